From an optimization exercise on the open Yosys and OpenROAD flow, aimed at small area, a short achievable clock period and few clock cycles per item; shortcuts taken in it are not production practice.
In this exercise RTL edits were held to simulation tests only and were not proved equivalent to the original.
Order is by start time. A run may have started before the one above it ended, and the first run may already hold edits.
The series may have gaps, and a smaller design here may also do less where the tests do not look.
Power is estimated from default activity; no workload was simulated.

==> flow/design.v <==
`timescale 1ns / 1ps
module mat_mul #
	(
        parameter integer DIM_LOG = 2,     
        parameter integer DIM = 2**DIM_LOG,
        parameter integer SIZE = DIM*DIM,
        parameter integer SIZE_LOG = 2*DIM_LOG,
        parameter integer DATA_WIDTH = 32
    )
    (
		input wire  s00_axi_aclk,
		input wire  s00_axi_aresetn,
		output wire  s00_axis_tready,
		input wire [DATA_WIDTH-1 : 0] s00_axis_tdata,
		input wire  s00_axis_tlast,
        input wire  s00_axis_tvalid,
		output wire  m00_axis_tvalid,
        output wire [DATA_WIDTH-1 : 0] m00_axis_tdata,
        output wire [(DATA_WIDTH/8)-1 : 0] m00_axis_tstrb,
        output wire  m00_axis_tlast,
        input wire  m00_axis_tready,
        input wire sel, 
        input wire start
    );
	reg busy;               
	reg item_done;          
	reg matrix_done;        
	reg start_transfer;     
	reg transfer;           
	reg last_transfer;      
	reg mac_enable;         
    reg [DATA_WIDTH-1 : 0] mem_A [0 : SIZE-1];  
    reg [DATA_WIDTH-1 : 0] mem_B [0 : SIZE-1];  
    reg [DATA_WIDTH-1 : 0] mem_R [0 : SIZE-1];  
    reg [DATA_WIDTH-1 : 0] mat_A;    
    reg [DATA_WIDTH-1 : 0] mat_B;    
    reg [DATA_WIDTH-1 : 0] mat_R;    
    reg [SIZE_LOG-1 : 0] addr_stream_in;     
    reg [SIZE_LOG-1 : 0] addr_stream_out;    
    wire [SIZE_LOG-1 : 0] addr_A;    
    wire [SIZE_LOG-1 : 0] addr_B;    
    reg [SIZE_LOG-1 : 0] addr_R;     
    reg [DIM_LOG-1 : 0] row_cnt;     
    reg [DIM_LOG-1 : 0] col_cnt;     
    reg [DIM_LOG-1 : 0] tmp_cnt;     
    wire [DATA_WIDTH-1 : 0] mad;     
    reg [DATA_WIDTH-1 : 0] mac;      
    assign s00_axis_tready = !busy  && s00_axis_tvalid ;  
    always @ (posedge s00_axi_aclk) begin
        if (!s00_axi_aresetn || s00_axis_tlast)
            addr_stream_in <= 0;
        else if (s00_axis_tready)  
            addr_stream_in <= addr_stream_in+1 ;  
    end
    always @ (posedge s00_axi_aclk) begin 
        if (s00_axis_tvalid && !sel && s00_axis_tready)  
            mem_A [addr_stream_in] <= s00_axis_tdata;
        if (busy)  
            mat_A <= mem_A [addr_A];
    end
    always @ (posedge s00_axi_aclk) begin
        if (s00_axis_tvalid && sel && s00_axis_tready)  
            mem_B [addr_stream_in] <= s00_axis_tdata;
        if (busy)  
            mat_B <= mem_B [addr_B];
    end
    assign m00_axis_tstrb = 4'hf;    
    assign m00_axis_tdata = mat_R;   
    assign m00_axis_tlast = last_transfer;   
    assign m00_axis_tvalid =  transfer; 
    always @ (posedge s00_axi_aclk) begin
        if (!s00_axi_aresetn || matrix_done)  
            addr_stream_out <= 0;
        else if ((m00_axis_tready && transfer  || start_transfer  ))  
            addr_stream_out <=   addr_stream_out + 1;  
    end
    always @ (posedge s00_axi_aclk) begin
        if (!s00_axi_aresetn)
            start_transfer <= 0;
        else
            start_transfer <= matrix_done; 
    end
    always @ (posedge s00_axi_aclk) begin
        if (!s00_axi_aresetn || (m00_axis_tlast && m00_axis_tvalid && m00_axis_tready))  
            transfer <= 0;
        else if (start_transfer)  
            transfer <= 1; 
    end
    always @ (posedge s00_axi_aclk) begin
        if (!s00_axi_aresetn)
            last_transfer <= 0;
        else if (m00_axis_tready && transfer || start_transfer)
            last_transfer <= (addr_stream_out == SIZE-1); 
    end
    always @ (posedge s00_axi_aclk) begin
        if (item_done)  
            mem_R [addr_R] <= mad ;  
        if (m00_axis_tready && transfer || start_transfer)  
            mat_R <= mem_R [addr_stream_out];
    end
    always @ (posedge s00_axi_aclk) begin
        if (!s00_axi_aresetn || matrix_done ) 
            busy <= 0;
        else if (start )  
            busy <= 1'b1;
    end
    always @ (posedge s00_axi_aclk) begin
        if (!s00_axi_aresetn)
            item_done <= 0;
        else
            item_done <= (tmp_cnt==DIM-1 && busy) ;  
    end
    always @ (posedge s00_axi_aclk) begin
        if (!s00_axi_aresetn)
            matrix_done <= 0;
        else
            matrix_done <= (row_cnt == DIM-1) && (col_cnt == DIM-1) && (tmp_cnt==DIM-1) ;  
    end
    always @ (posedge s00_axi_aclk) begin
        if (!s00_axi_aresetn || start || tmp_cnt == DIM)  
            tmp_cnt <= 0;
        else if (busy && !matrix_done)  
            tmp_cnt <= tmp_cnt + 1;
    end
    always @ (posedge s00_axi_aclk) begin
        if (!s00_axi_aresetn || start || col_cnt==DIM)  
            col_cnt <= 0;
        else if (busy && tmp_cnt==DIM-1)  
            col_cnt <= col_cnt + 1;
    end
    always @ (posedge s00_axi_aclk) begin
        if (!s00_axi_aresetn || start || row_cnt==DIM)  
            row_cnt <= 0;
        else if (busy && col_cnt == DIM-1 && tmp_cnt==DIM-1)  
            row_cnt <= row_cnt + 1;
    end
    assign addr_A = row_cnt * (DIM) + tmp_cnt;  
    assign addr_B = tmp_cnt * (DIM) + col_cnt;
    always @ (posedge s00_axi_aclk) begin
        if (!s00_axi_aresetn || start)
            addr_R <= 0;
        else if (busy && item_done)  
            addr_R <= addr_R + 1 ;  
    end
    assign mad = mat_A * mat_B + mac;
    always @ (posedge s00_axi_aclk) begin
       if (!s00_axi_aresetn || tmp_cnt==0 )  
           mac <= 0;
       else if (mac_enable)
           mac <= mad ;  
    end
    always @ (posedge s00_axi_aclk) begin
       if (!s00_axi_aresetn)
           mac_enable <= 0;
       else if (busy)
           mac_enable <= 1;  
    end
endmodule
==> flow/run.sh <==
#!/bin/bash
# synth_recipe.tcl (not shown) runs the flow's synth.tcl, then flattens the netlist and writes it again
# the make line also repeats each setting of config.mk as NAME=value (left out here)
make -C /OpenROAD-flow-scripts/flow DESIGN_CONFIG=/design/flow/config.mk WORK_HOME=/design/flow/orfs CLKGATE_MAP_FILE= SYNTH_SCRIPT=/design/flow/synth_recipe.tcl finish
==> flow/config.mk <==
export PLATFORM = sky130hd
export DESIGN_NAME = mat_mul
export DESIGN_NICKNAME = mat_mul
export VERILOG_FILES = /design/flow/design.v
export SDC_FILE = /design/flow/constraint.sdc
export NUM_CORES = 4
export LEC_CHECK = 0
export CAP_MARGIN = 20
export CORE_MARGIN = 2
export CORE_UTILIZATION = 40
export PLACE_DENSITY = 0.6
export SLEW_MARGIN = 20
==> flow/constraint.sdc <==
create_clock -name core_clock -period 10.0 [get_ports {s00_axi_aclk}]
set_input_delay 2.0000 -clock core_clock [delete_from_list [all_inputs] [get_ports {s00_axi_aclk}]]
set_output_delay 2.0000 -clock core_clock [all_outputs]
set_load 0.01 [all_outputs]
==> results.txt, run 1 <==
- YS warnings: 1
- Max Cap Viol: 0
- Final Hold Vio Count: 0
- Seq. cell area: 50,200 µm²
- Clk buf depth: 3
- Core area: 197,000 µm²
- DRT Wirelength: 189,000 µm
- Crit path required time: 10,550 ps
- Via-to-Cell Ratio: 5.30
- Run status: finished clean
- DRT antenna net count: 0
- Final slew viol count: 0
- Fin crit period: 8930 ps
- Post-CTS Hold Fix Bufs: 0
- EDFF count, synth: 1,632
- First-pass GRT wire length: 279,000 µm
- Die height: 450 µm
- Number of setup buffers added after CTS: 0
- Drt initial violations: 3,437
- CP arrival: 9480 ps
- Clock Latency Late Sink: 870 ps
- Crit path kind: flip-flop to flip-flop
- Hold depth: 1
- Synth area leaders: edfxtp_1 (62%), mux4_2 (14%), fa_1 (11%)
- Multi-input logic area: 27,000 µm²
- Row count: 163
- Reg-to-Reg Start: mat_B[2]
- Yosys top cell by area: edfxtp_1
- Setup repair after global routing missed its margin: false
- Startpoint types: flip-flop
- Drt drc: 0
- Async SR Flop Fraction: 0%
- Syn-to-layout area delta: 12.8%
- Total negative setup slack: 0 ps
- Slew @ Worst Pin: 1040 ps
- DRT Pass-1 Iters: 5
- #FFs+latches synth: 1,689
- Post-synthesis sequential area ratio: 63.1%
- Max Freq: 0.112 GHz
- Total CTS buffers: 175
- Syn Area/Cell: 18.0 µm²
- Crit Path Max Fanout: 30
- Largest net degree at the start of global routing: 64
- Clk sinks: 1,689
- Antenna violations before repair: 21
- DPL Wire Length: 113,000 µm
- Worst clock skew: 94.8 ps
- Synth cell types: 51
- # fillers: 17,100
- CTS resizes: 0
- Post-Synthesis Cells: 4,406
- Layout Nets: 5,184
- Final setup viols: 0
- Layout cells sized above 1: 20.0%
- Tcrit/Tclk final: 89.3%
- Die Width: 450 µm
- Clock-pin slew on the worst setup and hold paths: 60 ps
- H-tree depth: 4
- Min-Delay Path Class: flip-flop to flip-flop
- RD Place Congestion: 0.824
- Most common cell in the synthesized netlist: edfxtp_1
- Congestion Overflow GR: 0
- Min-delay src: mac_enable
- Most used DFF post-synth: edfxtp_1
- Die area: 202,000 µm²
- Reg2reg path depth: 23
- Port Buffers: 73
- Worst slew margin: 28.6%
- CP endpoint kind: flip-flop
- Root Buffer: clkbuf_16
- DR vias: 39,000
- Ports: 78
- Post-synth top area share: 61.6%
- Cell area after synthesis: 79,500 µm²
- Vias in the first global route: 41,400
- Worst Setup SP: mat_B[2]
- Per-cell routed wire length: 25.7 µm
- Initial core utilization: 40.3%
- Tot GR Track Use: 18.9%
- CTS tree: done
- Top cells by count, synth: edfxtp_1 (1,632), inv_1 (510), mux4_2 (480)
[layout by cell type (no fill, tap or decap), types with 7 or more instances in the layout]
cell type | netlist | layout
dfxtp_1 | 57 | 45
xnor2_1 | 70 | 68
dfxtp_4 | 0 | 7
nor2_1 | 103 | 59
bufinv_16 | 0 | 12
clkinv_2 | 0 | 19
diode_2 | 0 | 8
buf_2 | 2 | 27
nand3_1 | 14 | 14
fa_1 | 438 | 438
nand2b_1 | 11 | 11
ha_1 | 137 | 137
inv_1 | 510 | 509
clkbuf_1 | 162 | 48
edfxtp_1 | 1632 | 1632
clkdlybuf4s50_1 | 0 | 46
clkbuf_16 | 0 | 178
a21o_1 | 13 | 13
clkinv_16 | 0 | 8
xor2_1 | 26 | 24
and2_1 | 292 | 292
a21oi_1 | 31 | 31
mux2i_1 | 31 | 31
buf_4 | 4 | 126
clkinv_1 | 0 | 37
nor2_4 | 0 | 44
mux4_2 | 480 | 480
o21ai_0 | 15 | 15
nand2_1 | 265 | 265
[final timing paths]
check,to,slack (ps)
worst max-delay path,mem_R[2][31],1070
worst min-delay path,mac_enable,480
worst max register to register,mem_R[2][31],1070
worst min register to register,mac_enable,480
[metrics by stage]
| stage | setup WS, ps | util (%) | area, µm² | hold slack [ps] | instances |
|---|---|---|---|---|---|
| 3_3_place_gp | 1030 | 42.6 | 84100 | 459 | 7031 |
| 3_5_place_dp | 988 | 42.6 | 84000 | 466 | 7031 |
| 6_report | 1070 | 45.4 | 89700 | 482 | 7360 |
| 5_1_grt | 680 | 45.4 | 89700 | 518 | 7355 |
| 2_1_floorplan | 2540 | - | 79500 | 444 | 4409 |
| 4_1_cts | 946 | 45.4 | 89700 | 480 | 7350 |
[final cells by class]
cell class                      instances  share of cell area [%]
Sequential cell                      1689                    56.0
Inverter                              511                    2.14
Multi-Input combinational cell       1992                    30.1
Timing Repair Buffer                  201                    1.78
Tap cell                             2640                    3.68
Antenna cell                            8                  0.0223
Clock inverter                         89                    1.09
Clock buffer                          230                    5.23
[logic make-up after synthesis]
family	share of synthesized area (%)
AOI/OAI and AO/OA	0.782
xor gates and xnor gates	1.09
adders and majority gates	13.2
buffers and inverters	3.46
DFF	63.1
muxes	14.0
other	0.00472
and+or+nand+nor	4.42
[sequential cells by signal (all words and copies together), names as in the netlist, 4 cells and up]
signal,flops
addr_stream_in,4
mac,32
addr_R,4
mem_R,512
mat_A,32
mem_A,512
addr_stream_out,4
mat_B,32
mem_B,512
mat_R,32
[routing by layer]
layer | up-vias | share of wire (%) | GRT usage (%)
met3 | 254 | 5.3 | 3.06
li1 | 16500 | - | -
met5 | - | 0.0069 | 0
met1 | 21300 | 42 | 26.2
met2 | 1036 | 50 | 31.1
met4 | 2 | 2.3 | 5.00
[worst max-delay path, cell delays in order, from the launching register on]
cell,delay [ps]
edfxtp_1,1050
nand2_1,200
fa_1,550
fa_1,500
inv_1,50
fa_1,470
inv_1,50
fa_1,530
inv_1,50
fa_1,490
inv_1,50
fa_1,550
fa_1,430
fa_1,490
inv_1,50
ha_1,390
a21oi_1,170
o21ai_0,130
a22oi_1,240
o211ai_1,230
a2111oi_0,980
o21ai_0,290
nand3_1,180
and2_1,480
Testbench counts, summed over its fixed seeds: cycles 18,952, jobs 192.
Power of run 1 is left out: the tool's default activity adds up to more than one toggle a clock period on the data nets, which glitch-free logic cannot reach.
## Run 2: large edit since run 1, in outline
flow/design.v: 158 -> 3973 lines; modules unchanged: 0
  mat_mul: edited, 157 -> 3972 lines, shown in part
==> module mat_mul, changes in run 2, first 51 of 4114 lines <==
@@ -1,157 +1,3972 @@
 module mat_mul #
-	(
-        parameter integer DIM_LOG = 2,     
+    (
+        parameter integer DIM_LOG = 2,
         parameter integer DIM = 2**DIM_LOG,
         parameter integer SIZE = DIM*DIM,
         parameter integer SIZE_LOG = 2*DIM_LOG,
         parameter integer DATA_WIDTH = 32
     )
     (
-		input wire  s00_axi_aclk,
-		input wire  s00_axi_aresetn,
-		output wire  s00_axis_tready,
-		input wire [DATA_WIDTH-1 : 0] s00_axis_tdata,
-		input wire  s00_axis_tlast,
+        input wire  s00_axi_aclk,
+        input wire  s00_axi_aresetn,
+        output wire  s00_axis_tready,
+        input wire [DATA_WIDTH-1 : 0] s00_axis_tdata,
+        input wire  s00_axis_tlast,
         input wire  s00_axis_tvalid,
-		output wire  m00_axis_tvalid,
+        output wire  m00_axis_tvalid,
         output wire [DATA_WIDTH-1 : 0] m00_axis_tdata,
         output wire [(DATA_WIDTH/8)-1 : 0] m00_axis_tstrb,
         output wire  m00_axis_tlast,
         input wire  m00_axis_tready,
-        input wire sel, 
+        input wire sel,
         input wire start
     );
-	reg busy;               
-	reg item_done;          
-	reg matrix_done;        
-	reg start_transfer;     
-	reg transfer;           
-	reg last_transfer;      
-	reg mac_enable;         
-    reg [DATA_WIDTH-1 : 0] mem_A [0 : SIZE-1];  
-    reg [DATA_WIDTH-1 : 0] mem_B [0 : SIZE-1];  
-    reg [DATA_WIDTH-1 : 0] mem_R [0 : SIZE-1];  
-    reg [DATA_WIDTH-1 : 0] mat_A;    
-    reg [DATA_WIDTH-1 : 0] mat_B;    
-    reg [DATA_WIDTH-1 : 0] mat_R;    
-    reg [SIZE_LOG-1 : 0] addr_stream_in;     
-    reg [SIZE_LOG-1 : 0] addr_stream_out;    
-    wire [SIZE_LOG-1 : 0] addr_A;    
-    wire [SIZE_LOG-1 : 0] addr_B;    
-    reg [SIZE_LOG-1 : 0] addr_R;     
==> run 2 against run 1 <==
Critical path depth is 2 lower. Wire length is 120% higher. Worst hold slack worse by 2.1 ps. Synthesized cell count grew to 2.8 times the previous value. Final cell count is 120% higher. Register-to-register slack better by 2500 ps. Global-route usage is 6.8 points higher. First-iteration DRC count grew to 3.7 times the previous value. Critical path type unchanged. Critical endpoint is now s2_1_1[31]. Highest routed layer unchanged.
==> results.txt, run 2 <==
- Crit path required time: 10,590 ps
- Per-cell routed wire length: 26.1 µm
- Most used DFF post-synth: edfxtp_1
- Most frequent cells in the layout: edfxtp_1 (1,632), nand2_1 (1,278), a21oi_1 (1,257)
- Final slew viol count: 0
- First-pass GRT wire length: 607,000 µm
- Port Buffers: 73
- Clk sinks: 1,650
- Top cells by count, synth: edfxtp_1 (1,632), nand2_1 (1,278), a21oi_1 (1,257)
- Clk buf depth: 4
- Min-Delay Path Class: flip-flop to flip-flop
- Slew @ Worst Pin: 1110 ps
- Post-Place Setup Slack: 3700 ps
- Most common cell in the synthesized netlist: edfxtp_1
- Tcrit/Tclk final: 64.0%
- Cell area after synthesis: 124,000 µm²
- CP arrival: 6990 ps
- Post-Synthesis Cells: 12,300
- Layout cells sized above 1: 7.75%
- Max Freq: 0.156 GHz
- Root Buffer: clkbuf_16
- Setup repair after global routing missed its margin: false
- # fillers: 28,700
- Clock-pin slew on the worst setup and hold paths: 60 ps
- Drt drc: 0
- Dpl cells: 15,500
- Die Width: 562 µm
- Initial core utilization: 40.2%
- Die height: 562 µm
- Startpoint types: flip-flop
- Syn-to-layout area delta: 7.69%
- Number of setup buffers added after CTS: 0
- YS warnings: 1
- Largest regs: mem_A (512), mem_B (512)
- Async SR Flop Fraction: 0%
- CTS resizes: 0
- Post-synthesis sequential area ratio: 39.7%
- EDFF count, synth: 1,632
- Ports: 78
- Antenna violations before repair: 23
- DR vias: 95,300
- H-tree depth: 4
- Worst clock skew: 90.6 ps
- Core area: 309,000 µm²
- RD Place Congestion: 0.948
- Synth cell types: 71
- Drt initial violations: 12,800
- Adder-cell area share of the yosys netlist: 18.3%
- XOR/XNOR Fraction of Synth Area: 2.87%
- Synth Area in Compound Gates: 17.5%
- Crit Path Max Fanout: 35
- Die area: 315,000 µm²
- Total negative setup slack: 0 ps
- Most common cell after layout, fill and taps aside: edfxtp_1
- Post-synth top area share: 39.4%
- Max Cap Viol: 0
- Crit path kind: flip-flop to flip-flop
- CP endpoint kind: flip-flop
- DPL Wire Length: 280,000 µm
- Vias in the first global route: 89,800
- Worst slew margin: 25.8%
- DRT antenna net count: 0
- DRT Wirelength: 414,000 µm
- Row count: 204
- Mux share of post-synthesis cell area: 5.23%
- Total CTS buffers: 185
- Congestion Overflow GR: 0
- Synth area leaders: edfxtp_1 (39%), fa_1 (15%), a21oi_1 (5.1%)
- Via-to-Cell Ratio: 6.01
- Yosys top cell by area: edfxtp_1
- Post-CTS Hold Fix Bufs: 0
- CTS tree: done
- Tot GR Track Use: 25.7%
- Syn Area/Cell: 10.1 µm²
- DRT Pass-1 Iters: 12
- Final setup viols: 0
- Simple logic cell fraction of the synthesized area: 8.83%
- Run status: finished clean
- Layout Nets: 12,700
- Main combinational cell family by area after synthesis: adder cells
- Final Non-Filler Cells: 15,900
- Final Hold Vio Count: 0
- Final worst slack: 3600 ps
- Largest net degree at the start of global routing: 154
- Clock Latency Late Sink: 890 ps
- #FFs+latches synth: 1,650
- Fin crit period: 6400 ps
run 2: final timing paths:
kind	end	cells past startpoint	slack (ps)	startpoint
max	s2_1_1[31]	21	3600	ay1[3]
min reg2reg	v3	1	480	v2
min	v3	1	480	v2
max reg2reg	s2_1_1[31]	21	3600	ay1[3]
run 2: area by class of cell:
| type | count | area (µm²) | area share (%) |
|---|---|---|---|
| well taps | 4120 | 5150 | 3.85 |
| clock buffers | 214 | 4760 | 3.55 |
| flip-flops and latches | 1650 | 49400 | 36.9 |
| repair buffers | 371 | 3050 | 2.28 |
| clock inverters | 116 | 1300 | 0.969 |
| inverters | 1201 | 4520 | 3.37 |
| diodes | 4 | 10.0 | 0.00747 |
| multi-input cells | 8175 | 65800 | 49.1 |
run 2: cells by family (layout without fill, tap and decap cells):
family          Yosys count  in the layout
compound gates         3538           3538
simple gates           2612           2612
flops                  1650           1650
fa+ha+maj              1296           1296
other cells               1              8
mux                     325            325
xor+xnor                400            400
buf+inv                2493           1902
run 2: critical path, stage by stage, from the launching register on:
cell and delay (ps):
edfxtp_1 930, buf_4 470, and2_1 200, buf_4 340, a22oi_1 110, o22ai_1 150
a21oi_1 90, fa_1 550, inv_1 50, fa_1 480, inv_1 60, fa_1 550
inv_1 60, fa_1 420, fa_1 410, xnor2_1 190, xnor2_1 160, xnor2_1 170
xnor2_1 170, xnor2_1 150, xnor3_1 250, xnor2_1 130
run 2: per-stage QoR:
stage	instance area [µm²]	utilization [%]	hold slack (ps)
2_1_floorplan	124000	-	424
3_3_place_gp	128000	41.3	456
3_5_place_dp	128000	41.3	458
4_1_cts	134000	43.3	479
5_1_grt	134000	43.3	520
6_report	134000	43.3	480
run 2: routing by layer:
metal  global-route usage, %  wire length [µm]
met1                    33.8            162000
met5                       0                56
met4                    11.5             21000
met3                    5.25             38900
met2                    40.8            192000
Testbench counts for the RTL of run 2, summed over its fixed seeds: cycles 6,488, jobs 192.
Power of run 2 is not shown: the default activity estimate is doubtful for this run.
## Run 3: large edit since run 2, in outline
flow/design.v: 3973 -> 4125 lines; modules unchanged: 0
  mat_mul: edited, 3972 -> 4124 lines, shown in part
==> module mat_mul, changes in run 3, first 51 of 3411 lines <==
@@ -74,8 +74,10 @@
         if (pop && f_sel0)
             mem_B[wr_addr] <= f_data0;
     end
-    reg        v1, v2, v3;
-    reg        l1, l2, l3;
+    reg        v1, v2;
+    reg        l1, l2;
+    reg        o_v, o_l, k_v, k_l;    
+    reg [31:0] k_data;
     reg [31:0] ay0, ay1, ay2, ay3;      
     reg [31:0] bx0, bx1, bx2, bx3;      
   reg [31:0] s2_0_0;
@@ -87,7 +89,7 @@
   reg [31:0] s2_3_0;
   reg [31:0] s2_3_1;
     reg [31:0] r_out;
-    wire adv   = !v3 || m00_axis_tready;
+    wire adv   = !k_v;
     wire issue = active && adv;
     always @(posedge s00_axi_aclk) begin
         if (rst) begin
@@ -118,335 +120,368 @@
     end
     always @(posedge s00_axi_aclk) begin
         if (rst) begin
-            v1 <= 1'b0; v2 <= 1'b0; v3 <= 1'b0;
-            l1 <= 1'b0; l2 <= 1'b0; l3 <= 1'b0;
+            v1 <= 1'b0; v2 <= 1'b0;
         end else if (adv) begin
             v1 <= issue;
-            l1 <= issue && idx == 4'd15;
-            v2 <= v1; l2 <= l1;
-            v3 <= v2; l3 <= l2;
+            v2 <= v1;
+        end
+        if (adv) begin
+            l1 <= idx == 4'd15;
+            l2 <= l1;
         end
     end
-  wire p0_one0 = ay0[0] ^ 1'b0;
-  wire p0_two0 = (ay0[1] & ~ay0[0] & ~1'b0) | (~ay0[1] & ay0[0] & 1'b0);
-  wire p0_neg0 = ay0[1];
-  wire p0_pp0_0 = (p0_one0 & bx0[0]) ^ p0_neg0;
-  wire p0_pp0_1 = ((p0_one0 & bx0[1]) | (p0_two0 & bx0[0])) ^ p0_neg0;
-  wire p0_pp0_2 = ((p0_one0 & bx0[2]) | (p0_two0 & bx0[1])) ^ p0_neg0;
-  wire p0_pp0_3 = ((p0_one0 & bx0[3]) | (p0_two0 & bx0[2])) ^ p0_neg0;
-  wire p0_pp0_4 = ((p0_one0 & bx0[4]) | (p0_two0 & bx0[3])) ^ p0_neg0;
-  wire p0_pp0_5 = ((p0_one0 & bx0[5]) | (p0_two0 & bx0[4])) ^ p0_neg0;
-  wire p0_pp0_6 = ((p0_one0 & bx0[6]) | (p0_two0 & bx0[5])) ^ p0_neg0;
==> run 3 against run 2 <==
Still clean. Non-clock buffer count shrank 17. Sequential cell count grew 34. Clock skew grew 7.9 ps. Critical path type unchanged. Highest routed layer unchanged.
==> results.txt, run 3 <==
- Synth area leaders: edfxtp_1 (44%), fa_1 (17%), xnor2_1 (5.9%)
- DR vias: 72,500
- Port Buffers: 73
- DRT Wirelength: 344,000 µm
- Post-Synthesis Cells: 9,271
- Ports: 78
- Run status: finished clean
- # fillers: 25,400
- Layout cells sized above 1: 10.0%
- Startpoint types: flip-flop
- Row count: 194
- EDFF count, synth: 1,635
- Max Freq: 0.164 GHz
- Post-synth top area share: 43.6%
- Fin crit period: 6110 ps
- XOR/XNOR Fraction of Synth Area: 9.12%
- Reg2reg path depth: 19
- Synth Area in Compound Gates: 9.96%
- Yosys top cell by area: edfxtp_1
- YS warnings: 1
- CP endpoint kind: flip-flop
- Adder-cell area share of the yosys netlist: 18.9%
- CTS tree: done
- Die area: 286,000 µm²
- Core area: 280,000 µm²
- DRT antenna net count: 0
- Final slew viol count: 0
- Root Buffer: clkbuf_16
- Synth cell types: 64
- Setup repair after global routing missed its margin: false
- Clk buf depth: 4
- #FFs+latches synth: 1,684
- Total CTS buffers: 185
- Post-CTS Hold Fix Bufs: 0
- Main combinational cell family by area after synthesis: adder cells
- Per-cell routed wire length: 26.7 µm
- Syn-to-layout area delta: 9.97%
- Crit path kind: flip-flop to flip-flop
- Final Hold Vio Count: 0
- Antenna violations before repair: 28
- CP arrival: 6730 ps
- Drt initial violations: 9,203
- DPL Wire Length: 245,000 µm
- Initial core utilization: 40.2%
- Worst slew margin: 22.2%
- DRT Pass-1 Iters: 7
- Final setup viols: 0
- Post-synthesis sequential area ratio: 44.5%
- Async SR Flop Fraction: 0%
- Simple logic cell fraction of the synthesized area: 4.81%
- First-pass GRT wire length: 502,000 µm
- Largest regs: mem_A (512), mem_B (512)
- Drt drc: 0
- Largest net degree at the start of global routing: 135
- Min-Delay Path Class: flip-flop to flip-flop
- Worst clock skew: 98.5 ps
- Most used DFF post-synth: edfxtp_1
- Vias in the first global route: 71,200
- Max Cap Viol: 0
- Most frequent cells in the layout: edfxtp_1 (1,635), inv_1 (1,141), fa_1 (961)
- Syn Area/Cell: 12.1 µm²
- Clock-pin slew on the worst setup and hold paths: 60 ps
- Top cells by count, synth: edfxtp_1 (1,635), inv_1 (1,141), fa_1 (961)
- Via-to-Cell Ratio: 5.63
- Tcrit/Tclk final: 61.1%
- Die height: 534 µm
- Cell area after synthesis: 113,000 µm²
- Clock Latency Late Sink: 890 ps
- Layout Nets: 10,200
- Congestion Overflow GR: 0
- Most common cell after layout, fill and taps aside: edfxtp_1
- Number of setup buffers added after CTS: 0
- Die Width: 534 µm
- Crit Path Max Fanout: 23
- Reg2Reg Setup Slack: 3890 ps
- RD Place Congestion: 0.936
- Total negative setup slack: 0 ps
- Tot GR Track Use: 23.9%
- Clk sinks: 1,684
- Most common cell in the synthesized netlist: edfxtp_1
- Mux share of post-synthesis cell area: 6.12%
- Hold depth: 0
- CTS resizes: 0
- Slew @ Worst Pin: 1170 ps
- Crit path required time: 10,610 ps
- H-tree depth: 4
[run 3: changes by cell type after synthesis, moves of 150 or more]
| cell | change |
|---|---|
| a211oi_1 | -159 |
| a21oi_1 | -937 |
| clkbuf_1 | -439 |
| maj3_1 | -202 |
| nand2_1 | -703 |
| nor2_1 | -308 |
| o21ai_0 | -320 |
| o221ai_1 | +150 |
| o22ai_1 | -155 |
| xnor2_1 | +477 |
| xor2_1 | +300 |
[run 3: kinds of logic (layout without fill, tap and decap cells)]
| family | after synthesis | after routing |
|---|---|---|
| multiplexers | 363 | 363 |
| AND/OR/NAND/NOR | 1307 | 1307 |
| AO/OA/AOI/OAI | 1676 | 1676 |
| adder cells (fa/ha/maj) | 1122 | 1122 |
| buffers and inverters | 1946 | 1828 |
| flip-flops | 1684 | 1684 |
| other | 1 | 12 |
| XOR/XNOR | 1172 | 1172 |
[run 3: cell type report]
type / instances / area, µm² / share of cell area, %
antenna: 8 / 20.0 / 0.0162
tap: 3724 / 4660 / 3.77
clock buffer: 212 / 4780 / 3.87
inverter: 1142 / 4290 / 3.47
multi-input combinational: 5644 / 55400 / 44.8
timing repair buffer: 354 / 3170 / 2.56
clock inverter: 120 / 1290 / 1.05
sequential: 1684 / 50100 / 40.5
[run 3: worst max-delay path, cell delays in order (launching register included)]
cell      delay [ps]
edfxtp_1         700
buf_4            430
nor2_1           120
nand2_1          570
o221ai_1         300
fa_1             550
inv_1             60
fa_1             510
inv_1             70
fa_1             550
inv_1             60
fa_1             410
fa_1             410
xnor2_1          220
xnor2_1          170
xnor2_1          160
xnor2_1          160
xnor2_1          110
xnor2_1          210
xnor2_1           80
[run 3: final timing paths]
check               endpoint    from
setup reg to reg  s2_2_1[31]  ay2[7]
hold / removal            l2      l1
hold reg to reg           l2      l1
setup / recovery  s2_2_1[31]  ay2[7]
[run 3: stage by stage]
step           cell area (µm²)  worst slack [ps]  util (%)  hold WS, ps  cells
2_1_floorplan           113000              2140         -          400   9274
3_3_place_gp            117000              4000      41.9          410  12500
3_5_place_dp            117000              3920      42.0          434  12500
4_1_cts                 124000              3890      44.2          423  12900
5_1_grt                 124000              3540      44.2          436  12900
6_report                124000              3890      44.2          425  12900
[run 3: per-layer routing]
metal	vias up	wire length, µm	global-route usage, %
li1	31500	-	-
met5	-	67	0
met3	486	26700	2.93
met4	8	12400	7.69
met1	37300	148000	35.1
met2	3231	157000	37.0
Testbench counts for the RTL of run 3, summed over its fixed seeds: cycles 6,488, jobs 192.
Power of run 3 is not shown: default switching activity piles up to over one toggle a cycle in this logic, so the estimate is an artifact.
==> run 4: too many edits to list; what changed since run 3 <==
flow/design.v: 4125 -> 3885 lines; modules unchanged: 0
  mat_mul: edited, 4124 -> 3884 lines, shown in part
==> module mat_mul, changes in run 4, first 52 of 2635 lines <==
@@ -78,7 +78,7 @@
     reg        l1, l2;
     reg        o_v, o_l, k_v, k_l;    
     reg [31:0] k_data;
-    reg [31:0] ay0, ay1, ay2, ay3;      
+    reg [63:0] ae0, ae1, ae2, ae3;      
     reg [31:0] bx0, bx1, bx2, bx3;      
   reg [31:0] s2_0_0;
   reg [31:0] s2_0_1;
@@ -90,6 +90,22 @@
   reg [31:0] s2_3_1;
     reg [31:0] r_out;
     wire adv   = !k_v;
+    function [63:0] booth_enc;
+        input [31:0] y;
+        integer d;
+        reg b2, b1, b0;
+        begin
+            for (d = 0; d < 16; d = d + 1) begin
+                b2 = y[2*d+1];
+                b1 = y[2*d];
+                b0 = (d == 0) ? 1'b0 : y[2*d-1];
+                booth_enc[d]    = !b2 && (b1 ^ b0);
+                booth_enc[16+d] = !b2 && b1 && b0;
+                booth_enc[32+d] = b2 && (b1 ^ b0);
+                booth_enc[48+d] = b2 && !b1 && !b0;
+            end
+        end
+    endfunction
     wire issue = active && adv;
     always @(posedge s00_axi_aclk) begin
         if (rst) begin
@@ -107,10 +123,10 @@
     always @(posedge s00_axi_aclk) begin
         if (issue) begin
             if (idx[1:0] == 2'd0) begin
-                ay0 <= mem_A[{idx[3:2], 2'd0}];
-                ay1 <= mem_A[{idx[3:2], 2'd1}];
-                ay2 <= mem_A[{idx[3:2], 2'd2}];
-                ay3 <= mem_A[{idx[3:2], 2'd3}];
+                ae0 <= booth_enc(mem_A[{idx[3:2], 2'd0}]);
+                ae1 <= booth_enc(mem_A[{idx[3:2], 2'd1}]);
+                ae2 <= booth_enc(mem_A[{idx[3:2], 2'd2}]);
+                ae3 <= booth_enc(mem_A[{idx[3:2], 2'd3}]);
             end
             bx0 <= mem_B[{2'd0, idx[1:0]}];
             bx1 <= mem_B[{2'd1, idx[1:0]}];
@@ -130,358 +146,294 @@
             l2 <= l1;
         end
     end
-  wire p0_p10 = ~ay0[1] & (ay0[0] ^ 1'b0);
--- a/flow/config.mk
+++ b/flow/config.mk
@@ -9,4 +9,5 @@
 export CORE_MARGIN = 2
 export CORE_UTILIZATION = 40
 export PLACE_DENSITY = 0.6
+export SETUP_SLACK_MARGIN = 5
 export SLEW_MARGIN = 20
==> run 4 against run 3 <==
Critical path depth fell by 3. Via count fell by 0.24%. Fmax rose by 25%. Wire length is 2.0% higher. Die area grew 5.8%. Non-clock buffer count rose by 122. Sequential cell count is 126 higher. Critical endpoint is now r_out[28]. Highest routed layer unchanged.
==> results.txt, run 4 <==
- Worst clock skew: 67.7 ps
- Fin crit period: 4900 ps
- Startpoint types: flip-flop
- #FFs+latches synth: 1,810
- Reg2reg path depth: 16
- Die height: 550 µm
- Final setup viols: 0
- Met2 usage: 35.3%
- CTS tree: done
- Reg-to-Reg Start: s2_1_0[0]
- Hold depth: 2
- Worst slew margin: 25.4%
- Largest regs: mem_A (512), mem_B (512)
- Run status: finished clean
- Max Cap Viol: 0
- Die area: 302,000 µm²
- Most common cell in the synthesized netlist: edfxtp_1
- Layout cells sized above 1: 16.6%
- Most used DFF post-synth: edfxtp_1
- Crit path required time: 10,580 ps
- Worst hold endpoint: k_data[26]
- Crit Path Max Fanout: 3
- Max Freq: 0.204 GHz
- First-pass GRT wire length: 510,000 µm
- Total negative setup slack: 0 ps
- Drt drc: 0
- Port Buffers: 73
- Reg2reg end: r_out[28]
- Post-synthesis sequential area ratio: 45.2%
- Congestion Overflow GR: 0
- DRT Pass-1 Iters: 5
- DRT Wirelength: 351,000 µm
- Reg2Reg Setup Slack: 5100 ps
- Clk sinks: 1,810
- Min-Delay Path Class: flip-flop to flip-flop
- # fillers: 26,500
- Top cells by count, synth: edfxtp_1 (1,759), inv_1 (1,246), mux2i_1 (1,044)
- RD Place Congestion: 0.897
- YS warnings: 1
- Tcrit/Tclk final: 49.0%
- Final worst slack: 5100 ps
- Post-Place Setup Slack: 4820 ps
- Clock Latency Late Sink: 900 ps
- Initial core utilization: 40.2%
- Row count: 200
- DPL Wire Length: 241,000 µm
- Setup repair after global routing missed its margin: true
- Final Hold Vio Count: 0
- Most frequent cells in the layout: edfxtp_1 (1,759), inv_1 (1,231), mux2i_1 (1,044)
- Drt initial violations: 7,385
- EDFF count, synth: 1,759
- Antenna violations before repair: 26
- Clock-pin slew on the worst setup and hold paths: 60 ps
- Root Buffer: clkbuf_16
- Via-to-Cell Ratio: 5.48
- Layout Nets: 10,300
- CP endpoint kind: flip-flop
- Async SR Flop Fraction: 0%
- Core area: 297,000 µm²
- CP arrival: 5480 ps
- Clk buf depth: 4
- Met1 usage: 33.6%
- Vias in the first global route: 72,900
- Final slew viol count: 0
- Worst Setup SP: s2_1_0[0]
- Synth area leaders: edfxtp_1 (44%), fa_1 (16%), mux2i_1 (8.8%)
- Die Width: 550 µm
- Slew @ Worst Pin: 1110 ps
- Total CTS buffers: 201
- Yosys top cell by area: edfxtp_1
- Syn Area/Cell: 13.0 µm²
- Syn-to-layout area delta: 11.2%
- Gr busiest metal: met2
- Post-Synthesis Cells: 9,163
- Hold slack: 464 ps
- Seq. cell area: 53,900 µm²
- Multi-input logic area: 58,200 µm²
- H-tree depth: 4
- Met3 Usage GRT: 2.87%
- DR vias: 72,400
- Min-delay src: k_data[26]
- Crit path kind: flip-flop to flip-flop
- Per-cell routed wire length: 26.5 µm
- Cell area after synthesis: 119,000 µm²
- Most common cell after layout, fill and taps aside: edfxtp_1
- DRT antenna net count: 0
- Synth cell types: 65
- Tot GR Track Use: 22.8%
- Largest net degree at the start of global routing: 141
- Ports: 78
- Post-synth top area share: 44.4%
[run 4: final cells by class]
class                           instances  area share (%)
Antenna cell                           12          0.0227
Clock buffer                          238            3.96
Clock inverter                        122           0.914
Inverter                             1249            3.56
Multi-Input combinational cell       5362            44.0
Sequential cell                      1810            40.7
Tap cell                             3939            3.72
Timing Repair Buffer                  476            3.16
Timing Repair inverter                  2         0.00756
[run 4: how the worst max path moves through the flow]
stage / endpoint / slack (ps) / cells past startpoint
floorplan: ae0[0] / 4770 / 3
global placement: r_out[29] / 4840 / 17
detailed placement: s2_1_1[31] / 4820 / 16
CTS: r_out[30] / 4980 / 17
global route: r_out[29] / 4950 / 17
finish: r_out[28] / 5100 / 16
[run 4: cell families after synthesis]
group                      Yosys count  share of synthesized area [%]
AOI/OAI and AO/OA                  763                           4.54
muxes                             1767                           18.0
other                                1                        0.00315
xor gates and xnor gates           214                           1.57
DFF                               1810                           45.2
adders and majority gates         1122                           17.8
buffers and inverters             1994                           6.32
and+or+nand+nor                   1492                           6.46
[run 4: through the flow]
step,util [%],std cells,area [µm²]
final,44.6,13200,132000
after global routing,44.6,13200,132000
after CTS,43.9,13000,130000
after detailed placement,41.7,12600,124000
after global placement,41.7,12600,124000
after floorplan,-,9166,119000
[run 4: worst max-delay path, cell delays in order (launching register included)]
cell and delay [ps]:
edfxtp_1 400, fa_2 640, inv_1 70, fa_1 350, inv_1 70, fa_1 430, inv_1 100, fa_1 460
fa_2 380, nor2b_1 150, o211ai_1 130, a31o_1 250, a2111o_1 450, a31oi_4 260, a311oi_4 160, xor2_1 200
o21ai_1 90
[run 4: what timing repair did]
item / CTS / global route
hold buffers: 0 / 0
resized for setup: 16 / 42
pin swaps: 6 / 39
setup endpoints to repair: 12 / 33
gates cloned: 0 / 2
buffers inserted: 13 / 196
[run 4: metal layers]
metal / vias up / share of wire (%) / wire (µm)
met2: 2626 / 45 / 158000
met1: 37800 / 44 / 156000
met4: 4 / 3.5 / 12200
met5: - / 0.0077 / 27
li1: 31500 / - / -
met3: 453 / 6.9 / 24200
Testbench counts for the RTL of run 4, summed over its fixed seeds: cycles 6,488, jobs 192.
Power of run 4 is left out for the same reason.
==> run 5: too many edits to list; what changed since run 4 <==
flow/design.v: 3885 -> 2174 lines; modules unchanged: 0
  mat_mul: edited, 3884 -> 2173 lines, shown in part
==> module mat_mul, changes in run 5, first 41 of 3722 lines <==
@@ -21,6 +21,7 @@
         input wire sel,
         input wire start
     );
+    localparam [1:0] OP_OUT = 2'd0, OP_XI = 2'd1, OP_ETA = 2'd2;
     wire rst = !s00_axi_aresetn;
     reg [31:0] f_data0, f_data1;
     reg        f_sel0, f_sel1, f_last0, f_last1;
@@ -33,9 +34,27 @@
     reg [3:0]  wr_addr;
     reg        active;       
     reg [3:0]  idx;          
-    wire a_safe = (wr_addr[3:2] < idx[3:2]) || (wr_addr[3:2] == idx[3:2] && idx[1:0] != 2'd0);
-    wire wr_ok  = !active || (!f_sel0 && a_safe);
+    reg [3:0]  xi_dirty;     
+    reg [3:0]  eta_dirty;    
+    reg        o_v, o_l, k_v, k_l;    
+    reg [31:0] r_out;
+    reg [31:0] k_data;
+    reg        v0, v1, v2;             
+    reg [1:0]  t0_op, t1_op, t2_op;
+    wire adv      = !k_v;
+    wire any_dirty = (xi_dirty != 4'd0) || (eta_dirty != 4'd0);
+    wire do_out   = adv && active && (idx != 4'd0 || !any_dirty);
+    wire do_aux   = adv && !do_out && any_dirty && (!active || idx == 4'd0);
+    wire aux_xi   = xi_dirty != 4'd0;
+    wire [1:0] xi_sel  = xi_dirty[0] ? 2'd0 : xi_dirty[1] ? 2'd1 : xi_dirty[2] ? 2'd2 : 2'd3;
+    wire [1:0] eta_sel = eta_dirty[0] ? 2'd0 : eta_dirty[1] ? 2'd1 : eta_dirty[2] ? 2'd2 : 2'd3;
+    wire a_safe = (wr_addr[3:2] < idx[3:2]) ||
+                  (wr_addr[3:2] == idx[3:2] && (idx[1:0] != 2'd0 || do_out));
+    wire b_busy = active || (v0 && t0_op == OP_OUT && !adv);
+    wire wr_ok  = f_sel0 ? !b_busy : (!active || a_safe);
     wire pop    = (f_cnt != 2'd0) && wr_ok;
+    wire wr_A   = pop && !f_sel0;
+    wire wr_B   = pop && f_sel0;
     wire [1:0] f_cnt_next = f_cnt + {1'b0, push} - {1'b0, pop};
     always @(posedge s00_axi_aclk) begin
         if (rst) begin
@@ -69,371 +88,393 @@
             wr_addr <= f_last0 ? 4'd0 : wr_addr + 4'd1;
     end
==> run 5 against run 4 <==
Design area shrank 9.7%. Non-clock buffer count shrank 39. Highest routed layer unchanged. Critical path type unchanged. Clock skew shrank 9.1 ps. Via count shrank 15%. Still clean on timing, DRC and antenna.
==> results.txt, run 5 <==
- Min-Delay Path Class: flip-flop to flip-flop
- Synth cell types: 72
- Slew @ Worst Pin: 1100 ps
- Multi-input logic area: 45,000 µm²
- Fin crit period: 5930 ps
- YS warnings: 1
- Ports: 78
- Setup repair after global routing missed its margin: true
- Run status: finished clean
- # fillers: 22,800
- Tcrit/Tclk final: 59.3%
- RD Place Congestion: 0.888
- Post-CTS Hold Fix Bufs: 0
- Startpoint types: flip-flop
- Total CTS buffers: 200
- Top cells by count, synth: edfxtp_1 (1,846), inv_1 (741), mux2i_1 (534)
- DRT antenna net count: 0
- Most common cell in the synthesized netlist: edfxtp_1
- Die Width: 516 µm
- DPL Wire Length: 179,000 µm
- #FFs+latches synth: 1,906
- Post-synthesis sequential area ratio: 54.0%
- Initial core utilization: 40.3%
- CP arrival: 6510 ps
- DR vias: 61,400
- Via-to-Cell Ratio: 5.44
- Post-Synthesis Cells: 7,434
- Vias in the first global route: 63,000
- Die area: 266,000 µm²
- Syn-to-layout area delta: 14.1%
- Synth area leaders: edfxtp_1 (53%), fa_1 (9.8%), mux4_2 (6.8%)
- Clock Latency Late Sink: 880 ps
- Post-synth top area share: 52.9%
- CTS tree: done
- Worst slew margin: 26.7%
- Async SR Flop Fraction: 0%
- Die height: 516 µm
- Final setup viols: 0
- Per-cell routed wire length: 25.0 µm
- Layout cells sized above 1: 19.1%
- Core area: 260,000 µm²
- H-tree depth: 4
- Largest net degree at the start of global routing: 98
- Port Buffers: 73
- Crit Path Max Fanout: 6
- Most common cell after layout, fill and taps aside: edfxtp_1
- Layout Nets: 8,389
- Cell area after synthesis: 105,000 µm²
- Final slew viol count: 0
- Final Hold Vio Count: 0
- Root Buffer: clkbuf_16
- Drt drc: 0
- Drt initial violations: 5,062
- Max Cap Viol: 0
- Clk buf depth: 3
- Congestion Overflow GR: 0
- Clock-pin slew on the worst setup and hold paths: 60 ps
- Clk sinks: 1,906
- Yosys top cell by area: edfxtp_1
- Most used DFF post-synth: edfxtp_1
- Syn Area/Cell: 14.1 µm²
- EDFF count, synth: 1,846
- Post-layout util: 46.0%
- DRT Wirelength: 282,000 µm
- Crit path required time: 10,580 ps
- Row count: 187
- Total negative setup slack: 0 ps
- First-pass GRT wire length: 417,000 µm
- Tot GR Track Use: 21.0%
- Max Freq: 0.169 GHz
- Largest regs: mem_A (512), mem_B (512)
- DRT Pass-1 Iters: 5
- Crit path kind: flip-flop to flip-flop
- CP endpoint kind: flip-flop
- Antenna violations before repair: 14
- Most frequent cells in the layout: edfxtp_1 (1,846), inv_1 (721), mux2i_1 (534)
- Seq. cell area: 56,600 µm²
- Worst clock skew: 58.6 ps
[run 5: kinds of logic (layout without fill, tap and decap cells)]
family          after synthesis  count (layout)  synth area share, %
compound gates              775             775                 4.98
xor+xnor                    237             237                 1.98
fa+ha+maj                   741             741                 12.5
buf+inv                    1211            1553                 4.43
flops                      1906            1906                 54.0
mux                        1126            1126                 14.9
other cells                   1               7              0.00358
simple gates               1437            1440                 7.17
[run 5: worst paths after layout]
path | startpoint | end | slack [ps] | depth (start not counted)
max | t2_j[0] | r_out[31] | 4070 | 22
min | l1 | l2 | 420 | 0
max reg2reg | t2_j[0] | r_out[31] | 4070 | 22
min reg2reg | l1 | l2 | 420 | 0
[run 5: area by class of cell]
| class | instances | share of cell area, % |
|---|---|---|
| Inverter | 741 | 2.33 |
| Sequential cell | 1906 | 47.4 |
| Timing Repair Buffer | 437 | 3.34 |
| Antenna cell | 3 | 0.00628 |
| Clock inverter | 116 | 1.15 |
| Tap cell | 3496 | 3.66 |
| Clock buffer | 259 | 4.53 |
| Multi-Input combinational cell | 4323 | 37.6 |
[run 5: what timing repair did]
| action | in CTS | in global routing |
|---|---|---|
| pin swaps | 46 | 59 |
| gates resized for setup | 115 | 113 |
| endpoints found under the setup margin | 379 | 357 |
| cloned | 3 | 3 |
| buffers inserted | 83 | 95 |
[run 5: critical path, cell delays in order (launching register included)]
cell	delay [ps]
edfxtp_1	390
buf_12	150
buf_12	150
buf_6	120
mux4_2	490
nand2b_4	160
fa_1	480
inv_1	50
fa_1	470
inv_1	50
fa_2	530
inv_2	40
ha_4	210
buf_4	150
and4_4	180
o311a_4	140
o311a_4	410
a2111oi_4	350
o21ai_2	160
a2111oi_4	400
o41ai_4	130
xnor2_2	180
mux2_4	280
[run 5: layer usage]
layer  track usage [%]  up-vias  part of all wire [%]  wire (µm)
met5                 0        -                0.0046         13
met4              6.49        2                   3.3       9430
met3              2.73      399                   5.4      15300
met2              34.4     1910                    48     134000
met1              29.2    32000                    44     123000
li1                  -    27000                     -          -
[run 5: metrics by stage]
step	area [µm²]	std cells	setup slack [ps]	hold WS, ps
after global routing	120000	11300	3940	434
after global placement	110000	10700	3090	404
after floorplan	105000	7437	4350	400
final	120000	11300	4070	422
after detailed placement	110000	10700	2880	405
after CTS	118000	11200	4000	419
Testbench counts for the RTL of run 5, summed over its fixed seeds: cycles 6,504, jobs 192.
Power of run 5 is left out for the same reason.
==> inputs of run 6 (changes only) <==
==> flow/design.v: back to that of run 4 <==
==> flow/flow/run.sh (new file) <==
#!/bin/bash
# Standard layout (standard.sh, unchanged synthesis) with timing repair
# aimed below the 10 ns clock: repair_timing works until the setup slack
# reaches SETUP_SLACK_MARGIN, so the layout gets faster than the clock asks.
set -euo pipefail
export SETUP_SLACK_MARGIN=6
bash standard.sh > standard_make.log 2>&1
==> flow/standard.sh (new file) <==
#!/bin/bash
# synth_recipe.tcl (not shown) runs the flow's synth.tcl, then flattens the netlist and writes it again
# the make line also repeats each setting of config.mk as NAME=value (left out here)
make -C /OpenROAD-flow-scripts/flow DESIGN_CONFIG=/design/flow/config.mk WORK_HOME=/design/flow/orfs CLKGATE_MAP_FILE= SYNTH_SCRIPT=/design/flow/synth_recipe.tcl "${@:-finish}"
--- a/flow/config.mk
+++ b/flow/config.mk
@@ -9,5 +9,4 @@
 export CORE_MARGIN = 2
 export CORE_UTILIZATION = 40
 export PLACE_DENSITY = 0.6
-export SETUP_SLACK_MARGIN = 5
 export SLEW_MARGIN = 20
removed: flow/run.sh
==> run 6 against run 5 <==
Clock-buffer cell count down 15. Die area up 13%. Sequential share of layout area down 9.4 points. Critical path type unchanged. Clock skew up 51 ps. Critical path depth down 4. Highest routed layer unchanged. Largest cell class is now multi-input gates. Area after synthesis up 14%. Still clean. Final cell count up 22%. Sequential cell count down 96. Synthesized cell count up 23%. Register-to-register slack better by 910 ps. Non-clock buffer count up 572. Worst setup slack better by 910 ps.
==> results.txt, run 6 <==
- Drt drc: 0
- YS warnings: 1
- Drt initial violations: 8,249
- Setup repair after global routing missed its margin: true
- DR vias: 76,100
- Post-synthesis sequential area ratio: 45.2%
- CTS tree: done
- Largest stage delay on the critical path: 630 ps
- Min-Delay Path Class: flip-flop to flip-flop
- # fillers: 25,500
- Synth area leaders: edfxtp_1 (44%), fa_1 (16%), mux2i_1 (8.8%)
- Clk buf depth: 4
- Most used DFF post-synth: edfxtp_1
- Port Buffers: 73
- Worst-path cell chain: fa_2 > inv_2 > fa_2 > inv_1 > ha_1 > ha_1 > ha_1 > inv_1 > fa_2 > nor2b_4 > o211ai_1 > a31o_2 > a2111o_1 > a31oi_4 > a311oi_4 > buf_4 > nor3_2 > nor3b_4
- Final Hold Vio Count: 0
- Yosys top cell by area: edfxtp_1
- Max Cap Viol: 0
- CP arrival: 5680 ps
- DRT Wirelength: 385,000 µm
- H-tree depth: 4
- Async SR Flop Fraction: 0%
- Clk sinks: 1,810
- Die height: 550 µm
- Layout Nets: 10,800
- Slew @ Worst Pin: 1180 ps
- Crit path kind: flip-flop to flip-flop
- EDFF count, synth: 1,759
- Largest net degree at the start of global routing: 134
- Vias in the first global route: 77,300
- DRT Pass-1 Iters: 6
- Cell area after synthesis: 119,000 µm²
- DRT antenna net count: 0
- Per-cell routed wire length: 28.0 µm
- Most common cell in the synthesized netlist: edfxtp_1
- Core area: 297,000 µm²
- Layout cells sized above 1: 27.2%
- Top cells by count, synth: edfxtp_1 (1,759), inv_1 (1,246), mux2i_1 (1,044)
- Syn-to-layout area delta: 19.2%
- Fin crit period: 5020 ps
- Syn Area/Cell: 13.0 µm²
- Root Buffer: clkbuf_16
- Crit path required time: 10,660 ps
- Final setup viols: 0
- Row count: 200
- Crit Path Max Fanout: 3
- Ports: 78
- Post-layout util: 47.9%
- Total CTS buffers: 199
- Tot GR Track Use: 25.2%
- Worst clock skew: 110 ps
- Worst slew margin: 21.1%
- Run status: finished clean
- Startpoint types: flip-flop
- Initial core utilization: 40.2%
- Tcrit/Tclk final: 50.2%
- Clock Latency Late Sink: 930 ps
- Reg2Reg Setup Slack: 4980 ps
- Most common cell after layout, fill and taps aside: edfxtp_1
- Crit-path leading delay family: adder cells
- #FFs+latches synth: 1,810
- Synth cell types: 65
- Largest regs: mem_A (512), mem_B (512)
- Number of buffer and inverter stages on the critical path: 4
- Antenna violations before repair: 31
- Die Width: 550 µm
- Die area: 302,000 µm²
- Most frequent cells in the layout: edfxtp_1 (1,759), inv_1 (1,062), mux2i_1 (1,034)
- Clock-pin slew on the worst setup and hold paths: 60 ps
- Final slew viol count: 0
- First-pass GRT wire length: 551,000 µm
- Max Freq: 0.199 GHz
- CP max stage cell: fa_2
- CP endpoint kind: flip-flop
- DPL Wire Length: 242,000 µm
- Post-synth top area share: 44.4%
- RD Place Congestion: 0.898
- Via-to-Cell Ratio: 5.54
- Congestion Overflow GR: 0
- Total negative setup slack: 0 ps
- Post-Synthesis Cells: 9,163
[run 6: cell count changes in the layout (fill, tap and decap cells not counted), sizes merged, moves of 156 or more]
| cell | before | now |
|---|---|---|
| buf | 362 | 873 |
| inv | 748 | 1258 |
| mux2i | 534 | 1044 |
| fa | 515 | 961 |
| a211oi | 257 | 485 |
| mux2 | 274 | 467 |
| nand2 | 382 | 553 |
| nor2b | 418 | 574 |
[run 6: path summary, 6_finish.rpt]
check                                start    endpoint  cells past startpoint
worst min register to register  k_data[15]  k_data[15]                      2
worst max register to register   s2_0_0[0]   r_out[30]                     18
worst max-delay path             s2_0_0[0]   r_out[30]                     18
worst min-delay path            k_data[15]  k_data[15]                      2
[run 6: metal layers]
layer	up-vias	routed length, µm	GRT usage (%)
li1	32600	-	-
met1	39500	162000	35.2
met2	3311	172000	38.6
met3	744	30800	4.30
met4	12	19500	10.8
met5	-	97	0
[run 6: cells by family (layout without fill, tap and decap cells)]
logic type / Yosys count / count (layout) / synth area share (%)
AND/OR/NAND/NOR: 1492 / 1495 / 6.46
XOR/XNOR: 214 / 214 / 1.57
flip-flops: 1810 / 1810 / 45.2
AO/OA/AOI/OAI: 763 / 763 / 4.54
other: 1 / 18 / 0.00315
multiplexers: 1767 / 1767 / 18.0
buffers and inverters: 1994 / 2613 / 6.32
adder cells (fa/ha/maj): 1122 / 1122 / 17.8
[run 6: tightest hold or removal path, stage by stage, from the launching register on]
cell and delay (ps):
dfxtp_1 300, nand2_1 60, o21ai_2 60
[run 6: stage by stage]
step / hold slack (ps) / cell area, µm² / worst slack [ps] / instances
2_1_floorplan: 400 / 119000 / 4770 / 9166
3_3_place_gp: 435 / 124000 / 4770 / 12600
3_5_place_dp: 448 / 124000 / 4820 / 12600
4_1_cts: 451 / 140000 / 5030 / 13600
5_1_grt: 483 / 142000 / 4850 / 13700
6_report: 449 / 142000 / 4980 / 13700
[run 6: layout make-up]
class / instances / area [µm²] / area share (%)
antenna: 14 / 35.0 / 0.0247
clock buffer: 244 / 5340 / 3.76
clock inverter: 109 / 1210 / 0.856
inverter: 1249 / 4720 / 3.32
multi-input combinational: 5365 / 60300 / 42.5
sequential: 1810 / 53900 / 37.9
tap: 3939 / 4930 / 3.47
timing repair buffer: 1009 / 11600 / 8.14
timing repair inverter: 2 / 12.5 / 0.00881
[run 6: repair_timing]
item | 4_1_cts | 5_1_grt
setup buffers | 564 | 95
resized for setup | 772 | 378
gates cloned | 60 | 9
pin swaps | 342 | 273
hold buffers | 0 | 0
endpoints found under the setup margin | 949 | 897
Testbench counts for the RTL of run 6, summed over its fixed seeds: cycles 6,488, jobs 192.
Power of run 6 is left out for the same reason.
## Run 7: large edit since run 6, in outline
flow/design.v: 3885 -> 2175 lines; modules unchanged: 0
  mat_mul: edited, 3884 -> 2174 lines, shown in part
==> module mat_mul, changes in run 7, first 38 of 3723 lines <==
@@ -21,6 +21,7 @@
         input wire sel,
         input wire start
     );
+    localparam [1:0] OP_OUT = 2'd0, OP_XI = 2'd1, OP_ETA = 2'd2;
     wire rst = !s00_axi_aresetn;
     reg [31:0] f_data0, f_data1;
     reg        f_sel0, f_sel1, f_last0, f_last1;
@@ -33,9 +34,30 @@
     reg [3:0]  wr_addr;
     reg        active;       
     reg [3:0]  idx;          
-    wire a_safe = (wr_addr[3:2] < idx[3:2]) || (wr_addr[3:2] == idx[3:2] && idx[1:0] != 2'd0);
-    wire wr_ok  = !active || (!f_sel0 && a_safe);
+    reg [3:0]  xi_dirty;     
+    reg [3:0]  eta_dirty;    
+    reg        o_v, o_l, k_v, k_l;    
+    reg [31:0] r_out;
+    reg [31:0] k_data;
+    reg        v0, v1, v2;             
+    reg [1:0]  t0_op, t1_op, t2_op;
+    reg [1:0]  t0_i, t1_i, t2_i;
+    reg [1:0]  t0_j, t1_j, t2_j;
+    wire adv      = !k_v;
+    wire any_dirty = (xi_dirty != 4'd0) || (eta_dirty != 4'd0);
+    wire hazard   = v0 && ((t0_op == OP_XI && t0_i == idx[3:2]) || (t0_op == OP_ETA && t0_j == idx[1:0]));
+    wire do_out   = adv && active && (idx != 4'd0 || !any_dirty) && !hazard;
+    wire do_aux   = adv && !do_out && any_dirty && (!active || idx == 4'd0);
+    wire aux_xi   = xi_dirty != 4'd0;
+    wire [1:0] xi_sel  = xi_dirty[0] ? 2'd0 : xi_dirty[1] ? 2'd1 : xi_dirty[2] ? 2'd2 : 2'd3;
+    wire [1:0] eta_sel = eta_dirty[0] ? 2'd0 : eta_dirty[1] ? 2'd1 : eta_dirty[2] ? 2'd2 : 2'd3;
+    wire a_safe = (wr_addr[3:2] < idx[3:2]) ||
+                  (wr_addr[3:2] == idx[3:2] && (idx[1:0] != 2'd0 || do_out));
+    wire b_busy = active || (v0 && t0_op == OP_OUT && !adv);
+    wire wr_ok  = f_sel0 ? !b_busy : (!active || a_safe);
     wire pop    = (f_cnt != 2'd0) && wr_ok;
+    wire wr_A   = pop && !f_sel0;
+    wire wr_B   = pop && f_sel0;
removed: flow/flow/run.sh
removed: flow/standard.sh
==> flow/run.sh (new file) <==
#!/bin/bash
# synth_recipe.tcl (not shown) runs the flow's synth.tcl, then flattens the netlist and writes it again
# the make line also repeats each setting of config.mk as NAME=value (left out here)
make -C /OpenROAD-flow-scripts/flow DESIGN_CONFIG=/design/flow/config.mk WORK_HOME=/design/flow/orfs CLKGATE_MAP_FILE= SYNTH_SCRIPT=/design/flow/synth_recipe.tcl finish
--- a/flow/config.mk
+++ b/flow/config.mk
@@ -9,4 +9,5 @@
 export CORE_MARGIN = 2
 export CORE_UTILIZATION = 40
 export PLACE_DENSITY = 0.6
+export SETUP_SLACK_MARGIN = 5
 export SLEW_MARGIN = 20
==> run 7 against run 6 <==
Still clean. First-iteration DRC count fell by 30%. Global-route usage fell by 4.9 points. Clock-buffer cell count fell by 3. Register-to-register slack improved by 70 ps. Via count fell by 20%. Synthesized cell count fell by 19%. Design area fell by 16%. Fmax rose by 1.4%. Sequential share of layout area rose by 11 points. Highest routed layer is now met4.
==> results.txt, run 7 <==
- Async SR Flop Fraction: 0%
- Min-Delay Path Class: flip-flop to flip-flop
- Clock Latency Late Sink: 890 ps
- Max Freq: 0.202 GHz
- Die Width: 520 µm
- Die height: 520 µm
- Tcrit/Tclk final: 49.5%
- Number of buffer and inverter stages on the critical path: 3
- Main combinational cell family by area after synthesis: multiplexers
- DRT antenna net count: 0
- Met2 WL: 128,000 µm
- Post-synthesis sequential area ratio: 55.0%
- # fillers: 23,300
- Reg2reg path depth: 18
- Layout cells sized above 1: 16.5%
- Final Hold Vio Count: 0
- DR vias: 60,800
- Max Cap Viol: 0
- Ports: 78
- First-pass GRT wire length: 410,000 µm
- Crit-path leading delay family: adder cells
- Layout Nets: 8,327
- Total negative setup slack: 0 ps
- Congestion Overflow GR: 0
- Synth area leaders: edfxtp_1 (54%), fa_1 (9.7%), mux4_2 (6.7%)
- Crit path required time: 10,580 ps
- Per-cell routed wire length: 24.6 µm
- Syn-to-layout area delta: 12.4%
- EDFF count, synth: 1,910
- Most common cell after layout, fill and taps aside: edfxtp_1
- Clk sinks: 1,970
- Post-synth top area share: 53.9%
- XOR/XNOR Fraction of Synth Area: 2.07%
- CP max stage cell: fa_1
- Crit path kind: flip-flop to flip-flop
- Worst-path cell chain: nor2_4 > fa_1 > fa_1 > inv_2 > fa_1 > inv_2 > ha_4 > a21oi_2 > and4b_1 > o31a_1 > o211ai_1 > buf_4 > a21oi_2 > o41a_1 > a21o_1 > a21oi_4 > xnor2_4 > mux2_4
- Seq. cell area: 58,600 µm²
- RD Place Congestion: 0.851
- Post-CTS Hold Fix Bufs: 0
- Port Buffers: 73
- Total CTS buffers: 201
- Clk buf depth: 3
- Drt initial violations: 5,797
- H-tree depth: 4
- Crit Path Max Fanout: 6
- Synth cell types: 81
- Top cells by count, synth: edfxtp_1 (1,910), inv_1 (698), mux2i_1 (532)
- CP most frequent cell: fa_1
- Adder-cell area share of the yosys netlist: 12.4%
- Hold depth: 0
- CP endpoint kind: flip-flop
- Most common cell in the synthesized netlist: edfxtp_1
- DRT Wirelength: 277,000 µm
- Syn Area/Cell: 14.3 µm²
- CTS tree: done
- Clock-pin slew on the worst setup and hold paths: 60 ps
- Row count: 189
- Core area: 265,000 µm²
- DPL Wire Length: 177,000 µm
- Yosys top cell by area: edfxtp_1
- Worst clock skew: 96.4 ps
- Initial core utilization: 40.2%
- Startpoint types: flip-flop
- Die area: 270,000 µm²
- Synth Area in Compound Gates: 4.92%
- Most used DFF post-synth: edfxtp_1
- Tot GR Track Use: 20.2%
- Vias in the first global route: 61,400
- Cell area after synthesis: 106,000 µm²
- Largest stage delay on the critical path: 530 ps
- Final slew viol count: 0
- Largest net degree at the start of global routing: 108
- Worst slew margin: 27.1%
- Slew @ Worst Pin: 1090 ps
- Drt drc: 0
- Simple logic cell fraction of the synthesized area: 6.87%
- Most frequent cells in the layout: edfxtp_1 (1,910), inv_1 (694), mux2i_1 (532)
- DRT Pass-1 Iters: 6
- DR WL met3: 14,900 µm
- Met1 Routed Length: 125,000 µm
- Fin crit period: 4950 ps
- YS warnings: 1
- Largest regs: mem_A (512), mem_B (512)
- CP arrival: 5520 ps
- Root Buffer: clkbuf_16
- Multi-input logic area: 44,000 µm²
- CP Depth: 18
- Final setup viols: 0
- Run status: finished clean
- Via-to-Cell Ratio: 5.40
- Mux share of post-synthesis cell area: 14.6%
- Top Layer Used: met4
- #FFs+latches synth: 1,970
- Post-Synthesis Cells: 7,451
- Setup repair after global routing missed its margin: true
- Antenna violations before repair: 4
run 7: changes by cell type after synthesis, sizes merged, moves of 85 or more:
cell	change
inv	-549
nor2	+95
nand2	-168
a21oi	+85
a211oi	-226
nor2b	-160
clkbuf	-227
mux2	-195
fa	-445
edfxtp	+151
and2	+140
mux2i	-512
run 7: cell type report:
type                    count  area share [%]
clock inverters           131            1.22
inverters                 698            2.20
repair buffers            363            2.82
clock buffers             241            4.35
flip-flops and latches   1970            49.0
multi-input cells        4312            36.8
well taps                3533            3.69
diodes                      3         0.00627
run 7: timing repair:
item	in CTS	in global routing
gates cloned	1	0
resized for setup	28	57
buffers inserted	30	101
endpoints found under the setup margin	284	123
pin swaps	2	24
run 7: cells by family (layout without fill, tap and decap cells):
family | Yosys count | after routing
AO/OA/AOI/OAI | 762 | 762
XOR/XNOR | 250 | 250
adder cells (fa/ha/maj) | 742 | 742
buffers and inverters | 1172 | 1433
flip-flops | 1970 | 1970
multiplexers | 1122 | 1122
other | 1 | 7
AND/OR/NAND/NOR | 1432 | 1432
run 7: metal layers:
metal / up-vias / track usage (%)
met5: - / 0
met4: 0 / 6.62
met3: 387 / 2.49
met2: 1804 / 31.8
met1: 31500 / 29.2
li1: 27100 / -
run 7: final timing paths:
| path | end | start | slack [ps] |
|---|---|---|---|
| setup / recovery | r_out[19] | t2_op[0] | 5050 |
| hold / removal | l2 | l1 | 420 |
| setup reg to reg | r_out[19] | t2_op[0] | 5050 |
| hold reg to reg | l2 | l1 | 420 |
run 7: stage by stage:
| stage | worst slack [ps] | instances | hold slack [ps] | instance area (µm²) | utilization (%) |
|---|---|---|---|---|---|
| detailed placement | 4170 | 10700 | 405 | 111000 | 42.0 |
| global route | 4880 | 11200 | 433 | 120000 | 45.2 |
| CTS | 5000 | 11100 | 419 | 118000 | 44.7 |
| floorplan | 5040 | 7454 | 400 | 106000 | - |
| global placement | 4120 | 10700 | 409 | 111000 | 42.0 |
| finish | 5050 | 11300 | 418 | 120000 | 45.2 |
Testbench counts for the RTL of run 7, summed over its fixed seeds: cycles 6,504, jobs 192.
Power of run 7 is left out for the same reason.
==> inputs of run 8 (changes only) <==
--- a/flow/config.mk
+++ b/flow/config.mk
@@ -7,7 +7,7 @@
 export LEC_CHECK = 0
 export CAP_MARGIN = 20
 export CORE_MARGIN = 2
-export CORE_UTILIZATION = 40
-export PLACE_DENSITY = 0.6
+export CORE_UTILIZATION = 60
+export PLACE_DENSITY = 0.75
 export SETUP_SLACK_MARGIN = 5
 export SLEW_MARGIN = 20
==> run 8 against run 7 <==
Sequential share of layout area up 0.73 points. Core utilization up 22 points. Die area down 33%. Critical path type unchanged.
==> results.txt, run 8 <==
- Most common cell in the synthesized netlist: edfxtp_1
- Crit path kind: flip-flop to flip-flop
- Setup repair after global routing missed its margin: true
- Post-synth top area share: 53.9%
- Congestion Overflow GR: 0
- Clk buf depth: 3
- Synth area leaders: edfxtp_1 (54%), fa_1 (9.7%), mux4_2 (6.7%)
- Clock-pin slew on the worst setup and hold paths: 60 ps
- Cell area after synthesis: 106,000 µm²
- Post-synthesis sequential area ratio: 55.0%
- Slew @ Worst Pin: 1160 ps
- Final Hold Vio Count: 0
- Post-layout util: 66.9%
- Min-Delay Path Class: flip-flop to flip-flop
- Yosys top cell by area: edfxtp_1
- Crit path required time: 10,510 ps
- DPL Wire Length: 170,000 µm
- Most used DFF post-synth: edfxtp_1
- Layout Nets: 8,320
- Vias in the first global route: 63,200
- Row count: 154
- Core area: 176,000 µm²
- Drt drc: 0
- Clk sinks: 1,970
- Per-cell routed wire length: 27.0 µm
- DRT Pass-1 Iters: 8
- Top cells by count, synth: edfxtp_1 (1,910), inv_1 (698), mux2i_1 (532)
- Tcrit/Tclk final: 49.9%
- Worst slew margin: 22.2%
- Largest regs: mem_A (512), mem_B (512)
- H-tree depth: 4
- Synth cell types: 81
- Via-to-Cell Ratio: 6.26
- DRT antenna net count: 0
- Layout cells sized above 1: 16.6%
- Startpoint types: flip-flop
- Max Freq: 0.201 GHz
- Clock Latency Late Sink: 840 ps
- #FFs+latches synth: 1,970
- CP max stage cell: fa_1
- Tot GR Track Use: 30.1%
- Initial core utilization: 60.4%
- Worst-path cell chain: nor2_4 > fa_1 > fa_1 > inv_1 > fa_1 > inv_1 > ha_4 > a21oi_2 > and4b_1 > o31a_1 > o211ai_1 > buf_4 > a211oi_2 > o21ai_1 > a31oi_1 > a21oi_2 > o21ba_2 > xnor2_4
- Run status: finished clean
- Crit Path Max Fanout: 8
- Largest net degree at the start of global routing: 164
- DRT Wirelength: 272,000 µm
- Post-CTS Hold Fix Bufs: 0
- EDFF count, synth: 1,910
- YS warnings: 1
- Die area: 181,000 µm²
- CTS tree: done
- Root Buffer: clkbuf_16
- Syn-to-layout area delta: 10.7%
- Total CTS buffers: 192
- Drt initial violations: 7,293
- Dpl cells: 9,567
- CP endpoint kind: flip-flop
- First-pass GRT wire length: 405,000 µm
- Fin crit period: 4990 ps
- Die Width: 425 µm
- DR vias: 62,900
- Post-Synthesis Cells: 7,451
- Total negative setup slack: 0 ps
- Syn Area/Cell: 14.3 µm²
- Final slew viol count: 0
- Ports: 78
- CP arrival: 5500 ps
- Most common cell after layout, fill and taps aside: edfxtp_1
- Largest stage delay on the critical path: 510 ps
- Die height: 425 µm
- Antenna violations before repair: 2
- Async SR Flop Fraction: 0%
- Port Buffers: 73
- RD Place Congestion: 0.932
- Final Non-Filler Cells: 10,000
- Most frequent cells in the layout: edfxtp_1 (1,910), inv_1 (696), mux2i_1 (532)
- Final setup viols: 0
- Worst clock skew: 46.3 ps
- Max Cap Viol: 0
- CP most frequent cell: fa_1
[run 8: cell counts after synthesis]
No cell type changed its count.
[run 8: cell type report]
class,instances,area [µm²]
multi-input cells,4314,44000
fillers,11900,58400
clock inverters,102,1250
repair buffers,363,3190
clock buffers,255,5310
flip-flops and latches,1970,58600
well taps,2340,2930
diodes,4,10.0
inverters,698,2640
[run 8: cells by family (layout without fill, tap and decap cells)]
kind of cell / after synthesis / count (layout) / share of synthesized area (%)
mux: 1122 / 1122 / 14.6
compound gates: 762 / 762 / 4.92
simple gates: 1432 / 1434 / 6.87
fa+ha+maj: 742 / 742 / 12.4
other cells: 1 / 8 / 0.00352
buf+inv: 1172 / 1418 / 4.18
xor+xnor: 250 / 250 / 2.07
flops: 1970 / 1970 / 55.0
[run 8: worst paths after layout]
path | from | to | slack, ps | cells after the start
setup / recovery | t2_op[0] | eta0[31] | 5010 | 18
hold / removal | k_data[9] | k_data[9] | 440 | 2
setup reg to reg | t2_op[0] | eta0[31] | 5010 | 18
hold reg to reg | k_data[9] | k_data[9] | 440 | 2
[run 8: per-layer routing]
layer  share of wire (%)  up-vias  routed length (µm)  global-route usage [%]
met2                  47     3136              129000                    47.3
met4                 4.5        2               12300                    12.3
met1                  40    32200              109000                    42.9
li1                    -    27000                   -                       -
met5              0.0033        -                   9                       0
met3                 8.0      573               21800                    4.12
[run 8: what timing repair did]
item,in CTS,in global routing
pin swaps,3,22
endpoints found under the setup margin,312,305
gates cloned,0,3
buffers inserted,28,87
resized for setup,27,54
[run 8: stage by stage]
stage	hold slack [ps]	worst slack [ps]	cell area [µm²]
floorplan	400	5040	106000
global placement	422	4330	110000
detailed placement	432	4100	110000
CTS	445	4900	117000
global route	467	4900	118000
finish	444	5010	118000
[run 8: worst max-delay path, delay by kind of cell, from the launching register on]
| kind | cells | cell delay (ps) |
|---|---|---|
| DFF | 1 | 430 |
| buffers and inverters | 3 | 300 |
| and+or+nand+nor | 2 | 460 |
| adders and majority gates | 4 | 1710 |
| xor gates and xnor gates | 1 | 170 |
| AOI/OAI and AO/OA | 8 | 1630 |
Power of run 8 is left out for the same reason.
==> inputs of run 9 (changes only) <==
--- a/flow/config.mk
+++ b/flow/config.mk
@@ -7,7 +7,8 @@
 export LEC_CHECK = 0
 export CAP_MARGIN = 20
 export CORE_MARGIN = 2
-export CORE_UTILIZATION = 60
-export PLACE_DENSITY = 0.75
+export CORE_UTILIZATION = 40
+export CTS_BUF_LIST = sky130_fd_sc_hd__clkbuf_8
+export PLACE_DENSITY = 0.6
 export SETUP_SLACK_MARGIN = 5
 export SLEW_MARGIN = 20
==> run 9 against run 8 <==
Clock skew is 61 ps higher. Die area rose by 49%. Critical path depth increased by 2. Non-clock buffer count down 1. Register-to-register slack improved by 50 ps. Sequential share of layout area is 0.62 points lower. First-iteration DRC count shrank 25%. Wire length is 2.9% higher. Fmax rose by 0.98%. Worst hold slack got worse by 22 ps. Design area is 1.3% higher. Via count decreased by 2.1%. Highest routed layer unchanged.
==> results.txt, run 9 <==
- Run status: finished clean
- Layout cells sized above 1: 17.8%
- Congestion Overflow GR: 0
- Drt initial violations: 5,498
- CP most frequent cell: fa_1
- Met3 Usage GRT: 2.71%
- Initial core utilization: 40.2%
- Total negative setup slack: 0 ps
- DRT antenna net count: 0
- Row count: 189
- Largest regs: mem_A (512), mem_B (512)
- Root Buffer: clkbuf_8
- Tot GR Track Use: 20.3%
- Simple logic cell fraction of the synthesized area: 6.87%
- Most used DFF post-synth: edfxtp_1
- Synth cell types: 81
- Gr busiest metal: met2
- Post-synth top area share: 53.9%
- Post-Synthesis Cells: 7,451
- Crit path required time: 10,640 ps
- Final slew viol count: 0
- Post-CTS Hold Fix Bufs: 0
- Largest net degree at the start of global routing: 108
- Max Freq: 0.202 GHz
- Async SR Flop Fraction: 0%
- Startpoint types: flip-flop
- DRT Pass-1 Iters: 5
- RD Place Congestion: 0.851
- Adder-cell area share of the yosys netlist: 12.4%
- Max Cap Viol: 0
- Worst slew margin: 20.7%
- Top cells by count, synth: edfxtp_1 (1,910), inv_1 (698), mux2i_1 (532)
- Main combinational cell family by area after synthesis: multiplexers
- Slew @ Worst Pin: 1180 ps
- Tcrit/Tclk final: 49.4%
- Crit Path Max Fanout: 8
- Syn-to-layout area delta: 12.1%
- Clk sinks: 1,970
- Worst-path cell chain: nor2_4 > fa_1 > fa_1 > inv_2 > fa_1 > inv_2 > ha_4 > a21oi_2 > and4b_1 > o31a_1 > o211ai_1 > buf_4 > buf_6 > a211oi_4 > o21ai_2 > buf_6 > a31oi_4 > a21oi_4 > o21ba_4 > xnor2_4
- Layout Nets: 8,449
- Worst clock skew: 108 ps
- CP max stage cell: fa_1
- First-pass GRT wire length: 412,000 µm
- Crit-path leading delay family: adder cells
- Mux share of post-synthesis cell area: 14.6%
- Min-Delay Path Class: flip-flop to flip-flop
- Number of buffer and inverter stages on the critical path: 5
- H-tree depth: 5
- Final worst slack: 5060 ps
- Syn Area/Cell: 14.3 µm²
- Port Buffers: 73
- Final setup viols: 0
- Setup repair after global routing missed its margin: true
- Core area: 265,000 µm²
- Total CTS buffers: 324
- Die area: 270,000 µm²
- Cell area after synthesis: 106,000 µm²
- Synth area leaders: edfxtp_1 (54%), fa_1 (9.7%), mux4_2 (6.7%)
- YS warnings: 1
- Fin crit period: 4940 ps
- Met2 usage: 31.8%
- DRT Wirelength: 280,000 µm
- Crit path kind: flip-flop to flip-flop
- Post-Place Setup Slack: 4170 ps
- # fillers: 23,500
- Via-to-Cell Ratio: 5.38
- Die height: 520 µm
- Largest stage delay on the critical path: 530 ps
- CP endpoint kind: flip-flop
- Post-layout util: 45.1%
- Clock-pin slew on the worst setup and hold paths: 60 ps
- Antenna violations before repair: 7
- Clock Latency Late Sink: 1080 ps
- CTS tree: done
- Die Width: 520 µm
- DR vias: 61,600
- Yosys top cell by area: edfxtp_1
- Reg-to-Reg Start: t2_op[0]
- Clk buf depth: 4
- Met1 usage: 29.2%
- XOR/XNOR Fraction of Synth Area: 2.07%
- CP arrival: 5580 ps
- Hold depth: 0
- Min-delay src: l1
- Post-synthesis sequential area ratio: 55.0%
- Per-cell routed wire length: 24.4 µm
- Worst hold endpoint: l2
- Reg2Reg Setup Slack: 5060 ps
- Ports: 78
- Reg2reg end: eta0[31]
- Most common cell in the synthesized netlist: edfxtp_1
- Drt drc: 0
- Final Hold Vio Count: 0
- Reg2reg path depth: 20
- Vias in the first global route: 62,500
- Most common cell after layout, fill and taps aside: edfxtp_1
- EDFF count, synth: 1,910
- #FFs+latches synth: 1,970
- Most frequent cells in the layout: edfxtp_1 (1,910), inv_1 (790), mux2i_1 (532)
- DPL Wire Length: 177,000 µm
- Synth Area in Compound Gates: 4.92%
## run 9: cell counts after synthesis
Identical to the previous run, type by type.
## run 9: what timing repair did
| action | in CTS | in global routing |
|---|---|---|
| buffers inserted | 36 | 91 |
| gates cloned | 1 | 2 |
| endpoints found under the setup margin | 297 | 197 |
| pin swaps | 4 | 32 |
| resized for setup | 31 | 74 |
## run 9: layout make-up
cell class | instances | area [µm²] | share of cell area [%]
diodes | 4 | 10.0 | 0.00839
clock buffers | 338 | 4650 | 3.90
clock inverters | 238 | 1640 | 1.37
inverters | 698 | 2640 | 2.21
multi-input cells | 4312 | 44000 | 36.9
flip-flops and latches | 1970 | 58600 | 49.1
well taps | 3533 | 4420 | 3.70
repair buffers | 362 | 3400 | 2.85
## run 9: worst max path at each step
stage	from	to	slack [ps]	cells past startpoint
2_1_floorplan	s00_axis_tvalid	f_data1[0]	5040	2
3_3_place_gp	t2_op[0]	r_out[30]	4120	17
3_5_place_dp	t2_op[0]	r_out[30]	4170	17
4_1_cts	s2_0_0[7]	r_out[30]	4950	16
5_1_grt	t2_op[0]	eta0[31]	4870	20
6_report	t2_op[0]	eta0[31]	5060	20
## run 9: worst register-to-register path: cells and delay by family, from the launching register on
kind | cells | cell delay [ps]
fa+ha+maj | 4 | 1750
compound gates | 8 | 1300
buf+inv | 5 | 520
simple gates | 2 | 440
flops | 1 | 430
xor+xnor | 1 | 160
## run 9: metal layers
metal,vias to the layer above,wire [µm]
li1,27300,-
met1,31700,125000
met2,2103,128000
met3,432,17300
met4,2,9590
met5,-,7
## run 9: per-stage QoR
step	instance area [µm²]	std cells	hold slack, ps
after floorplan	106000	7454	400
after global placement	111000	10700	409
after detailed placement	111000	10700	405
after CTS	118000	11400	423
after global routing	119000	11500	439
final	119000	11500	421
## run 9: cell families (layout without fill, tap and decap cells)
| family | Yosys count | count (layout) |
|---|---|---|
| compound gates | 762 | 762 |
| fa+ha+maj | 742 | 742 |
| other cells | 1 | 8 |
| buf+inv | 1172 | 1636 |
| mux | 1122 | 1122 |
| flops | 1970 | 1970 |
| xor+xnor | 250 | 250 |
| simple gates | 1432 | 1432 |
Power of run 9 is left out for the same reason.
## Run 10: large edit since run 9, in outline
flow/design.v: 2175 -> 2250 lines; modules unchanged: 0
  mat_mul: edited, 2174 -> 2249 lines, shown in part
==> module mat_mul, changes in run 10, first 42 of 2043 lines <==
@@ -39,10 +39,10 @@
     reg        o_v, o_l, k_v, k_l;    
     reg [31:0] r_out;
     reg [31:0] k_data;
-    reg        v0, v1, v2;             
-    reg [1:0]  t0_op, t1_op, t2_op;
-    reg [1:0]  t0_i, t1_i, t2_i;
-    reg [1:0]  t0_j, t1_j, t2_j;
+    reg        v0, v1, v2, v3;         
+    reg [1:0]  t0_op, t1_op, t2_op, t3_op;
+    reg [1:0]  t0_i, t1_i, t2_i, t3_i;
+    reg [1:0]  t0_j, t1_j, t2_j, t3_j;
     wire adv      = !k_v;
     wire any_dirty = (xi_dirty != 4'd0) || (eta_dirty != 4'd0);
     wire hazard   = v0 && ((t0_op == OP_XI && t0_i == idx[3:2]) || (t0_op == OP_ETA && t0_j == idx[1:0]));
@@ -53,7 +53,7 @@
     wire [1:0] eta_sel = eta_dirty[0] ? 2'd0 : eta_dirty[1] ? 2'd1 : eta_dirty[2] ? 2'd2 : 2'd3;
     wire a_safe = (wr_addr[3:2] < idx[3:2]) ||
                   (wr_addr[3:2] == idx[3:2] && (idx[1:0] != 2'd0 || do_out));
-    wire b_busy = active || (v0 && t0_op == OP_OUT && !adv);
+    wire b_busy = active;
     wire wr_ok  = f_sel0 ? !b_busy : (!active || a_safe);
     wire pop    = (f_cnt != 2'd0) && wr_ok;
     wire wr_A   = pop && !f_sel0;
@@ -96,8 +96,9 @@
         if (wr_B)
             mem_B[wr_addr] <= f_data0;
     end
-    reg        l0, l1, l2;
+    reg        l0, l1, l2, l3;
     reg [31:0] a0, a1, a2, a3;         
+    reg [31:0] b0, b1, b2, b3;         
     wire [1:0] iss_op = do_out ? OP_OUT : aux_xi ? OP_XI : OP_ETA;
     wire [1:0] iss_i  = do_out ? idx[3:2] : xi_sel;
     wire [1:0] iss_j  = do_out ? idx[1:0] : eta_sel;
@@ -144,12 +145,13 @@
             a2 <= 32'd0;
             a3 <= 32'd0;
         end
+        if (adv) begin
+            b0 <= (iss_op == OP_XI) ? 32'd0 : mem_B[{2'd0, iss_j}];
+            b1 <= (iss_op == OP_XI) ? 32'd0 : mem_B[{2'd1, iss_j}];
==> run 10 against run 9 <==
Largest cell class unchanged. Worst hold slack better by 1.5 ps. Clock-buffer cell count is 29 higher. Critical path depth is 11 lower. Synthesized cell count is 2.1% higher. Sequential cell count is 192 higher. Wire length is 8.8% higher. Highest routed layer is now met4. Non-clock buffer count is 101 lower. Worst setup slack better by 250 ps. Critical endpoint is now b0[31]. Register-to-register slack better by 250 ps. Clock skew is 28 ps lower.
==> results.txt, run 10 <==
- Most used DFF post-synth: edfxtp_1
- Post-synth top area share: 56.0%
- Clock-pin slew on the worst setup and hold paths: 60 ps
- DRT Wirelength: 304,000 µm
- Syn Area/Cell: 14.8 µm²
- Largest regs: mem_A (512), mem_B (512)
- Congestion Overflow GR: 0
- Layout cells sized above 1: 16.9%
- DRT antenna net count: 0
- Final Hold Vio Count: 0
- Port Buffers: 73
- CP endpoint kind: flip-flop
- Antenna violations before repair: 8
- Startpoint types: flip-flop
- Core area: 280,000 µm²
- Ports: 78
- Die area: 286,000 µm²
- DPL Wire Length: 196,000 µm
- Reg2Reg Setup Slack: 5320 ps
- Total CTS buffers: 359
- #FFs+latches synth: 2,162
- Max Cap Viol: 0
- Async SR Flop Fraction: 0%
- Top cells by count, synth: edfxtp_1 (2,103), inv_1 (632), nor2b_1 (543)
- Crit Path Max Fanout: 64
- Post-Synthesis Cells: 7,604
- Via-to-Cell Ratio: 5.45
- CP arrival: 5350 ps
- Crit path required time: 10,660 ps
- Setup repair after global routing missed its margin: false
- Drt initial violations: 6,090
- Most frequent cells in the layout: edfxtp_1 (2,103), inv_1 (747), nor2b_1 (543)
- Drt drc: 0
- Clk buf depth: 4
- Synth cell types: 97
- Yosys top cell by area: edfxtp_1
- Syn-to-layout area delta: 10.5%
- Tot GR Track Use: 21.1%
- Root Buffer: clkbuf_8
- Reg2reg path depth: 9
- Row count: 194
- Crit path kind: flip-flop to flip-flop
- Post-synthesis sequential area ratio: 57.1%
- Cell area after synthesis: 113,000 µm²
- CTS tree: done
- Run status: finished clean
- Per-cell routed wire length: 25.8 µm
- Tcrit/Tclk final: 46.8%
- Most common cell in the synthesized netlist: edfxtp_1
- Min-Delay Path Class: flip-flop to flip-flop
- DR vias: 64,100
- Reg-to-Reg Start: idx[1]
- Slew @ Worst Pin: 1140 ps
- Synth area leaders: edfxtp_1 (56%), fa_1 (9.1%), mux4_2 (6.4%)
- Layout Nets: 8,530
- H-tree depth: 5
- Total negative setup slack: 0 ps
- Min-delay src: l0
- Clk sinks: 2,162
- Worst hold endpoint: l1
- Reg2reg end: b0[31]
- EDFF count, synth: 2,103
- Final slew viol count: 0
- Max Freq: 0.213 GHz
- Die Width: 535 µm
- Vias in the first global route: 66,000
- Fin crit period: 4680 ps
- Clock Latency Late Sink: 1030 ps
- Die height: 535 µm
- Worst clock skew: 79.3 ps
- YS warnings: 1
- Most common cell after layout, fill and taps aside: edfxtp_1
- Final setup viols: 0
- RD Place Congestion: 0.872
- Initial core utilization: 40.3%
- DRT Pass-1 Iters: 6
- Worst slew margin: 24.1%
- Largest net degree at the start of global routing: 130
- First-pass GRT wire length: 447,000 µm
- Hold depth: 0
- # fillers: 24,600
-- run 10: cell types whose count changed after synthesis, sizes merged, moves of 12 or more --
cell | previous run | this run
a21oi | 121 | 136
and2 | 156 | 31
buf | 129 | 151
clkbuf | 345 | 327
edfxtp | 1910 | 2103
inv | 698 | 633
nand2b | 26 | 13
nor2 | 259 | 179
nor2b | 414 | 543
or2 | 16 | 71
xnor2 | 176 | 188
xor2 | 73 | 60
-- run 10: routing by layer --
| layer | vias to the layer above | part of all wire [%] | global-route usage (%) |
|---|---|---|---|
| li1 | 28000 | - | - |
| met1 | 33200 | 43 | 29.3 |
| met2 | 2330 | 47 | 33.7 |
| met3 | 519 | 6.2 | 3.08 |
| met4 | 0 | 3.8 | 7.94 |
| met5 | - | 0 | 0 |
-- run 10: how the worst max path moves through the flow --
stage                      end             from  cells past startpoint  slack [ps]
finish                  b0[31]           idx[1]                      9        5320
global route             b2[4]      xi_dirty[0]                     10        5020
CTS                     b3[15]           idx[1]                     10        5100
detailed placement      b2[11]           idx[0]                     10        4940
global placement        b2[11]           idx[0]                     10        4980
floorplan           f_data1[0]  s00_axis_tvalid                      2        5110
-- run 10: cell type report --
class	count	area (µm²)	share of cell area [%]
Sequential cell	2162	64300	51.7
Multi-Input combinational cell	4334	44200	35.5
Clock buffer	367	5050	4.06
Tap cell	3724	4660	3.74
Inverter	634	2390	1.92
Timing Repair Buffer	261	2300	1.84
Clock inverter	280	1610	1.30
Antenna cell	4	10.0	0.00804
-- run 10: what timing repair did --
item,4_1_cts,5_1_grt
gates cloned,1,0
endpoints found under the setup margin,18,59
gates resized for setup,0,3
hold buffers,0,0
buffers inserted,0,0
pin swaps,1,0
-- run 10: per-stage QoR --
| step | hold slack (ps) | area, µm² | utilization [%] | instances | setup WS, ps |
|---|---|---|---|---|---|
| 2_1_floorplan | 400 | 113000 | - | 7607 | 5110 |
| 3_3_place_gp | 403 | 118000 | 42.0 | 11100 | 4980 |
| 3_5_place_dp | 405 | 118000 | 42.1 | 11100 | 4940 |
| 4_1_cts | 423 | 124000 | 44.5 | 11800 | 5100 |
| 5_1_grt | 433 | 125000 | 44.5 | 11800 | 5020 |
| 6_report | 423 | 125000 | 44.5 | 11800 | 5320 |
-- run 10: cells by family after synthesis --
| logic type | synth area share [%] |
|---|---|
| fa+ha+maj | 11.6 |
| other cells | 0.00333 |
| flops | 57.1 |
| compound gates | 4.91 |
| xor+xnor | 1.98 |
| mux | 13.8 |
| buf+inv | 3.94 |
| simple gates | 6.66 |
-- run 10: worst max-delay path: stages (launching register included) --
cell and delay (ps):
dfxtp_1 440, inv_1 130, ha_1 290, nand2_1 130, o2111ai_2 680, inv_2 300
nor2_4 630, buf_4 630, buf_4 780, nor2b_1 210
Testbench counts for the RTL of run 10, summed over its fixed seeds: cycles 6,512, jobs 192.
Power of run 10 is not shown: the default activity estimate is doubtful for this run.
==> inputs of run 11 (changes only) <==
==> flow/flow/run.sh (new file) <==
#!/bin/bash
# Standard layout (standard.sh, unchanged synthesis) with timing repair
# aimed below the 10 ns clock: repair_timing works until the setup slack
# reaches SETUP_SLACK_MARGIN, so the layout gets faster than the clock asks.
set -euo pipefail
export SETUP_SLACK_MARGIN=6
bash standard.sh > standard_make.log 2>&1
==> flow/standard.sh (new file) <==
#!/bin/bash
# synth_recipe.tcl (not shown) runs the flow's synth.tcl, then flattens the netlist and writes it again
# the make line also repeats each setting of config.mk as NAME=value (left out here)
make -C /OpenROAD-flow-scripts/flow DESIGN_CONFIG=/design/flow/config.mk WORK_HOME=/design/flow/orfs CLKGATE_MAP_FILE= SYNTH_SCRIPT=/design/flow/synth_recipe.tcl "${@:-finish}"
--- a/flow/config.mk
+++ b/flow/config.mk
@@ -10,5 +10,4 @@
 export CORE_UTILIZATION = 40
 export CTS_BUF_LIST = sky130_fd_sc_hd__clkbuf_8
 export PLACE_DENSITY = 0.6
-export SETUP_SLACK_MARGIN = 5
 export SLEW_MARGIN = 20
removed: flow/run.sh
==> run 11 against run 10 <==
Critical endpoint is now s3_b[24]. Register-to-register slack better by 700 ps. First-iteration DRC count up 0.43%. Design area up 2.4%. Die area unchanged. Fmax up 18%. Global-route usage about the same.
==> results.txt, run 11 <==
- Worst hold endpoint: l2
- Final setup viols: 0
- Final Non-Filler Cells: 11,900
- Largest regs: mem_A (512), mem_B (512)
- Via-to-Cell Ratio: 5.44
- Largest net degree at the start of global routing: 83
- Drt drc: 0
- Slew @ Worst Pin: 1070 ps
- Synth cell types: 97
- Port Buffers: 73
- Tot GR Track Use: 21.1%
- Multi-input logic area: 44,600 µm²
- Post-synth top area share: 56.0%
- Hold depth: 0
- Crit path required time: 10,730 ps
- Run status: finished clean
- Die height: 535 µm
- Clock Latency Late Sink: 1080 ps
- Crit Path Max Fanout: 8
- Syn-to-layout area delta: 13.1%
- Syn Area/Cell: 14.8 µm²
- Startpoint types: flip-flop
- Synth area leaders: edfxtp_1 (56%), fa_1 (9.1%), mux4_2 (6.4%)
- # fillers: 24,400
- Tcrit/Tclk final: 39.9%
- Post-CTS Hold Fix Bufs: 0
- EDFF count, synth: 2,103
- Final Hold Vio Count: 0
- Total CTS buffers: 361
- Max Cap Viol: 0
- H-tree depth: 5
- Post-Place Setup Slack: 5160 ps
- Antenna violations before repair: 14
- Fin crit period: 3990 ps
- Min-Delay Path Class: flip-flop to flip-flop
- Post-route cell area: 128,000 µm²
- Simple logic cell fraction of the synthesized area: 6.66%
- CP arrival: 4720 ps
- Setup repair after global routing missed its margin: true
- Reg-to-Reg Start: t2_i[0]
- Main combinational cell family by area after synthesis: multiplexers
- Final slew viol count: 0
- DPL Wire Length: 196,000 µm
- Top cells by count, synth: edfxtp_1 (2,103), inv_1 (632), nor2b_1 (543)
- Initial core utilization: 40.3%
- Max Freq: 0.251 GHz
- Final worst slack: 6010 ps
- Async SR Flop Fraction: 0%
- Most common cell in the synthesized netlist: edfxtp_1
- Seq. cell area: 64,300 µm²
- XOR/XNOR Fraction of Synth Area: 1.98%
- Clk buf depth: 4
- Row count: 194
- DRT antenna net count: 0
- Mux share of post-synthesis cell area: 13.8%
- Die area: 286,000 µm²
- Drt initial violations: 6,116
- Min-delay src: l1
- Worst slew margin: 28.4%
- Core area: 280,000 µm²
- Post-synthesis sequential area ratio: 57.1%
- Per-cell routed wire length: 25.6 µm
- CTS tree: done
- Most common cell after layout, fill and taps aside: edfxtp_1
- Crit path kind: flip-flop to flip-flop
- Worst clock skew: 106 ps
- First-pass GRT wire length: 447,000 µm
- CP endpoint kind: flip-flop
- Placed inst area: 118,000 µm²
- Adder-cell area share of the yosys netlist: 11.6%
- Congestion Overflow GR: 0
- Reg2Reg Setup Slack: 6010 ps
- Layout Nets: 8,710
- Vias in the first global route: 65,700
- Cell area after synthesis: 113,000 µm²
- Total negative setup slack: 0 ps
- Layout cells sized above 1: 19.3%
- DR vias: 65,000
- Clk sinks: 2,162
- Dpl cells: 11,100
- Reg2reg path depth: 10
- Root Buffer: clkbuf_8
- Ports: 78
- DRT Pass-1 Iters: 6
- DRT Wirelength: 306,000 µm
- Post-Synthesis Cells: 7,604
- YS warnings: 1
- Reg2reg end: s3_b[24]
- Synth Area in Compound Gates: 4.91%
- Clock-pin slew on the worst setup and hold paths: 60 ps
- Most frequent cells in the layout: edfxtp_1 (2,103), inv_1 (731), nor2b_1 (542)
- Yosys top cell by area: edfxtp_1
- RD Place Congestion: 0.870
- #FFs+latches synth: 2,162
- Die Width: 535 µm
- Most used DFF post-synth: edfxtp_1
==> run 11: cell count changes in the layout (fill, tap and decap cells not counted), moves of 16 or more <==
cell and change:
clkinv_2 -17, buf_6 +48, inv_1 -16, buf_12 +35, a211oi_1 -24, buf_4 +64, clkinv_1 +22, a211oi_2 +18
==> run 11: timing repair <==
action	in CTS	in global routing
pin swaps	12	54
setup endpoints to repair	1124	1063
gates cloned	6	7
resized for setup	84	142
setup buffers	89	87
==> run 11: per-layer routing <==
| metal | vias to the layer above | GRT usage (%) | wire (µm) |
|---|---|---|---|
| met2 | 2426 | 32.9 | 140000 |
| met4 | 2 | 7.25 | 11200 |
| met1 | 33600 | 29.8 | 134000 |
| met3 | 563 | 3.62 | 20900 |
| li1 | 28400 | - | - |
| met5 | - | 0 | 12 |
==> run 11: cell families (layout without fill, tap and decap cells) <==
logic type / Yosys count / count (layout)
other: 1 / 6
buffers and inverters: 1112 / 1722
AND/OR/NAND/NOR: 1427 / 1429
flip-flops: 2162 / 2162
AO/OA/AOI/OAI: 793 / 793
multiplexers: 1121 / 1121
XOR/XNOR: 249 / 249
adder cells (fa/ha/maj): 739 / 739
==> run 11: worst max-delay path, stage by stage, from the launching register on <==
cell and delay [ps]:
edfxtp_1 370, buf_6 150, buf_16 160, buf_4 130
mux4_2 480, or2_2 340, fa_2 570, fa_1 450
fa_1 550, inv_1 50, fa_1 440
==> run 11: layout make-up <==
| class | count | area share, % |
|---|---|---|
| Sequential cell | 2162 | 50.5 |
| Multi-Input combinational cell | 4335 | 35.0 |
| Antenna cell | 2 | 0.00392 |
| Tap cell | 3724 | 3.65 |
| Timing Repair Buffer | 438 | 3.66 |
| Clock buffer | 371 | 4.00 |
| Clock inverter | 279 | 1.39 |
| Inverter | 634 | 1.87 |
==> run 11: metrics by stage <==
step | hold slack, ps | util, %
2_1_floorplan | 400 | -
3_3_place_gp | 407 | 42.0
3_5_place_dp | 408 | 42.1
4_1_cts | 423 | 45.0
5_1_grt | 434 | 45.6
6_report | 420 | 45.6
==> run 11: worst max path at each step <==
stage                           start            to  slack (ps)
final                         t2_i[0]      s3_b[24]        6010
after global placement         idx[0]         a0[1]        5240
after floorplan                   k_v     r_out[31]        5920
after CTS                 xi_dirty[0]  mem_B[9][20]        5760
after global routing          t2_i[0]      s3_b[24]        5930
after detailed placement       idx[0]         b2[4]        5160
Power of run 11 is not shown: the default activity estimate is doubtful for this run.
==> inputs of run 12 (changes only) <==
==> flow/flow/run.sh (replaced) <==
#!/bin/bash
# Standard layout (standard.sh, unchanged synthesis) with timing repair
# aimed below the 10 ns clock: repair_timing works until the setup slack
# reaches SETUP_SLACK_MARGIN, so the layout gets faster than the clock asks.
set -euo pipefail
export SETUP_SLACK_MARGIN=6.3
bash standard.sh > standard_make.log 2>&1
==> run 12 against run 11 <==
Wire length increased by 6.4%. Critical path depth is 1 higher. Worst hold slack gained 3.0 ps. Clock skew decreased by 24 ps. First-iteration DRC count rose by 7.8%. Die area unchanged. Fmax is 0.88% higher. Clock-buffer cell count increased by 2. Area after synthesis unchanged. Still clean on timing, DRC and antenna. Design area grew 2.7%.
==> results.txt, run 12 <==
- Run status: finished clean
- DR vias: 66,800
- Syn Area/Cell: 14.8 µm²
- CP arrival: 4670 ps
- Congestion Overflow GR: 0
- Synth cell types: 97
- Initial core utilization: 40.3%
- Post-synth top area share: 56.0%
- DRT antenna net count: 0
- Largest stage delay on the critical path: 530 ps
- DRT Pass-1 Iters: 6
- Most frequent cells in the layout: edfxtp_1 (2,103), inv_1 (735), nor2b_1 (540)
- Synth area leaders: edfxtp_1 (56%), fa_1 (9.1%), mux4_2 (6.4%)
- Syn-to-layout area delta: 16.2%
- Largest net degree at the start of global routing: 171
- Post-layout util: 46.8%
- H-tree depth: 5
- Reg-to-Reg Start: t2_i[0]
- Post-synthesis sequential area ratio: 57.1%
- # fillers: 24,000
- Post-Place Setup Slack: 5230 ps
- Worst hold endpoint: l1
- Row count: 194
- Clk sinks: 2,162
- Worst clock skew: 81.7 ps
- Post-Synthesis Cells: 7,604
- Drt initial violations: 6,590
- Worst-path cell chain: buf_6 > buf_16 > buf_12 > buf_12 > mux4_2 > or2_4 > fa_2 > fa_2 > fa_1 > inv_2 > fa_2
- Reg2reg path depth: 11
- Via-to-Cell Ratio: 5.51
- Post-CTS Hold Fix Bufs: 0
- Tot GR Track Use: 22.3%
- Clock Latency Late Sink: 1030 ps
- Layout cells sized above 1: 23.5%
- First-pass GRT wire length: 468,000 µm
- Most common cell in the synthesized netlist: edfxtp_1
- Tcrit/Tclk final: 39.5%
- Total negative setup slack: 0 ps
- CP endpoint kind: flip-flop
- CP max stage cell: fa_2
- Crit-path leading delay family: adder cells
- Die height: 535 µm
- Crit Path Max Fanout: 3
- Vias in the first global route: 68,100
- Per-cell routed wire length: 26.9 µm
- Final Non-Filler Cells: 12,100
- Die Width: 535 µm
- Clk buf depth: 4
- Fin crit period: 3950 ps
- Max Cap Viol: 0
- DPL Wire Length: 194,000 µm
- Final slew viol count: 0
- Layout Nets: 8,891
- Most common cell after layout, fill and taps aside: edfxtp_1
- Largest regs: mem_A (512), mem_B (512)
- Core area: 280,000 µm²
- Port Buffers: 73
- Startpoint types: flip-flop
- Met2 WL: 149,000 µm
- Setup repair after global routing missed its margin: true
- CTS tree: done
- Die area: 286,000 µm²
- RD Place Congestion: 0.864
- Clock-pin slew on the worst setup and hold paths: 60 ps
- Min-delay src: l0
- Worst slew margin: 26.6%
- Ports: 78
- Crit path required time: 10,720 ps
- Async SR Flop Fraction: 0%
- Drt drc: 0
- Top cells by count, synth: edfxtp_1 (2,103), inv_1 (632), nor2b_1 (543)
- YS warnings: 1
- Final worst slack: 6050 ps
- CP most frequent cell: fa_2
- Top Layer Used: met5
- Reg2Reg Setup Slack: 6050 ps
- Yosys top cell by area: edfxtp_1
- Dpl cells: 11,100
- Max Freq: 0.253 GHz
- Number of buffer and inverter stages on the critical path: 5
- Total CTS buffers: 359
- DRT Wirelength: 326,000 µm
- Antenna violations before repair: 5
- Cell area after synthesis: 113,000 µm²
- Final setup viols: 0
- Hold depth: 0
- Slew @ Worst Pin: 1100 ps
- Crit path kind: flip-flop to flip-flop
- #FFs+latches synth: 2,162
- DR WL met3: 23,600 µm
- Met1 Routed Length: 137,000 µm
- Reg2reg end: s3_b[9]
- Final Hold Vio Count: 0
- Min-Delay Path Class: flip-flop to flip-flop
- Root Buffer: clkbuf_8
- EDFF count, synth: 2,103
- Most used DFF post-synth: edfxtp_1
-- run 12: cell types whose count changed in the layout (fill, tap and decap cells not counted), moves of 30 or more --
cell	change
a211oi_2	+52
a211oi_1	-56
clkinv_1	-34
inv_2	+30
fa_2	+71
fa_1	-71
buf_4	+59
buf_12	+68
-- run 12: kinds of logic after synthesis --
group           after synthesis  share of synthesized area, %
compound gates              793                          4.91
xor+xnor                    249                          1.98
fa+ha+maj                   739                          11.6
buf+inv                    1112                          3.94
flops                      2162                          57.1
mux                        1121                          13.8
other cells                   1                       0.00333
simple gates               1427                          6.66
-- run 12: worst max-delay path by stage --
stage,start,endpoint,slack [ps],depth (start not counted)
6_report,t2_i[0],s3_b[9],6050,11
5_1_grt,t2_i[0],s3_b[21],5970,9
4_1_cts,t2_i[0],s3_b[9],6050,11
3_5_place_dp,s00_axis_tvalid,f_data0[22],5230,6
3_3_place_gp,s00_axis_tvalid,f_data0[8],5200,6
2_1_floorplan,wr_addr[2],mem_B[13][0],6070,9
-- run 12: layer usage --
metal / global-route usage, % / up-vias
li1: - / 28800
met1: 30.8 / 34500
met2: 34.6 / 2820
met3: 3.70 / 668
met4: 9.99 / 2
met5: 0 / -
-- run 12: cell type report --
cell class | count | area, µm² | area share [%]
clock inverter | 270 | 1580 | 1.21
clock buffer | 373 | 5130 | 3.92
antenna | 4 | 10.0 | 0.00764
sequential | 2162 | 64300 | 49.1
tap | 3724 | 4660 | 3.56
multi-input combinational | 4355 | 45600 | 34.8
timing repair buffer | 601 | 7230 | 5.52
inverter | 634 | 2390 | 1.83
-- run 12: timing repair --
item	in CTS	in global routing
gates resized for setup	474	171
setup endpoints to repair	1655	1134
pin swaps	173	93
buffers inserted	267	69
cloned	42	15
-- run 12: stage by stage --
step | hold WS (ps) | area [µm²]
floorplan | 400 | 113000
global placement | 405 | 118000
detailed placement | 410 | 118000
CTS | 424 | 129000
global route | 428 | 131000
finish | 423 | 131000
Power of run 12 is not shown: the default activity estimate is doubtful for this run.
==> inputs of run 13 (changes only) <==
==> flow/flow/run.sh (replaced) <==
#!/bin/bash
# Standard layout (standard.sh, unchanged synthesis) with timing repair
# aimed below the 10 ns clock: repair_timing works until the setup slack
# reaches SETUP_SLACK_MARGIN, so the layout gets faster than the clock asks.
set -euo pipefail
export SETUP_SLACK_MARGIN=6
bash standard.sh > standard_make.log 2>&1
--- a/flow/config.mk
+++ b/flow/config.mk
@@ -8,6 +8,8 @@
 export CAP_MARGIN = 20
 export CORE_MARGIN = 2
 export CORE_UTILIZATION = 40
-export CTS_BUF_LIST = sky130_fd_sc_hd__clkbuf_8
+export CTS_BUF_LIST = sky130_fd_sc_hd__clkbuf_16
+export CTS_CLUSTER_DIAMETER = 60
+export CTS_CLUSTER_SIZE = 16
 export PLACE_DENSITY = 0.6
 export SLEW_MARGIN = 20
==> run 13 against run 12 <==
Still clean. Area after synthesis is the same. Worst hold slack worse by 3.0 ps. Die area unchanged. Largest cell class unchanged.
==> results.txt, run 13 <==
- Run status: finished clean
- Drt drc: 0
- Per-cell routed wire length: 26.4 µm
- Final Non-Filler Cells: 11,600
- Reg2reg path depth: 10
- Vias in the first global route: 64,200
- Clk buf depth: 4
- Post-layout util: 45.2%
- Syn Area/Cell: 14.8 µm²
- Clock Latency Late Sink: 880 ps
- Setup repair after global routing missed its margin: true
- Ports: 78
- Largest net degree at the start of global routing: 83
- Max Freq: 0.250 GHz
- Core area: 280,000 µm²
- Seq. cell area: 64,300 µm²
- Die height: 535 µm
- Crit Path Max Fanout: 32
- Antenna violations before repair: 14
- Synth cell types: 97
- Die area: 286,000 µm²
- Syn-to-layout area delta: 12.3%
- Startpoint types: flip-flop
- Most frequent cells in the layout: edfxtp_1 (2,103), inv_1 (667), nor2b_1 (542)
- Yosys top cell by area: edfxtp_1
- Total negative setup slack: 0 ps
- Tot GR Track Use: 21.0%
- Multi-input logic area: 44,700 µm²
- # fillers: 24,200
- Number of buffer and inverter stages on the critical path: 2
- CTS tree: done
- Root Buffer: clkbuf_16
- Largest stage delay on the critical path: 500 ps
- Cell area after synthesis: 113,000 µm²
- CP endpoint kind: flip-flop
- Port Buffers: 73
- Async SR Flop Fraction: 0%
- Row count: 194
- CP arrival: 4520 ps
- First-pass GRT wire length: 444,000 µm
- DRT Pass-1 Iters: 5
- H-tree depth: 4
- DR vias: 64,400
- DPL Wire Length: 196,000 µm
- Worst slew margin: 27.6%
- Clock-pin slew on the worst setup and hold paths: 70 ps
- Die Width: 535 µm
- Post-synth top area share: 56.0%
- Top cells by count, synth: edfxtp_1 (2,103), inv_1 (632), nor2b_1 (543)
- Post-Synthesis Cells: 7,604
- Congestion Overflow GR: 0
- Layout cells sized above 1: 17.5%
- Dpl cells: 11,100
- Drt initial violations: 6,643
- Final slew viol count: 0
- Top Layer Used: met5
- Final setup viols: 0
- Clk sinks: 2,162
- Post-synthesis sequential area ratio: 57.1%
- Synth area leaders: edfxtp_1 (56%), fa_1 (9.1%), mux4_2 (6.4%)
- Reg2reg end: mem_B[3][30]
- Slew @ Worst Pin: 1090 ps
- YS warnings: 1
- Most used DFF post-synth: edfxtp_1
- Most common cell in the synthesized netlist: edfxtp_1
- DRT Wirelength: 306,000 µm
- Tcrit/Tclk final: 40.1%
- Reg2Reg Setup Slack: 5990 ps
- Min-Delay Path Class: flip-flop to flip-flop
- Worst-path cell chain: nor4_4 > nand2_1 > nor3_2 > o2111ai_4 > a211oi_2 > o22ai_2 > inv_1 > nand3_1 > nor3_4 > buf_4
- Most common cell after layout, fill and taps aside: edfxtp_1
- Post-CTS Hold Fix Bufs: 0
- RD Place Congestion: 0.870
- Crit path kind: flip-flop to flip-flop
- Max Cap Viol: 0
- Final Hold Vio Count: 0
- Crit-path leading delay family: simple AND/OR/NAND/NOR gates
- Layout Nets: 8,549
- DR WL met3: 21,300 µm
- Initial core utilization: 40.3%
- Worst Setup SP: xi_dirty[0]
- Crit path required time: 10,510 ps
- Total CTS buffers: 188
- CP max stage cell: nand3_1
- Hold depth: 0
- DRT antenna net count: 0
- Fin crit period: 4010 ps
- Reg-to-Reg Start: xi_dirty[0]
- Via-to-Cell Ratio: 5.55
- EDFF count, synth: 2,103
- #FFs+latches synth: 2,162
- Met2 WL: 141,000 µm
- Met1 Routed Length: 132,000 µm
- Worst hold endpoint: l2
- Largest regs: mem_A (512), mem_B (512)
- Min-delay src: l1
- Worst clock skew: 85.0 ps
==> run 13: metrics by stage <==
step | setup slack, ps | area, µm² | hold WS [ps]
CTS | 5790 | 125000 | 424
global placement | 5240 | 118000 | 407
detailed placement | 5160 | 118000 | 408
floorplan | 5920 | 113000 | 400
global route | 5800 | 127000 | 434
finish | 5990 | 127000 | 420
==> run 13: cells by family (layout without fill, tap and decap cells) <==
| kind of cell | after synthesis | in the layout | synth area share [%] |
|---|---|---|---|
| compound gates | 793 | 793 | 4.91 |
| xor+xnor | 249 | 249 | 1.98 |
| fa+ha+maj | 739 | 739 | 11.6 |
| buf+inv | 1112 | 1369 | 3.94 |
| flops | 2162 | 2162 | 57.1 |
| mux | 1121 | 1121 | 13.8 |
| other cells | 1 | 5 | 0.00333 |
| simple gates | 1427 | 1434 | 6.66 |
==> run 13: layout make-up <==
cell class | instances | share of cell area (%)
multi-input combinational | 4340 | 35.3
inverter | 634 | 1.89
sequential | 2162 | 50.8
clock buffer | 191 | 3.78
antenna | 1 | 0.00198
clock inverter | 99 | 0.693
timing repair buffer | 445 | 3.82
tap | 3724 | 3.68
==> run 13: how the worst max path moves through the flow <==
stage          depth (start not counted)           end  slack, ps
6_report                              10  mem_B[3][30]       5990
2_1_floorplan                          5     r_out[31]       5920
5_1_grt                               10  mem_B[3][22]       5800
3_3_place_gp                          10         a0[1]       5240
4_1_cts                                9   mem_B[9][0]       5790
3_5_place_dp                          10         b2[4]       5160
==> run 13: timing repair <==
action,CTS,global route
gates cloned,8,13
setup buffers,92,89
gates resized for setup,80,166
endpoints found under the setup margin,1062,881
pin swaps,22,79
==> run 13: metal layers <==
metal	vias up	track usage, %
met5	-	0
met4	2	6.67
met3	512	2.97
met2	2530	32.9
met1	33400	30.1
li1	27900	-
Power of run 13 is not shown: the default activity estimate is doubtful for this run.
## Run 14: large edit since run 13, in outline
flow/design.v: 2250 -> 2250 lines; modules unchanged: 0
  mat_mul: edited, 2249 -> 2249 lines, shown in part
==> module mat_mul as of run 14, first 48 of 2249 lines <==
module mat_mul #
    (
        parameter integer DIM_LOG = 2,
        parameter integer DIM = 2**DIM_LOG,
        parameter integer SIZE = DIM*DIM,
        parameter integer SIZE_LOG = 2*DIM_LOG,
        parameter integer DATA_WIDTH = 32
    )
    (
        input wire  s00_axi_aclk,
        input wire  s00_axi_aresetn,
        output wire  s00_axis_tready,
        input wire [DATA_WIDTH-1 : 0] s00_axis_tdata,
        input wire  s00_axis_tlast,
        input wire  s00_axis_tvalid,
        output wire  m00_axis_tvalid,
        output wire [DATA_WIDTH-1 : 0] m00_axis_tdata,
        output wire [(DATA_WIDTH/8)-1 : 0] m00_axis_tstrb,
        output wire  m00_axis_tlast,
        input wire  m00_axis_tready,
        input wire sel,
        input wire start
    );
    localparam [1:0] OP_OUT = 2'd0, OP_XI = 2'd1, OP_ETA = 2'd2;
    wire rst = !s00_axi_aresetn;
    reg [31:0] f_data0, f_data1;
    reg        f_sel0, f_sel1, f_last0, f_last1;
    reg [1:0]  f_cnt;
    reg        in_ready;
    assign s00_axis_tready = in_ready;
    wire push = s00_axis_tvalid && in_ready;
    reg [31:0] mem_A [0:15];
    reg [31:0] mem_B [0:15];
    reg [3:0]  wr_addr;
    reg        active;       
    reg [3:0]  idx;          
    reg [3:0]  xi_dirty;     
    reg [3:0]  eta_dirty;    
    reg        o_v, o_l, k_v, k_l;    
    reg [31:0] r_out;
    reg [31:0] k_data;
    reg        v0, v1, v2, v3;         
    reg [1:0]  t0_op, t1_op, t2_op, t3_op;
    reg [1:0]  t0_i, t1_i, t2_i, t3_i;
    reg [1:0]  t0_j, t1_j, t2_j, t3_j;
    wire adv      = !k_v;
    wire any_dirty = (xi_dirty != 4'd0) || (eta_dirty != 4'd0);
    wire hazard   = v0 && ((t0_op == OP_XI && t0_i == idx[3:2]) || (t0_op == OP_ETA && t0_j == idx[1:0]));
--- a/flow/config.mk
+++ b/flow/config.mk
@@ -8,8 +8,6 @@
 export CAP_MARGIN = 20
 export CORE_MARGIN = 2
 export CORE_UTILIZATION = 40
-export CTS_BUF_LIST = sky130_fd_sc_hd__clkbuf_16
-export CTS_CLUSTER_DIAMETER = 60
-export CTS_CLUSTER_SIZE = 16
+export CTS_BUF_LIST = sky130_fd_sc_hd__clkbuf_8
 export PLACE_DENSITY = 0.6
 export SLEW_MARGIN = 20
==> run 14 against run 13 <==
Global-route usage down 0.46 points. Synthesized cell count down 2.8%. Register-to-register slack better by 60 ps. Fmax up 1.5%. Non-clock buffer count down 41. Sequential share of layout area up 0.28 points.
==> results.txt, run 14 <==
- Min-Delay Path Class: flip-flop to flip-flop
- DRT Pass-1 Iters: 6
- Post-synth top area share: 56.6%
- Worst slew margin: 25.8%
- CP arrival: 4650 ps
- Worst clock skew: 163 ps
- RD Place Congestion: 0.893
- Number of buffer and inverter stages on the critical path: 2
- Crit path kind: flip-flop to flip-flop
- Tot GR Track Use: 20.5%
- YS warnings: 1
- Layout cells sized above 1: 20.0%
- Die height: 532 µm
- H-tree depth: 5
- # fillers: 24,100
- Crit Path Max Fanout: 4
- Total negative setup slack: 0 ps
- Per-cell routed wire length: 25.5 µm
- DRT antenna net count: 0
- Multi-input logic area: 44,300 µm²
- Synth area leaders: edfxtp_1 (57%), fa_1 (9.3%), mux4_2 (6.5%)
- Largest regs: mem_A (512), mem_B (512)
- Worst-path cell chain: buf_4 > mux2_4 > a211oi_4 > fa_1 > fa_1 > fa_2 > fa_1 > inv_1 > fa_1
- Final setup viols: 0
- Syn-to-layout area delta: 12.8%
- Slew @ Worst Pin: 1110 ps
- First-pass GRT wire length: 434,000 µm
- Most frequent cells in the layout: edfxtp_1 (2,103), inv_1 (621), nor2b_1 (576)
- Top cells by count, synth: edfxtp_1 (2,103), nor2b_1 (576), fa_1 (516)
- Largest net degree at the start of global routing: 162
- Final worst slack: 6050 ps
- Root Buffer: clkbuf_8
- Row count: 193
- Fin crit period: 3950 ps
- Clk sinks: 2,162
- Drt initial violations: 5,855
- Max Cap Viol: 0
- Final slew viol count: 0
- Antenna violations before repair: 16
- Yosys top cell by area: edfxtp_1
- Die area: 283,000 µm²
- Port Buffers: 73
- Seq. cell area: 64,300 µm²
- Max Freq: 0.253 GHz
- CTS tree: done
- Post-route cell area: 126,000 µm²
- Final Hold Vio Count: 0
- Run status: finished clean
- Most used DFF post-synth: edfxtp_1
- Clock Latency Late Sink: 1060 ps
- Via-to-Cell Ratio: 5.42
- Die Width: 532 µm
- Async SR Flop Fraction: 0%
- Clock-pin slew on the worst setup and hold paths: 60 ps
- Congestion Overflow GR: 0
- Post-Synthesis Cells: 7,392
- Layout Nets: 8,481
- Vias in the first global route: 64,400
- CP most frequent cell: fa_1
- EDFF count, synth: 2,103
- Synth cell types: 96
- Post-synthesis sequential area ratio: 57.6%
- Tcrit/Tclk final: 39.5%
- Total CTS buffers: 361
- DR vias: 63,400
- Post-layout util: 45.5%
- CP endpoint kind: flip-flop
- Setup repair after global routing missed its margin: true
- Post-Place Setup Slack: 5390 ps
- Initial core utilization: 40.3%
- Crit-path leading delay family: adder cells
- #FFs+latches synth: 2,162
- Placed inst area: 117,000 µm²
- Crit path required time: 10,700 ps
- Largest stage delay on the critical path: 550 ps
- Ports: 78
- Clk buf depth: 4
- Most common cell after layout, fill and taps aside: edfxtp_1
- CP max stage cell: fa_1
- Most common cell in the synthesized netlist: edfxtp_1
- Syn Area/Cell: 15.1 µm²
- DPL Wire Length: 186,000 µm
- Core area: 277,000 µm²
- Cell area after synthesis: 112,000 µm²
- DRT Wirelength: 298,000 µm
- Drt drc: 0
- Startpoint types: flip-flop
[run 14: changes by cell type after synthesis, sizes merged, moves of 14 or more]
cell,delta
a211oi,+22
buf,-17
clkbuf,+14
inv,-127
mux2,+25
mux2i,-77
nand2,-54
nand2b,+64
nor2b,+34
or2,-44
[run 14: layer usage]
layer	vias up	share of wire, %	track usage [%]	wire length (µm)
li1	27700	-	-	-
met4	6	3.5	6.87	10400
met5	-	0.018	0	54
met1	32800	43	28.8	128000
met2	2347	47	32.4	139000
met3	519	6.7	3.46	19900
[run 14: cell type report]
cell class	count	area share, %
clock inverter	262	1.28
inverter	506	1.52
timing repair inverter	1	0.00398
timing repair buffer	404	3.10
antenna	5	0.00994
clock buffer	380	4.15
sequential	2162	51.1
multi-input combinational	4266	35.1
tap	3705	3.68
[run 14: cell families after synthesis]
group           synth area share [%]
compound gates                  4.81
xor+xnor                        2.01
fa+ha+maj                       11.8
buf+inv                         3.48
flops                           57.6
mux                             13.5
other cells                  0.00336
simple gates                    6.83
[run 14: path summary, 6_finish.rpt]
path                start          to  slack (ps)  cells past startpoint
hold reg to reg   t1_i[0]     t2_i[0]         410                      0
hold / removal    t1_i[0]     t2_i[0]         410                      0
setup reg to reg  xs0[25]  s2_0_2[28]        6050                      9
setup / recovery  xs0[25]  s2_0_2[28]        6050                      9
[run 14: what timing repair did]
action,CTS,global route
endpoints found under the setup margin,693,727
hold buffers,0,0
setup buffers,109,47
pin swaps,8,43
gates resized for setup,88,97
gates cloned,8,14
[run 14: per-stage QoR]
stage	hold WS (ps)	std cells
after CTS	415	11600
after floorplan	400	7395
after global routing	422	11700
final	407	11700
after global placement	408	10900
after detailed placement	406	10900
Testbench counts for the RTL of run 14, summed over its fixed seeds: cycles 6,512, jobs 192.
Power of run 14 is not shown: the default activity estimate is doubtful for this run.
==> inputs of run 15 (changes only) <==
==> flow/flow/run.sh (replaced) <==
#!/bin/bash
# Standard layout (standard.sh, unchanged synthesis) with timing repair
# aimed below the 10 ns clock: repair_timing works until the setup slack
# reaches SETUP_SLACK_MARGIN, so the layout gets faster than the clock asks.
set -euo pipefail
export SETUP_SLACK_MARGIN=6.3
bash standard.sh > standard_make.log 2>&1
==> run 15 against run 14 <==
Final cell count rose by 0.76%. Global-route usage grew 0.68 points. Die area unchanged. Non-clock buffer count up 87. Sequential cell count unchanged. Area after synthesis stayed put. Critical path depth stayed put. Worst hold slack got worse by 27 ps. Core utilization grew 0.86 points. Wire length increased by 3.6%. Critical path type unchanged. Largest cell class unchanged.
==> results.txt, run 15 <==
- DR vias: 64,000
- Setup repair after global routing missed its margin: true
- Die height: 532 µm
- Total negative setup slack: 0 ps
- Most common cell after layout, fill and taps aside: edfxtp_1
- Post-synth top area share: 56.6%
- CP arrival: 4530 ps
- Total CTS buffers: 360
- Clock Latency Late Sink: 1050 ps
- Layout cells sized above 1: 23.0%
- Top cells by count, synth: edfxtp_1 (2,103), nor2b_1 (576), fa_1 (516)
- Syn Area/Cell: 15.1 µm²
- Post-CTS Hold Fix Bufs: 0
- Row count: 193
- DRT Pass-1 Iters: 5
- Antenna violations before repair: 12
- # fillers: 24,000
- Post-Synthesis Cells: 7,392
- Final Hold Vio Count: 0
- Drt initial violations: 6,005
- Worst-path cell chain: buf_12 > nor2b_2 > a211oi_4 > fa_1 > fa_1 > fa_2 > fa_1 > inv_2 > fa_2
- Async SR Flop Fraction: 0%
- Crit path required time: 10,710 ps
- Yosys top cell by area: edfxtp_1
- Synth area leaders: edfxtp_1 (57%), fa_1 (9.3%), mux4_2 (6.5%)
- Clk sinks: 2,162
- Most frequent cells in the layout: edfxtp_1 (2,103), inv_1 (615), nor2b_1 (575)
- Synth cell types: 96
- Port Buffers: 73
- CP max stage cell: fa_1
- Hold slack: 380 ps
- DRT antenna net count: 0
- H-tree depth: 5
- Cell area after synthesis: 112,000 µm²
- Worst clock skew: 87.3 ps
- Root Buffer: clkbuf_8
- Startpoint types: flip-flop
- CTS tree: done
- Reg2reg end: s2_1_2[30]
- Drt drc: 0
- EDFF count, synth: 2,103
- Vias in the first global route: 64,900
- Final slew viol count: 0
- Tcrit/Tclk final: 38.2%
- Ports: 78
- Layout Nets: 8,564
- Tot GR Track Use: 21.2%
- Die area: 283,000 µm²
- Largest stage delay on the critical path: 540 ps
- First-pass GRT wire length: 445,000 µm
- Post-synthesis sequential area ratio: 57.6%
- RD Place Congestion: 0.882
- Fin crit period: 3820 ps
- DRT Wirelength: 308,000 µm
- Clk buf depth: 4
- Reg2reg path depth: 9
- Per-cell routed wire length: 26.2 µm
- Worst slew margin: 27.1%
- Final setup viols: 0
- Reg2Reg Setup Slack: 6180 ps
- Hold depth: 0
- CP endpoint kind: flip-flop
- Clock-pin slew on the worst setup and hold paths: 60 ps
- Most common cell in the synthesized netlist: edfxtp_1
- Max Freq: 0.262 GHz
- Max Cap Viol: 0
- Reg-to-Reg Start: es1[50]
- Min-delay src: l1
- Via-to-Cell Ratio: 5.43
- Core area: 277,000 µm²
- Congestion Overflow GR: 0
- Min-Delay Path Class: flip-flop to flip-flop
- Slew @ Worst Pin: 1090 ps
- Initial core utilization: 40.3%
- DPL Wire Length: 185,000 µm
- Crit path kind: flip-flop to flip-flop
- #FFs+latches synth: 2,162
- Run status: finished clean
- Most used DFF post-synth: edfxtp_1
- Post-layout util: 46.3%
- Largest regs: mem_A (512), mem_B (512)
- YS warnings: 1
- Worst hold endpoint: l2
- Die Width: 532 µm
- Crit Path Max Fanout: 29
- Largest net degree at the start of global routing: 100
- Syn-to-layout area delta: 14.9%
- CP most frequent cell: fa_1
[run 15: cell type report]
cell class                      instances  area, µm²  share of cell area [%]
Sequential cell                      2162      64300                    50.2
Multi-Input combinational cell       4263      45000                    35.1
Timing Repair Buffer                  491       5590                    4.36
Clock buffer                          376       5170                    4.03
Tap cell                             3705       4640                    3.61
Inverter                              506       1920                    1.50
Clock inverter                        273       1640                    1.28
Antenna cell                            3       7.51                 0.00585
Timing Repair inverter                  1       5.00                 0.00390
[run 15: what timing repair did]
action                     in CTS  in global routing
setup buffers                 157                 53
gates cloned                   30                 10
setup endpoints to repair    1140                742
pin swaps                      97                 89
resized for setup             431                169
[run 15: through the flow]
stage               instance area (µm²)  instances  setup slack, ps
detailed placement               117000      10900             4830
CTS                              127000      11700             6110
finish                           128000      11800             6180
floorplan                        112000       7395             6290
global route                     128000      11800             6110
global placement                 117000      10900             4860
[run 15: worst max-delay path by stage]
stage / from / end / cells past startpoint
CTS: xs1[22] / s2_1_2[30] / 10
global placement: k_v / a1[21] / 7
global route: es1[50] / s2_1_2[30] / 9
detailed placement: k_v / a1[21] / 7
finish: es1[50] / s2_1_2[30] / 9
floorplan: s00_axis_tvalid / f_data0[0] / 5
[run 15: critical path: cells and delay by family (launching register included)]
family,cells,cell delay (ps)
AO/OA/AOI/OAI,1,210
adder cells (fa/ha/maj),5,2370
buffers and inverters,2,230
flip-flops,1,410
AND/OR/NAND/NOR,1,210
[run 15: kinds of logic after synthesis]
family                     share of synthesized area [%]
DFF                                                 57.6
other                                            0.00336
muxes                                               13.5
and+or+nand+nor                                     6.83
AOI/OAI and AO/OA                                   4.81
adders and majority gates                           11.8
buffers and inverters                               3.48
xor gates and xnor gates                            2.01
[run 15: per-layer routing]
metal	vias to the layer above	wire length, µm	GRT usage, %
li1	27900	-	-
met1	33100	133000	29.4
met2	2411	142000	33.4
met3	576	20000	3.28
met4	4	13000	8.39
met5	-	24	0
Power of run 15 is not shown: the default activity estimate is doubtful for this run.
==> run 16: too many edits to list; what changed since run 15 <==
flow/design.v: 2250 -> 2315 lines; modules unchanged: 0
  mat_mul: edited, 2249 -> 2314 lines, shown in part
==> module mat_mul, changes in run 16, first 35 of 2172 lines <==
@@ -45,7 +45,8 @@
     reg [1:0]  t0_j, t1_j, t2_j, t3_j;
     wire adv      = !k_v;
     wire any_dirty = (xi_dirty != 4'd0) || (eta_dirty != 4'd0);
-    wire hazard   = v0 && ((t0_op == OP_XI && t0_i == idx[3:2]) || (t0_op == OP_ETA && t0_j == idx[1:0]));
+    wire hazard   = (v0 && ((t0_op == OP_XI && t0_i == idx[3:2]) || (t0_op == OP_ETA && t0_j == idx[1:0]))) ||
+                    (v1 && ((t1_op == OP_XI && t1_i == idx[3:2]) || (t1_op == OP_ETA && t1_j == idx[1:0])));
     wire do_out   = adv && active && (idx != 4'd0 || !any_dirty) && !hazard;
     wire do_aux   = adv && !do_out && any_dirty && (!active || idx == 4'd0);
     wire aux_xi   = xi_dirty != 4'd0;
@@ -189,9 +190,11 @@
   reg [31:0] s2_0_0;
   reg [31:0] s2_0_1;
   reg [31:0] s2_0_2;
+  reg [31:0] s2_0_3;
   reg [31:0] s2_1_0;
   reg [31:0] s2_1_1;
   reg [31:0] s2_1_2;
+  reg [31:0] s2_1_3;
   wire p0_ng0 = es0[32] | es0[48];
   wire p0_pp0_0 = (es0[0] & xs0[0]) | (es0[32] & ~xs0[0]) | es0[48];
   wire p0_pp0_1 = (es0[0] & xs0[1]) | (es0[16] & xs0[0]) | (es0[32] & ~xs0[1]) | (es0[48] & ~xs0[0]);
@@ -844,62 +847,6 @@
   wire t2_362 = (t2_254 & t2_256) | (t2_254 & t2_258) | (t2_256 & t2_258);
   wire t2_363 = t2_259 ^ t2_261 ^ t2_263;
   wire t2_364 = (t2_259 & t2_261) | (t2_259 & t2_263) | (t2_261 & t2_263);
-  wire t2_365 = p0_pp0_4 ^ p0_pp1_2;
-  wire t2_366 = p0_pp0_4 & p0_pp1_2;
-  wire t2_367 = p0_pp0_5 ^ p0_pp1_3;
-  wire t2_368 = p0_pp0_5 & p0_pp1_3;
-  wire t2_369 = p0_pp2_2 ^ p0_pp3_0 ^ p0_ng3;
-  wire t2_370 = (p0_pp2_2 & p0_pp3_0) | (p0_pp2_2 & p0_ng3) | (p0_pp3_0 & p0_ng3);
-  wire t2_371 = p0_pp2_3 ^ p0_pp3_1 ^ t2_266;
-  wire t2_372 = (p0_pp2_3 & p0_pp3_1) | (p0_pp2_3 & t2_266) | (p0_pp3_1 & t2_266);
-  wire t2_373 = p0_ng4 ^ t2_268 ^ t2_269;
==> run 16 against run 15 <==
Final cell count up 2.5%. Critical path depth shrank 8. Wire length rose by 1.6%. Design area is 0.86% higher. Global-route usage shrank 0.095 points. Clock skew increased by 37 ps.
==> results.txt, run 16 <==
- Post-synthesis sequential area ratio: 58.9%
- Fin crit period: 3810 ps
- Tcrit/Tclk final: 38.1%
- CP max stage cell: edfxtp_1
- Max Cap Viol: 0
- Worst hold endpoint: l2
- Reg2reg path depth: 8
- DRT Wirelength: 314,000 µm
- Startpoint types: flip-flop
- Clock-pin slew on the worst setup and hold paths: 60 ps
- Crit path kind: flip-flop to primary output
- Die height: 541 µm
- Worst clock skew: 125 ps
- Most common cell after layout, fill and taps aside: edfxtp_1
- Main combinational cell family by area after synthesis: multiplexers
- Most used DFF post-synth: edfxtp_1
- Core area: 287,000 µm²
- Run status: finished clean
- Clk sinks: 2,280
- EDFF count, synth: 2,221
- Post-CTS Hold Fix Bufs: 0
- First-pass GRT wire length: 456,000 µm
- Via-to-Cell Ratio: 5.45
- Placed inst area: 121,000 µm²
- Mux share of post-synthesis cell area: 13.6%
- Initial core utilization: 40.1%
- Worst slew margin: 23.2%
- Largest regs: mem_A (512), mem_B (512)
- Slew @ Worst Pin: 1150 ps
- XOR/XNOR Fraction of Synth Area: 1.95%
- Reg-to-Reg Start: es0[37]
- Root Buffer: clkbuf_8
- H-tree depth: 5
- YS warnings: 1
- Post-Synthesis Cells: 7,702
- Synth area leaders: edfxtp_1 (58%), fa_1 (9.0%), mux2i_1 (7.9%)
- Per-cell routed wire length: 26.0 µm
- CP arrival: 1810 ps
- Clock Latency Late Sink: 1090 ps
- DR vias: 65,800
- Syn Area/Cell: 15.0 µm²
- DRT antenna net count: 0
- Layout cells sized above 1: 16.3%
- Syn-to-layout area delta: 12.3%
- RD Place Congestion: 0.866
- Most frequent cells in the layout: edfxtp_1 (2,221), mux2i_1 (908), inv_1 (606)
- Ports: 78
- Total CTS buffers: 384
- Layout Nets: 8,760
- Die area: 292,000 µm²
- Adder-cell area share of the yosys netlist: 11.4%
- Simple logic cell fraction of the synthesized area: 5.81%
- CP endpoint kind: primary output
- Antenna violations before repair: 5
- Final slew viol count: 0
- Congestion Overflow GR: 0
- Setup repair after global routing missed its margin: true
- Top cells by count, synth: edfxtp_1 (2,221), mux2i_1 (908), fa_1 (516)
- Max Freq: 0.262 GHz
- Drt initial violations: 6,036
- Total negative setup slack: 0 ps
- Min-Delay Path Class: flip-flop to flip-flop
- Drt drc: 0
- Reg2reg end: s2_0_3[28]
- Number of buffer and inverter stages on the critical path: 1
- Row count: 197
- Most common cell in the synthesized netlist: edfxtp_1
- Largest stage delay on the critical path: 580 ps
- Cell area after synthesis: 115,000 µm²
- Final setup viols: 0
- Synth cell types: 106
- Crit-path leading delay family: flip-flops
- Final Hold Vio Count: 0
- Reg2Reg Setup Slack: 6300 ps
- Hold depth: 0
- Port Buffers: 73
- Largest net degree at the start of global routing: 156
- DPL Wire Length: 194,000 µm
- DRT Pass-1 Iters: 5
- Tot GR Track Use: 21.1%
- #FFs+latches synth: 2,280
- CTS tree: done
- Vias in the first global route: 67,200
- Clk buf depth: 4
- Crit Path Max Fanout: 1
- Crit path required time: 8000 ps
- Die Width: 541 µm
- Yosys top cell by area: edfxtp_1
- Worst-path cell chain: buf_2
- Post-synth top area share: 57.9%
- Min-delay src: l1
- Post-route cell area: 129,000 µm²
- Synth Area in Compound Gates: 5.10%
- Async SR Flop Fraction: 0%
## run 16: cell type report
cell class,count,area (µm²)
clock inverter,292,1700
tap,3781,4730
multi-input combinational,4485,44200
antenna,5,12.5
timing repair buffer,364,3560
clock buffer,399,5490
fill,25000,158000
sequential,2280,67900
inverter,468,1760
## run 16: routing by layer
metal / wire [µm] / GRT usage [%]
met1: 133000 / 28.5
met2: 148000 / 33.9
met3: 18300 / 3.04
met4: 14400 / 9.40
met5: 0 / 0
## run 16: worst max path at each step
stage,start,to,slack (ps),cells after the start
6_report,r_out[31],m00_axis_tdata[31],6190,1
5_1_grt,r_out[31],m00_axis_tdata[31],6110,1
4_1_cts,r_out[31],m00_axis_tdata[31],6030,1
3_5_place_dp,t1_i[0],a0[7],5090,10
3_3_place_gp,t1_i[0],a0[5],5060,9
2_1_floorplan,s00_axis_tvalid,f_data0[0],6290,5
## run 16: stage by stage
step | hold WS, ps | instances | utilization [%] | setup slack [ps]
floorplan | 400 | 7705 | - | 6290
global placement | 401 | 11300 | 41.9 | 5060
detailed placement | 405 | 11300 | 42.0 | 5090
CTS | 397 | 12100 | 44.8 | 6030
global route | 395 | 12100 | 45.0 | 6110
finish | 385 | 12100 | 45.0 | 6190
## run 16: cell families (layout without fill, tap and decap cells)
logic type | count (synthesis) | in the layout
flip-flops | 2280 | 2280
AND/OR/NAND/NOR | 1339 | 1341
multiplexers | 1303 | 1303
AO/OA/AOI/OAI | 850 | 850
buffers and inverters | 942 | 1523
other | 1 | 9
XOR/XNOR | 249 | 249
adder cells (fa/ha/maj) | 738 | 738
## run 16: what timing repair did
item / 4_1_cts / 5_1_grt
cloned: 6 / 3
hold endpoints to repair: 0 / 0
gates resized for setup: 185 / 81
setup endpoints to repair: 1042 / 795
pin swaps: 7 / 11
buffers inserted: 69 / 15
Testbench counts for the RTL of run 16, summed over its fixed seeds: cycles 6,512, jobs 192.
Power of run 16 is not shown: the default activity estimate is doubtful for this run.
==> inputs of run 17 (changes only) <==
==> flow/flow/run.sh (replaced) <==
#!/bin/bash
# Standard layout (standard.sh, unchanged synthesis) with timing repair
# aimed below the 10 ns clock: repair_timing works until the setup slack
# reaches SETUP_SLACK_MARGIN, so the layout gets faster than the clock asks.
set -euo pipefail
export SETUP_SLACK_MARGIN=6.6
bash standard.sh > standard_make.log 2>&1
==> run 17 against run 16 <==
Worst hold slack improved by 35 ps. Design area grew 2.4%. Critical path depth did not move. First-iteration DRC count increased by 11%. Non-clock buffer count increased by 139. Final cell count increased by 1.1%. Area after synthesis unchanged. Via count is 2.3% higher. Clock skew shrank 2.8 ps. Worst setup slack got worse by 89 ps. Sequential share of layout area is 1.2 points lower. Global-route usage up 0.79 points. Critical path type unchanged. Largest cell class unchanged.
==> results.txt, run 17 <==
- Clock-pin slew on the worst setup and hold paths: 60 ps
- Via-to-Cell Ratio: 5.51
- EDFF count, synth: 2,221
- Dpl cells: 11,300
- Startpoint types: flip-flop
- First-pass GRT wire length: 470,000 µm
- Post-synth top area share: 57.9%
- Hold slack: 421 ps
- Crit path required time: 8000 ps
- Final Non-Filler Cells: 12,200
- Post-synthesis sequential area ratio: 58.9%
- Adder-cell area share of the yosys netlist: 11.4%
- Syn-to-layout area delta: 15.0%
- Run status: finished clean
- Most common cell after layout, fill and taps aside: edfxtp_1
- Die height: 541 µm
- CP endpoint kind: primary output
- Syn Area/Cell: 15.0 µm²
- Crit-path leading delay family: flip-flops
- DPL Wire Length: 195,000 µm
- Vias in the first global route: 68,300
- H-tree depth: 5
- Fin crit period: 3900 ps
- DRT Wirelength: 329,000 µm
- Top cells by count, synth: edfxtp_1 (2,221), mux2i_1 (908), fa_1 (516)
- Worst-path cell chain: buf_2
- Ports: 78
- Worst slew margin: 25.6%
- CP arrival: 1900 ps
- Cell area after synthesis: 115,000 µm²
- DRT antenna net count: 0
- Layout Nets: 8,896
- PwrDens: 346 nW/µm²
- Crit path kind: flip-flop to primary output
- Final slew viol count: 0
- Setup repair after global routing missed its margin: true
- Largest regs: mem_A (512), mem_B (512)
- DR vias: 67,300
- Die Width: 541 µm
- Congestion Overflow GR: 0
- Min-Delay Path Class: flip-flop to flip-flop
- Clock Latency Late Sink: 1090 ps
- CP max stage cell: edfxtp_1
- Final Hold Vio Count: 0
- Largest net degree at the start of global routing: 127
- Clk buf depth: 4
- Per-cell routed wire length: 26.9 µm
- Slew @ Worst Pin: 1120 ps
- Drt drc: 0
- Pleak: 53.3 nW
- Async SR Flop Fraction: 0%
- Final setup viols: 0
- Post-CTS Hold Fix Bufs: 0
- Post-Synthesis Cells: 7,702
- Crit Path Max Fanout: 3
- Synth area leaders: edfxtp_1 (58%), fa_1 (9.0%), mux2i_1 (7.9%)
- Die area: 292,000 µm²
- DRT Pass-1 Iters: 8
- Antenna violations before repair: 8
- Clk sinks: 2,280
- Max Freq: 0.256 GHz
- Max VDD drop: 0.288 mV
- Port Buffers: 73
- Main combinational cell family by area after synthesis: multiplexers
- XOR/XNOR Fraction of Synth Area: 1.95%
- Tot GR Track Use: 21.9%
- Core area: 287,000 µm²
- Most common cell in the synthesized netlist: edfxtp_1
- Max Cap Viol: 0
- YS warnings: 1
- Simple logic cell fraction of the synthesized area: 5.81%
- Most frequent cells in the layout: edfxtp_1 (2,221), mux2i_1 (908), inv_1 (570)
- Initial core utilization: 40.1%
- Worst clock skew: 122 ps
- Total negative setup slack: 0 ps
- Most used DFF post-synth: edfxtp_1
- Layout cells sized above 1: 20.0%
- CTS tree: done
- Yosys top cell by area: edfxtp_1
- Largest stage delay on the critical path: 660 ps
- Mux share of post-synthesis cell area: 13.6%
- Post-layout util: 46.1%
- Tcrit/Tclk final: 39.0%
- Number of buffer and inverter stages on the critical path: 1
- Synth Area in Compound Gates: 5.10%
- # fillers: 24,800
- Total CTS buffers: 377
- Synth cell types: 106
- #FFs+latches synth: 2,280
- Drt initial violations: 6,675
- Root Buffer: clkbuf_8
- Row count: 197
- RD Place Congestion: 0.881
-- run 17: report_power, final --
| part | internal, mW | switching [mW] | total (mW) |
|---|---|---|---|
| Sequential | 14.7 | 0.989 | 15.7 |
| Clock | 4.05 | 3.79 | 7.84 |
| Combinational | 9.00 | 13.3 | 22.3 |
| Total | 27.7 | 18.1 | 45.8 |
-- run 17: worst paths after layout --
| check | slack [ps] | endpoint | startpoint | cells past startpoint |
|---|---|---|---|---|
| max | 6100 | m00_axis_tdata[31] | r_out[31] | 1 |
| min | 420 | t3_j[0] | t2_j[0] | 0 |
| max reg2reg | 6490 | s2_0_3[29] | xs0[22] | 8 |
| min reg2reg | 420 | t3_j[0] | t2_j[0] | 0 |
-- run 17: what timing repair did --
| item | CTS | global route |
|---|---|---|
| endpoints found under the setup margin | 1497 | 973 |
| pin swaps | 101 | 79 |
| gates cloned | 34 | 9 |
| resized for setup | 476 | 197 |
| buffers inserted | 150 | 47 |
-- run 17: metal layers --
metal / part of all wire [%] / GRT usage [%] / wire, µm
met1: 42 / 29.7 / 138000
met2: 46 / 34.6 / 152000
met5: 0.0040 / 0 / 13
met4: 5.0 / 10.4 / 16400
met3: 6.7 / 3.35 / 22000
-- run 17: kinds of logic after synthesis --
kind of cell | count (synthesis)
compound gates | 850
fa+ha+maj | 738
other cells | 1
flops | 2280
simple gates | 1339
buf+inv | 942
mux | 1303
xor+xnor | 249
-- run 17: area by class of cell --
class / instances / area [µm²] / area share (%)
Timing Repair Buffer: 503 / 5820 / 4.39
Sequential cell: 2280 / 67900 / 51.2
Tap cell: 3781 / 4730 / 3.57
Inverter: 468 / 1780 / 1.34
Multi-Input combinational cell: 4488 / 45200 / 34.1
Clock inverter: 297 / 1790 / 1.35
Antenna cell: 7 / 17.5 / 0.0132
Clock buffer: 386 / 5310 / 4.01
Timing Repair inverter: 1 / 5.00 / 0.00378
-- run 17: stage by stage --
step	setup slack [ps]	power (mW)	cell area [µm²]
CTS	5990	45.4	131000
global route	6050	48.6	133000
floorplan	6430	28.2	115000
global placement	5240	36.0	121000
finish	6100	45.8	133000
detailed placement	5250	36.5	121000
==> inputs of run 18 (changes only) <==
==> flow/flow/run.sh (replaced) <==
#!/bin/bash
# Standard layout (standard.sh, unchanged synthesis) with timing repair
# aimed below the 10 ns clock: repair_timing works until the setup slack
# reaches SETUP_SLACK_MARGIN, so the layout gets faster than the clock asks.
set -euo pipefail
export SETUP_SLACK_MARGIN=6.3
bash standard.sh > standard_make.log 2>&1
--- a/flow/config.mk
+++ b/flow/config.mk
@@ -8,6 +8,8 @@
 export CAP_MARGIN = 20
 export CORE_MARGIN = 2
 export CORE_UTILIZATION = 40
-export CTS_BUF_LIST = sky130_fd_sc_hd__clkbuf_8
+export CTS_BUF_LIST = sky130_fd_sc_hd__clkbuf_16
+export CTS_CLUSTER_DIAMETER = 60
+export CTS_CLUSTER_SIZE = 16
 export PLACE_DENSITY = 0.6
 export SLEW_MARGIN = 20
==> run 18 against run 17 <==
Core utilization shrank 1.4 points. Synthesized cell count is the same. Critical path depth is the same. Clock-buffer cell count shrank 184. Design area shrank 3.0%. Wire length shrank 5.4%. First-iteration DRC count shrank 7.3%. Via count shrank 3.8%. Worst setup slack gained 260 ps. Fmax grew 7.1%. Area after synthesis is the same. Register-to-register slack lost 130 ps.
==> results.txt, run 18 <==
- Root Buffer: clkbuf_16
- Max Freq: 0.274 GHz
- Post-synthesis sequential area ratio: 58.9%
- Syn-to-layout area delta: 11.5%
- Ports: 78
- Post-route cell area: 129,000 µm²
- Cell area after synthesis: 115,000 µm²
- Congestion Overflow GR: 0
- Via-to-Cell Ratio: 5.52
- DRT Wirelength: 311,000 µm
- Vias in the first global route: 65,600
- #FFs+latches synth: 2,280
- Per-cell routed wire length: 26.5 µm
- Die height: 541 µm
- DR vias: 64,700
- CP endpoint kind: primary output
- Layout Nets: 8,577
- Drt drc: 0
- Fin crit period: 3650 ps
- Crit path required time: 8000 ps
- Reg2Reg Setup Slack: 6360 ps
- Tcrit/Tclk final: 36.5%
- Final Hold Vio Count: 0
- Top cells by count, synth: edfxtp_1 (2,221), mux2i_1 (908), fa_1 (516)
- Max Cap Viol: 0
- Crit-path leading delay family: flip-flops
- First-pass GRT wire length: 451,000 µm
- Largest net degree at the start of global routing: 156
- Clock Latency Late Sink: 920 ps
- Min-Delay Path Class: flip-flop to flip-flop
- Post-synth top area share: 57.9%
- Layout cells sized above 1: 14.4%
- Synth area leaders: edfxtp_1 (58%), fa_1 (9.0%), mux2i_1 (7.9%)
- Die Width: 541 µm
- Number of buffer and inverter stages on the critical path: 1
- Clock-pin slew on the worst setup and hold paths: 70 ps
- DRT antenna net count: 0
- CTS tree: done
- EDFF count, synth: 2,221
- Antenna violations before repair: 6
- Crit path kind: flip-flop to primary output
- Initial core utilization: 40.1%
- Row count: 197
- Largest regs: mem_A (512), mem_B (512)
- Post-Synthesis Cells: 7,702
- Port Buffers: 73
- Final Non-Filler Cells: 11,700
- Crit Path Max Fanout: 1
- Slew @ Worst Pin: 1150 ps
- Async SR Flop Fraction: 0%
- CP arrival: 1650 ps
- Clk buf depth: 4
- Largest stage delay on the critical path: 590 ps
- CP max stage cell: edfxtp_1
- Drt initial violations: 6,185
- Startpoint types: flip-flop
- Setup repair after global routing missed its margin: true
- H-tree depth: 4
- Clk sinks: 2,280
- DRT Pass-1 Iters: 6
- Total CTS buffers: 199
- Core area: 287,000 µm²
- Final setup viols: 0
- Total negative setup slack: 0 ps
- Tot GR Track Use: 20.9%
- Most used DFF post-synth: edfxtp_1
- Synth cell types: 106
- Yosys top cell by area: edfxtp_1
- Worst-path cell chain: buf_2
- Most common cell after layout, fill and taps aside: edfxtp_1
- # fillers: 25,000
- Most frequent cells in the layout: edfxtp_1 (2,221), mux2i_1 (908), inv_1 (515)
- Worst slew margin: 23.5%
- Worst clock skew: 113 ps
- Placed inst area: 121,000 µm²
- Run status: finished clean
- Post-layout util: 44.7%
- Die area: 292,000 µm²
- Dpl cells: 11,300
- RD Place Congestion: 0.866
- YS warnings: 1
- Most common cell in the synthesized netlist: edfxtp_1
- DPL Wire Length: 194,000 µm
- Syn Area/Cell: 15.0 µm²
- Final slew viol count: 0
## run 18: cell types whose count changed in the layout (fill, tap and decap cells not counted), sizes merged, moves of 6 or more
| cell | change |
|---|---|
| inv | -61 |
| clkinvlp | -6 |
| bufbuf | -22 |
| clkinv | -90 |
| bufinv | -7 |
| clkbuf | -191 |
| buf | -142 |
| dlygate4sd2 | +33 |
## run 18: worst register-to-register path, cell delays in order (launching register included)
cell and delay [ps]:
edfxtp_1 400, ha_1 330, a211oi_1 380, o211ai_1 170, and3_1 240, a21o_4 260
a2111oi_4 420, o21bai_1 140, a21oi_1 220, xnor2_1 330, mux2_2 480
## run 18: repair_timing
item	4_1_cts	5_1_grt
pin swaps	9	19
hold buffers	0	0
setup buffers	73	13
gates resized for setup	131	95
cloned	5	4
endpoints found under the setup margin	1043	759
## run 18: cells by family (layout without fill, tap and decap cells)
kind of cell | after synthesis | in the layout | share of synthesized area, %
adder cells (fa/ha/maj) | 738 | 738 | 11.4
XOR/XNOR | 249 | 249 | 1.95
AND/OR/NAND/NOR | 1339 | 1341 | 5.81
buffers and inverters | 942 | 1170 | 3.25
other | 1 | 10 | 0.00325
flip-flops | 2280 | 2280 | 58.9
AO/OA/AOI/OAI | 850 | 850 | 5.10
multiplexers | 1303 | 1303 | 13.6
## run 18: final cells by class
type	count	area (µm²)	area share, %
Sequential cell	2280	67900	52.8
Multi-Input combinational cell	4485	44300	34.4
Clock buffer	202	5050	3.93
Tap cell	3781	4730	3.68
Timing Repair Buffer	366	3520	2.74
Inverter	468	1760	1.37
Clock inverter	134	1310	1.02
Antenna cell	6	15.0	0.0117
## run 18: final timing paths
check	from	to	cells after the start
max reg2reg	s3_a[1]	r_out[25]	10
min	t2_j[1]	t3_j[1]	0
max	r_out[31]	m00_axis_tdata[31]	1
min reg2reg	t2_j[1]	t3_j[1]	0
## run 18: metrics by stage
step | hold WS, ps | setup slack, ps
2_1_floorplan | 400 | 6290
3_3_place_gp | 401 | 5060
3_5_place_dp | 405 | 5090
4_1_cts | 422 | 6270
5_1_grt | 429 | 6220
6_report | 423 | 6350
## run 18: routing by layer
metal / vias up / global-route usage (%) / share of wire [%]
li1: 28500 / - / -
met1: 33500 / 28.6 / 42
met2: 2200 / 33.9 / 47
met3: 523 / 2.56 / 6.0
met4: 0 / 8.62 / 4.4
met5: - / 0 / 0
Power of run 18 is not shown: the default activity estimate is doubtful for this run.
==> inputs of run 19 (changes only) <==
--- a/flow/config.mk
+++ b/flow/config.mk
@@ -9,7 +9,7 @@
 export CORE_MARGIN = 2
 export CORE_UTILIZATION = 40
 export CTS_BUF_LIST = sky130_fd_sc_hd__clkbuf_16
-export CTS_CLUSTER_DIAMETER = 60
-export CTS_CLUSTER_SIZE = 16
+export CTS_CLUSTER_DIAMETER = 70
+export CTS_CLUSTER_SIZE = 22
 export PLACE_DENSITY = 0.6
 export SLEW_MARGIN = 20
==> run 19 against run 18 <==
Still clean on timing, DRC and antenna. Die area stayed put. First-iteration DRC count up 2.3%. Non-clock buffer count fell by 1. Register-to-register slack got worse by 40 ps. Fmax fell by 1.7%. Via count is essentially flat. Area after synthesis unchanged. Clock skew is 18 ps lower. Critical path depth unchanged. Sequential cell count is the same. Wire length barely moved. Critical endpoint unchanged.
==> results.txt, run 19 <==
- Initial core utilization: 40.1%
- Reg2reg end: s2_1_3[27]
- Dpl cells: 11,300
- Via-to-Cell Ratio: 5.56
- Worst slew margin: 21.3%
- Startpoint types: flip-flop
- Largest stage delay on the critical path: 620 ps
- Clock Latency Late Sink: 890 ps
- Min-delay src: l0
- Multi-input logic area: 44,300 µm²
- Cell area after synthesis: 115,000 µm²
- Vias in the first global route: 65,100
- Most frequent cells in the layout: edfxtp_1 (2,221), mux2i_1 (908), fa_1 (512)
- Hold depth: 0
- DRT Pass-1 Iters: 6
- First-pass GRT wire length: 449,000 µm
- Yosys top cell by area: edfxtp_1
- Drt initial violations: 6,328
- Reg2Reg Setup Slack: 6320 ps
- Worst hold endpoint: l1
- Layout Nets: 8,535
- DRT Wirelength: 311,000 µm
- Worst-path cell chain: buf_2
- Largest net degree at the start of global routing: 156
- Ports: 78
- Crit-path leading delay family: flip-flops
- Hold slack: 423 ps
- #FFs+latches synth: 2,280
- Post-synth top area share: 57.9%
- Post-Synthesis Cells: 7,702
- Synth cell types: 106
- Die area: 292,000 µm²
- Final Non-Filler Cells: 11,600
- Total negative setup slack: 0 ps
- Max Freq: 0.270 GHz
- Die height: 541 µm
- CP arrival: 1710 ps
- Root Buffer: clkbuf_16
- Layout cells sized above 1: 13.9%
- Antenna violations before repair: 7
- CTS tree: done
- Run status: finished clean
- Drt drc: 0
- Most common cell after layout, fill and taps aside: edfxtp_1
- Total CTS buffers: 158
- CP max stage cell: edfxtp_1
- Number of buffer and inverter stages on the critical path: 1
- Fin crit period: 3710 ps
- Max Cap Viol: 0
- Slew @ Worst Pin: 1170 ps
- Reg2reg path depth: 8
- Seq. cell area: 67,900 µm²
- Clock-pin slew on the worst setup and hold paths: 80 ps
- Core area: 287,000 µm²
- EDFF count, synth: 2,221
- DPL Wire Length: 194,000 µm
- Final setup viols: 0
- Clk sinks: 2,280
- Port Buffers: 73
- Final slew viol count: 0
- Syn-to-layout area delta: 10.5%
- H-tree depth: 4
- Final Hold Vio Count: 0
- Crit path kind: flip-flop to primary output
- RD Place Congestion: 0.866
- Tot GR Track Use: 20.9%
- Setup repair after global routing missed its margin: true
- Post-synthesis sequential area ratio: 58.9%
- Largest regs: mem_A (512), mem_B (512)
- Synth area leaders: edfxtp_1 (58%), fa_1 (9.0%), mux2i_1 (7.9%)
- Syn Area/Cell: 15.0 µm²
- Per-cell routed wire length: 26.7 µm
- Die Width: 541 µm
- Row count: 197
- Min-Delay Path Class: flip-flop to flip-flop
- Most used DFF post-synth: edfxtp_1
- Clk buf depth: 4
- Congestion Overflow GR: 0
- Top cells by count, synth: edfxtp_1 (2,221), mux2i_1 (908), fa_1 (516)
- Post-layout util: 44.3%
- Tcrit/Tclk final: 37.1%
- # fillers: 25,100
- Reg-to-Reg Start: es1[33]
- Async SR Flop Fraction: 0%
- DRT antenna net count: 0
- DR vias: 64,700
- Crit path required time: 8000 ps
- Worst clock skew: 94.3 ps
- Crit Path Max Fanout: 1
- Most common cell in the synthesized netlist: edfxtp_1
- CP endpoint kind: primary output
- YS warnings: 1
==> run 19: cell types whose count changed in the layout (fill, tap and decap cells not counted), moves of 3 or more <==
cell / delta
buf_4: -5
buf_6: +9
buf_8: -9
clkbuf_16: -43
clkbuf_8: +3
clkinv_2: -4
inv_1: -28
inv_16: +7
inv_6: -5
inv_8: -8
==> run 19: worst max path at each step <==
stage / startpoint / slack (ps) / end / cells past startpoint
6_report: r_out[31] / 6290 / m00_axis_tdata[31] / 1
5_1_grt: es1[4] / 6250 / s2_1_3[29] / 8
4_1_cts: r_out[31] / 6240 / m00_axis_tdata[31] / 1
3_5_place_dp: t1_i[0] / 5090 / a0[7] / 10
3_3_place_gp: t1_i[0] / 5060 / a0[5] / 9
2_1_floorplan: s00_axis_tvalid / 6290 / f_data0[0] / 5
==> run 19: kinds of logic (layout without fill, tap and decap cells) <==
group | count (synthesis) | in the layout | share of synthesized area, %
adder cells (fa/ha/maj) | 738 | 738 | 11.4
flip-flops | 2280 | 2280 | 58.9
AO/OA/AOI/OAI | 850 | 850 | 5.10
multiplexers | 1303 | 1303 | 13.6
other | 1 | 10 | 0.00325
AND/OR/NAND/NOR | 1339 | 1341 | 5.81
XOR/XNOR | 249 | 249 | 1.95
buffers and inverters | 942 | 1091 | 3.25
==> run 19: final cells by class <==
type,count,area share [%]
diodes,6,0.0118
inverters,468,1.39
clock buffers,158,3.10
multi-input cells,4485,34.8
well taps,3781,3.71
flip-flops and latches,2280,53.3
clock inverters,100,0.964
repair buffers,365,2.77
==> run 19: repair_timing <==
action | in CTS | in global routing
resized for setup | 138 | 73
setup endpoints to repair | 1107 | 784
pin swaps | 8 | 19
hold buffers | 0 | 0
setup buffers | 71 | 12
cloned | 6 | 5
==> run 19: per-layer routing <==
layer | vias to the layer above | global-route usage [%] | routed length (µm)
met3 | 481 | 2.49 | 17100
li1 | 28400 | - | -
met5 | - | 0 | 0
met1 | 33600 | 28.8 | 133000
met2 | 2201 | 33.9 | 148000
met4 | 0 | 8.00 | 13000
==> run 19: metrics by stage <==
stage | cell area (µm²) | setup slack, ps
floorplan | 115000 | 6290
global placement | 121000 | 5060
detailed placement | 121000 | 5090
CTS | 127000 | 6240
global route | 127000 | 6250
finish | 127000 | 6290
Power of run 19 is not shown: the default activity estimate is doubtful for this run.
==> inputs of run 20 (changes only) <==
--- a/flow/config.mk
+++ b/flow/config.mk
@@ -7,9 +7,9 @@
 export LEC_CHECK = 0
 export CAP_MARGIN = 20
 export CORE_MARGIN = 2
-export CORE_UTILIZATION = 40
+export CORE_UTILIZATION = 50
 export CTS_BUF_LIST = sky130_fd_sc_hd__clkbuf_16
 export CTS_CLUSTER_DIAMETER = 70
 export CTS_CLUSTER_SIZE = 22
-export PLACE_DENSITY = 0.6
+export PLACE_DENSITY = 0.65
 export SLEW_MARGIN = 20
==> run 20 against run 19 <==
Still clean. Global-route usage rose by 4.4 points. Synthesized cell count did not move. Sequential cell count did not move. Wire length fell by 3.0%. Clock-buffer cell count fell by 13. Register-to-register slack barely moved. Non-clock buffer count rose by 5. Design area fell by 1.2%. Fmax rose by 0.90%. Core utilization rose by 10 points. Critical endpoint is now s2_1_3[30].
==> results.txt, run 20 <==
- Run status: finished clean
- Post-synthesis sequential area ratio: 58.9%
- CP most frequent cell: fa_1
- Clock-pin slew on the worst setup and hold paths: 90 ps
- Tot GR Track Use: 25.3%
- Yosys top cell by area: edfxtp_1
- Die area: 234,000 µm²
- Root Buffer: clkbuf_16
- Drt initial violations: 7,195
- Largest net degree at the start of global routing: 175
- Largest stage delay on the critical path: 550 ps
- Top cells by count, synth: edfxtp_1 (2,221), mux2i_1 (908), fa_1 (516)
- Post-synth top area share: 57.9%
- Worst clock skew: 43.9 ps
- # fillers: 18,100
- Max Freq: 0.272 GHz
- #FFs+latches synth: 2,280
- Crit path required time: 10,570 ps
- Initial core utilization: 50.2%
- RD Place Congestion: 0.910
- Synth cell types: 106
- EDFF count, synth: 2,221
- Final slew viol count: 0
- Layout Nets: 8,527
- Final Hold Vio Count: 0
- DRT Pass-1 Iters: 6
- Post-Synthesis Cells: 7,702
- H-tree depth: 4
- Syn Area/Cell: 15.0 µm²
- Largest regs: mem_A (512), mem_B (512)
- Total CTS buffers: 144
- Port Buffers: 73
- Drt drc: 0
- Clk sinks: 2,280
- Worst-path cell chain: buf_4 > mux2_2 > a211oi_2 > fa_1 > fa_1 > fa_1 > inv_1 > fa_1
- Worst slew margin: 32.5%
- Setup repair after global routing missed its margin: true
- Async SR Flop Fraction: 0%
- First-pass GRT wire length: 436,000 µm
- Crit path kind: flip-flop to flip-flop
- Clock Latency Late Sink: 860 ps
- Die height: 484 µm
- Die Width: 484 µm
- Most common cell after layout, fill and taps aside: edfxtp_1
- Congestion Overflow GR: 0
- Max Cap Viol: 0
- Cell area after synthesis: 115,000 µm²
- Vias in the first global route: 64,100
- CP endpoint kind: flip-flop
- DRT Wirelength: 302,000 µm
- Core area: 230,000 µm²
- Post-CTS Hold Fix Bufs: 0
- Most common cell in the synthesized netlist: edfxtp_1
- Crit Path Max Fanout: 4
- Total negative setup slack: 0 ps
- CP max stage cell: fa_1
- Clk buf depth: 3
- Startpoint types: flip-flop
- Most frequent cells in the layout: edfxtp_1 (2,221), mux2i_1 (908), fa_1 (514)
- Slew @ Worst Pin: 1010 ps
- CTS tree: done
- DRT antenna net count: 0
- Row count: 176
- Tcrit/Tclk final: 36.8%
- CP arrival: 4250 ps
- Per-cell routed wire length: 27.7 µm
- Synth area leaders: edfxtp_1 (58%), fa_1 (9.0%), mux2i_1 (7.9%)
- Hold slack: 426 ps
- Final setup viols: 0
- Antenna violations before repair: 8
- Most used DFF post-synth: edfxtp_1
- DPL Wire Length: 194,000 µm
- Syn-to-layout area delta: 9.14%
- Min-Delay Path Class: flip-flop to flip-flop
- Via-to-Cell Ratio: 5.93
- DR vias: 64,500
- Layout cells sized above 1: 13.6%
- Ports: 78
- YS warnings: 1
- Fin crit period: 3680 ps
-- run 20: cell type report --
type | count | area [µm²] | area share [%]
Clock inverter | 96 | 1140 | 0.904
Multi-Input combinational cell | 4485 | 44200 | 35.1
Timing Repair Buffer | 370 | 3390 | 2.69
Inverter | 468 | 1770 | 1.41
Sequential cell | 2280 | 67900 | 54.0
Tap cell | 3026 | 3790 | 3.01
Antenna cell | 1 | 2.50 | 0.00199
Timing Repair inverter | 1 | 5.00 | 0.00398
Clock buffer | 145 | 3630 | 2.88
-- run 20: layer usage --
| metal | vias to the layer above | wire (µm) | GRT usage (%) | share of wire (%) |
|---|---|---|---|---|
| met1 | 33100 | 126000 | 35.7 | 42 |
| li1 | 28400 | - | - | - |
| met5 | - | 0 | 0 | 0 |
| met4 | 0 | 13500 | 10.7 | 4.5 |
| met3 | 484 | 19800 | 2.97 | 6.6 |
| met2 | 2543 | 143000 | 40.1 | 47 |
-- run 20: path summary, 6_finish.rpt --
kind	cells after the start	endpoint	slack (ps)	from
min reg2reg	0	l2	430	l1
max	8	s2_1_3[30]	6320	xs1[22]
min	0	l2	430	l1
max reg2reg	8	s2_1_3[30]	6320	xs1[22]
-- run 20: stage by stage --
stage | cells | cell area [µm²] | setup slack (ps) | util (%)
2_1_floorplan | 7705 | 115000 | 6290 | -
3_3_place_gp | 10500 | 119000 | 5160 | 52.0
3_5_place_dp | 10500 | 120000 | 5060 | 52.0
4_1_cts | 10800 | 125000 | 6280 | 54.5
5_1_grt | 10900 | 126000 | 6230 | 54.8
6_report | 10900 | 126000 | 6320 | 54.8
-- run 20: what timing repair did --
item / 4_1_cts / 5_1_grt
setup buffers: 73 / 31
pin swaps: 1 / 9
gates resized for setup: 86 / 83
endpoints found under the setup margin: 931 / 848
gates cloned: 2 / 5
-- run 20: critical path: cells and delay by family, from the launching register on --
family / cells / cell delay [ps]
AO/OA/AOI/OAI: 1 / 270
buffers and inverters: 2 / 230
flip-flops: 1 / 500
multiplexers: 1 / 330
adder cells (fa/ha/maj): 4 / 2060
-- run 20: cells by family after synthesis --
group                      Yosys count  share of synthesized area (%)
AOI/OAI and AO/OA                  850                           5.10
xor gates and xnor gates           249                           1.95
adders and majority gates          738                           11.4
buffers and inverters              942                           3.25
DFF                               2280                           58.9
muxes                             1303                           13.6
other                                1                        0.00325
and+or+nand+nor                   1339                           5.81
Power of run 20 is not shown: the default activity estimate is doubtful for this run.
==> inputs of run 21 (changes only) <==
==> flow/flow/run.sh (replaced) <==
#!/bin/bash
# Standard layout (standard.sh, unchanged synthesis) with timing repair
# aimed below the 10 ns clock: repair_timing works until the setup slack
# reaches SETUP_SLACK_MARGIN, so the layout gets faster than the clock asks.
set -euo pipefail
export SETUP_SLACK_MARGIN=6.4
bash standard.sh > standard_make.log 2>&1
--- a/flow/config.mk
+++ b/flow/config.mk
@@ -7,9 +7,9 @@
 export LEC_CHECK = 0
 export CAP_MARGIN = 20
 export CORE_MARGIN = 2
-export CORE_UTILIZATION = 50
+export CORE_UTILIZATION = 40
 export CTS_BUF_LIST = sky130_fd_sc_hd__clkbuf_16
 export CTS_CLUSTER_DIAMETER = 70
 export CTS_CLUSTER_SIZE = 22
-export PLACE_DENSITY = 0.65
+export PLACE_DENSITY = 0.6
 export SLEW_MARGIN = 20
==> run 21 against run 20 <==
Largest cell class unchanged. Final cell count increased by 7.8%. Critical endpoint is now m00_axis_tlast. Sequential share of layout area decreased by 1.1 points. Critical path type is now flip-flop to primary output. Still clean on timing, DRC and antenna. Worst hold slack about the same.
==> results.txt, run 21 <==
- Run status: finished clean
- Drt initial violations: 6,831
- Layout cells sized above 1: 15.2%
- Most used DFF post-synth: edfxtp_1
- Async SR Flop Fraction: 0%
- Via-to-Cell Ratio: 5.55
- Worst Setup EP: m00_axis_tlast
- Total CTS buffers: 154
- Drt drc: 0
- Tcrit/Tclk final: 36.1%
- Post-Synthesis Cells: 7,702
- CP arrival: 1610 ps
- Syn-to-layout area delta: 11.4%
- Number of buffer and inverter stages on the critical path: 1
- Layout Nets: 8,610
- Yosys top cell by area: edfxtp_1
- Slew @ Worst Pin: 1260 ps
- Congestion Overflow GR: 0
- DRT antenna net count: 0
- Initial core utilization: 40.1%
- DR WL met3: 17,900 µm
- Largest net degree at the start of global routing: 166
- Clk buf depth: 4
- Die area: 292,000 µm²
- Top Layer Used: met4
- Largest stage delay on the critical path: 590 ps
- Root Buffer: clkbuf_16
- Antenna violations before repair: 9
- Row count: 197
- Worst-path cell chain: buf_2
- EDFF count, synth: 2,221
- Cell area after synthesis: 115,000 µm²
- Max Cap Viol: 0
- Ports: 78
- First-pass GRT wire length: 451,000 µm
- RD Place Congestion: 0.875
- CP max stage cell: edfxtp_1
- DR vias: 65,100
- Min-Delay Path Class: flip-flop to flip-flop
- Crit Path Max Fanout: 1
- Clk sinks: 2,280
- Reg2reg end: b1[11]
- Largest regs: mem_A (512), mem_B (512)
- Met2 WL: 150,000 µm
- Reg-to-Reg Start: t1_i[0]
- Post-synthesis sequential area ratio: 58.9%
- Most frequent cells in the layout: edfxtp_1 (2,221), mux2i_1 (908), fa_1 (510)
- Max Freq: 0.277 GHz
- Crit-path leading delay family: flip-flops
- Clock Latency Late Sink: 860 ps
- Top cells by count, synth: edfxtp_1 (2,221), mux2i_1 (908), fa_1 (516)
- Post-layout util: 44.7%
- Crit path kind: flip-flop to primary output
- Final setup viols: 0
- Post-route cell area: 128,000 µm²
- Most common cell in the synthesized netlist: edfxtp_1
- Die height: 541 µm
- Post-synth top area share: 57.9%
- Core area: 287,000 µm²
- Synth cell types: 106
- DRT Wirelength: 317,000 µm
- CTS tree: done
- Post-CTS Hold Fix Bufs: 0
- Tot GR Track Use: 20.9%
- Final Hold Vio Count: 0
- Reg2reg path depth: 12
- DRT Pass-1 Iters: 6
- Syn Area/Cell: 15.0 µm²
- Crit path required time: 8000 ps
- Worst slew margin: 15.6%
- Worst Setup SP: o_l
- Startpoint types: flip-flop
- Fin crit period: 3610 ps
- Vias in the first global route: 65,600
- Reg2Reg Setup Slack: 6460 ps
- Final slew viol count: 0
- CP endpoint kind: primary output
- Most common cell after layout, fill and taps aside: edfxtp_1
- CP Depth: 1
- YS warnings: 1
- DPL Wire Length: 195,000 µm
- Worst clock skew: 73.8 ps
- #FFs+latches synth: 2,280
- Clock-pin slew on the worst setup and hold paths: 80 ps
- H-tree depth: 4
- Met1 Routed Length: 136,000 µm
- Placed inst area: 120,000 µm²
- Port Buffers: 73
- Total negative setup slack: 0 ps
- Setup repair after global routing missed its margin: true
- Synth area leaders: edfxtp_1 (58%), fa_1 (9.0%), mux2i_1 (7.9%)
- Per-cell routed wire length: 27.0 µm
- Die Width: 541 µm
-- run 21: cell types whose count changed in the layout (fill, tap and decap cells not counted), moves of 9 or more --
| cell | previous run | this run |
|---|---|---|
| a211oi_4 | 2 | 11 |
| buf_12 | 10 | 35 |
| buf_6 | 34 | 45 |
| and2_4 | 1 | 13 |
| inv_1 | 495 | 480 |
| buf_4 | 233 | 257 |
| a211oi_1 | 153 | 139 |
| clkinvlp_4 | 3 | 13 |
| clkbuf_16 | 149 | 173 |
-- run 21: final cells by class --
type	count	area (µm²)
clock inverter	97	1050
antenna	7	17.5
inverter	468	1770
clock buffer	159	3980
timing repair buffer	437	4420
timing repair inverter	1	5.00
fill	25100	159000
tap	3781	4730
sequential	2280	67900
multi-input combinational	4491	44500
-- run 21: worst min path at each step --
stage,depth (start not counted),startpoint,end,slack (ps)
2_1_floorplan,0,l0,l1,400
3_3_place_gp,0,l2,l3,400
3_5_place_dp,0,t2_i[0],t3_i[0],400
4_1_cts,0,t2_i[0],t3_i[0],430
5_1_grt,0,t2_i[1],t3_i[1],440
6_report,0,t2_i[0],t3_i[0],430
-- run 21: repair_timing --
item                       4_1_cts  5_1_grt
gates resized for setup        180      148
setup buffers                   89       74
setup endpoints to repair     1070     1030
pin swaps                       20       47
gates cloned                    11       16
-- run 21: per-layer routing --
metal | vias up | global-route usage (%)
li1 | 28500 | -
met1 | 33700 | 29.1
met2 | 2281 | 34.0
met3 | 513 | 2.03
met4 | 0 | 7.87
met5 | - | 0
-- run 21: metrics by stage --
step	cells	hold WS (ps)	setup WS, ps
floorplan	7705	400	6400
global placement	11300	404	5230
detailed placement	11300	405	5170
CTS	11600	426	6220
global route	11700	439	6320
finish	11700	426	6390
-- run 21: logic make-up (layout without fill, tap and decap cells) --
logic type	count (synthesis)	in the layout	share of synthesized area, %
other cells	1	11	0.00325
xor+xnor	249	249	1.95
compound gates	850	851	5.10
mux	1303	1303	13.6
buf+inv	942	1162	3.25
flops	2280	2280	58.9
fa+ha+maj	738	738	11.4
simple gates	1339	1346	5.81
Power of run 21 is not shown: the default activity estimate is doubtful for this run.
==> inputs of run 22 (changes only) <==
--- a/flow/config.mk
+++ b/flow/config.mk
@@ -7,9 +7,9 @@
 export LEC_CHECK = 0
 export CAP_MARGIN = 20
 export CORE_MARGIN = 2
-export CORE_UTILIZATION = 40
+export CORE_UTILIZATION = 50
 export CTS_BUF_LIST = sky130_fd_sc_hd__clkbuf_16
 export CTS_CLUSTER_DIAMETER = 70
 export CTS_CLUSTER_SIZE = 22
-export PLACE_DENSITY = 0.6
+export PLACE_DENSITY = 0.65
 export SLEW_MARGIN = 20
==> run 22 against run 21 <==
Largest cell class unchanged. Critical path depth up 6. Clock skew down 9.5 ps. Synthesized cell count unchanged. Non-clock buffer count down 20. Still clean.
==> results.txt, run 22 <==
- Drt initial violations: 7,136
- Post-synth top area share: 57.9%
- CP most frequent cell: fa_1
- Placed inst area: 119,000 µm²
- Most common cell after layout, fill and taps aside: edfxtp_1
- DRT Pass-1 Iters: 6
- Via-to-Cell Ratio: 5.95
- RD Place Congestion: 0.882
- Setup repair after global routing missed its margin: true
- CP max stage cell: fa_1
- Async SR Flop Fraction: 0%
- Initial core utilization: 50.2%
- Largest net degree at the start of global routing: 142
- Max Cap Viol: 0
- Post-Synthesis Cells: 7,702
- Max Freq: 0.279 GHz
- Core area: 230,000 µm²
- Crit-path leading delay family: adder cells
- Yosys top cell by area: edfxtp_1
- Hold slack: 426 ps
- Root Buffer: clkbuf_16
- CP arrival: 4150 ps
- Tcrit/Tclk final: 35.9%
- Clk buf depth: 3
- Clk sinks: 2,280
- Min-Delay Path Class: flip-flop to flip-flop
- Largest stage delay on the critical path: 540 ps
- Post-synthesis sequential area ratio: 58.9%
- Most used DFF post-synth: edfxtp_1
- Ports: 78
- Cell area after synthesis: 115,000 µm²
- Crit path kind: flip-flop to flip-flop
- Die height: 484 µm
- Post-CTS Hold Fix Bufs: 0
- Row count: 176
- Final slew viol count: 0
- Tot GR Track Use: 25.7%
- Fin crit period: 3590 ps
- Worst slew margin: 24.4%
- Drt drc: 0
- Congestion Overflow GR: 0
- Layout Nets: 8,582
- Crit Path Max Fanout: 22
- Startpoint types: flip-flop
- DRT antenna net count: 0
- Worst clock skew: 64.3 ps
- Total negative setup slack: 0 ps
- Syn-to-layout area delta: 10.5%
- Clock-pin slew on the worst setup and hold paths: 80 ps
- #FFs+latches synth: 2,280
- Most frequent cells in the layout: edfxtp_1 (2,221), mux2i_1 (908), fa_1 (511)
- CTS tree: done
- Antenna violations before repair: 9
- Die area: 234,000 µm²
- Final Hold Vio Count: 0
- Post-route cell area: 127,000 µm²
- Clock Latency Late Sink: 860 ps
- Layout cells sized above 1: 15.0%
- Most common cell in the synthesized netlist: edfxtp_1
- YS warnings: 1
- Syn Area/Cell: 15.0 µm²
- Per-cell routed wire length: 28.1 µm
- Run status: finished clean
- Port Buffers: 73
- First-pass GRT wire length: 443,000 µm
- Synth cell types: 106
- Top cells by count, synth: edfxtp_1 (2,221), mux2i_1 (908), fa_1 (516)
- CP endpoint kind: flip-flop
- Number of buffer and inverter stages on the critical path: 2
- Final setup viols: 0
- DR vias: 65,100
- Slew @ Worst Pin: 1130 ps
- Die Width: 484 µm
- Crit path required time: 10,560 ps
- H-tree depth: 4
- Vias in the first global route: 65,200
- DRT Wirelength: 307,000 µm
- Largest regs: mem_A (512), mem_B (512)
- DPL Wire Length: 193,000 µm
- EDFF count, synth: 2,221
- Synth area leaders: edfxtp_1 (58%), fa_1 (9.0%), mux2i_1 (7.9%)
- Total CTS buffers: 150
- Worst-path cell chain: buf_4 > mux2_2 > a211oi_1 > fa_1 > fa_1 > inv_1 > fa_1
## run 22: changes by cell type in the layout (fill, tap and decap cells not counted), sizes merged, moves of 4 or more
cell	change
buf	-18
clkinv	+9
clkbuf	-7
clkinvlp	-7
inv	+7
and2	-4
diode	-4
## run 22: repair_timing
action                                   CTS  global route
setup buffers                             99            52
endpoints found under the setup margin  1201           932
gates cloned                               7            11
pin swaps                                  9            35
endpoints found under the hold margin      0             0
gates resized for setup                  186           124
## run 22: area by class of cell
| class | instances | area (µm²) |
|---|---|---|
| fill | 17900 | 102000 |
| clock inverter | 107 | 1350 |
| tap | 3026 | 3790 |
| antenna | 3 | 7.51 |
| timing repair buffer | 417 | 4120 |
| multi-input combinational | 4487 | 44600 |
| sequential | 2280 | 67900 |
| clock buffer | 153 | 3830 |
| inverter | 468 | 1770 |
| timing repair inverter | 1 | 5.00 |
## run 22: cells by family (layout without fill, tap and decap cells)
family | after synthesis | after routing | share of synthesized area [%]
flops | 2280 | 2280 | 58.9
simple gates | 1339 | 1342 | 5.81
mux | 1303 | 1303 | 13.6
buf+inv | 942 | 1146 | 3.25
compound gates | 850 | 851 | 5.10
fa+ha+maj | 738 | 738 | 11.4
xor+xnor | 249 | 249 | 1.95
other cells | 1 | 7 | 0.00325
## run 22: path summary, 6_finish.rpt
check	from	endpoint	slack, ps	depth (start not counted)
worst max-delay path	xs1[11]	s2_1_3[23]	6410	7
worst min-delay path	t2_i[1]	t3_i[1]	430	0
worst max register to register	xs1[11]	s2_1_3[23]	6410	7
worst min register to register	t2_i[1]	t3_i[1]	430	0
## run 22: through the flow
step,utilization [%],instances,setup WS (ps)
global route,55.4,10900,6330
detailed placement,52.0,10500,5060
global placement,52.0,10500,5080
finish,55.4,10900,6410
CTS,54.9,10900,6200
floorplan,-,7705,6400
## run 22: metal layers
metal | track usage [%] | vias to the layer above | share of wire, %
met5 | 0 | - | 0
met4 | 11.4 | 0 | 5.0
met3 | 3.14 | 523 | 6.4
met2 | 41.1 | 2553 | 47
met1 | 35.6 | 33600 | 41
li1 | - | 28500 | -
Power of run 22 is not shown: the default activity estimate is doubtful for this run.
==> inputs of run 23 (changes only) <==
==> flow/flow/run.sh (replaced) <==
#!/bin/bash
# Standard layout (standard.sh, unchanged synthesis) with timing repair
# aimed below the 10 ns clock: repair_timing works until the setup slack
# reaches SETUP_SLACK_MARGIN, so the layout gets faster than the clock asks.
set -euo pipefail
export SETUP_SLACK_MARGIN=6.5
bash standard.sh > standard_make.log 2>&1
==> run 23 against run 22 <==
Sequential cell count stayed put. Core utilization is 0.42 points higher. Clock-buffer cell count is 2 lower. Final cell count is 0.53% higher. Critical endpoint is now m00_axis_tdata[31]. Die area stayed put. Still clean. Fmax is 0.52% lower. Highest routed layer unchanged. First-iteration DRC count is 2.6% lower. Register-to-register slack better by 80 ps. Area after synthesis stayed put. Critical path type is now flip-flop to primary output. Wire length is 2.7% higher. Global-route usage is 0.59 points higher.
==> results.txt, run 23 <==
- Layout Nets: 8,644
- Worst clock skew: 61.2 ps
- Setup repair after global routing missed its margin: true
- Core area: 230,000 µm²
- Syn-to-layout area delta: 11.3%
- Crit path kind: flip-flop to primary output
- Most common cell in the synthesized netlist: edfxtp_1
- RD Place Congestion: 0.872
- Tcrit/Tclk final: 36.1%
- Initial core utilization: 50.2%
- Ports: 78
- Top cells by count, synth: edfxtp_1 (2,221), mux2i_1 (908), fa_1 (516)
- Total negative setup slack: 0 ps
- Worst slew margin: 24.0%
- Post-layout util: 55.9%
- Clock-pin slew on the worst setup and hold paths: 80 ps
- First-pass GRT wire length: 449,000 µm
- # fillers: 17,900
- Die area: 234,000 µm²
- Tot GR Track Use: 26.3%
- CP endpoint kind: primary output
- Post-Place Setup Slack: 5200 ps
- Synth area leaders: edfxtp_1 (58%), fa_1 (9.0%), mux2i_1 (7.9%)
- Synth cell types: 106
- Final Non-Filler Cells: 11,000
- Root Buffer: clkbuf_16
- Port Buffers: 73
- Max Freq: 0.277 GHz
- Seq. cell area: 67,900 µm²
- Max Cap Viol: 0
- Clk buf depth: 3
- Largest regs: mem_A (512), mem_B (512)
- Multi-input logic area: 44,700 µm²
- DPL Wire Length: 191,000 µm
- Cell area after synthesis: 115,000 µm²
- Clock Latency Late Sink: 840 ps
- Most common cell after layout, fill and taps aside: edfxtp_1
- Total CTS buffers: 146
- DR vias: 65,900
- Final slew viol count: 0
- Die Width: 484 µm
- Drt drc: 0
- Largest net degree at the start of global routing: 150
- Dpl cells: 10,500
- DRT Wirelength: 315,000 µm
- Run status: finished clean
- YS warnings: 1
- Clk sinks: 2,280
- Async SR Flop Fraction: 0%
- Per-cell routed wire length: 28.7 µm
- Min-Delay Path Class: flip-flop to flip-flop
- Post-synthesis sequential area ratio: 58.9%
- Largest stage delay on the critical path: 560 ps
- Via-to-Cell Ratio: 5.99
- Crit-path leading delay family: flip-flops
- Row count: 176
- Layout cells sized above 1: 16.1%
- DRT antenna net count: 0
- Final Hold Vio Count: 0
- Number of buffer and inverter stages on the critical path: 1
- Post-CTS Hold Fix Bufs: 0
- Most used DFF post-synth: edfxtp_1
- DRT Pass-1 Iters: 5
- CTS tree: done
- CP arrival: 1610 ps
- Slew @ Worst Pin: 1140 ps
- H-tree depth: 4
- Yosys top cell by area: edfxtp_1
- Antenna violations before repair: 10
- Congestion Overflow GR: 0
- Startpoint types: flip-flop
- Crit path required time: 8000 ps
- Worst-path cell chain: buf_2
- Post-synth top area share: 57.9%
- Fin crit period: 3610 ps
- Crit Path Max Fanout: 1
- Most frequent cells in the layout: edfxtp_1 (2,221), mux2i_1 (908), fa_1 (503)
- CP max stage cell: edfxtp_1
- Vias in the first global route: 65,100
- EDFF count, synth: 2,221
- Syn Area/Cell: 15.0 µm²
- Reg2Reg Setup Slack: 6490 ps
- Final setup viols: 0
- Final worst slack: 6390 ps
- #FFs+latches synth: 2,280
- Die height: 484 µm
- Drt initial violations: 6,947
- Post-Synthesis Cells: 7,702
-- run 23: per-stage QoR --
step | area, µm² | hold slack [ps]
4_1_cts | 127000 | 424
5_1_grt | 128000 | 436
3_3_place_gp | 119000 | 404
2_1_floorplan | 115000 | 400
3_5_place_dp | 119000 | 406
6_report | 128000 | 424
-- run 23: kinds of logic (layout without fill, tap and decap cells) --
logic type	after synthesis	after routing	synth area share [%]
buffers and inverters	942	1202	3.25
AOI/OAI and AO/OA	850	851	5.10
DFF	2280	2280	58.9
and+or+nand+nor	1339	1345	5.81
other	1	6	0.00325
adders and majority gates	738	738	11.4
xor gates and xnor gates	249	249	1.95
muxes	1303	1303	13.6
-- run 23: per-layer routing --
metal	GRT usage [%]	up-vias	wire length (µm)	share of wire, %
li1	-	28600	-	-
met5	0	-	0	0
met2	41.3	2860	146000	46
met4	12.7	0	17800	5.6
met3	3.79	623	23400	7.4
met1	36.3	33900	128000	41
-- run 23: path summary, 6_finish.rpt --
kind,end,depth (start not counted),start
hold / removal,l2,0,l1
hold reg to reg,l2,0,l1
setup / recovery,m00_axis_tdata[31],1,r_out[31]
setup reg to reg,s2_0_3[22],7,xs0[20]
-- run 23: timing repair --
action	in CTS	in global routing
hold endpoints to repair	0	0
setup buffers	135	69
pin swaps	40	78
gates cloned	22	15
setup endpoints to repair	1279	983
resized for setup	291	141
-- run 23: cell type report --
cell class / instances / share of cell area [%]
diodes: 2 / 0.00390
clock buffers: 151 / 2.95
clock inverters: 102 / 0.882
inverters: 468 / 1.39
multi-input cells: 4490 / 34.8
flip-flops and latches: 2280 / 52.9
well taps: 3026 / 2.95
repair buffers: 479 / 4.06
repair inverters: 2 / 0.00780
Power of run 23 is not shown: the default activity estimate is doubtful for this run.
==> inputs of run 24 (changes only) <==
==> flow/flow/run.sh (replaced) <==
#!/bin/bash
# Standard layout (standard.sh, unchanged synthesis) with timing repair
# aimed below the 10 ns clock: repair_timing works until the setup slack
# reaches SETUP_SLACK_MARGIN, so the layout gets faster than the clock asks.
set -euo pipefail
export SETUP_SLACK_MARGIN=6.6
bash standard.sh > standard_make.log 2>&1
==> run 24 against run 23 <==
Critical path type is now flip-flop to flip-flop. Still clean on timing, DRC and antenna. Sequential cell count unchanged. Fmax up 3.1%. First-iteration DRC count up 6.5%. Sequential share of layout area down 0.46 points. Design area up 0.89%.
==> results.txt, run 24 <==
- Run status: finished clean
- Max Cap Viol: 0
- Tot GR Track Use: 26.4%
- Final setup viols: 0
- Layout cells sized above 1: 17.8%
- Crit path required time: 10,550 ps
- Setup repair after global routing missed its margin: true
- Post-layout util: 56.4%
- Max VDD drop: 0.333 mV
- DRT Wirelength: 318,000 µm
- First-pass GRT wire length: 452,000 µm
- Clock-pin slew on the worst setup and hold paths: 90 ps
- Reg-to-Reg Start: es1[1]
- DPL Wire Length: 195,000 µm
- Syn Area/Cell: 15.0 µm²
- Total CTS buffers: 148
- Async SR Flop Fraction: 0%
- Total negative setup slack: 0 ps
- Flop pwr share: 35.9%
- Slew @ Worst Pin: 1070 ps
- Most common cell in the synthesized netlist: edfxtp_1
- Tcrit/Tclk final: 35.0%
- Fin crit period: 3500 ps
- Clk sinks: 2,280
- Per-cell routed wire length: 28.8 µm
- Worst slew margin: 28.4%
- DRT antenna net count: 0
- Clock Latency Late Sink: 850 ps
- Crit Path Max Fanout: 4
- Startpoint types: flip-flop
- Clock Power Share: 14.4%
- Switching part of the total: 39.8%
- Via-to-Cell Ratio: 5.98
- Top cells by count, synth: edfxtp_1 (2,221), mux2i_1 (908), fa_1 (516)
- CTS tree: done
- EDFF count, synth: 2,221
- #FFs+latches synth: 2,280
- Synth cell types: 106
- H-tree depth: 4
- Layout Nets: 8,698
- DR vias: 66,100
- Hold depth: 0
- Die height: 484 µm
- Clk buf depth: 3
- Comb pwr share: 49.7%
- Row count: 176
- Die area: 234,000 µm²
- Crit path kind: flip-flop to flip-flop
- Worst hold endpoint: t3_i[1]
- Most common cell after layout, fill and taps aside: edfxtp_1
- Pleak: 51.7 nW
- Int Pwr: 26.4 mW
- Syn-to-layout area delta: 12.3%
- Cell area after synthesis: 115,000 µm²
- Max Freq: 0.286 GHz
- Synth area leaders: edfxtp_1 (58%), fa_1 (9.0%), mux2i_1 (7.9%)
- Root Buffer: clkbuf_16
- Largest net degree at the start of global routing: 93
- Min-Delay Path Class: flip-flop to flip-flop
- Final slew viol count: 0
- CP endpoint kind: flip-flop
- Most frequent cells in the layout: edfxtp_1 (2,221), mux2i_1 (908), fa_1 (485)
- DRT Pass-1 Iters: 5
- Most used DFF post-synth: edfxtp_1
- Final worst slack: 6500 ps
- Reg2Reg Setup Slack: 6500 ps
- Drt initial violations: 7,402
- RD Place Congestion: 0.926
- Min-delay src: t2_i[1]
- Net Switching: 17.5 mW
- Largest regs: mem_A (512), mem_B (512)
- Port Buffers: 73
- Reg2reg end: s2_1_3[30]
- Reg2reg path depth: 8
- Congestion Overflow GR: 0
- Yosys top cell by area: edfxtp_1
- Initial core utilization: 50.2%
- Vias in the first global route: 64,800
- Post-synth top area share: 57.9%
- Post-CTS Hold Fix Bufs: 0
- Hold slack: 402 ps
- Post-synthesis sequential area ratio: 58.9%
- Post-Synthesis Cells: 7,702
- Die Width: 484 µm
- Post-Place Setup Slack: 4780 ps
- Worst clock skew: 43.5 ps
- # fillers: 17,700
- Core area: 230,000 µm²
- PwrDens: 340 nW/µm²
- Ports: 78
- CP arrival: 4050 ps
- Drt drc: 0
- Antenna violations before repair: 6
- Final Hold Vio Count: 0
- YS warnings: 1
## run 24: final cells by class
class	count	area, µm²	area share [%]
flip-flops and latches	2280	67900	52.4
multi-input cells	4486	45100	34.8
repair buffers	535	6100	4.72
well taps	3026	3790	2.93
clock buffers	151	3780	2.92
inverters	468	1780	1.37
clock inverters	97	988	0.764
repair inverters	2	10.0	0.00773
diodes	3	7.51	0.00580
## run 24: critical path: stages, from the launching register on
cell and delay [ps]:
edfxtp_1 450, buf_12 170, mux2_2 260, a211oi_2 240
fa_1 490, fa_1 560, fa_1 520, inv_1 60
fa_2 440
## run 24: power groups by stage
stage	Clock [mW]	Combinational, mW	Sequential, mW
after global routing	6.76	24.0	15.9
final	6.33	21.8	15.8
after floorplan	0	12.6	15.6
after detailed placement	0	20.1	16.2
after global placement	0	19.5	16.1
after CTS	6.44	21.3	15.8
## run 24: worst max path at each step
stage / endpoint / from
floorplan: s2_1_3[26] / es1[34]
global placement: a0[20] / t1_i[1]
detailed placement: a0[26] / t1_i[1]
CTS: s2_1_3[29] / xs1[22]
global route: s2_1_3[30] / es1[1]
finish: s2_1_3[30] / es1[1]
## run 24: timing repair
action / CTS / global route
endpoints found under the setup margin: 1380 / 1003
endpoints found under the hold margin: 0 / 0
pin swaps: 73 / 91
setup buffers: 179 / 50
gates cloned: 31 / 22
resized for setup: 459 / 184
## run 24: logic make-up (layout without fill, tap and decap cells)
logic type	after synthesis	in the layout	synth area share (%)
adder cells (fa/ha/maj)	738	738	11.4
buffers and inverters	942	1253	3.25
AO/OA/AOI/OAI	850	851	5.10
flip-flops	2280	2280	58.9
AND/OR/NAND/NOR	1339	1341	5.81
XOR/XNOR	249	249	1.95
multiplexers	1303	1303	13.6
other	1	7	0.00325
## run 24: per-stage QoR
step	cells	power (mW)	instance area (µm²)
finish	11000	43.9	129000
global route	11000	46.6	129000
CTS	11000	43.5	128000
detailed placement	10500	36.3	120000
global placement	10500	35.6	119000
floorplan	7705	28.2	115000
## run 24: per-layer routing
metal  vias up  GRT usage [%]  share of wire (%)
li1      28700              -                  -
met1     34100           36.9                 41
met5         -              0             0.0035
met3       552           3.80                7.2
met4         2           10.7                4.8
met2      2772           41.9                 47
==> inputs of run 25 (changes only) <==
==> flow/flow/run.sh (replaced) <==
#!/bin/bash
# Standard layout (standard.sh, unchanged synthesis) with timing repair
# aimed below the 10 ns clock: repair_timing works until the setup slack
# reaches SETUP_SLACK_MARGIN, so the layout gets faster than the clock asks.
set -euo pipefail
export SETUP_SLACK_MARGIN=6.5
bash standard.sh > standard_make.log 2>&1
--- a/flow/config.mk
+++ b/flow/config.mk
@@ -7,9 +7,9 @@
 export LEC_CHECK = 0
 export CAP_MARGIN = 20
 export CORE_MARGIN = 2
-export CORE_UTILIZATION = 50
+export CORE_UTILIZATION = 55
 export CTS_BUF_LIST = sky130_fd_sc_hd__clkbuf_16
 export CTS_CLUSTER_DIAMETER = 70
 export CTS_CLUSTER_SIZE = 22
-export PLACE_DENSITY = 0.65
+export PLACE_DENSITY = 0.7
 export SLEW_MARGIN = 20
==> run 25 against run 24 <==
Register-to-register slack got worse by 110 ps. First-iteration DRC count increased by 6.5%. Core utilization increased by 4.8 points. Clock-buffer cell count decreased by 6. Design area decreased by 1.3%. Fmax decreased by 3.3%. Sequential cell count unchanged. Non-clock buffer count decreased by 59. Clock skew about the same. Worst hold slack improved by 21 ps. Critical endpoint is now m00_axis_tdata[28].
==> results.txt, run 25 <==
- Post-route cell area: 128,000 µm²
- Final setup viols: 0
- Worst slew margin: 29.4%
- Synth cell types: 106
- Per-cell routed wire length: 29.2 µm
- Multi-input logic area: 44,700 µm²
- CP arrival: 1620 ps
- Antenna violations before repair: 8
- Crit Path Max Fanout: 1
- DPL Wire Length: 191,000 µm
- Slew @ Worst Pin: 1050 ps
- Die area: 213,000 µm²
- Seq. cell area: 67,900 µm²
- CP max stage cell: edfxtp_1
- Async SR Flop Fraction: 0%
- Worst clock skew: 43.9 ps
- Tot GR Track Use: 29.1%
- Crit path required time: 8000 ps
- DRT antenna net count: 0
- Largest stage delay on the critical path: 560 ps
- RD Place Congestion: 0.922
- Tcrit/Tclk final: 36.2%
- Port Buffers: 73
- Drt initial violations: 7,883
- Cell area after synthesis: 115,000 µm²
- DRT Pass-1 Iters: 6
- Syn-to-layout area delta: 10.9%
- Die Width: 462 µm
- DR vias: 66,500
- CP endpoint kind: primary output
- Number of buffer and inverter stages on the critical path: 1
- Syn Area/Cell: 15.0 µm²
- Final Hold Vio Count: 0
- Total CTS buffers: 143
- Synth area leaders: edfxtp_1 (58%), fa_1 (9.0%), mux2i_1 (7.9%)
- Clk sinks: 2,280
- Run status: finished clean
- Top cells by count, synth: edfxtp_1 (2,221), mux2i_1 (908), fa_1 (516)
- Placed inst area: 119,000 µm²
- Hold depth: 0
- Setup repair after global routing missed its margin: true
- Initial core utilization: 55.2%
- Reg2reg path depth: 8
- #FFs+latches synth: 2,280
- Worst-path cell chain: buf_2
- Crit path kind: flip-flop to primary output
- Total negative setup slack: 0 ps
- Ports: 78
- Post-synth top area share: 57.9%
- Fin crit period: 3620 ps
- Yosys top cell by area: edfxtp_1
- Most used DFF post-synth: edfxtp_1
- Most common cell in the synthesized netlist: edfxtp_1
- Min-delay src: l1
- Most frequent cells in the layout: edfxtp_1 (2,221), mux2i_1 (908), fa_1 (505)
- Die height: 462 µm
- Clock Latency Late Sink: 860 ps
- Drt drc: 0
- Row count: 168
- Post-Synthesis Cells: 7,702
- Reg2Reg Setup Slack: 6390 ps
- Final slew viol count: 0
- CTS tree: done
- Startpoint types: flip-flop
- Max Freq: 0.276 GHz
- Clock-pin slew on the worst setup and hold paths: 90 ps
- Congestion Overflow GR: 0
- Min-Delay Path Class: flip-flop to flip-flop
- DRT Wirelength: 314,000 µm
- Max Cap Viol: 0
- Reg-to-Reg Start: xs0[20]
- First-pass GRT wire length: 448,000 µm
- Most common cell after layout, fill and taps aside: edfxtp_1
- Layout Nets: 8,633
- Reg2reg end: s2_0_3[28]
- Vias in the first global route: 65,600
- Final worst slack: 6380 ps
- Clk buf depth: 3
- Root Buffer: clkbuf_16
- Core area: 209,000 µm²
- Worst hold endpoint: l2
- Largest regs: mem_A (512), mem_B (512)
- YS warnings: 1
- Via-to-Cell Ratio: 6.18
- Post-synthesis sequential area ratio: 58.9%
- Post-Place Setup Slack: 4420 ps
- Largest net degree at the start of global routing: 171
- Layout cells sized above 1: 16.1%
- # fillers: 15,300
- H-tree depth: 4
- Crit-path leading delay family: flip-flops
- EDFF count, synth: 2,221
run 25: cell counts after synthesis:
Identical to the previous run, type by type.
run 25: area by class of cell:
cell class                      count  area share, %
Timing Repair Buffer              476           3.99
Sequential cell                  2280           53.1
Multi-Input combinational cell   4486           35.0
Timing Repair inverter              1        0.00392
Clock inverter                     92          0.922
Tap cell                         2805           2.75
Inverter                          468           1.39
Antenna cell                        9         0.0176
Clock buffer                      145           2.84
run 25: how the worst max path moves through the flow:
stage | start | end | slack (ps) | depth (start not counted)
5_1_grt | r_out[28] | m00_axis_tdata[28] | 6350 | 1
6_report | r_out[28] | m00_axis_tdata[28] | 6380 | 1
3_5_place_dp | t1_j[0] | a3[20] | 4420 | 10
2_1_floorplan | xs1[14] | s2_1_3[30] | 6510 | 8
4_1_cts | r_out[28] | m00_axis_tdata[28] | 6320 | 1
3_3_place_gp | t1_j[0] | a3[30] | 4510 | 11
run 25: stage by stage:
step	utilization [%]	hold slack, ps	instances
floorplan	-	400	7705
global placement	57.0	403	10300
detailed placement	57.0	405	10300
CTS	60.5	415	10700
global route	61.1	438	10800
finish	61.1	423	10800
run 25: kinds of logic (layout without fill, tap and decap cells):
family	Yosys count	after routing	synth area share [%]
compound gates	850	851	5.10
buf+inv	942	1182	3.25
other cells	1	13	0.00325
fa+ha+maj	738	738	11.4
mux	1303	1303	13.6
flops	2280	2280	58.9
xor+xnor	249	249	1.95
simple gates	1339	1341	5.81
run 25: repair_timing:
action	CTS	global route
buffers inserted	151	56
gates cloned	19	13
gates resized for setup	304	143
setup endpoints to repair	1143	1016
pin swaps	34	69
hold buffers	0	0
run 25: layer usage:
metal | part of all wire, % | GRT usage [%] | wire length, µm | up-vias
li1 | - | - | - | 28600
met1 | 40 | 41.0 | 126000 | 34200
met2 | 46 | 45.2 | 145000 | 3108
met3 | 8.3 | 4.32 | 26000 | 680
met4 | 5.5 | 13.6 | 17300 | 6
met5 | 0.013 | 0 | 41 | -
Power of run 25 is not shown: the default activity estimate is doubtful for this run.

-- static timing again, ports no longer ideal --
No port has a modelled driver above. Below, the same layouts with a new extraction and two added sets of constraints. Step 1: set_driving_cell puts a clkbuf_16 on s00_axi_aclk and a buf_2 on each other input, an assumption about the parent block. Step 2, shift: input delay + t, output delay - t, t = (earliest + latest rising clock arrival at the registers) / 2. This alone moves slack from input paths to output paths. Three values: ideal ports, drivers, drivers and shift; two values: the first two.
run | t, ns | setup slack, ns | worst setup path at the end | latest minus earliest clock arrival (ns) | cell pins on the clock port's net
run 1 | 0.900 | 1.068 / 1.068 / 1.068 | register to register | 0.099 / 0.098 | 1
run 2 | 0.946 | 3.600 / 3.600 / 3.600 | register to register | 0.091 / 0.091 | 1
run 3 | 0.940 | 3.886 / 3.886 / 3.886 | register to register | 0.106 / 0.106 | 1
run 4 | 0.964 | 5.097 / 5.097 / 5.097 | register to register | 0.071 / 0.071 | 1
run 5 | 0.932 | 4.069 / 4.069 / 4.069 | register to register | 0.062 / 0.061 | 1
run 6 | 0.971 | 4.984 / 4.984 / 4.984 | register to register | 0.116 / 0.116 | 1
run 7 | 0.934 | 5.053 / 5.053 / 5.053 | register to register | 0.116 / 0.116 | 1
run 8 | 0.915 | 5.013 / 5.013 / 5.013 | register to register | 0.057 / 0.057 | 1
run 9 | 1.079 | 5.062 / 5.062 / 5.062 | register to register | 0.158 / 0.158 | 1
run 10 | 1.085 | 5.316 / 5.316 / 5.316 | register to register | 0.093 / 0.093 | 1
run 11 | 1.123 | 6.014 / 6.014 / 5.302 | input to register | 0.113 / 0.114 | 1
run 12 | 1.089 | 6.049 / 6.049 / 5.524 | input to register | 0.088 / 0.088 | 1
run 13 | 0.935 | 5.993 / 5.993 / 5.549 | input to register | 0.090 / 0.091 | 1
run 14 | 1.082 | 6.052 / 6.051 / 6.052 | register to register | 0.163 / 0.164 | 1
run 15 | 1.113 | 6.179 / 6.150 / 5.898 | input to register | 0.090 / 0.090 | 1
run 16 | 1.114 | 6.186 / 6.101 / 5.937 | input to register | 0.135 / 0.135 | 1
run 17 | 1.111 | 6.097 / 6.008 / 6.010 | input to register | 0.151 / 0.151 | 1
run 18 | 0.952 | 6.354 / 6.263 / 5.966 | input to register | 0.112 / 0.113 | 1
run 19 | 0.930 | 6.291 / 6.202 / 5.947 | input to register | 0.102 / 0.102 | 1
run 20 | 0.938 | 6.324 / 6.282 / 6.001 | input to register | 0.054 / 0.054 | 1
run 21 | 0.930 | 6.385 / 6.279 / 5.910 | input to register | 0.081 / 0.082 | 1
run 22 | 0.918 | 6.411 / 6.341 / 6.008 | input to register | 0.077 / 0.077 | 1
run 23 | 0.905 | 6.392 / 6.301 / 6.003 | input to register | 0.067 / 0.068 | 1
run 24 | 0.921 | 6.501 / 6.496 / 6.087 | input to register | 0.048 / 0.048 | 1
run 25 | 0.935 | 6.382 / 6.286 / 5.890 | input to register | 0.051 / 0.051 | 1
After both steps setup and hold are still met in every run listed. The setup slack of run 11, which loses most, moves by 0.000 ns with the drivers and by -0.712 ns with both steps.
